This is an optimization exercise on Yosys and OpenROAD, whose aim is a short achievable clock period and few clock cycles, not a production implementation.
Function was checked by simulation only, so behaviour that the tests miss may differ from the original.
Runs are listed by start time; runs that overlapped did not see each other's results, and the first one shown may already differ from the original design.
Not every run is shown, and edits may drop behaviour that the tests do not exercise.
No activity file was given, so power comes from the tool's default toggle rates.

`flow/design.v`:
```
`timescale 1ns / 1ps
module immgen(
  input [2:0] imm_sel,
  input [31:7] inst,
  output [31:0] imm
);
assign imm = (imm_sel == 3'b000) ? {{21{inst[31]}}, inst[30:20]} :  
             (imm_sel == 3'b001) ? {{21{inst[31]}}, inst[30:25], inst[11:7]} :  
             (imm_sel == 3'b010) ? {{20{inst[31]}}, inst[7], inst[30:25],inst[11:8], 1'b0}  :  
             (imm_sel == 3'b011) ? {inst[31], inst[30:12], 12'b0} :  
             {{12{inst[31]}}, inst[19:12], inst[20], inst[30:21], 1'b0};  
endmodule
`timescale 1ns / 1ps
module regfile(
    input [4:0] a_rs1,
	output [31:0] rs1,
	input [4:0] a_rs2,
	output [31:0] rs2,
	input [4:0] a_rd,
	input [31:0] rd,
	input we, 
	input clk 
);
reg [31:0] regfile [31:0];  
assign rs1 = a_rs1!=0 ? regfile[a_rs1] : 0;
assign rs2 = a_rs2!=0 ? regfile[a_rs2] : 0;
always @(posedge clk) begin
	if (we)
		regfile[a_rd] <= rd;
end
endmodule
`timescale 1ns / 1ps
module branchcomp (
    input [31:0] a, 
    input [31:0] b,
    input br_un,
    output br_eq,
	output br_lt
);
wire [31:0] b_n;
wire [31:0] addout;
wire cout;
assign br_eq = a == b;
assign b_n = ~b;
assign addout = a + b_n + 1;
assign br_lt = (a[31] == b[31]) ? addout[31] :
                (br_un) ? b[31] : 
                a[31];
endmodule
`timescale 1ns / 1ps
module alu (
    input [31:0] a, b,
    input [3:0] aluop,
    output [31:0] result
);    
    wire [31:0] logicout;  
    wire [31:0] addout;  
    wire [31:0] arithout;  
    wire [31:0] n_b;  
    wire [31:0] sel_b;  
    wire [31:0] sltu_slt;  
    wire [31:0] sll;  
    wire [32:0] shift_right;  
    wire cout;  
assign shift_right = $signed({(aluop[3]) ? a[31] : 1'b0, a[31:0]}) >>> b[4:0];
assign logicout = (aluop[1:0] == 2'b00) ? a ^ b :
                  (aluop[1:0] == 2'b10) ? a | b :
                  (aluop[1:0] == 2'b11) ? a & b :
                  shift_right[31:0];
assign n_b = ~b;
assign sel_b = (aluop[3] | aluop[1]) ? n_b : b;
assign addout = a + sel_b + {31'b0, (aluop[3] | aluop[1])};
assign sltu_slt = (a[31] == b[31]) ? {31'b0, addout[31]} :
                  (aluop[0]) ? {31'b0, b[31]} : 
                  {31'b0, a[31]};
assign sll = a << b[4:0];
assign arithout = (aluop[1:0] == 2'b00) ? addout :
                  (aluop[1:0] == 2'b01) ? sll :
                  sltu_slt;
assign result = (aluop[2]) ? logicout : arithout;
endmodule
`timescale 1ns / 1ps
module loadstoreunit(
    input [2:0] funct3,
    input [31:0] data_w, addr, data_rdata,
    input mem_rw,
    output [31:0] data_r, data_addr, data_wdata,
    output [3:0] data_we
);
localparam [1:0] LB_LBU = 2'b00;
localparam [1:0] LH_LHU = 2'b01;
localparam [1:0] LW = 2'b10;
localparam [1:0] SB = 2'b00;
localparam [1:0] SH = 2'b01;
localparam [1:0] SW = 2'b10;
localparam [1:0] BYTE_0 = 2'b00;
localparam [1:0] BYTE_1 = 2'b01;
localparam [1:0] BYTE_2 = 2'b10;
localparam [1:0] BYTE_3 = 2'b11;
wire [7:0] lb_sel;
wire [31:0] lb_s_u; 
wire [15:0] lh_sel;
wire [31:0] lh_s_u;
wire [3:0] we_sb_sel, we_sh_sel, we_sel;
assign data_addr = {addr[31:2], 2'b0};
assign lb_sel = (addr[1:0] == BYTE_0) ? data_rdata[7:0] :
                (addr[1:0] == BYTE_1) ? data_rdata[15:8] :
                (addr[1:0] == BYTE_2) ? data_rdata[23:16] :
                data_rdata[31:24];  
assign lb_s_u = funct3[2] ? {24'b0, lb_sel} : {{24{lb_sel[7]}}, lb_sel};
assign lh_sel = addr[1] ? data_rdata[31:16] : data_rdata[15:0];
assign lh_s_u = funct3[2] ? {16'b0, lh_sel} : {{16{lh_sel[15]}}, lh_sel};
assign data_r = (funct3[1:0] == LB_LBU) ? lb_s_u :
             (funct3[1:0] == LH_LHU) ? lh_s_u :
             data_rdata;  
assign data_wdata = (funct3[1:0] == SB) ? {4{data_w[7:0]}} :
                    (funct3[1:0] == SH) ? {2{data_w[15:0]}} :
                    data_w;  
assign we_sb_sel = (addr[1:0] == BYTE_0) ? 4'b0001 :
                   (addr[1:0] == BYTE_1) ? 4'b0010 :
                   (addr[1:0] == BYTE_2) ? 4'b0100 :
                   4'b1000;  
assign we_sh_sel = addr[1] ? 4'b1100 : 4'b0011;
assign we_sel = (funct3[1:0] == SB) ? we_sb_sel :
                (funct3[1:0] == SH) ? we_sh_sel :
                4'b1111;  
assign data_we = mem_rw ? we_sel : 4'b0000;
endmodule
`timescale 1ns / 1ps
module controlunit(
	input [4:0] opcode,
	input [2:0] funct3,
	input funct7,
	input br_eq,
	input br_lt,
	output pc_sel,
	output [2:0] imm_sel,
	output reg_wen,
	output br_un,
	output [1:0] a_sel,
	output b_sel,
	output [3:0] alu_sel,
	output mem_rw,
	output [1:0] wb_sel,
	output trap
);
localparam [4:0] LOAD = 5'b00000;
localparam [4:0] OP_IMM = 5'b00100;
localparam [4:0] AUIPC = 5'b00101;
localparam [4:0] STORE = 5'b01000;
localparam [4:0] OP = 5'b01100;
localparam [4:0] LUI = 5'b01101;
localparam [4:0] BRANCH = 5'b11000;
localparam [4:0] JALR = 5'b11001;
localparam [4:0] JAL = 5'b11011;
localparam [4:0] SYSTEM = 5'b11100;
localparam [2:0] BEQ = 3'b000;
localparam [2:0] BNE = 3'b001;
localparam [2:0] BLT = 3'b100;
localparam [2:0] BGE = 3'b101;
localparam [2:0] BLTU = 3'b110;
localparam [2:0] BGEU = 3'b111;
localparam [2:0] SRAI_SRLI = 3'b101;
wire branch_taken;
wire alu4_imm;  
assign pc_sel = ((opcode == JALR) | (opcode == JAL) | branch_taken);
assign branch_taken = ((opcode == BRANCH) & (funct3 == BEQ) & br_eq) |
					  ((opcode == BRANCH) & (funct3 == BNE) & ~br_eq) | 
					  ((opcode == BRANCH) & (funct3 == BLT) & br_lt) |
					  ((opcode == BRANCH) & (funct3 == BLTU) & br_lt) |
					  ((opcode == BRANCH) & (funct3 == BGE) & ~br_lt) |
					  ((opcode == BRANCH) & (funct3 == BGEU) & ~br_lt);
assign imm_sel = (opcode == STORE) ? 3'b001 :  
				 (opcode == BRANCH) ? 3'b010 :  
				 ((opcode == AUIPC) | (opcode == LUI)) ? 3'b011 :  
				 (opcode == JAL) ? 3'b101 :  
				 3'b000;  
assign reg_wen = ~((opcode == STORE) | (opcode == BRANCH));
assign br_un = (opcode == BRANCH) & funct3[1];
assign a_sel = (opcode == LUI) ? 2'b10 :
			   (opcode == AUIPC) | (opcode == BRANCH) | (opcode == JAL) ? 2'b01 :
			   2'b00;
assign b_sel = (opcode == OP);
assign alu4_imm = (funct3[2:0] == SRAI_SRLI) ? funct7 : 1'b0;
assign alu_sel = (opcode == OP) ? {funct7, funct3[2:0]} : 
				 (opcode == OP_IMM) ? {alu4_imm, funct3[2:0]} : 
				 4'b0000;  
assign mem_rw = (opcode == STORE);
assign wb_sel = (opcode == LOAD) ? 2'b00 :  
				((opcode == JALR) | (opcode == JAL)) ? 2'b10 : 
				2'b01;  
assign trap = (opcode == SYSTEM);  
endmodule
`timescale 1ns / 1ps
module rv32i(
   input clk,
	input reset,
   input  [31:0] inst_rdata,
   output [31:0] inst_addr,
   input [31:0] data_rdata,
   output [31:0] data_addr,
   output [31:0] data_wdata,
   output [3:0] data_we,
   output trap
);
wire [31:0] inst;  
reg [31:0] pc;  
wire [31:0] pc_next;  
wire [31:0] pc_plus_4;  
wire [31:0] wb;
wire [31:0] rs1;
wire [31:0] rs2;
wire [4:0] a_rs1;
wire [31:0] imm; 
wire [31:0] a;  
wire [31:0] b;  
wire [31:0] alu;  
wire [31:0] mem;  
wire pc_sel;  
wire [2:0] imm_sel;
wire reg_wen;
wire br_un;
wire br_eq;
wire br_lt;
wire [1:0] a_sel;  
wire b_sel;  
wire [3:0] alu_sel;
wire mem_rw;
wire [1:0] wb_sel;  
always @ (posedge clk) begin
	if (reset) pc <= 32'b0;  
	else pc <= pc_next;  
end
assign pc_plus_4 = pc + 4; 
assign pc_next = pc_sel ? alu : pc_plus_4;
assign inst = inst_rdata;
assign inst_addr = pc;
immgen i_imm (
   .imm_sel(imm_sel),
   .inst(inst[31:7]),
   .imm(imm));
regfile i_regf (
   .a_rs1(inst[19:15]),
   .a_rs2(inst[24:20]),
   .a_rd(inst[11:7]),
   .rs1(rs1),
   .rs2(rs2),
   .rd(wb),
   .we(reg_wen),
   .clk(clk));
branchcomp i_branchcomp(
   .a(rs1),
   .b(rs2),
   .br_un(br_un),
   .br_eq(br_eq),
   .br_lt(br_lt));
assign a = (a_sel == 2'b00) ? rs1 : 
           (a_sel == 2'b01) ? pc :
           32'b0;
assign b = b_sel ? rs2 : imm;
alu i_alu (
   .a(a),
   .b(b),
   .result(alu),
   .aluop(alu_sel));	
loadstoreunit i_lsu(
   .funct3(inst[14:12]),
   .data_r(mem),
   .addr(alu),
   .mem_rw(mem_rw),
   .data_w(rs2),
   .data_rdata(data_rdata),
   .data_addr(data_addr),
   .data_we(data_we),
   .data_wdata(data_wdata));
assign wb = (wb_sel == 2'b00) ? mem :
            (wb_sel == 2'b01) ? alu :
            pc_plus_4;
controlunit i_cont (
   .opcode(inst[6:2]),
	.funct3(inst[14:12]),
	.funct7(inst[30]),
	.br_eq(br_eq),
	.br_lt(br_lt),
	.pc_sel(pc_sel),
	.imm_sel(imm_sel),
	.reg_wen(reg_wen),
	.br_un(br_un),
	.a_sel(a_sel),
	.b_sel(b_sel),
	.alu_sel(alu_sel),
	.mem_rw(mem_rw),
	.wb_sel(wb_sel),
   .trap(trap));
endmodule
```
`flow/run.sh`:
```
#!/bin/bash
# synth_recipe.tcl (not shown) runs the flow's synth.tcl, then flattens the netlist and writes it again
# the make line also repeats each setting of config.mk as NAME=value (left out here)
make -C /OpenROAD-flow-scripts/flow DESIGN_CONFIG=/design/flow/config.mk WORK_HOME=/design/flow/orfs CLKGATE_MAP_FILE= SYNTH_SCRIPT=/design/flow/synth_recipe.tcl finish
```
`flow/config.mk`:
```
export PLATFORM = sky130hd
export DESIGN_NAME = rv32i
export DESIGN_NICKNAME = rv32i
export VERILOG_FILES = /design/flow/design.v
export SDC_FILE = /design/flow/constraint.sdc
export NUM_CORES = 4
export LEC_CHECK = 0
export CAP_MARGIN = 20
export CORE_MARGIN = 2
export CORE_UTILIZATION = 40
export SETUP_SLACK_MARGIN = 0.3
export SLEW_MARGIN = 20
```
`flow/constraint.sdc`:
```
create_clock -name core_clock -period 11.0 [get_ports {clk}]
set_input_delay 2.2000 -clock core_clock [delete_from_list [all_inputs] [get_ports {clk}]]
set_output_delay 2.2000 -clock core_clock [all_outputs]
set_load 0.01 [all_outputs]
```
==> metrics.md, run 1 <==
| Metric | Value |
|---|---|
| Status | complete, no violations |
| Core area | 152,000 um^2 |
| Commonest cells post-synth | edfxtp_1 (1,024), mux2i_1 (495), mux4_2 (371), nor2_1 (233), nand2_1 (222) |
| Tcrit/Tclk final | 96.0% |
| Actual slew at the worst max-slew pin | 1.12 ns |
| Max_slew headroom | 25.0% |
| Power Density | 173 nW/um^2 |
| Hold_sp | pc[1] |
| RSZ-0062 raised after global routing | true |
| Yosys reg bits | 1,056 |
| Reg2Reg Depth | 25 |
| Post-synth top area share | 50.1% |
| Initial core utilization | 40.3% |
| Max-Cap Viols | 0 |
| CP startpoint kind | input pin |
| Reg power frac | 41.9% |
| Number of global-route vias before repair | 45,200 |
| Synth warnings | 2 |
| Synth Flop Type | edfxtp_1 |
| # setup viols final | 0 |
| Post-DP HPWL | 173,000 um |
| Fmax | 0.0947 GHz |
| Power, Total | 12.3 mW |
| Final #Nets | 5,020 |
| Area growth, synth to finish | 15.3% |
| CP required | 8.80 ns |
| Die width | 396 um |
| Share of cells above drive strength 1 | 23.5% |
| Synth Area per Inst | 13.6 um^2 |
| Largest net degree at the start of global routing | 76 |
| Min Hold Slack | 0.732 ns |
| I/O pin cnt | 167 |
| Full die area | 157,000 um^2 |
| Clk pwr share | 29.4% |
| Min cycle time layout | 10.56 ns |
| CTS max path bufs | 3 |
| Global-route wire length before repair | 353,000 um |
| Largest area contributor in the netlist | edfxtp_1 |
| Crit path arrival time | 8.36 ns |
| Post-synthesis cell type count | 112 |
| Switching fraction of total power | 32.8% |
| Placer congestion estimate | 1.09 |
| Root Driver | clkbuf_16 |
| Worst R2R End | i_regf.regfile[19][21] |
| Max-slew violation total from the final report | 0 |
| FFs w/ async S/R, synth | 0% |
| CP Class | input pin to output port |
| Gr usage total | 32.0% |
| Port Buf Inserts | 162 |
| P_int | 8.25 mW |
| Clk sinks | 1,056 |
| Final setup TNS | 0 ns |
| Combinational power share | 28.7% |
| Worst Skew | 0.0425 ns |
| Count leader, synth | edfxtp_1 |
| Final global-route overflow total | 0 |
| Hold Path End | pc[1] |
| Number of synthesized flops with an enable pin | 1,024 |
| Hold depth | 2 |
| Max IR drop VDD | 0.134 mV |
| Antenna violations before repair | 14 |
| CTS HTree Levels | 3 |
| Synth area leaders | edfxtp_1 (50%), mux4_2 (14%), mux2i_1 (8.1%) |
| Clock Latency Late Sink | 0.76 ns |
| CP Capture Type | output port |
| Multi-input logic area | 28,000 um^2 |
| Vias per cell | 6.72 |
| Layout fillers | 13,500 |
| R2r setup slk | 4.10 ns |
| Post-Syn Instances | 4,502 |
| CTS tree | yes |
| DRT Pass-1 Iters | 8 |
| P_sw | 4.03 mW |
| Seq/Total Area, Yosys | 51.2% |
| Die H | 396 um |
| TritonCTS Buffers | 107 |
| Worst Path Max Fanout | 75 |
| Final WL | 256,000 um |
| Via count | 46,700 |
| Final hold viol count | 0 |
| Cell Area, Synth | 61,300 um^2 |
| Clock transition at path regs | 0.09 ns |
| HP Class | register to register |
| Static leakage | 24.9 nW |
| Placement Rows | 143 |
| Routed length per instance | 36.9 um |
| Worst r2r src | i_regf.regfile[27][7] |
| DR iter-0 viols | 6,777 |
| Post-DRT Antenna Nets | 0 |
| Post-route DRC | 0 |
| Fin util | 46.5% |
| Storage cell area | 31,400 um^2 |
## placed cells by master (no fill, tap or decap), types with 92 or more instances in the layout
cell,synthesis,final
a21oi_1,184,182
a22oi_1,176,176
buf_4,27,385
clkbuf_16,0,108
clkdlybuf4s50_1,0,150
edfxtp_1,1024,1024
ha_1,128,128
inv_1,92,92
mux2i_1,495,495
mux4_2,371,371
nand2_1,222,219
nand3_1,99,99
nor2_1,233,200
o21ai_0,148,144
## state kept, by name (all words and copies together), names as in the netlist
register        count
i_regf.regfile   1024
pc                 32
## power by group through the flow
| stage | combinational, mW | clock [mW] | sequential, mW |
|---|---|---|---|
| after floorplan | 1.78 | 0 | 5.21 |
| after global placement | 3.36 | 0 | 5.22 |
| after detailed placement | 3.39 | 0 | 5.22 |
| after CTS | 3.41 | 3.65 | 5.14 |
| after global routing | 3.65 | 3.79 | 5.15 |
| final | 3.52 | 3.61 | 5.14 |
## layout make-up
cell class                      count  share of cell area, %
Antenna cell                        7                 0.0248
Multi-Input combinational cell   2975                   39.6
Sequential cell                  1056                   44.4
Clock inverter                     75                  0.932
Clock buffer                      122                   3.89
Timing Repair Buffer              567                   7.00
Tap cell                         2030                   3.59
Inverter                          118                  0.630
## critical path, stage by stage
cell             delay (ns)
buf_8                  0.28
buf_12                 0.40
mux4_2                 0.34
mux4_2                 0.24
nand2_1                0.05
a21oi_1                0.88
o221ai_1               0.22
buf_4                  0.23
xnor2_1                0.13
ha_1                   0.37
a21o_1                 0.21
a21o_1                 0.23
a221oi_1               0.31
or2_2                  0.19
nand3_1                0.34
a21oi_2                0.34
xnor2_1                0.20
a32oi_1                0.08
a21oi_1                0.26
clkdlybuf4s50_1        0.67
## cells by family (layout without fill, tap and decap cells)
logic type | count (synthesis) | after routing | synth area share, %
AOI/OAI and AO/OA | 1036 | 1036 | 11.9
xor gates and xnor gates | 87 | 87 | 1.25
adders and majority gates | 129 | 129 | 2.64
buffers and inverters | 472 | 882 | 3.96
DFF | 1056 | 1056 | 51.2
muxes | 934 | 934 | 23.0
other | 1 | 9 | 0.00611
and+or+nand+nor | 787 | 787 | 6.11
## per-layer routing
| metal | up-vias | global-route usage (%) | wire length [um] |
|---|---|---|---|
| li1 | 18800 | - | - |
| met1 | 23900 | 41.4 | 94900 |
| met2 | 3208 | 48.8 | 114000 |
| met3 | 778 | 7.42 | 28700 |
| met4 | 4 | 20.0 | 18500 |
| met5 | - | 0 | 25 |
## worst max path at each step
stage	to	slack (ns)	startpoint	depth (start not counted)
after floorplan	data_we[0]	0.96	inst_rdata[20]	28
after global placement	data_addr[26]	0.30	inst_rdata[19]	25
after detailed placement	data_addr[26]	0.36	inst_rdata[19]	24
after CTS	data_addr[28]	0.35	inst_rdata[19]	27
after global routing	data_addr[28]	0.27	inst_rdata[20]	27
final	data_addr[27]	0.44	inst_rdata[21]	20
## per-stage QoR
stage               std cells  area, um^2  setup WS (ns)
global route             6944       70700          0.274
finish                   6950       70800          0.439
global placement         6743       67200          0.304
floorplan                4503       61400          0.963
detailed placement       6744       67200          0.362
CTS                      6941       70600          0.347
## what timing repair did
item | CTS | global route
setup buffers | 0 | 2
gates resized for setup | 0 | 20
hold buffers | 0 | 0
setup endpoints to repair | 0 | 18
Testbench counts, summed over its fixed seeds: cycles 126,595.
==> run 2, diff against run 1 <==
==> flow/design.v (replaced) <==
`timescale 1ns / 1ps
module immgen(
  input i_type, s_type, b_type, u_type, j_type,
  input [31:7] inst,
  output [31:0] imm
);
assign imm = ({32{i_type}} & {{21{inst[31]}}, inst[30:20]}) |
             ({32{s_type}} & {{21{inst[31]}}, inst[30:25], inst[11:7]}) |
             ({32{b_type}} & {{20{inst[31]}}, inst[7], inst[30:25], inst[11:8], 1'b0}) |
             ({32{u_type}} & {inst[31:12], 12'b0}) |
             ({32{j_type}} & {{12{inst[31]}}, inst[19:12], inst[20], inst[30:21], 1'b0});
endmodule
`timescale 1ns / 1ps
module regfile(
    input [4:0] a_rs1,
	output [31:0] rs1,
	input [4:0] a_rs2,
	output [31:0] rs2,
	input [4:0] a_rd,
	input [31:0] rd,
	input we,
	input clk
);
reg [31:0] regfile [31:0];
assign rs1 = a_rs1!=0 ? regfile[a_rs1] : 0;
assign rs2 = a_rs2!=0 ? regfile[a_rs2] : 0;
always @(posedge clk) begin
	if (we)
		regfile[a_rd] <= rd;
end
endmodule
`timescale 1ns / 1ps
module branchcomp (
    input [31:0] a,
    input [31:0] b,
    input br_un,
    output br_eq,
	output br_lt
);
wire [32:0] as = {~br_un & a[31], a};
wire [32:0] bs = {~br_un & b[31], b};
assign br_eq = a == b;
assign br_lt = $signed(as) < $signed(bs);
endmodule
`timescale 1ns / 1ps
module alu (
    input [31:0] a, b,
    input sub,           
    input arith,         
    input sel_add, sel_sll, sel_sr, sel_slt, sel_xor, sel_or, sel_and,
    input lt,            
    output [31:0] sum,
    output [31:0] result
);
wire [31:0] bb = sub ? ~b : b;
assign sum = a + bb + {31'b0, sub};
wire [31:0] sll = a << b[4:0];
wire [32:0] sr = $signed({arith & a[31], a}) >>> b[4:0];
assign result = ({32{sel_add}} & sum) |
                ({32{sel_sll}} & sll) |
                ({32{sel_sr}}  & sr[31:0]) |
                ({32{sel_slt}} & {31'b0, lt}) |
                ({32{sel_xor}} & (a ^ b)) |
                ({32{sel_or}}  & (a | b)) |
                ({32{sel_and}} & (a & b));
endmodule
`timescale 1ns / 1ps
module loadstoreunit(
    input [2:0] st_funct3,
    input [1:0] st_addr,
    input [31:0] st_data,
    input st_en,
    output [31:0] st_wdata,
    output [3:0] st_we,
    input [2:0] ld_funct3,
    input [1:0] ld_addr,
    input [31:0] data_rdata,
    output [31:0] ld_data
);
assign st_wdata = (st_funct3[1:0] == 2'b00) ? {4{st_data[7:0]}} :
                  (st_funct3[1:0] == 2'b01) ? {2{st_data[15:0]}} :
                  st_data;
wire [3:0] we_b = 4'b0001 << st_addr;
wire [3:0] we_h = st_addr[1] ? 4'b1100 : 4'b0011;
assign st_we = ~st_en ? 4'b0000 :
               (st_funct3[1:0] == 2'b00) ? we_b :
               (st_funct3[1:0] == 2'b01) ? we_h :
               4'b1111;
wire [7:0] lb = (ld_addr == 2'd0) ? data_rdata[7:0] :
                (ld_addr == 2'd1) ? data_rdata[15:8] :
                (ld_addr == 2'd2) ? data_rdata[23:16] :
                data_rdata[31:24];
wire [15:0] lh = ld_addr[1] ? data_rdata[31:16] : data_rdata[15:0];
assign ld_data = (ld_funct3[1:0] == 2'b00) ? {{24{~ld_funct3[2] & lb[7]}}, lb} :
                 (ld_funct3[1:0] == 2'b01) ? {{16{~ld_funct3[2] & lh[15]}}, lh} :
                 data_rdata;
endmodule
`timescale 1ns / 1ps
module controlunit(
	input [4:0] opcode,
	input [2:0] funct3,
	input funct7,
	input [4:0] rd,
	output is_load, is_store, is_branch, is_jal, is_jalr, is_sys,
	output uses_rs1, uses_rs2,
	output wen,
	output i_type, s_type, b_type, u_type, j_type,
	output a_pc, a_zero, b_imm,
	output sub, arith, cmp_un,
	output sel_add, sel_sll, sel_sr, sel_slt, sel_xor, sel_or, sel_and, sel_link
);
localparam [4:0] LOAD = 5'b00000;
localparam [4:0] OP_IMM = 5'b00100;
localparam [4:0] AUIPC = 5'b00101;
localparam [4:0] STORE = 5'b01000;
localparam [4:0] OP = 5'b01100;
localparam [4:0] LUI = 5'b01101;
localparam [4:0] BRANCH = 5'b11000;
localparam [4:0] JALR = 5'b11001;
localparam [4:0] JAL = 5'b11011;
localparam [4:0] SYSTEM = 5'b11100;
wire op     = opcode == OP;
wire op_imm = opcode == OP_IMM;
wire lui    = opcode == LUI;
wire auipc  = opcode == AUIPC;
wire alu_op = op | op_imm;
assign is_load   = opcode == LOAD;
assign is_store  = opcode == STORE;
assign is_branch = opcode == BRANCH;
assign is_jal    = opcode == JAL;
assign is_jalr   = opcode == JALR;
assign is_sys    = opcode == SYSTEM;
assign uses_rs1 = alu_op | is_load | is_store | is_branch | is_jalr;
assign uses_rs2 = op | is_store | is_branch;
assign wen = (alu_op | lui | auipc | is_load | is_jal | is_jalr) & (rd != 5'd0);
assign i_type = op_imm | is_load | is_jalr;
assign s_type = is_store;
assign b_type = is_branch;
assign u_type = lui | auipc;
assign j_type = is_jal;
assign a_pc   = auipc;
assign a_zero = lui;
assign b_imm  = ~(op | is_branch);
assign sub    = op & funct7 & (funct3 == 3'b000);
assign arith  = funct7;
assign cmp_un = is_branch ? funct3[1] : funct3[0];
assign sel_add  = (alu_op & (funct3 == 3'b000)) | is_load | is_store | lui | auipc;
assign sel_sll  = alu_op & (funct3 == 3'b001);
assign sel_slt  = alu_op & (funct3[2:1] == 2'b01);
assign sel_xor  = alu_op & (funct3 == 3'b100);
assign sel_sr   = alu_op & (funct3 == 3'b101);
assign sel_or   = alu_op & (funct3 == 3'b110);
assign sel_and  = alu_op & (funct3 == 3'b111);
assign sel_link = is_jal | is_jalr;
endmodule
`timescale 1ns / 1ps
module rv32i(
   input clk,
	input reset,
   input  [31:0] inst_rdata,
   output [31:0] inst_addr,
   input [31:0] data_rdata,
   output [31:0] data_addr,
   output [31:0] data_wdata,
   output [3:0] data_we,
   output trap
);
reg [31:0] pc_f;
reg [15:0] btb_v;
reg [25:0] btb_tag [0:15];
reg [29:0] btb_tgt [0:15];
reg valid_d;
reg [31:0] ir_d;
reg [31:0] pc_d;
reg pred_d;
reg [31:0] opa_e, opb_e, sd_e;
reg fa_m_e, fa_w_e, fb_m_e, fb_w_e, fs_m_e, fs_w_e;
reg [4:0] rd_e;
reg wen_e, is_load_e, is_store_e, is_branch_e, is_jal_e, is_jalr_e;
reg pred_e, pred_btb_e;
reg [2:0] funct3_e;
reg sub_e, arith_e, cmp_un_e;
reg sel_add_e, sel_sll_e, sel_sr_e, sel_slt_e, sel_xor_e, sel_or_e, sel_and_e, sel_link_e;
reg [31:0] pc_e, link_e, alt_e, target_e;
reg trap_e;
reg wen_m, is_load_m;
reg [4:0] rd_m;
reg [31:0] result_m;
reg [2:0] funct3_m;
reg [1:0] addr_lo_m;
reg [29:0] daddr_m;
reg [3:0] dwe_m;
reg [31:0] dwdata_m;
reg wen_w;
reg [4:0] rd_w;
reg [31:0] value_w;
assign inst_addr = pc_f;
wire [3:0] f_idx = pc_f[5:2];
wire btb_hit = btb_v[f_idx] & (btb_tag[f_idx] == pc_f[31:6]);
wire [31:0] btb_target = {btb_tgt[f_idx], 2'b00};
wire [4:0] rs1_d = ir_d[19:15];
wire [4:0] rs2_d = ir_d[24:20];
wire [4:0] rd_d  = ir_d[11:7];
wire [2:0] funct3_d = ir_d[14:12];
wire is_load_d, is_store_d, is_branch_d, is_jal_d, is_jalr_d, is_sys_d;
wire uses_rs1_d, uses_rs2_d, wen_d;
wire i_type_d, s_type_d, b_type_d, u_type_d, j_type_d;
wire a_pc_d, a_zero_d, b_imm_d;
wire sub_d, arith_d, cmp_un_d;
wire sel_add_d, sel_sll_d, sel_sr_d, sel_slt_d, sel_xor_d, sel_or_d, sel_and_d, sel_link_d;
controlunit i_cont (
	.opcode(ir_d[6:2]), .funct3(funct3_d), .funct7(ir_d[30]), .rd(rd_d),
	.is_load(is_load_d), .is_store(is_store_d), .is_branch(is_branch_d),
	.is_jal(is_jal_d), .is_jalr(is_jalr_d), .is_sys(is_sys_d),
	.uses_rs1(uses_rs1_d), .uses_rs2(uses_rs2_d), .wen(wen_d),
	.i_type(i_type_d), .s_type(s_type_d), .b_type(b_type_d), .u_type(u_type_d), .j_type(j_type_d),
	.a_pc(a_pc_d), .a_zero(a_zero_d), .b_imm(b_imm_d),
	.sub(sub_d), .arith(arith_d), .cmp_un(cmp_un_d),
	.sel_add(sel_add_d), .sel_sll(sel_sll_d), .sel_sr(sel_sr_d), .sel_slt(sel_slt_d),
	.sel_xor(sel_xor_d), .sel_or(sel_or_d), .sel_and(sel_and_d), .sel_link(sel_link_d));
wire [31:0] imm_d;
immgen i_imm (
   .i_type(i_type_d), .s_type(s_type_d), .b_type(b_type_d), .u_type(u_type_d), .j_type(j_type_d),
   .inst(ir_d[31:7]),
   .imm(imm_d));
wire [31:0] target_d = pc_d + imm_d;
wire [31:0] link_d = pc_d + 32'd4;
wire [31:0] rf1, rf2;
regfile i_regf (
   .a_rs1(rs1_d), .a_rs2(rs2_d),
   .rs1(rf1), .rs2(rf2),
   .a_rd(rd_w), .rd(value_w), .we(wen_w),
   .clk(clk));
wire m_hit1 = wen_m & ~is_load_m & (rd_m == rs1_d);
wire m_hit2 = wen_m & ~is_load_m & (rd_m == rs2_d);
wire w_hit1 = wen_w & (rd_w == rs1_d);
wire w_hit2 = wen_w & (rd_w == rs2_d);
wire [31:0] rs1_val = m_hit1 ? result_m : w_hit1 ? value_w : rf1;
wire [31:0] rs2_val = m_hit2 ? result_m : w_hit2 ? value_w : rf2;
wire e_dep1 = wen_e & (rd_e == rs1_d);
wire e_dep2 = wen_e & (rd_e == rs2_d);
wire ml_dep1 = wen_m & is_load_m & (rd_m == rs1_d);
wire ml_dep2 = wen_m & is_load_m & (rd_m == rs2_d);
wire stall = valid_d & is_load_e & ((uses_rs1_d & e_dep1) | (uses_rs2_d & e_dep2));
wire redirect_d = valid_d & ~pred_d & ~stall & (is_jal_d | (is_branch_d & ir_d[31]));
wire pred_taken_d = pred_d | redirect_d;
wire [31:0] a_e = fa_m_e ? result_m : fa_w_e ? value_w : opa_e;
wire [31:0] b_e = fb_m_e ? result_m : fb_w_e ? value_w : opb_e;
wire [31:0] s_e = fs_m_e ? result_m : fs_w_e ? value_w : sd_e;
wire br_eq, br_lt;
branchcomp i_branchcomp (
   .a(a_e), .b(b_e), .br_un(cmp_un_e),
   .br_eq(br_eq), .br_lt(br_lt));
wire [31:0] sum_e, alu_e;
alu i_alu (
   .a(a_e), .b(b_e), .sub(sub_e), .arith(arith_e),
   .sel_add(sel_add_e), .sel_sll(sel_sll_e), .sel_sr(sel_sr_e), .sel_slt(sel_slt_e),
   .sel_xor(sel_xor_e), .sel_or(sel_or_e), .sel_and(sel_and_e),
   .lt(br_lt),
   .sum(sum_e), .result(alu_e));
wire [31:0] result_e = alu_e | ({32{sel_link_e}} & link_e);
wire cond_e = funct3_e[2] ? (br_lt ^ funct3_e[0]) : (br_eq ^ funct3_e[0]);
wire taken_e = is_jal_e | (is_branch_e & cond_e);
wire mispredict = (is_branch_e & (cond_e ^ pred_e)) | is_jalr_e;
wire [31:0] mp_pc = is_jalr_e ? {sum_e[31:1], 1'b0} : alt_e;
wire [31:0] st_wdata;
wire [3:0] st_we;
wire [31:0] ld_data;
loadstoreunit i_lsu (
   .st_funct3(funct3_e), .st_addr(sum_e[1:0]), .st_data(s_e), .st_en(is_store_e),
   .st_wdata(st_wdata), .st_we(st_we),
   .ld_funct3(funct3_m), .ld_addr(addr_lo_m), .data_rdata(data_rdata),
   .ld_data(ld_data));
assign data_addr = {daddr_m, 2'b00};
assign data_we = dwe_m;
assign data_wdata = dwdata_m;
assign trap = trap_e;
wire go_d = valid_d & ~stall & ~mispredict;
wire [3:0] e_idx = pc_e[5:2];
always @(posedge clk) begin
	if (reset) pc_f <= 32'b0;
	else if (mispredict) pc_f <= mp_pc;
	else if (stall) pc_f <= pc_f;
	else if (redirect_d) pc_f <= target_d;
	else if (btb_hit) pc_f <= btb_target;
	else pc_f <= pc_f + 32'd4;
	if (reset) btb_v <= 16'b0;
	else if ((is_branch_e | is_jal_e) & taken_e) btb_v[e_idx] <= 1'b1;
	else if (is_branch_e & ~cond_e & pred_btb_e) btb_v[e_idx] <= 1'b0;
	if ((is_branch_e | is_jal_e) & taken_e) begin
		btb_tag[e_idx] <= pc_e[31:6];
		btb_tgt[e_idx] <= target_e[31:2];
	end
	if (reset | mispredict) valid_d <= 1'b0;
	else if (~stall) valid_d <= ~redirect_d;
	if (~stall) begin
		ir_d <= inst_rdata;
		pc_d <= pc_f;
		pred_d <= btb_hit;
	end
	if (reset | ~go_d) begin
		wen_e <= 1'b0;
		is_load_e <= 1'b0;
		is_store_e <= 1'b0;
		is_branch_e <= 1'b0;
		is_jal_e <= 1'b0;
		is_jalr_e <= 1'b0;
		trap_e <= 1'b0;
	end else begin
		wen_e <= wen_d;
		is_load_e <= is_load_d;
		is_store_e <= is_store_d;
		is_branch_e <= is_branch_d;
		is_jal_e <= is_jal_d;
		is_jalr_e <= is_jalr_d;
		trap_e <= is_sys_d;
	end
	if (~stall) begin
		opa_e <= a_zero_d ? 32'b0 : a_pc_d ? pc_d : rs1_val;
		opb_e <= b_imm_d ? imm_d : rs2_val;
		sd_e <= rs2_val;
		fa_m_e <= uses_rs1_d & e_dep1;
		fa_w_e <= uses_rs1_d & ~e_dep1 & ml_dep1;
		fb_m_e <= ~b_imm_d & e_dep2;
		fb_w_e <= ~b_imm_d & ~e_dep2 & ml_dep2;
		fs_m_e <= e_dep2;
		fs_w_e <= ~e_dep2 & ml_dep2;
		rd_e <= rd_d;
		pred_e <= pred_taken_d;
		pred_btb_e <= pred_d;
		funct3_e <= funct3_d;
		sub_e <= sub_d;
		arith_e <= arith_d;
		cmp_un_e <= cmp_un_d;
		sel_add_e <= sel_add_d;
		sel_sll_e <= sel_sll_d;
		sel_sr_e <= sel_sr_d;
		sel_slt_e <= sel_slt_d;
		sel_xor_e <= sel_xor_d;
		sel_or_e <= sel_or_d;
		sel_and_e <= sel_and_d;
		sel_link_e <= sel_link_d;
		pc_e <= pc_d;
		link_e <= link_d;
		alt_e <= pred_taken_d ? link_d : target_d;
		target_e <= target_d;
	end
	if (reset) begin
		wen_m <= 1'b0;
		is_load_m <= 1'b0;
		dwe_m <= 4'b0;
	end else begin
		wen_m <= wen_e;
		is_load_m <= is_load_e;
		dwe_m <= st_we;
	end
	rd_m <= rd_e;
	result_m <= result_e;
	funct3_m <= funct3_e;
	addr_lo_m <= sum_e[1:0];
	daddr_m <= sum_e[31:2];
	dwdata_m <= st_wdata;
	if (reset) wen_w <= 1'b0;
	else wen_w <= wen_m;
	rd_w <= rd_m;
	value_w <= is_load_m ? ld_data : result_m;
end
endmodule
==> metrics.md, run 2 <==
| Metric | Value |
|---|---|
| Area growth, synth to finish | 13.3% |
| Global-route wire length before repair | 528,000 um (+50%) |
| Actual slew at the worst max-slew pin | 1.19 ns (+0.0667 ns) |
| Critical path's most frequent cell | buf_4 |
| DRT Pass-1 Iters | 6 (-2) |
| Reg2Reg Depth | 17 (-32%) |
| Largest family of logic cells by synthesized area | multiplexers |
| Post-DRT Antenna Nets | 0 (unchanged) |
| Seq/Total Area, Yosys | 62.5% (+11 points) |
| Crit path arrival time | 7.84 ns (-0.52 ns) |
| Placed Area | 121,000 um^2 (+80%) |
| FFs w/ async S/R, synth | 0% (unchanged) |
| Vias per cell | 6.24 (-7.3%) |
| Hold depth | 0 (-2) |
| R2r setup slk | 3.63 ns (-0.47 ns) |
| WP buf/inv | 3 (-1) |
| PostCTS Resize Cnt | 0 (unchanged) |
| Synth Flop Type | edfxtp_1 |
| Clk sinks | 2,448 (+130%) |
| Antenna violations before repair | 30 (+16) |
| Clock transition at path regs | 0.06 ns (-0.03 ns) |
| Commonest cells post-synth | edfxtp_1 (2,230), mux4_2 (892), nor2_1 (517), nand2_1 (362), a21oi_1 (343) |
| Max_slew headroom | 20.0% (-5.0 points) |
| Die H | 538 um (+36%) |
| Root Driver | clkbuf_16 |
| Most common cell after layout, fill and taps aside | edfxtp_1 |
| HP Class | register to register |
| CP required | 11.46 ns (+2.66 ns) |
| Cell Area, Synth | 114,000 um^2 (+86%) |
| Final WL | 377,000 um (+47%) |
| Worst r2r src | fb_w_e |
| Post-DP HPWL | 236,000 um (+37%) |
| Post-route DRC | 0 (unchanged) |
| Full die area | 290,000 um^2 (+85%) |
| Hold_sp | rd_m[3] |
| CTS max path bufs | 4 (+1) |
| Critical Path Start | fb_w_e |
| Largest registers | i_regf.regfile (1024), btb_tgt (480), btb_tag (416) |
| Max-Cap Viols | 0 (unchanged) |
| CP startpoint kind | register |
| Largest reg by FF count | i_regf.regfile |
| Max-slew violation total from the final report | 0 (unchanged) |
| Number of global-route vias before repair | 68,800 (+52%) |
| Worst Path Max Fanout | 49 (-35%) |
| Hold-fix buffers, CTS | 0 (unchanged) |
| # setup viols final | 0 (unchanged) |
| Initial core utilization | 40.1% (-0.21 points) |
| Largest net degree at the start of global routing | 147 (+93%) |
| Post-Synth Adder-Cell Area | 1.84% (-0.80 points) |
| Final global-route overflow total | 0 (unchanged) |
| Final hold viol count | 0 (unchanged) |
| Crit-path slowest cell | buf_4 |
| Placed Cells | 10,700 (+59%) |
| Worst Skew | 0.0675 ns (+0.0250 ns) |
| Port Buf Inserts | 162 (unchanged) |
| Synth Area per Inst | 16.2 um^2 (+19%) |
| Min cycle time layout | 7.37 ns (-3.19 ns) |
| Final cell count without fillers | 11,200 (+62%) |
| Synth area leaders | edfxtp_1 (59%), mux4_2 (18%), dfxtp_1 (3.8%) |
| Static leakage | 43.9 nW (+76%) |
| Placement Rows | 196 (+37%) |
| DR iter-0 viols | 9,445 (+39%) |
| Number of synthesized flops with an enable pin | 2,230 (+120%) |
| Post-synthesis cell type count | 82 (-27%) |
| Gr usage total | 25.5% (-6.5 points) |
| Fmax | 0.136 GHz (+43%) |
| Mux cell area share after synthesis | 20.9% (-2.0 points) |
| CP Class | register to register |
| Final setup TNS | 0 ns (unchanged) |
| Place WS | 3.91 ns (+3.55 ns) |
| Synth warnings | 2 (unchanged) |
| Crit-path cells | buf_4, mux2i_1, o21a_2, buf_4, ha_1, nor4_1, nand4_1, nor3_1, a211oi_1, o211ai_1, mux2i_1, or2_2, a21o_1, nor2b_1, nor2b_1, and2_4, buf_4 |
| CTS tree | yes |
| Critical path's largest stage delay | 0.69 ns (-0.19 ns) |
| Max IR drop VDD | 0.134 mV (-0.16%) |
| CTS HTree Levels | 5 (+2) |
| Count leader, synth | edfxtp_1 |
| CP delay by family, top | simple AND/OR/NAND/NOR gates |
| Post-Synth Simple-Gate Area | 5.15% (-0.96 points) |
| Yosys reg bits | 2,448 (+130%) |
| Post-Syn Instances | 7,067 (+57%) |
| Status | complete, no violations |
| Min Hold Slack | 0.395 ns (-0.337 ns) |
| Synth Area in XOR/XNOR | 1.66% (+0.40 points) |
| Largest area contributor in the netlist | edfxtp_1 |
| TritonCTS Buffers | 267 (+150%) |
| CP Capture Type | register |
| Clock Latency Late Sink | 0.90 ns (+0.14 ns) |
| Tcrit/Tclk final | 67.0% (-29 points) |
| Final #Nets | 7,487 (+49%) |
| Placer congestion estimate | 0.976 (-10%) |
| Worst R2R End | btb_tgt[1][24] |
| Share of cells above drive strength 1 | 22.7% (-0.82 points) |
| RSZ-0062 raised after global routing | false |
| Compound-Gate Fraction of Synth Area | 5.84% (-6.1 points) |
| Worst Slack Setup Final | 3.63 ns (+3.19 ns) |
| Max FFs per register | 1,024 (unchanged) |
| I/O pin cnt | 167 (unchanged) |
| Via count | 70,000 (+50%) |
| Post-synth top area share | 58.7% (+8.5 points) |
| Die width | 538 um (+36%) |
| Power Density | 169 nW/um^2 (-2.5%) |
| Core area | 284,000 um^2 (+87%) |
| Hold Path End | rd_w[3] |
| Setup Buffers After CTS | 0 (unchanged) |
| Most frequent cells in the layout | edfxtp_1 (2,230), mux4_2 (892), nor2_1 (480) |
| Routed length per instance | 33.5 um (-9.0%) |
| Post-route cell area | 129,000 um^2 (+83%) |
run 2: cell type report:
class                      count  area (um^2)
fill                       24600       155000
sequential                  2448        71400
multi-input combinational   4003        40900
clock buffer                 331         7080
tap                         3762         4710
timing repair buffer         399         3540
clock inverter               143         1230
inverter                     135          508
antenna                       10         25.0
run 2: logic make-up (layout without fill, tap and decap cells):
| kind of cell | count (synthesis) | in the layout |
|---|---|---|
| fa+ha+maj | 167 | 167 |
| simple gates | 1297 | 1297 |
| compound gates | 1062 | 1062 |
| xor+xnor | 216 | 216 |
| buf+inv | 617 | 1008 |
| mux | 1259 | 1259 |
| other cells | 1 | 12 |
| flops | 2448 | 2448 |
run 2: power by group:
group          switching [mW]  internal (mW)  total (mW)
Sequential              0.249           10.4        10.6
Combinational            1.56          0.984        2.55
Clock                    3.78           4.92        8.69
Total                    5.59           16.3        21.9
run 2: how the worst max path moves through the flow:
| stage | to | slack, ns | cells past startpoint |
|---|---|---|---|
| 6_report | btb_tgt[1][24] | 3.63 | 17 |
| 5_1_grt | btb_tgt[1][24] | 3.32 | 17 |
| 4_1_cts | btb_tgt[3][24] | 3.86 | 17 |
| 3_5_place_dp | btb_tgt[3][18] | 3.91 | 17 |
| 3_3_place_gp | btb_tgt[3][24] | 3.80 | 16 |
| 2_1_floorplan | alt_e[0] | 0.75 | 9 |
run 2: layer usage:
metal  vias to the layer above  track usage, %  share of wire, %
li1                      28700               -                 -
met1                     36800            35.1                40
met2                      3795            40.1                46
met3                       699            4.76               9.6
met4                         6            10.2               4.5
met5                         -               0            0.0096
run 2: stage by stage:
stage	util (%)	power, mW
after floorplan	-	12.2
after CTS	45.4	22.0
after global placement	42.5	13.3
final	45.5	21.9
after detailed placement	42.5	13.3
after global routing	45.5	22.5
Testbench counts for the RTL of run 2, summed over its fixed seeds: cycles 140,210.
==> run 3, diff against run 2 <==
--- a/flow/design.v
+++ b/flow/design.v
@@ -168,5 +168,9 @@
 reg [31:0] pc_f;
-reg [15:0] btb_v;
-reg [25:0] btb_tag [0:15];
-reg [29:0] btb_tgt [0:15];
+reg [7:0] btb_v;
+reg [26:0] btb_tag [0:7];
+reg [29:0] btb_tgt [0:7];
+reg upd_set, upd_clr;
+reg [2:0] upd_idx;
+reg [26:0] upd_tag;
+reg [29:0] upd_tgt;
 reg valid_d;
@@ -185,2 +189,3 @@
 reg trap_e;
+reg kill_e;
 reg wen_m, is_load_m;
@@ -197,5 +202,11 @@
 assign inst_addr = pc_f;
-wire [3:0] f_idx = pc_f[5:2];
-wire btb_hit = btb_v[f_idx] & (btb_tag[f_idx] == pc_f[31:6]);
+wire [2:0] f_idx = pc_f[4:2];
+wire btb_hit = btb_v[f_idx] & (btb_tag[f_idx] == pc_f[31:5]);
 wire [31:0] btb_target = {btb_tgt[f_idx], 2'b00};
+wire wen_x = wen_e & ~kill_e;
+wire is_load_x = is_load_e & ~kill_e;
+wire is_store_x = is_store_e & ~kill_e;
+wire is_branch_x = is_branch_e & ~kill_e;
+wire is_jal_x = is_jal_e & ~kill_e;
+wire is_jalr_x = is_jalr_e & ~kill_e;
 wire [4:0] rs1_d = ir_d[19:15];
@@ -239,7 +250,7 @@
 wire [31:0] rs2_val = m_hit2 ? result_m : w_hit2 ? value_w : rf2;
-wire e_dep1 = wen_e & (rd_e == rs1_d);
-wire e_dep2 = wen_e & (rd_e == rs2_d);
+wire e_dep1 = wen_x & (rd_e == rs1_d);
+wire e_dep2 = wen_x & (rd_e == rs2_d);
 wire ml_dep1 = wen_m & is_load_m & (rd_m == rs1_d);
 wire ml_dep2 = wen_m & is_load_m & (rd_m == rs2_d);
-wire stall = valid_d & is_load_e & ((uses_rs1_d & e_dep1) | (uses_rs2_d & e_dep2));
+wire stall = valid_d & is_load_x & ((uses_rs1_d & e_dep1) | (uses_rs2_d & e_dep2));
 wire redirect_d = valid_d & ~pred_d & ~stall & (is_jal_d | (is_branch_d & ir_d[31]));
@@ -262,4 +273,4 @@
 wire cond_e = funct3_e[2] ? (br_lt ^ funct3_e[0]) : (br_eq ^ funct3_e[0]);
-wire taken_e = is_jal_e | (is_branch_e & cond_e);
-wire mispredict = (is_branch_e & (cond_e ^ pred_e)) | is_jalr_e;
+wire taken_e = is_jal_x | (is_branch_x & cond_e);
+wire mispredict = (is_branch_x & (cond_e ^ pred_e)) | is_jalr_x;
 wire [31:0] mp_pc = is_jalr_e ? {sum_e[31:1], 1'b0} : alt_e;
@@ -269,3 +280,3 @@
 loadstoreunit i_lsu (
-   .st_funct3(funct3_e), .st_addr(sum_e[1:0]), .st_data(s_e), .st_en(is_store_e),
+   .st_funct3(funct3_e), .st_addr(sum_e[1:0]), .st_data(s_e), .st_en(is_store_x),
    .st_wdata(st_wdata), .st_we(st_we),
@@ -277,4 +288,3 @@
 assign trap = trap_e;
-wire go_d = valid_d & ~stall & ~mispredict;
-wire [3:0] e_idx = pc_e[5:2];
+wire go_d = valid_d & ~stall;
 always @(posedge clk) begin
@@ -286,8 +296,18 @@
 	else pc_f <= pc_f + 32'd4;
-	if (reset) btb_v <= 16'b0;
-	else if ((is_branch_e | is_jal_e) & taken_e) btb_v[e_idx] <= 1'b1;
-	else if (is_branch_e & ~cond_e & pred_btb_e) btb_v[e_idx] <= 1'b0;
-	if ((is_branch_e | is_jal_e) & taken_e) begin
-		btb_tag[e_idx] <= pc_e[31:6];
-		btb_tgt[e_idx] <= target_e[31:2];
+	if (reset) begin
+		upd_set <= 1'b0;
+		upd_clr <= 1'b0;
+	end else begin
+		upd_set <= taken_e;
+		upd_clr <= is_branch_x & ~cond_e & pred_btb_e;
+	end
+	upd_idx <= pc_e[4:2];
+	upd_tag <= pc_e[31:5];
+	upd_tgt <= target_e[31:2];
+	if (reset) btb_v <= 8'b0;
+	else if (upd_set) btb_v[upd_idx] <= 1'b1;
+	else if (upd_clr) btb_v[upd_idx] <= 1'b0;
+	if (upd_set) begin
+		btb_tag[upd_idx] <= upd_tag;
+		btb_tgt[upd_idx] <= upd_tgt;
 	end
@@ -308,3 +328,5 @@
 		trap_e <= 1'b0;
+		kill_e <= 1'b0;
 	end else begin
+		kill_e <= mispredict;
 		wen_e <= wen_d;
@@ -315,5 +337,5 @@
 		is_jalr_e <= is_jalr_d;
-		trap_e <= is_sys_d;
+		trap_e <= is_sys_d & ~mispredict;
 	end
-	if (~stall) begin
+	begin
 		opa_e <= a_zero_d ? 32'b0 : a_pc_d ? pc_d : rs1_val;
@@ -352,4 +374,4 @@
 	end else begin
-		wen_m <= wen_e;
-		is_load_m <= is_load_e;
+		wen_m <= wen_x;
+		is_load_m <= is_load_x;
 		dwe_m <= st_we;
==> flow/flow/run.sh (new file) <==
#!/bin/bash
set -euo pipefail
MARGIN=7.6

# 1. standard synthesis, unchanged
bash standard.sh synth > synth.log 2>&1

# 2. floorplan to final layout, with the setup-repair margin
sed "s|\"\${@:-finish}\"|SETUP_SLACK_MARGIN=$MARGIN \"\${@:-finish}\"|" standard.sh > standard_margin.sh
grep -q "SETUP_SLACK_MARGIN=$MARGIN" standard_margin.sh
bash standard_margin.sh finish > layout.log 2>&1
test -f out/final.def
==> flow/standard.sh (new file) <==
#!/bin/bash
# synth_recipe.tcl (not shown) runs the flow's synth.tcl, then flattens the netlist and writes it again
# the make line also repeats each setting of config.mk as NAME=value (left out here)
make -C /OpenROAD-flow-scripts/flow DESIGN_CONFIG=/design/flow/config.mk WORK_HOME=/design/flow/orfs CLKGATE_MAP_FILE= SYNTH_SCRIPT=/design/flow/synth_recipe.tcl "${@:-finish}"
removed: flow/run.sh
==> metrics.md, run 3 <==
| Metric | Value |
|---|---|
| CP required | 11.72 ns (+0.26 ns) |
| HP Class | register to register |
| Full die area | 244,000 um^2 (-16%) |
| Clock Latency Late Sink | 0.92 ns (+0.02 ns) |
| Root Driver | clkbuf_16 |
| Largest reg by FF count | i_regf.regfile |
| Hold_sp | pc_e[10] |
| Synth area leaders | edfxtp_1 (48%), mux4_2 (18%), dfxtp_1 (11%) |
| CTS HTree Levels | 4 (-1) |
| Most frequent cells in the layout | edfxtp_1 (1,543), mux4_2 (754), dfxtp_1 (390) |
| CP Capture Type | register |
| Count leader, synth | edfxtp_1 |
| CP Class | register to register |
| Fmax | 0.246 GHz (+81%) |
| Die H | 494 um (-8.2%) |
| Worst Slack Setup Final | 6.94 ns (+3.31 ns) |
| Clock transition at path regs | 0.06 ns (about the same) |
| Worst Path Max Fanout | 6 (-88%) |
| DR iter-0 viols | 8,067 (-15%) |
| Largest net degree at the start of global routing | 66 (-55%) |
| Yosys reg bits | 2,062 (-16%) |
| Antenna violations before repair | 37 (+23%) |
| Most common cell after layout, fill and taps aside | edfxtp_1 |
| Max-Cap Viols | 0 (unchanged) |
| Global-route wire length before repair | 488,000 um (-7.7%) |
| Final WL | 356,000 um (-5.4%) |
| Post-Syn Instances | 6,301 (-11%) |
| Synth warnings | 2 (unchanged) |
| CTS tree | yes |
| Static leakage | 41.5 nW (-5.5%) |
| Synth Flop Type | edfxtp_1 |
| Vias per cell | 6.27 (+0.58%) |
| Routed length per instance | 34.9 um (+4.1%) |
| Die width | 494 um (-8.2%) |
| Number of global-route vias before repair | 62,500 (-9.2%) |
| Synth Area per Inst | 15.2 um^2 (-5.7%) |
| RSZ-0062 raised after global routing | true |
| Final #Nets | 7,085 (-5.4%) |
| Crit path arrival time | 4.78 ns (-3.06 ns) |
| Min cycle time layout | 4.06 ns (-3.31 ns) |
| Place WS | 5.43 ns (+1.51 ns) |
| Tcrit/Tclk final | 36.9% (-30 points) |
| TritonCTS Buffers | 212 (-21%) |
| Final cell count without fillers | 10,200 (-9.0%) |
| CTS max path bufs | 3 (-1) |
| Clk sinks | 2,062 (-16%) |
| Initial core utilization | 40.3% (+0.16 points) |
| Post-route DRC | 0 (unchanged) |
| DRT Pass-1 Iters | 8 (+2) |
| Max FFs per register | 1,024 (unchanged) |
| CP startpoint kind | register |
| Actual slew at the worst max-slew pin | 1.20 ns (+0.0135 ns) |
| Post-synth top area share | 48.3% (-10 points) |
| Final global-route overflow total | 0 (unchanged) |
| Max-slew violation total from the final report | 0 (unchanged) |
| Min Hold Slack | 0.234 ns (-0.161 ns) |
| Final hold viol count | 0 (unchanged) |
| I/O pin cnt | 167 (unchanged) |
| Placement Rows | 179 (-8.7%) |
| Placed Cells | 9,367 (-13%) |
| Power Density | 164 nW/um^2 (-3.1%) |
| Number of synthesized flops with an enable pin | 1,543 (-31%) |
| Cell Area, Synth | 96,000 um^2 (-16%) |
| Largest area contributor in the netlist | edfxtp_1 |
| Placer congestion estimate | 0.964 (-1.2%) |
| # setup viols final | 0 (unchanged) |
| FFs w/ async S/R, synth | 0% (unchanged) |
| Worst r2r src | fb_w_e |
| Post-DRT Antenna Nets | 0 (unchanged) |
| Gr usage total | 28.4% (+2.9 points) |
| Share of cells above drive strength 1 | 37.0% (+14 points) |
| Final setup TNS | 0 ns (unchanged) |
| Port Buf Inserts | 162 (unchanged) |
| Worst Skew | 0.104 ns (+0.0370 ns) |
| Area growth, synth to finish | 23.8% |
| Core area | 238,000 um^2 (-16%) |
| Max IR drop VDD | 0.137 mV (+2.3%) |
| Largest registers | i_regf.regfile (1024), btb_tgt (240), btb_tag (216) |
| Seq/Total Area, Yosys | 59.1% (-3.4 points) |
| Via count | 64,100 (-8.5%) |
| Status | complete, no violations |
| Commonest cells post-synth | edfxtp_1 (1,543), mux4_2 (754), dfxtp_1 (519), nor2_1 (440), mux2i_1 (378) |
| Post-DP HPWL | 216,000 um (-8.6%) |
| Post-synthesis cell type count | 92 (+12%) |
| Critical Path Start | fb_w_e |
| Max_slew headroom | 19.4% (-0.60 points) |
[run 3: cell families after synthesis]
kind of cell             count (synthesis)  share of synthesized area, %
multiplexers                          1220                          22.7
AO/OA/AOI/OAI                          949                          6.43
AND/OR/NAND/NOR                       1160                          5.58
flip-flops                            2062                          59.1
adder cells (fa/ha/maj)                166                          2.18
buffers and inverters                  550                          2.30
XOR/XNOR                               193                          1.76
other                                    1                       0.00391
[run 3: per-stage QoR]
stage	total power [mW]	instance area, um^2	utilization [%]
2_1_floorplan	10.4	97000	-
3_3_place_gp	11.4	102000	42.9
3_5_place_dp	11.4	102000	42.9
4_1_cts	19.3	116000	48.8
5_1_grt	20.0	119000	49.9
6_report	19.5	119000	49.9
[run 3: cell type report]
type / count / area (um^2)
antenna: 11 / 27.5
clock buffer: 259 / 5630
clock inverter: 140 / 1710
fill: 19900 / 119000
inverter: 120 / 498
multi-input combinational: 3694 / 41500
sequential: 2062 / 57000
tap: 3167 / 3960
timing repair buffer: 763 / 8510
[run 3: final timing paths]
| check | end | slack, ns | depth (start not counted) |
|---|---|---|---|
| hold / removal | upd_tag[5] | 0.23 | 0 |
| setup reg to reg | result_m[30] | 6.94 | 16 |
| setup / recovery | result_m[30] | 6.94 | 16 |
| hold reg to reg | upd_tag[5] | 0.23 | 0 |
[run 3: layer usage]
metal	global-route usage, %	part of all wire (%)
met1	37.9	38
met4	14.4	6.1
met2	44.3	46
met3	5.42	9.4
met5	0	0.0095
[run 3: where the power goes]
| group | switching (mW) | total [mW] | internal (mW) |
|---|---|---|---|
| clock | 3.23 | 7.51 | 4.27 |
| sequential | 0.262 | 8.87 | 8.61 |
| combinational | 1.78 | 3.11 | 1.33 |
[run 3: what timing repair did]
item                                     CTS  global route
pin swaps                                141           158
endpoints found under the setup margin   388           281
hold buffers                               0             0
endpoints found under the hold margin      0             0
gates resized for setup                 1261           269
gates cloned                              29            17
buffers inserted                         290           103
[run 3: critical path, stage by stage (launching register included)]
cell	delay (ns)
dfxtp_4	0.40
buf_12	0.17
mux2_4	0.33
mux2i_4	0.19
buf_12	0.13
o21ai_4	0.05
fa_2	0.41
a211oi_2	0.24
o211ai_1	0.13
buf_4	0.17
nand3_4	0.07
o21ai_4	0.11
a311oi_4	0.41
a211oi_4	0.14
or2_1	0.28
a211o_1	0.34
a221o_1	0.33
Testbench counts for the RTL of run 3, summed over its fixed seeds: cycles 140,756.
==> run 4, diff against run 3 <==
--- a/flow/design.v
+++ b/flow/design.v
@@ -179,3 +179,9 @@
 reg pred_d;
-reg [31:0] opa_e, opb_e, sd_e;
+reg is_load_d, is_store_d, is_branch_d, is_jal_d, is_jalr_d, is_sys_d;
+reg uses_rs1_d, uses_rs2_d, wen_d;
+reg a_pc_d, a_zero_d, b_imm_d;
+reg sub_d, arith_d, cmp_un_d;
+reg sel_add_d, sel_sll_d, sel_sr_d, sel_slt_d, sel_xor_d, sel_or_d, sel_and_d, sel_link_d;
+reg [31:0] imm_d;
+reg [31:0] opa_e, opb_e, sd_e, imm_e;
 reg fa_m_e, fa_w_e, fb_m_e, fb_w_e, fs_m_e, fs_w_e;
@@ -189,2 +195,3 @@
 reg trap_e;
+reg br_inv_e;
 reg kill_e;
@@ -205,2 +212,23 @@
 wire [31:0] btb_target = {btb_tgt[f_idx], 2'b00};
+wire is_load_f, is_store_f, is_branch_f, is_jal_f, is_jalr_f, is_sys_f;
+wire uses_rs1_f, uses_rs2_f, wen_f;
+wire i_type_f, s_type_f, b_type_f, u_type_f, j_type_f;
+wire a_pc_f, a_zero_f, b_imm_f;
+wire sub_f, arith_f, cmp_un_f;
+wire sel_add_f, sel_sll_f, sel_sr_f, sel_slt_f, sel_xor_f, sel_or_f, sel_and_f, sel_link_f;
+controlunit i_cont (
+	.opcode(inst_rdata[6:2]), .funct3(inst_rdata[14:12]), .funct7(inst_rdata[30]), .rd(inst_rdata[11:7]),
+	.is_load(is_load_f), .is_store(is_store_f), .is_branch(is_branch_f),
+	.is_jal(is_jal_f), .is_jalr(is_jalr_f), .is_sys(is_sys_f),
+	.uses_rs1(uses_rs1_f), .uses_rs2(uses_rs2_f), .wen(wen_f),
+	.i_type(i_type_f), .s_type(s_type_f), .b_type(b_type_f), .u_type(u_type_f), .j_type(j_type_f),
+	.a_pc(a_pc_f), .a_zero(a_zero_f), .b_imm(b_imm_f),
+	.sub(sub_f), .arith(arith_f), .cmp_un(cmp_un_f),
+	.sel_add(sel_add_f), .sel_sll(sel_sll_f), .sel_sr(sel_sr_f), .sel_slt(sel_slt_f),
+	.sel_xor(sel_xor_f), .sel_or(sel_or_f), .sel_and(sel_and_f), .sel_link(sel_link_f));
+wire [31:0] imm_f;
+immgen i_imm (
+   .i_type(i_type_f), .s_type(s_type_f), .b_type(b_type_f), .u_type(u_type_f), .j_type(j_type_f),
+   .inst(inst_rdata[31:7]),
+   .imm(imm_f));
 wire wen_x = wen_e & ~kill_e;
@@ -215,23 +243,2 @@
 wire [2:0] funct3_d = ir_d[14:12];
-wire is_load_d, is_store_d, is_branch_d, is_jal_d, is_jalr_d, is_sys_d;
-wire uses_rs1_d, uses_rs2_d, wen_d;
-wire i_type_d, s_type_d, b_type_d, u_type_d, j_type_d;
-wire a_pc_d, a_zero_d, b_imm_d;
-wire sub_d, arith_d, cmp_un_d;
-wire sel_add_d, sel_sll_d, sel_sr_d, sel_slt_d, sel_xor_d, sel_or_d, sel_and_d, sel_link_d;
-controlunit i_cont (
-	.opcode(ir_d[6:2]), .funct3(funct3_d), .funct7(ir_d[30]), .rd(rd_d),
-	.is_load(is_load_d), .is_store(is_store_d), .is_branch(is_branch_d),
-	.is_jal(is_jal_d), .is_jalr(is_jalr_d), .is_sys(is_sys_d),
-	.uses_rs1(uses_rs1_d), .uses_rs2(uses_rs2_d), .wen(wen_d),
-	.i_type(i_type_d), .s_type(s_type_d), .b_type(b_type_d), .u_type(u_type_d), .j_type(j_type_d),
-	.a_pc(a_pc_d), .a_zero(a_zero_d), .b_imm(b_imm_d),
-	.sub(sub_d), .arith(arith_d), .cmp_un(cmp_un_d),
-	.sel_add(sel_add_d), .sel_sll(sel_sll_d), .sel_sr(sel_sr_d), .sel_slt(sel_slt_d),
-	.sel_xor(sel_xor_d), .sel_or(sel_or_d), .sel_and(sel_and_d), .sel_link(sel_link_d));
-wire [31:0] imm_d;
-immgen i_imm (
-   .i_type(i_type_d), .s_type(s_type_d), .b_type(b_type_d), .u_type(u_type_d), .j_type(j_type_d),
-   .inst(ir_d[31:7]),
-   .imm(imm_d));
 wire [31:0] target_d = pc_d + imm_d;
@@ -271,7 +278,9 @@
    .sum(sum_e), .result(alu_e));
+wire [31:0] addr_e = a_e + imm_e;
 wire [31:0] result_e = alu_e | ({32{sel_link_e}} & link_e);
-wire cond_e = funct3_e[2] ? (br_lt ^ funct3_e[0]) : (br_eq ^ funct3_e[0]);
+wire cmp_e = funct3_e[2] ? br_lt : br_eq;
+wire cond_e = cmp_e ^ funct3_e[0];
 wire taken_e = is_jal_x | (is_branch_x & cond_e);
-wire mispredict = (is_branch_x & (cond_e ^ pred_e)) | is_jalr_x;
-wire [31:0] mp_pc = is_jalr_e ? {sum_e[31:1], 1'b0} : alt_e;
+wire mispredict = (is_branch_x & (cmp_e ^ br_inv_e)) | is_jalr_x;
+wire [31:0] mp_pc = is_jalr_e ? {addr_e[31:1], 1'b0} : alt_e;
 wire [31:0] st_wdata;
@@ -280,3 +289,3 @@
 loadstoreunit i_lsu (
-   .st_funct3(funct3_e), .st_addr(sum_e[1:0]), .st_data(s_e), .st_en(is_store_x),
+   .st_funct3(funct3_e), .st_addr(addr_e[1:0]), .st_data(s_e), .st_en(is_store_x),
    .st_wdata(st_wdata), .st_we(st_we),
@@ -319,2 +328,26 @@
 		pred_d <= btb_hit;
+		is_load_d <= is_load_f;
+		is_store_d <= is_store_f;
+		is_branch_d <= is_branch_f;
+		is_jal_d <= is_jal_f;
+		is_jalr_d <= is_jalr_f;
+		is_sys_d <= is_sys_f;
+		uses_rs1_d <= uses_rs1_f;
+		uses_rs2_d <= uses_rs2_f;
+		wen_d <= wen_f;
+		a_pc_d <= a_pc_f;
+		a_zero_d <= a_zero_f;
+		b_imm_d <= b_imm_f;
+		sub_d <= sub_f;
+		arith_d <= arith_f;
+		cmp_un_d <= cmp_un_f;
+		sel_add_d <= sel_add_f;
+		sel_sll_d <= sel_sll_f;
+		sel_sr_d <= sel_sr_f;
+		sel_slt_d <= sel_slt_f;
+		sel_xor_d <= sel_xor_f;
+		sel_or_d <= sel_or_f;
+		sel_and_d <= sel_and_f;
+		sel_link_d <= sel_link_f;
+		imm_d <= imm_f;
 	end
@@ -343,2 +376,3 @@
 		sd_e <= rs2_val;
+		imm_e <= imm_d;
 		fa_m_e <= uses_rs1_d & e_dep1;
@@ -351,2 +385,3 @@
 		pred_e <= pred_taken_d;
+		br_inv_e <= funct3_d[0] ^ pred_taken_d;
 		pred_btb_e <= pred_d;
@@ -381,4 +416,4 @@
 	funct3_m <= funct3_e;
-	addr_lo_m <= sum_e[1:0];
-	daddr_m <= sum_e[31:2];
+	addr_lo_m <= addr_e[1:0];
+	daddr_m <= addr_e[31:2];
 	dwdata_m <= st_wdata;
--- a/flow/config.mk
+++ b/flow/config.mk
@@ -9,4 +9,4 @@
 export CORE_MARGIN = 2
-export CORE_UTILIZATION = 40
-export SETUP_SLACK_MARGIN = 0.3
+export CORE_UTILIZATION = 55
+export PLACE_DENSITY = 0.68
 export SLEW_MARGIN = 20
==> metrics.md, run 4 <==
| Metric | Value |
|---|---|
| Status | complete, no violations |
| Count leader, synth | edfxtp_1 |
| Largest net degree at the start of global routing | 85 (+29%) |
| Crit path arrival time | 5.24 ns (+0.46 ns) |
| Worst Path Max Fanout | 5 (-1) |
| CTS tree | yes |
| I/O pin cnt | 167 (unchanged) |
| Crit-path slowest cell | nor4bb_1 |
| Most frequent cells in the layout | edfxtp_1 (1,587), mux4_2 (743), dfxtp_1 (450) |
| Post-DP HPWL | 209,000 um (-3.2%) |
| Clock Latency Late Sink | 0.91 ns (about the same) |
| Root Driver | clkbuf_16 |
| Routed length per instance | 35.7 um (+2.3%) |
| Final hold viol count | 0 (unchanged) |
| Cell Area, Synth | 99,900 um^2 (+4.1%) |
| Number of global-route vias before repair | 64,400 (+3.0%) |
| Most common cell after layout, fill and taps aside | edfxtp_1 |
| Static leakage | 42.3 nW (+1.9%) |
| DR iter-0 viols | 9,229 (+14%) |
| Post-Syn Instances | 6,679 (+6.0%) |
| Yosys reg bits | 2,138 (+3.7%) |
| Initial core utilization | 55.3% (+15 points) |
| Critical path's most frequent cell | buf_4 |
| Max-slew violation total from the final report | 0 (unchanged) |
| Port Buf Inserts | 162 (unchanged) |
| Post-synthesis cell type count | 94 (+2.2%) |
| Antenna violations before repair | 42 (+14%) |
| Post-route DRC | 0 (unchanged) |
| Full die area | 185,000 um^2 (-24%) |
| Post-DRT Antenna Nets | 0 (unchanged) |
| Synth Flop Type | edfxtp_1 |
| Die H | 430 um (-13%) |
| Final #Nets | 7,359 (+3.9%) |
| Synth warnings | 2 (unchanged) |
| CP Class | register to register |
| CP required | 11.72 ns (about the same) |
| DRT Pass-1 Iters | 6 (-2) |
| HP Class | register to register |
| Final global-route overflow total | 0 (unchanged) |
| Post-synth top area share | 47.7% (-0.58 points) |
| Placer congestion estimate | 1.03 (+7.2%) |
| Fin util | 65.7% (+16 points) |
| Max_slew headroom | 14.6% (-4.8 points) |
| CTS max path bufs | 3 (unchanged) |
| R2r setup slk | 6.48 ns (-0.46 ns) |
| Hold_sp | pc_e[15] |
| Share of cells above drive strength 1 | 31.4% (-5.6 points) |
| Hold Path End | upd_tag[10] |
| Seq/Total Area, Yosys | 58.7% (-0.36 points) |
| Synth Area per Inst | 15.0 um^2 (-1.8%) |
| Final setup TNS | 0 ns (unchanged) |
| Reg2Reg Depth | 14 (-2) |
| Clk sinks | 2,138 (+3.7%) |
| Worst Skew | 0.0550 ns (-0.0495 ns) |
| Max-Cap Viols | 0 (unchanged) |
| Tcrit/Tclk final | 41.1% (+4.2 points) |
| Worst R2R End | upd_clr |
| Placement Rows | 156 (-13%) |
| Number of synthesized flops with an enable pin | 1,587 (+2.9%) |
| Core area | 181,000 um^2 (-24%) |
| Actual slew at the worst max-slew pin | 1.27 ns (+0.0671 ns) |
| Die width | 430 um (-13%) |
| Crit. path cell count | 14 (-2) |
| Hold depth | 0 (unchanged) |
| Largest reg by FF count | i_regf.regfile |
| Hold-fix buffers, CTS | 0 (unchanged) |
| TritonCTS Buffers | 214 (+0.94%) |
| Area growth, synth to finish | 18.7% |
| CP startpoint kind | register |
| CP delay by family, top | simple AND/OR/NAND/NOR gates |
| # setup viols final | 0 (unchanged) |
| Max FFs per register | 1,024 (unchanged) |
| Synth area leaders | edfxtp_1 (48%), mux4_2 (17%), dfxtp_1 (11%) |
| Largest registers | i_regf.regfile (1024), btb_tgt (240), btb_tag (216) |
| WP buf/inv | 3 (unchanged) |
| Gr usage total | 36.8% (+8.4 points) |
| Clock transition at path regs | 0.06 ns (about the same) |
| RSZ-0062 raised after global routing | true |
| Commonest cells post-synth | edfxtp_1 (1,587), mux4_2 (743), dfxtp_1 (551), nor2_1 (484), mux2i_1 (406) |
| CP Capture Type | register |
| Min cycle time layout | 4.52 ns (+0.461 ns) |
| CTS HTree Levels | 4 (unchanged) |
| Crit-path cells | buf_12, buf_4, mux2i_1, nor2_1, a21oi_2, ha_1, or4_4, nor4b_4, o311ai_2, buf_4, a41o_1, a21oi_1, xnor2_1, nor4bb_1 |
| Fmax | 0.221 GHz (-10%) |
| Critical path's largest stage delay | 0.79 ns (+0.38 ns) |
| Worst r2r src | fb_w_e |
| Vias per cell | 6.89 (+9.9%) |
| Via count | 66,700 (+4.1%) |
| FFs w/ async S/R, synth | 0% (unchanged) |
| Global-route wire length before repair | 479,000 um (-1.8%) |
| Max IR drop VDD | 0.178 mV (+30%) |
| Largest area contributor in the netlist | edfxtp_1 |
| Final WL | 345,000 um (-3.1%) |
| Power Density | 166 nW/um^2 (+1.2%) |
## run 4: cell count changes in the layout (fill, tap and decap cells not counted), moves of 48 or more
cell and delta:
nand2_1 +78, buf_4 -74, buf_6 -69, ha_1 +66, a21oi_1 +62, dfxtp_1 +60
nor2_1 +57, mux2i_1 +48
## run 4: metrics by stage
| step | setup slack, ns | power (mW) | cells | hold slack (ns) | instance area, um^2 |
|---|---|---|---|---|---|
| after floorplan | 6.95 | 10.8 | 6680 | 0.310 | 101000 |
| after global placement | 5.11 | 11.8 | 8932 | 0.310 | 105000 |
| after detailed placement | 5.07 | 11.8 | 8932 | 0.312 | 105000 |
| after CTS | 6.62 | 19.5 | 9547 | 0.326 | 116000 |
| after global routing | 6.42 | 20.2 | 9653 | 0.329 | 119000 |
| final | 6.48 | 19.7 | 9681 | 0.322 | 119000 |
## run 4: timing repair
item	in CTS	in global routing
gates cloned	29	9
gates resized for setup	956	240
buffers inserted	183	95
pin swaps	92	108
endpoints found under the setup margin	366	283
## run 4: worst max-delay path by stage
stage,startpoint,to,slack (ns)
2_1_floorplan,fb_w_e,pc_f[10],6.95
3_3_place_gp,fb_w_e,pc_f[14],5.11
3_5_place_dp,fb_w_e,pc_f[11],5.07
4_1_cts,fb_w_e,pc_f[7],6.62
5_1_grt,fb_w_e,pc_f[3],6.42
6_report,fb_w_e,upd_clr,6.48
## run 4: layout make-up
cell class	instances	area, um^2
fill	12400	61900
sequential	2138	59000
multi-input combinational	3980	41900
timing repair buffer	631	6900
clock buffer	284	5980
tap	2370	2970
clock inverter	119	1340
inverter	130	512
antenna	29	72.6
## run 4: power breakdown
part           switching [mW]  internal, mW
logic                    1.72          1.21
clock network            3.20          4.38
registers               0.260          8.91
total                    5.18          14.5
## run 4: per-layer routing
metal  vias up  share of wire [%]  track usage, %
met5         -              0.051               0
met4        26                7.9            24.4
met3      1109                 11            9.06
met2      4604                 45            55.4
met1     33700                 35            47.7
li1      27200                  -               -
## run 4: worst reg2reg max path: cells and delay by family, from the launching register on
family,cells,cell delay (ns)
compound gates,4,1.09
buf+inv,3,0.46
fa+ha+maj,1,0.33
mux,1,0.21
xor+xnor,1,0.14
flops,1,0.37
simple gates,4,1.75
## run 4: kinds of logic after synthesis
family	synth area share, %
other cells	0.00375
fa+ha+maj	2.50
mux	22.1
buf+inv	2.23
compound gates	6.66
simple gates	5.83
xor+xnor	1.91
flops	58.7
Testbench counts for the RTL of run 4, summed over its fixed seeds: cycles 140,756.
==> run 5, diff against run 4 <==
--- a/flow/design.v
+++ b/flow/design.v
@@ -169,3 +169,3 @@
 reg [7:0] btb_v;
-reg [26:0] btb_tag [0:7];
+reg [29:0] btb_tag [0:7];
 reg [29:0] btb_tgt [0:7];
@@ -173,3 +173,3 @@
 reg [2:0] upd_idx;
-reg [26:0] upd_tag;
+reg [29:0] upd_tag;
 reg [29:0] upd_tgt;
@@ -186,3 +186,2 @@
 reg [31:0] opa_e, opb_e, sd_e, imm_e;
-reg fa_m_e, fa_w_e, fb_m_e, fb_w_e, fs_m_e, fs_w_e;
 reg [4:0] rd_e;
@@ -199,3 +198,3 @@
 reg [4:0] rd_m;
-reg [31:0] result_m;
+reg [31:0] result_mb;   
 reg [2:0] funct3_m;
@@ -207,7 +206,16 @@
 reg [4:0] rd_w;
-reg [31:0] value_w;
+reg [31:0] value_w;     
 assign inst_addr = pc_f;
-wire [2:0] f_idx = pc_f[4:2];
-wire btb_hit = btb_v[f_idx] & (btb_tag[f_idx] == pc_f[31:5]);
-wire [31:0] btb_target = {btb_tgt[f_idx], 2'b00};
+wire [7:0] btb_hits;
+wire [29:0] btb_sel [0:8];
+assign btb_sel[0] = 30'b0;
+genvar bi;
+generate
+	for (bi = 0; bi < 8; bi = bi + 1) begin : btb_cmp
+		assign btb_hits[bi] = btb_v[bi] & (btb_tag[bi] == pc_f[31:2]);
+		assign btb_sel[bi+1] = btb_sel[bi] | ({30{btb_hits[bi]}} & btb_tgt[bi]);
+	end
+endgenerate
+wire btb_hit = |btb_hits;
+wire [31:0] btb_target = {btb_sel[8], 2'b00};
 wire is_load_f, is_store_f, is_branch_f, is_jal_f, is_jalr_f, is_sys_f;
@@ -251,12 +259,11 @@
    .clk(clk));
-wire m_hit1 = wen_m & ~is_load_m & (rd_m == rs1_d);
-wire m_hit2 = wen_m & ~is_load_m & (rd_m == rs2_d);
+wire m_hit1 = wen_m & (rd_m == rs1_d);
+wire m_hit2 = wen_m & (rd_m == rs2_d);
 wire w_hit1 = wen_w & (rd_w == rs1_d);
 wire w_hit2 = wen_w & (rd_w == rs2_d);
-wire [31:0] rs1_val = m_hit1 ? result_m : w_hit1 ? value_w : rf1;
-wire [31:0] rs2_val = m_hit2 ? result_m : w_hit2 ? value_w : rf2;
+wire [31:0] m_val = is_load_m ? ld_data : result_mb;
+wire [31:0] rs1_val = m_hit1 ? m_val : w_hit1 ? value_w : rf1;
+wire [31:0] rs2_val = m_hit2 ? m_val : w_hit2 ? value_w : rf2;
 wire e_dep1 = wen_x & (rd_e == rs1_d);
 wire e_dep2 = wen_x & (rd_e == rs2_d);
-wire ml_dep1 = wen_m & is_load_m & (rd_m == rs1_d);
-wire ml_dep2 = wen_m & is_load_m & (rd_m == rs2_d);
 wire stall = valid_d & is_load_x & ((uses_rs1_d & e_dep1) | (uses_rs2_d & e_dep2));
@@ -264,5 +271,5 @@
 wire pred_taken_d = pred_d | redirect_d;
-wire [31:0] a_e = fa_m_e ? result_m : fa_w_e ? value_w : opa_e;
-wire [31:0] b_e = fb_m_e ? result_m : fb_w_e ? value_w : opb_e;
-wire [31:0] s_e = fs_m_e ? result_m : fs_w_e ? value_w : sd_e;
+wire [31:0] a_e = opa_e;
+wire [31:0] b_e = opb_e;
+wire [31:0] s_e = sd_e;
 wire br_eq, br_lt;
@@ -313,3 +320,3 @@
 	upd_idx <= pc_e[4:2];
-	upd_tag <= pc_e[31:5];
+	upd_tag <= pc_e[31:2];
 	upd_tgt <= target_e[31:2];
@@ -373,12 +380,6 @@
 	begin
-		opa_e <= a_zero_d ? 32'b0 : a_pc_d ? pc_d : rs1_val;
-		opb_e <= b_imm_d ? imm_d : rs2_val;
-		sd_e <= rs2_val;
+		opa_e <= (uses_rs1_d & e_dep1) ? result_e : a_zero_d ? 32'b0 : a_pc_d ? pc_d : rs1_val;
+		opb_e <= (~b_imm_d & e_dep2) ? result_e : b_imm_d ? imm_d : rs2_val;
+		sd_e <= e_dep2 ? result_e : rs2_val;
 		imm_e <= imm_d;
-		fa_m_e <= uses_rs1_d & e_dep1;
-		fa_w_e <= uses_rs1_d & ~e_dep1 & ml_dep1;
-		fb_m_e <= ~b_imm_d & e_dep2;
-		fb_w_e <= ~b_imm_d & ~e_dep2 & ml_dep2;
-		fs_m_e <= e_dep2;
-		fs_w_e <= ~e_dep2 & ml_dep2;
 		rd_e <= rd_d;
@@ -414,3 +415,3 @@
 	rd_m <= rd_e;
-	result_m <= result_e;
+	if (wen_x) result_mb <= result_e;
 	funct3_m <= funct3_e;
@@ -422,3 +423,3 @@
 	rd_w <= rd_m;
-	value_w <= is_load_m ? ld_data : result_m;
+	if (wen_m) value_w <= is_load_m ? ld_data : result_mb;
 end
==> metrics.md, run 5 <==
| Metric | Value |
|---|---|
| Placed Area | 105,000 um^2 (+0.43%) |
| CP startpoint kind | register |
| Most common cell after layout, fill and taps aside | edfxtp_1 |
| Placer congestion estimate | 1.00 (-3.0%) |
| Fin util | 67.3% (+1.6 points) |
| Hold Path End | upd_tgt[10] |
| Synth warnings | 2 (unchanged) |
| Reg2Reg Depth | 13 (-1) |
| HP Class | register to register |
| CTS tree | yes |
| Worst Path Max Fanout | 4 (-1) |
| Post-synthesis cell type count | 102 (+8.5%) |
| Min cycle time layout | 3.87 ns (-0.655 ns) |
| R2r setup slk | 7.13 ns (+0.66 ns) |
| Number of global-route vias before repair | 65,000 (+1.0%) |
| RSZ-0062 raised after global routing | true |
| Crit path arrival time | 4.62 ns (-0.62 ns) |
| Seq/Total Area, Yosys | 59.6% (+0.84 points) |
| Commonest cells post-synth | edfxtp_1 (1,675), mux4_2 (712), dfxtp_1 (478), nor2_1 (367), xnor2_1 (318) |
| Compound-Gate Fraction of Synth Area | 7.12% (+0.46 points) |
| Max FFs per register | 1,024 (unchanged) |
| Die width | 431 um (+0.29%) |
| Tcrit/Tclk final | 35.2% (-6.0 points) |
| Post-DRT Antenna Nets | 0 (unchanged) |
| Post-route DRC | 0 (unchanged) |
| DR iter-0 viols | 10,700 (+16%) |
| Most frequent cells in the layout | edfxtp_1 (1,675), mux4_2 (712), buf_4 (393) |
| Final #Nets | 7,437 (+1.1%) |
| Largest net degree at the start of global routing | 85 (unchanged) |
| Fmax | 0.258 GHz (+17%) |
| Root Driver | clkbuf_16 |
| Power, Total | 19.2 mW (-2.4%) |
| Synth Area in XOR/XNOR | 3.77% (+1.9 points) |
| Final WL | 360,000 um (+4.2%) |
| CTS HTree Levels | 4 (unchanged) |
| Met1 usage in global routing | 49.4% (+1.7 points) |
| Most Crowded Layer GR | met2 |
| CTS max path bufs | 3 (unchanged) |
| M2 GR Usage | 57.5% (+2.1 points) |
| Placement Rows | 156 (unchanged) |
| Count leader, synth | edfxtp_1 |
| Largest reg by FF count | i_regf.regfile |
| Routed length per instance | 36.9 um (+3.4%) |
| Post-synth top area share | 50.0% (+2.4 points) |
| Via count | 68,800 (+3.1%) |
| Gr usage total | 37.9% (+1.2 points) |
| Number of synthesized flops with an enable pin | 1,675 (+5.5%) |
| Clock Latency Late Sink | 0.88 ns (-0.03 ns) |
| Post-DP HPWL | 213,000 um (+2.0%) |
| Place WS | 5.68 ns (+0.602 ns) |
| Max-Cap Viols | 0 (unchanged) |
| Post-route cell area | 122,000 um^2 (+2.7%) |
| Worst Skew | 0.0665 ns (+0.0116 ns) |
| Synth Flop Type | edfxtp_1 |
| Largest family of logic cells by synthesized area | multiplexers |
| Final hold viol count | 0 (unchanged) |
| Status | complete, no violations |
| CP Capture Type | register |
| Die H | 431 um (+0.29%) |
| Min Hold Slack | 0.321 ns (-0.00146 ns) |
| Final setup TNS | 0 ns (unchanged) |
| CP Class | register to register |
| Actual slew at the worst max-slew pin | 1.27 ns (-0.0000604 ns) |
| # setup viols final | 0 (unchanged) |
| Clk sinks | 2,153 (+0.70%) |
| I/O pin cnt | 167 (unchanged) |
| Max-slew violation total from the final report | 0 (unchanged) |
| Clock transition at path regs | 0.07 ns (about the same) |
| Max IR drop VDD | 0.151 mV (-15%) |
| DRT Pass-1 Iters | 8 (+2) |
| Worst Slack Setup Final | 7.13 ns (+0.655 ns) |
| Max_slew headroom | 15.2% (+0.61 points) |
| Post-Synth Simple-Gate Area | 6.15% (+0.32 points) |
| Initial core utilization | 55.5% (+0.14 points) |
| Final global-route overflow total | 0 (unchanged) |
| Synth area leaders | edfxtp_1 (50%), mux4_2 (16%), dfxtp_1 (9.5%) |
| Post-Synth Adder-Cell Area | 2.56% (+0.060 points) |
| Full die area | 186,000 um^2 (+0.57%) |
| Hold_sp | target_e[12] |
| Yosys reg bits | 2,153 (+0.70%) |
| Post-Syn Instances | 6,579 (-1.5%) |
| Final cell count without fillers | 9,751 (+0.72%) |
| FFs w/ async S/R, synth | 0% (unchanged) |
| Static leakage | 42.7 nW (+0.95%) |
| Vias per cell | 7.05 (+2.4%) |
| Hold depth | 0 (unchanged) |
| Share of cells above drive strength 1 | 34.4% (+3.0 points) |
| Antenna violations before repair | 42 (unchanged) |
| Power Density | 158 nW/um^2 (-5.0%) |
| Synth Area per Inst | 15.3 um^2 (+2.1%) |
| Worst R2R End | pc_f[26] |
| Hold-fix buffers, CTS | 0 (unchanged) |
| Cell Area, Synth | 101,000 um^2 (+0.58%) |
| Global-route wire length before repair | 494,000 um (+3.3%) |
| Worst r2r src | opb_e[30] |
| CP required | 11.75 ns (+0.03 ns) |
| Largest registers | i_regf.regfile (1024), btb_tag (240), btb_tgt (240) |
| Mux cell area share after synthesis | 18.1% (-4.0 points) |
| Port Buf Inserts | 162 (unchanged) |
| TritonCTS Buffers | 209 (-2.3%) |
| Core area | 181,000 um^2 (+0.32%) |
| Largest area contributor in the netlist | edfxtp_1 |
| Placed Cells | 8,884 (-0.54%) |
| Area growth, synth to finish | 21.3% |
| GR Util met3 | 9.30% (+0.25 points) |
| Layout fillers | 12,200 (-1.3%) |
==> run 5: cell count changes after synthesis, sizes merged, moves of 87 or more <==
cell and change:
a21oi -123, clkbuf -87, edfxtp +88, mux2i -298, nand4 +108, nor2 -117
xnor2 +171
==> run 5: worst max-delay path, cell delays in order, from the launching register on <==
cell and delay (ns):
dfxtp_2 0.42, inv_1 0.09, ha_1 0.35, nor4_4 0.30
and2_4 0.20, and3_4 0.21, o311ai_2 0.10, buf_4 0.18
a31oi_4 0.30, mux2_4 0.36, a211o_4 0.36, buf_12 0.17
or4b_4 0.55, o2111a_1 0.16
==> run 5: worst max path at each step <==
stage	from	end
2_1_floorplan	data_rdata[31]	opb_e[20]
3_3_place_gp	opb_e[2]	pc_f[26]
3_5_place_dp	opb_e[2]	pc_f[26]
4_1_cts	pc_f[24]	inst_addr[24]
5_1_grt	opa_e[31]	pc_f[26]
6_report	opb_e[30]	pc_f[26]
==> run 5: logic make-up after synthesis <==
kind of cell	Yosys count
simple gates	1238
xor+xnor	430
buf+inv	598
compound gates	1037
fa+ha+maj	204
other cells	1
mux	918
flops	2153
==> run 5: report_power, final <==
part           leakage, nW  internal, mW  switching, mW
combinational         19.8          1.10           1.44
sequential            19.4          8.88          0.224
clock                 3.54          4.29           3.27
total                 42.7          14.3           4.93
==> run 5: cell type report <==
cell class | instances | area [um^2] | share of cell area [%]
repair inverters | 3 | 22.5 | 0.0185
well taps | 2370 | 2970 | 2.43
clock inverters | 127 | 1560 | 1.28
diodes | 28 | 70.1 | 0.0575
flip-flops and latches | 2153 | 60200 | 49.4
inverters | 179 | 734 | 0.603
multi-input cells | 3830 | 41600 | 34.2
repair buffers | 791 | 9030 | 7.41
clock buffers | 270 | 5700 | 4.67
==> run 5: layer usage <==
| layer | vias up | part of all wire (%) |
|---|---|---|
| met5 | - | 0.029 |
| met4 | 16 | 7.8 |
| met3 | 1239 | 13 |
| met2 | 5251 | 45 |
| met1 | 34900 | 34 |
| li1 | 27400 | - |
==> run 5: what timing repair did <==
item | in CTS | in global routing
endpoints found under the hold margin | 0 | 0
pin swaps | 144 | 149
setup buffers | 267 | 110
cloned | 34 | 13
resized for setup | 1232 | 357
setup endpoints to repair | 433 | 345
Testbench counts for the RTL of run 5, summed over its fixed seeds: cycles 140,756.
==> run 6, diff against run 5 <==
--- a/flow/design.v
+++ b/flow/design.v
@@ -76,2 +76,4 @@
     input [1:0] ld_addr,
+    output [11:0] ld_sel_next,
+    input [11:0] ld_sel,
     input [31:0] data_rdata,
@@ -88,10 +90,27 @@
                4'b1111;
-wire [7:0] lb = (ld_addr == 2'd0) ? data_rdata[7:0] :
-                (ld_addr == 2'd1) ? data_rdata[15:8] :
-                (ld_addr == 2'd2) ? data_rdata[23:16] :
-                data_rdata[31:24];
-wire [15:0] lh = ld_addr[1] ? data_rdata[31:16] : data_rdata[15:0];
-assign ld_data = (ld_funct3[1:0] == 2'b00) ? {{24{~ld_funct3[2] & lb[7]}}, lb} :
-                 (ld_funct3[1:0] == 2'b01) ? {{16{~ld_funct3[2] & lh[15]}}, lh} :
-                 data_rdata;
+wire ld_b = ld_funct3[1:0] == 2'b00;
+wire ld_h = ld_funct3[1:0] == 2'b01;
+wire ld_w = ~ld_b & ~ld_h;
+wire ld_s = ~ld_funct3[2];
+wire [3:0] lane_b = 4'b0001 << ld_addr;
+wire [3:0] lane_h = ld_addr[1] ? 4'b0100 : 4'b0001;
+wire [3:0] b0_n = ld_b ? lane_b : ld_h ? lane_h : 4'b0001;
+wire [1:0] b1_n = ld_w ? 2'b01 : ld_h ? (ld_addr[1] ? 2'b10 : 2'b01) : 2'b00;
+wire [3:0] e_n = ~ld_s ? 4'b0000 : ld_b ? lane_b : ld_h ? (ld_addr[1] ? 4'b1000 : 4'b0010) : 4'b0000;
+assign ld_sel_next = {ld_b, ld_w, e_n, b1_n, b0_n};
+wire [3:0] b0 = ld_sel[3:0];
+wire [1:0] b1 = ld_sel[5:4];
+wire [3:0] e  = ld_sel[9:6];
+wire sel_w = ld_sel[10];
+wire sel_b = ld_sel[11];
+wire [7:0] lane0 = data_rdata[7:0];
+wire [7:0] lane1 = data_rdata[15:8];
+wire [7:0] lane2 = data_rdata[23:16];
+wire [7:0] lane3 = data_rdata[31:24];
+wire ext = (e[0] & lane0[7]) | (e[1] & lane1[7]) | (e[2] & lane2[7]) | (e[3] & lane3[7]);
+wire [7:0] byte0 = ({8{b0[0]}} & lane0) | ({8{b0[1]}} & lane1) | ({8{b0[2]}} & lane2) | ({8{b0[3]}} & lane3);
+wire [7:0] byte1 = ({8{b1[0]}} & lane1) | ({8{b1[1]}} & lane3) | {8{ext & sel_b}};
+wire [7:0] byte2 = ({8{sel_w}} & lane2) | {8{ext}};
+wire [7:0] byte3 = ({8{sel_w}} & lane3) | {8{ext}};
+assign ld_data = {byte3, byte2, byte1, byte0};
 endmodule
@@ -168,2 +187,3 @@
 reg [31:0] pc_f;
+reg [29:0] pc_btb;   
 reg [7:0] btb_v;
@@ -171,3 +191,3 @@
 reg [29:0] btb_tgt [0:7];
-reg upd_set, upd_clr;
+reg upd_br, upd_jal, upd_eq, upd_lt, upd_f2, upd_f0, upd_pbtb;
 reg [2:0] upd_idx;
@@ -187,3 +207,3 @@
 reg [4:0] rd_e;
-reg wen_e, is_load_e, is_store_e, is_branch_e, is_jal_e, is_jalr_e;
+reg wen_e, is_load_e, is_store_e, is_branch_e, is_jal_e, is_jalr_e, auipc_e, fused_e;
 reg pred_e, pred_btb_e;
@@ -199,4 +219,3 @@
 reg [31:0] result_mb;   
-reg [2:0] funct3_m;
-reg [1:0] addr_lo_m;
+reg [11:0] ld_sel_m;
 reg [29:0] daddr_m;
@@ -214,3 +233,3 @@
 	for (bi = 0; bi < 8; bi = bi + 1) begin : btb_cmp
-		assign btb_hits[bi] = btb_v[bi] & (btb_tag[bi] == pc_f[31:2]);
+		assign btb_hits[bi] = btb_v[bi] & (btb_tag[bi] == pc_btb);
 		assign btb_sel[bi+1] = btb_sel[bi] | ({30{btb_hits[bi]}} & btb_tgt[bi]);
@@ -269,3 +288,5 @@
 wire stall = valid_d & is_load_x & ((uses_rs1_d & e_dep1) | (uses_rs2_d & e_dep2));
-wire redirect_d = valid_d & ~pred_d & ~stall & (is_jal_d | (is_branch_d & ir_d[31]));
+wire fuse_d = is_jalr_d & auipc_e & ~kill_e & e_dep1;
+wire [31:0] target_jr = target_e + imm_d;
+wire redirect_d = valid_d & ~pred_d & ~stall & (is_jal_d | (is_branch_d & ir_d[31]) | fuse_d);
 wire pred_taken_d = pred_d | redirect_d;
@@ -290,3 +311,3 @@
 wire taken_e = is_jal_x | (is_branch_x & cond_e);
-wire mispredict = (is_branch_x & (cmp_e ^ br_inv_e)) | is_jalr_x;
+wire mispredict = (is_branch_x & (cmp_e ^ br_inv_e)) | (is_jalr_x & ~fused_e);
 wire [31:0] mp_pc = is_jalr_e ? {addr_e[31:1], 1'b0} : alt_e;
@@ -295,2 +316,3 @@
 wire [31:0] ld_data;
+wire [11:0] ld_sel_e;
 loadstoreunit i_lsu (
@@ -298,3 +320,4 @@
    .st_wdata(st_wdata), .st_we(st_we),
-   .ld_funct3(funct3_m), .ld_addr(addr_lo_m), .data_rdata(data_rdata),
+   .ld_funct3(funct3_e), .ld_addr(addr_e[1:0]), .ld_sel_next(ld_sel_e),
+   .ld_sel(ld_sel_m), .data_rdata(data_rdata),
    .ld_data(ld_data));
@@ -305,16 +328,26 @@
 wire go_d = valid_d & ~stall;
+wire upd_cond = (upd_f2 ? upd_lt : upd_eq) ^ upd_f0;
+wire upd_set = upd_jal | (upd_br & upd_cond);
+wire upd_clr = upd_br & ~upd_cond & upd_pbtb;
+wire [31:0] pc_next = mispredict ? mp_pc :
+                      stall ? pc_f :
+                      redirect_d ? (fuse_d ? {target_jr[31:1], 1'b0} : target_d) :
+                      btb_hit ? btb_target :
+                      pc_f + 32'd4;
 always @(posedge clk) begin
 	if (reset) pc_f <= 32'b0;
-	else if (mispredict) pc_f <= mp_pc;
-	else if (stall) pc_f <= pc_f;
-	else if (redirect_d) pc_f <= target_d;
-	else if (btb_hit) pc_f <= btb_target;
-	else pc_f <= pc_f + 32'd4;
+	else pc_f <= pc_next;
+	pc_btb <= pc_next[31:2];
 	if (reset) begin
-		upd_set <= 1'b0;
-		upd_clr <= 1'b0;
+		upd_br <= 1'b0;
+		upd_jal <= 1'b0;
 	end else begin
-		upd_set <= taken_e;
-		upd_clr <= is_branch_x & ~cond_e & pred_btb_e;
+		upd_br <= is_branch_x;
+		upd_jal <= is_jal_x;
 	end
+	upd_eq <= br_eq;
+	upd_lt <= br_lt;
+	upd_f2 <= funct3_e[2];
+	upd_f0 <= funct3_e[0];
+	upd_pbtb <= pred_btb_e;
 	upd_idx <= pc_e[4:2];
@@ -367,2 +400,4 @@
 		is_jalr_e <= 1'b0;
+		auipc_e <= 1'b0;
+		fused_e <= 1'b0;
 		trap_e <= 1'b0;
@@ -377,2 +412,4 @@
 		is_jalr_e <= is_jalr_d;
+		auipc_e <= a_pc_d;
+		fused_e <= fuse_d;
 		trap_e <= is_sys_d & ~mispredict;
@@ -416,4 +453,3 @@
 	if (wen_x) result_mb <= result_e;
-	funct3_m <= funct3_e;
-	addr_lo_m <= addr_e[1:0];
+	ld_sel_m <= ld_sel_e;
 	daddr_m <= addr_e[31:2];
--- a/flow/config.mk
+++ b/flow/config.mk
@@ -9,4 +9,4 @@
 export CORE_MARGIN = 2
-export CORE_UTILIZATION = 55
-export PLACE_DENSITY = 0.68
+export CORE_UTILIZATION = 40
+export SETUP_SLACK_MARGIN = 0.3
 export SLEW_MARGIN = 20
==> metrics.md, run 6 <==
| Metric | Value |
|---|---|
| Synth Flop Type | edfxtp_1 |
| Clk sinks | 2,199 (+2.1%) |
| Switching fraction of total power | 26.4% (+0.75 points) |
| Via count | 72,200 (+5.0%) |
| Antenna violations before repair | 56 (+33%) |
| Critical path's most frequent cell | buf_4 |
| Synth Area per Inst | 14.7 um^2 (-3.7%) |
| Largest net degree at the start of global routing | 76 (-11%) |
| Die width | 512 um (+19%) |
| Number of synthesized flops with an enable pin | 1,675 (unchanged) |
| Actual slew at the worst max-slew pin | 1.27 ns (+0.000238 ns) |
| Full die area | 263,000 um^2 (+41%) |
| Placed Cells | 10,300 (+16%) |
| Initial core utilization | 40.2% (-15 points) |
| Min cycle time layout | 3.71 ns (-0.164 ns) |
| R2r setup slk | 7.29 ns (+0.16 ns) |
| RSZ-0062 raised after global routing | true |
| Post-Syn Instances | 7,030 (+6.9%) |
| Clock Latency Late Sink | 0.94 ns (+0.06 ns) |
| Fmax | 0.270 GHz (+4.4%) |
| Post-synthesis cell type count | 95 (-6.9%) |
| Most frequent cells in the layout | edfxtp_1 (1,675), mux4_2 (704), buf_4 (402) |
| CP required | 11.76 ns (about the same) |
| Crit-path cells | buf_12, buf_4, xor2_4, ha_4, a21oi_4, a21oi_2, o2111ai_4, a21oi_4, o41a_1, buf_4, buf_6, a21boi_2, o211ai_1, buf_4, o21a_1, mux2_4 |
| Max FFs per register | 1,024 (unchanged) |
| Cell Area, Synth | 103,000 um^2 (+2.9%) |
| Count leader, synth | edfxtp_1 |
| I/O pin cnt | 167 (unchanged) |
| Port Buf Inserts | 162 (unchanged) |
| Post-route DRC | 0 (unchanged) |
| Clk pwr share | 40.0% (+0.7 points) |
| Number of global-route vias before repair | 68,700 (+5.6%) |
| Max-slew violation total from the final report | 0 (unchanged) |
| Commonest cells post-synth | edfxtp_1 (1,675), mux4_2 (704), dfxtp_1 (524), nor2_1 (424), a21oi_1 (351) |
| Crit-path slowest cell | o41a_1 |
| Post-synth top area share | 48.6% (-1.4 points) |
| Worst Path Max Fanout | 7 (+3) |
| Critical path's largest stage delay | 0.47 ns (-0.08 ns) |
| Synth area leaders | edfxtp_1 (49%), mux4_2 (15%), dfxtp_1 (10%) |
| Share of cells above drive strength 1 | 34.3% (-0.13 points) |
| Largest reg by FF count | i_regf.regfile |
| Max IR drop VDD | 0.177 mV (+18%) |
| Status | complete, no violations |
| Seq/Total Area, Yosys | 58.8% (-0.77 points) |
| CP startpoint kind | register |
| Crit path arrival time | 4.46 ns (-0.16 ns) |
| Post-DRT Antenna Nets | 0 (unchanged) |
| CP Class | register to register |
| Die H | 512 um (+19%) |
| Largest area contributor in the netlist | edfxtp_1 |
| P_sw | 5.36 mW (+8.6%) |
| Gr usage total | 29.9% (-8.0 points) |
| # setup viols final | 0 (unchanged) |
| Max_slew headroom | 14.9% (-0.30 points) |
| Final cell count without fillers | 11,300 (+15%) |
| CTS max path bufs | 3 (unchanged) |
| Final WL | 405,000 um (+13%) |
| CTS tree | yes |
| Combinational power share | 13.9% (+0.7 points) |
| Min Hold Slack | 0.288 ns (-0.0329 ns) |
| Synth warnings | 2 (unchanged) |
| Core area | 257,000 um^2 (+42%) |
| Power Density | 158 nW/um^2 (+0.52%) |
| Placement Rows | 186 (+19%) |
| TritonCTS Buffers | 227 (+8.6%) |
| Worst Skew | 0.0848 ns (+0.0183 ns) |
| Vias per cell | 6.42 (-9.0%) |
| Final setup TNS | 0 ns (unchanged) |
| CTS HTree Levels | 4 (unchanged) |
| Hold-fix buffers, CTS | 0 (unchanged) |
| Tcrit/Tclk final | 33.7% (-1.5 points) |
| Final global-route overflow total | 0 (unchanged) |
| CP Capture Type | register |
| Yosys reg bits | 2,199 (+2.1%) |
| Largest registers | i_regf.regfile (1024), btb_tag (240), btb_tgt (240) |
| Final #Nets | 7,913 (+6.4%) |
| Clock transition at path regs | 0.07 ns (about the same) |
| Place WS | 5.67 ns (-0.00896 ns) |
| Root Driver | clkbuf_16 |
| Max-Cap Viols | 0 (unchanged) |
| Final hold viol count | 0 (unchanged) |
| Area growth, synth to finish | 23.7% |
| DRT Pass-1 Iters | 6 (-2) |
| DR iter-0 viols | 10,400 (-3.4%) |
| FFs w/ async S/R, synth | 0% (unchanged) |
| Worst Slack Setup Final | 7.29 ns (+0.164 ns) |
| Routed length per instance | 36.0 um (-2.5%) |
| Placer congestion estimate | 1.03 (+2.9%) |
| Most common cell after layout, fill and taps aside | edfxtp_1 |
| Post-DP HPWL | 251,000 um (+18%) |
| P_int | 14.9 mW (+4.5%) |
| HP Class | register to register |
| Static leakage | 44.7 nW (+4.7%) |
| Reg power frac | 46.2% (-1.2 points) |
| Global-route wire length before repair | 550,000 um (+11%) |
-- run 6: cell types whose count changed in the layout (fill, tap and decap cells not counted), moves of 41 or more --
cell | previous run | this run
nand2_1 | 279 | 322
dfxtp_4 | 51 | 95
a222oi_1 | 1 | 59
nor2_1 | 295 | 372
a21oi_1 | 161 | 275
mux2_2 | 57 | 98
-- run 6: power groups by stage --
stage	registers, mW	logic, mW	clock network [mW]
6_report	9.36	2.81	8.11
5_1_grt	9.36	2.90	8.47
4_1_cts	9.35	2.56	8.16
3_5_place_dp	9.59	2.12	0
3_3_place_gp	9.59	2.12	0
2_1_floorplan	9.37	1.34	0
-- run 6: worst paths after layout --
check,from,to,cells past startpoint
setup / recovery,sub_e,opb_e[24],16
hold / removal,pc_e[7],upd_tag[5],0
setup reg to reg,sub_e,opb_e[24],16
hold reg to reg,pc_e[7],upd_tag[5],0
-- run 6: logic make-up after synthesis --
family | synth area share, %
flops | 58.8
simple gates | 6.58
compound gates | 8.01
mux | 17.6
buf+inv | 2.42
xor+xnor | 3.78
fa+ha+maj | 2.87
other cells | 0.00363
-- run 6: critical path, delay by kind of cell (launching register included) --
kind	cells	cell delay (ns)
AOI/OAI and AO/OA	8	1.70
xor gates and xnor gates	1	0.21
adders and majority gates	1	0.24
buffers and inverters	5	0.78
DFF	1	0.38
muxes	1	0.27
-- run 6: what timing repair did --
| action | CTS | global route |
|---|---|---|
| buffers inserted | 251 | 153 |
| cloned | 51 | 12 |
| endpoints found under the setup margin | 527 | 710 |
| resized for setup | 1306 | 366 |
| pin swaps | 106 | 115 |
| hold endpoints to repair | 0 | 0 |
-- run 6: area by class of cell --
cell class | instances | area, um^2
antenna | 50 | 125
clock buffer | 297 | 6240
clock inverter | 136 | 1650
fill | 21500 | 129000
inverter | 166 | 661
multi-input combinational | 4230 | 44700
sequential | 2199 | 61200
tap | 3384 | 4230
timing repair buffer | 787 | 9120
timing repair inverter | 1 | 11.3
-- run 6: per-layer routing --
layer,up-vias,global-route usage (%),part of all wire [%]
li1,29200,-,-
met1,37300,40.7,38
met2,4769,44.8,44
met3,945,6.01,11
met4,8,16.9,6.9
met5,-,0,0.052
-- run 6: stage by stage --
| step | total power, mW | instance area [um^2] | utilization (%) |
|---|---|---|---|
| after floorplan | 10.7 | 104000 | - |
| after global placement | 11.7 | 109000 | 42.5 |
| after detailed placement | 11.7 | 109000 | 42.5 |
| after CTS | 20.1 | 124000 | 48.3 |
| after global routing | 20.7 | 128000 | 49.8 |
| final | 20.3 | 128000 | 49.8 |
Testbench counts for the RTL of run 6, summed over its fixed seeds: cycles 139,412.
==> run 7, diff against run 6 <==
--- a/flow/design.v
+++ b/flow/design.v
@@ -54,7 +54,9 @@
 );
-wire [31:0] bb = sub ? ~b : b;
-assign sum = a + bb + {31'b0, sub};
+wire [31:0] sum_a = a + b;
+wire [31:0] sum_s = a - b;
+assign sum = sub ? sum_s : sum_a;
 wire [31:0] sll = a << b[4:0];
 wire [32:0] sr = $signed({arith & a[31], a}) >>> b[4:0];
-assign result = ({32{sel_add}} & sum) |
+assign result = ({32{sel_add & ~sub}} & sum_a) |
+                ({32{sub}} & sum_s) |
                 ({32{sel_sll}} & sll) |
==> metrics.md, run 7 <==
| Metric | Value |
|---|---|
| Min Hold Slack | 0.285 ns (-0.00315 ns) |
| TritonCTS Buffers | 223 (-1.8%) |
| # setup viols final | 0 (unchanged) |
| DRT Pass-1 Iters | 7 (+1) |
| Core area | 257,000 um^2 (about the same) |
| Max IR drop VDD | 0.168 mV (-5.1%) |
| Commonest cells post-synth | edfxtp_1 (1,675), mux4_2 (699), dfxtp_1 (524), nor2_1 (414), nand2_1 (368) |
| Root Driver | clkbuf_16 |
| Critical path's most frequent cell | buf_12 |
| Post-DRT Antenna Nets | 0 (unchanged) |
| Number of synthesized flops with an enable pin | 1,675 (unchanged) |
| Yosys reg bits | 2,199 (unchanged) |
| Full die area | 262,000 um^2 (-0.15%) |
| CTS tree | yes |
| RSZ-0062 raised after global routing | true |
| Reg2Reg Depth | 15 (-1) |
| Status | complete, no violations |
| Die width | 512 um (about the same) |
| FFs w/ async S/R, synth | 0% (unchanged) |
| Count leader, synth | edfxtp_1 |
| Number of global-route vias before repair | 68,200 (-0.63%) |
| Cell Area, Synth | 103,000 um^2 (-0.15%) |
| Final global-route overflow total | 0 (unchanged) |
| Worst R2R End | pc_btb[28] |
| Power, Total | 20.2 mW (about the same) |
| Synth warnings | 2 (unchanged) |
| Worst Slack Setup Final | 7.13 ns (-0.169 ns) |
| Met1 wire length | 142,000 um (-8.6%) |
| Combinational power share | 15.1% (+1.2 points) |
| Largest net degree at the start of global routing | 79 (+3.9%) |
| R2r setup slk | 7.13 ns (-0.17 ns) |
| Post-synth top area share | 48.7% (+0.073 points) |
| Most common cell after layout, fill and taps aside | edfxtp_1 |
| Fmax | 0.258 GHz (-4.4%) |
| Port Buf Inserts | 162 (unchanged) |
| Largest area contributor in the netlist | edfxtp_1 |
| CP Class | register to register |
| Switching fraction of total power | 26.7% (+0.30 points) |
| Placer congestion estimate | 0.955 (-7.4%) |
| Crit path arrival time | 4.60 ns (+0.14 ns) |
| Hold depth | 0 (unchanged) |
| CP startpoint kind | register |
| Antenna violations before repair | 45 (-20%) |
| Final setup TNS | 0 ns (unchanged) |
| Clock transition at path regs | 0.07 ns (about the same) |
| Final cell count without fillers | 11,200 (-0.089%) |
| Worst Skew | 0.106 ns (+0.0215 ns) |
| Layout fillers | 21,500 (-0.17%) |
| Hold_sp | pc_e[13] |
| Max_slew headroom | 18.6% (+3.7 points) |
| Crit-path cells | buf_12, inv_2, ha_4, nor3_4, nand4_1, nor3_4, buf_12, xor2_2, a32oi_2, o32a_4, buf_12, nand2_8, a2111o_1, a21oi_2, a211oi_1 |
| P_int | 14.8 mW (-0.50%) |
| Post-Syn Instances | 7,077 (+0.67%) |
| I/O pin cnt | 167 (unchanged) |
| Multi-input logic area | 44,200 um^2 (-1.1%) |
| Share of cells above drive strength 1 | 33.6% (-0.70 points) |
| Metal2 WL | 183,000 um (+2.9%) |
| Highest routed layer | met5 |
| Storage cell area | 61,200 um^2 (about the same) |
| Largest reg by FF count | i_regf.regfile |
| Power Density | 160 nW/um^2 (+0.97%) |
| Post-synthesis cell type count | 97 (+2.1%) |
| Hold Path End | upd_tag[11] |
| Global-route wire length before repair | 536,000 um (-2.6%) |
| CP Capture Type | register |
| Worst r2r src | opb_e[4] |
| Final WL | 391,000 um (-3.4%) |
| Static leakage | 43.6 nW (-2.4%) |
| Clock Latency Late Sink | 0.95 ns (about the same) |
| Clk pwr share | 38.7% (-1.3 points) |
| CP required | 11.73 ns (-0.03 ns) |
| HP Class | register to register |
| Placement Rows | 186 (unchanged) |
| Max-Cap Viols | 0 (unchanged) |
| Clk sinks | 2,199 (unchanged) |
| Actual slew at the worst max-slew pin | 1.22 ns (-0.0506 ns) |
| Tcrit/Tclk final | 35.2% (+1.5 points) |
| Post-route DRC | 0 (unchanged) |
| Final hold viol count | 0 (unchanged) |
| Synth Flop Type | edfxtp_1 |
| Place WS | 5.20 ns (-0.464 ns) |
| Gr usage total | 28.9% (-1.0 points) |
| CTS HTree Levels | 4 (unchanged) |
| Most frequent cells in the layout | edfxtp_1 (1,675), mux4_2 (699), dfxtp_1 (372), buf_4 (372), nor2_1 (363) |
| DR iter-0 viols | 10,300 (-1.0%) |
| Routed length per instance | 34.8 um (-3.3%) |
| Largest registers | i_regf.regfile (1024), btb_tag (240), btb_tgt (240) |
| Post-DP HPWL | 243,000 um (-3.2%) |
| Placed Cells | 10,300 (+0.46%) |
| Reg power frac | 46.2% (about the same) |
| Min cycle time layout | 3.87 ns (+0.169 ns) |
| Via count | 71,600 (-0.83%) |
| Met3 WL post-DR | 40,300 um (-8.3%) |
| Synth Area per Inst | 14.6 um^2 (-0.81%) |
| Final #Nets | 7,903 (-0.13%) |
| Max FFs per register | 1,024 (unchanged) |
| CTS max path bufs | 3 (unchanged) |
| Max-slew violation total from the final report | 0 (unchanged) |
| Initial core utilization | 40.2% (about the same) |
| Area growth, synth to finish | 22.6% |
| Seq/Total Area, Yosys | 58.9% (+0.088 points) |
| Crit-path slowest cell | dfxtp_4 |
| Critical path's largest stage delay | 0.42 ns (-0.05 ns) |
| P_sw | 5.41 mW (+1.0%) |
| Synth area leaders | edfxtp_1 (49%), mux4_2 (15%), dfxtp_1 (10%) |
| Worst Path Max Fanout | 12 (+5) |
| Die H | 512 um (about the same) |
| Vias per cell | 6.37 (-0.74%) |
-- run 7: cell types whose count changed after synthesis, sizes merged, moves of 13 or more --
cell / change
a221o: -13
a21oi: -24
nor3: +35
o21ai: +54
nand2b: +17
nand2: +30
or2: +13
xor2: +22
a221oi: +35
ha: -37
a211oi: -31
xnor2: -48
nand4: -57
and2: +19
-- run 7: worst max-delay path, delay by kind of cell (launching register included) --
| family | cells | cell delay (ns) |
|---|---|---|
| xor gates and xnor gates | 1 | 0.08 |
| adders and majority gates | 1 | 0.29 |
| and+or+nand+nor | 4 | 1.20 |
| AOI/OAI and AO/OA | 5 | 1.18 |
| DFF | 1 | 0.42 |
| buffers and inverters | 4 | 0.56 |
-- run 7: power groups by stage --
stage	combinational [mW]	clock [mW]	sequential (mW)
after floorplan	1.44	0	9.38
after global placement	2.24	0	9.57
after detailed placement	2.24	0	9.57
after CTS	2.68	7.91	9.35
after global routing	3.18	8.24	9.36
final	3.06	7.83	9.36
-- run 7: cell families after synthesis --
kind of cell,count (synthesis),share of synthesized area [%]
flops,2199,58.9
compound gates,1277,8.35
simple gates,1444,6.78
xor+xnor,420,3.56
mux,917,17.5
other cells,1,0.00363
fa+ha+maj,199,2.45
buf+inv,620,2.47
-- run 7: how the worst max path moves through the flow --
stage / start / slack (ns) / depth (start not counted) / to
after floorplan: upd_f2 / 6.77 / 6 / btb_tag[3][0]
after global placement: opb_e[3] / 5.33 / 12 / pc_f[14]
after detailed placement: opb_e[3] / 5.20 / 12 / pc_f[14]
after CTS: opa_e[26] / 7.20 / 14 / pc_f[27]
after global routing: opb_e[31] / 7.15 / 14 / pc_f[27]
final: opb_e[4] / 7.13 / 15 / pc_btb[28]
-- run 7: layout make-up --
type | count | share of cell area (%)
antenna | 19 | 0.0376
tap | 3384 | 3.34
timing repair inverter | 3 | 0.0208
clock inverter | 127 | 1.22
timing repair buffer | 768 | 6.78
sequential | 2199 | 48.3
clock buffer | 297 | 4.83
multi-input combinational | 4275 | 34.9
inverter | 168 | 0.544
-- run 7: metal layers --
layer / GRT usage (%) / up-vias
li1: - / 29200
met1: 36.5 / 36800
met2: 45.9 / 4568
met3: 6.66 / 994
met4: 16.0 / 8
met5: 0 / -
-- run 7: through the flow --
stage,area [um^2],utilization [%]
2_1_floorplan,104000,-
3_3_place_gp,109000,42.5
3_5_place_dp,109000,42.5
4_1_cts,123000,47.8
5_1_grt,127000,49.3
6_report,127000,49.3
-- run 7: repair_timing --
item                                     CTS  global route
gates cloned                              48            14
resized for setup                       1227           438
endpoints found under the hold margin      0             0
hold buffers                               0             0
buffers inserted                         220           165
endpoints found under the setup margin   566           447
pin swaps                                 80           131
Testbench counts for the RTL of run 7, summed over its fixed seeds: cycles 139,412.
==> run 8, diff against run 7 <==
--- a/flow/design.v
+++ b/flow/design.v
@@ -54,9 +54,7 @@
 );
-wire [31:0] sum_a = a + b;
-wire [31:0] sum_s = a - b;
-assign sum = sub ? sum_s : sum_a;
+wire [31:0] bb = sub ? ~b : b;
+assign sum = a + bb + {31'b0, sub};
 wire [31:0] sll = a << b[4:0];
 wire [32:0] sr = $signed({arith & a[31], a}) >>> b[4:0];
-assign result = ({32{sel_add & ~sub}} & sum_a) |
-                ({32{sub}} & sum_s) |
+assign result = ({32{sel_add}} & sum) |
                 ({32{sel_sll}} & sll) |
@@ -124,3 +122,3 @@
 	input [4:0] rd,
-	output is_load, is_store, is_branch, is_jal, is_jalr, is_sys,
+	output is_load, is_store, is_branch, is_jal, is_jalr, is_sys, is_addi,
 	output uses_rs1, uses_rs2,
@@ -153,2 +151,3 @@
 assign is_sys    = opcode == SYSTEM;
+assign is_addi   = op_imm & (funct3 == 3'b000);
 assign uses_rs1 = alu_op | is_load | is_store | is_branch | is_jalr;
@@ -201,3 +200,3 @@
 reg pred_d;
-reg is_load_d, is_store_d, is_branch_d, is_jal_d, is_jalr_d, is_sys_d;
+reg is_load_d, is_store_d, is_branch_d, is_jal_d, is_jalr_d, is_sys_d, is_addi_d;
 reg uses_rs1_d, uses_rs2_d, wen_d;
@@ -207,5 +206,6 @@
 reg [31:0] imm_d;
+reg bz_rs1_d, bz_rs2_d;   
 reg [31:0] opa_e, opb_e, sd_e, imm_e;
 reg [4:0] rd_e;
-reg wen_e, is_load_e, is_store_e, is_branch_e, is_jal_e, is_jalr_e, auipc_e, fused_e;
+reg wen_e, is_load_e, is_store_e, is_branch_e, is_jal_e, is_jalr_e, auipc_e, fused_e, addi_e;
 reg pred_e, pred_btb_e;
@@ -241,3 +241,3 @@
 wire [31:0] btb_target = {btb_sel[8], 2'b00};
-wire is_load_f, is_store_f, is_branch_f, is_jal_f, is_jalr_f, is_sys_f;
+wire is_load_f, is_store_f, is_branch_f, is_jal_f, is_jalr_f, is_sys_f, is_addi_f;
 wire uses_rs1_f, uses_rs2_f, wen_f;
@@ -250,3 +250,3 @@
 	.is_load(is_load_f), .is_store(is_store_f), .is_branch(is_branch_f),
-	.is_jal(is_jal_f), .is_jalr(is_jalr_f), .is_sys(is_sys_f),
+	.is_jal(is_jal_f), .is_jalr(is_jalr_f), .is_sys(is_sys_f), .is_addi(is_addi_f),
 	.uses_rs1(uses_rs1_f), .uses_rs2(uses_rs2_f), .wen(wen_f),
@@ -292,4 +292,10 @@
 wire [31:0] target_jr = target_e + imm_d;
-wire redirect_d = valid_d & ~pred_d & ~stall & (is_jal_d | (is_branch_d & ir_d[31]) | fuse_d);
-wire pred_taken_d = pred_d | redirect_d;
+wire bz_d = addi_e & ((bz_rs1_d & e_dep1) | (bz_rs2_d & e_dep2));
+wire addi_zero_e = (opa_e ^ opb_e) == {opa_e[30:0] | opb_e[30:0], 1'b0};
+wire bz_taken_d = addi_zero_e ^ funct3_d[0];
+wire static_taken_d = bz_d ? bz_taken_d : (is_jal_d | (is_branch_d & ir_d[31]));
+wire redirect_tk_d = ~pred_d & static_taken_d;
+wire redirect_nt_d = pred_d & bz_d & ~bz_taken_d;
+wire redirect_d = valid_d & ~stall & (redirect_tk_d | redirect_nt_d | (~pred_d & fuse_d));
+wire pred_taken_d = bz_d ? bz_taken_d : (pred_d | redirect_d);
 wire [31:0] a_e = opa_e;
@@ -335,3 +341,3 @@
                       stall ? pc_f :
-                      redirect_d ? (fuse_d ? {target_jr[31:1], 1'b0} : target_d) :
+                      redirect_d ? (fuse_d ? {target_jr[31:1], 1'b0} : redirect_nt_d ? link_d : target_d) :
                       btb_hit ? btb_target :
@@ -375,2 +381,3 @@
 		is_jalr_d <= is_jalr_f;
+		is_addi_d <= is_addi_f;
 		is_sys_d <= is_sys_f;
@@ -394,2 +401,4 @@
 		imm_d <= imm_f;
+		bz_rs1_d <= is_branch_f & (inst_rdata[14:13] == 2'b00) & (inst_rdata[24:20] == 5'd0);
+		bz_rs2_d <= is_branch_f & (inst_rdata[14:13] == 2'b00) & (inst_rdata[19:15] == 5'd0) & (inst_rdata[24:20] != 5'd0);
 	end
@@ -404,2 +413,3 @@
 		fused_e <= 1'b0;
+		addi_e <= 1'b0;
 		trap_e <= 1'b0;
@@ -416,2 +426,3 @@
 		fused_e <= fuse_d;
+		addi_e <= is_addi_d;
 		trap_e <= is_sys_d & ~mispredict;
==> metrics.md, run 8 <==
| Metric | Value |
|---|---|
| Post-route cell area | 128,000 um^2 (+1.2%) |
| Largest net degree at the start of global routing | 65 (-18%) |
| Final setup TNS | 0 ns (unchanged) |
| Compound-Gate Fraction of Synth Area | 8.14% (-0.20 points) |
| Max FFs per register | 1,024 (unchanged) |
| Max IR drop VDD | 0.146 mV (-14%) |
| Post-route DRC | 0 (unchanged) |
| Core area | 260,000 um^2 (+1.4%) |
| Placed Area | 111,000 um^2 (+1.9%) |
| Post-Synth Adder-Cell Area | 2.83% (+0.39 points) |
| Max-Cap Viols | 0 (unchanged) |
| Max_slew headroom | 25.4% (+6.8 points) |
| Synth Area in XOR/XNOR | 3.93% (+0.36 points) |
| Most common cell after layout, fill and taps aside | edfxtp_1 |
| Global-route wire length before repair | 552,000 um (+2.9%) |
| Synth area leaders | edfxtp_1 (48%), mux4_2 (15%), dfxtp_1 (10%) |
| Fmax | 0.256 GHz (-0.81%) |
| Port Buf Inserts | 162 (unchanged) |
| Full die area | 266,000 um^2 (+1.5%) |
| CTS tree | yes |
| CTS HTree Levels | 4 (unchanged) |
| Post-Synth Simple-Gate Area | 6.96% (+0.19 points) |
| Largest family of logic cells by synthesized area | multiplexers |
| Clock transition at path regs | 0.06 ns (about the same) |
| FFs w/ async S/R, synth | 0% (unchanged) |
| Seq/Total Area, Yosys | 58.1% (-0.77 points) |
| Critical path's largest stage delay | 0.59 ns (+0.17 ns) |
| Static leakage | 44.6 nW (+2.2%) |
| Power, Total | 20.1 mW (-0.61%) |
| Routed length per instance | 35.3 um (+1.4%) |
| Storage cell area | 61,300 um^2 (+0.20%) |
| Crit-path slowest cell | or4b_4 |
| HP Class | register to register |
| Count leader, synth | edfxtp_1 |
| Worst Skew | 0.119 ns (+0.0129 ns) |
| CP Capture Type | register |
| Post-Syn Instances | 7,181 (+1.5%) |
| Clk sinks | 2,203 (+0.18%) |
| Crit-path cells | inv_4, ha_4, or4_4, or4b_4, or2_1, o22a_4, a21oi_4, mux2i_4, buf_12, buf_12, buf_6, a22o_1, o32a_1, and2_1 |
| Actual slew at the worst max-slew pin | 1.12 ns (-0.102 ns) |
| Largest registers | i_regf.regfile (1024), btb_tag (240), btb_tgt (240) |
| TritonCTS Buffers | 233 (+4.5%) |
| Worst Slack Setup Final | 7.09 ns (-0.0316 ns) |
| Fin util | 49.2% (-0.067 points) |
| Power Density | 157 nW/um^2 (-1.8%) |
| Die width | 516 um (+0.75%) |
| Critical path's most frequent cell | buf_12 |
| Multi-input logic area | 45,300 um^2 (+2.6%) |
| Synth Area per Inst | 14.6 um^2 (about the same) |
| Number of synthesized flops with an enable pin | 1,678 (+0.18%) |
| Placer congestion estimate | 0.981 (+2.7%) |
| Post-synth top area share | 48.1% (-0.64 points) |
| I/O pin cnt | 167 (unchanged) |
| CP required | 11.81 ns (+0.08 ns) |
| Worst Path Max Fanout | 7 (-5) |
| Placement Rows | 187 (+0.54%) |
| Area growth, synth to finish | 22.3% |
| Largest reg by FF count | i_regf.regfile |
| Status | complete, no violations |
| Post-DRT Antenna Nets | 0 (unchanged) |
| Root Driver | clkbuf_16 |
| Tcrit/Tclk final | 35.5% (+0.29 points) |
| Vias per cell | 6.37 (-0.11%) |
| Place WS | 5.65 ns (+0.451 ns) |
| Most frequent cells in the layout | edfxtp_1 (1,678), mux4_2 (703), dfxtp_1 (368) |
| Die H | 516 um (+0.75%) |
| Min cycle time layout | 3.91 ns (+0.0316 ns) |
| Antenna violations before repair | 49 (+8.9%) |
| DRT Pass-1 Iters | 8 (+1) |
| CTS max path bufs | 4 (+1) |
| Layout fillers | 22,000 (+2.5%) |
| Synth warnings | 2 (unchanged) |
| RSZ-0062 raised after global routing | true |
| # setup viols final | 0 (unchanged) |
| CP Class | register to register |
| Mux cell area share after synthesis | 17.6% (+0.062 points) |
| Post-DP HPWL | 254,000 um (+4.2%) |
| Number of global-route vias before repair | 69,800 (+2.3%) |
| Crit path arrival time | 4.71 ns (+0.11 ns) |
| Final #Nets | 8,030 (+1.6%) |
| Synth Flop Type | edfxtp_1 |
| Cell Area, Synth | 105,000 um^2 (+1.5%) |
| Post-synthesis cell type count | 102 (+5.2%) |
| Yosys reg bits | 2,203 (+0.18%) |
| Share of cells above drive strength 1 | 32.6% (-1.0 points) |
| CP startpoint kind | register |
| Largest area contributor in the netlist | edfxtp_1 |
| Initial core utilization | 40.3% (+0.063 points) |
| Final hold viol count | 0 (unchanged) |
| Final global-route overflow total | 0 (unchanged) |
| Max-slew violation total from the final report | 0 (unchanged) |
| Gr usage total | 29.5% (+0.63 points) |
| DR iter-0 viols | 9,672 (-5.9%) |
| Commonest cells post-synth | edfxtp_1 (1,678), mux4_2 (703), dfxtp_1 (525), nor2_1 (362), xnor2_1 (352) |
| Final WL | 404,000 um (+3.2%) |
| Via count | 72,800 (+1.7%) |
| Clock Latency Late Sink | 0.89 ns (-0.06 ns) |
## run 8: cell count changes in the layout (fill, tap and decap cells not counted), sizes merged, moves of 16 or more
cell	change
mux2	+18
nor3	-21
a21oi	-48
nand2	-27
xor2	-20
nand4	+69
nand3	+25
nor2b	-23
nor2	-53
o21ai	-49
and3	+16
xnor2	+70
ha	+37
a221o	+20
## run 8: per-layer routing
layer / global-route usage [%] / up-vias / part of all wire [%]
met1: 38.1 / 37600 / 37
met5: 0 / - / 0.0067
met4: 14.8 / 4 / 5.8
met3: 6.48 / 942 / 10
met2: 47.0 / 4520 / 47
li1: - / 29700 / -
## run 8: power breakdown
part / internal [mW] / switching [mW]
clock network: 4.57 / 3.38
logic: 1.22 / 1.61
registers: 9.08 / 0.271
total: 14.9 / 5.26
## run 8: worst max-delay path, delay by kind of cell (launching register included)
kind                       cells  cell delay (ns)
AOI/OAI and AO/OA              4             0.88
DFF                            1             0.39
adders and majority gates      1             0.23
and+or+nand+nor                4             1.51
buffers and inverters          4             0.50
muxes                          1             0.29
## run 8: layout make-up
cell class / count / share of cell area (%)
Clock inverter: 121 / 0.887
Multi-Input combinational cell: 4343 / 35.4
Inverter: 185 / 0.580
Clock buffer: 309 / 5.08
Sequential cell: 2203 / 47.8
Timing Repair Buffer: 763 / 6.78
Tap cell: 3496 / 3.41
Antenna cell: 20 / 0.0391
## run 8: logic make-up after synthesis
kind of cell             Yosys count
AND/OR/NAND/NOR                 1460
AO/OA/AOI/OAI                   1225
other                              1
flip-flops                      2203
adder cells (fa/ha/maj)          235
multiplexers                     942
XOR/XNOR                         470
buffers and inverters            645
## run 8: final timing paths
check | slack (ns) | endpoint | cells past startpoint | from
worst min-delay path | 0.30 | upd_tag[18] | 0 | pc_e[20]
worst max-delay path | 7.09 | pc_f[20] | 14 | opb_e[20]
worst max register to register | 7.09 | pc_f[20] | 14 | opb_e[20]
worst min register to register | 0.30 | upd_tag[18] | 0 | pc_e[20]
## run 8: metrics by stage
stage | hold slack [ns] | instances
3_3_place_gp | 0.313 | 10600
6_report | 0.297 | 11400
3_5_place_dp | 0.312 | 10600
4_1_cts | 0.301 | 11300
2_1_floorplan | 0.310 | 7182
5_1_grt | 0.304 | 11400
## run 8: timing repair
| item | CTS | global route |
|---|---|---|
| hold buffers | 0 | 0 |
| endpoints found under the setup margin | 706 | 384 |
| resized for setup | 1130 | 403 |
| pin swaps | 89 | 104 |
| cloned | 40 | 13 |
| buffers inserted | 237 | 113 |
Testbench counts for the RTL of run 8, summed over its fixed seeds: cycles 137,561.
==> run 9, diff against run 8 <==
--- a/flow/config.mk
+++ b/flow/config.mk
@@ -10,3 +10,3 @@
 export CORE_UTILIZATION = 40
-export SETUP_SLACK_MARGIN = 0.3
 export SLEW_MARGIN = 20
+export TNS_END_PERCENT = 5
==> metrics.md, run 9 <==
| Metric | Value |
|---|---|
| Status | complete, no violations |
| Share of cells above drive strength 1 | 27.1% (-5.4 points) |
| Core area | 260,000 um^2 (unchanged) |
| Crit-path cells | inv_4, ha_4, or4_4, or4b_4, or2_0, o22a_2, a21oi_4, mux2_4, nor2_8, buf_12, and3_1 |
| Post-synthesis cell type count | 102 (unchanged) |
| Min cycle time layout | 3.87 ns (-0.0328 ns) |
| Commonest cells post-synth | edfxtp_1 (1,678), mux4_2 (703), dfxtp_1 (525), nor2_1 (362), xnor2_1 (352) |
| HP Class | register to register |
| Most common cell after layout, fill and taps aside | edfxtp_1 |
| Post-Syn Instances | 7,181 (unchanged) |
| Clock transition at path regs | 0.07 ns (about the same) |
| Number of synthesized flops with an enable pin | 1,678 (unchanged) |
| CP required | 11.77 ns (-0.04 ns) |
| Placement Rows | 187 (unchanged) |
| Critical path's largest stage delay | 0.54 ns (-0.05 ns) |
| Full die area | 266,000 um^2 (unchanged) |
| CTS HTree Levels | 4 (unchanged) |
| Post-Synth Simple-Gate Area | 6.96% (unchanged) |
| Actual slew at the worst max-slew pin | 1.08 ns (-0.0399 ns) |
| Final global-route overflow total | 0 (unchanged) |
| Largest area contributor in the netlist | edfxtp_1 |
| Worst Path Max Fanout | 8 (+1) |
| CP Capture Type | register |
| Global-route wire length before repair | 536,000 um (-2.8%) |
| Post-DP HPWL | 251,000 um (-1.1%) |
| Min Hold Slack | 0.244 ns (-0.0534 ns) |
| Final #Nets | 7,846 (-2.3%) |
| Synth Area per Inst | 14.6 um^2 (unchanged) |
| Area growth, synth to finish | 18.5% |
| Post-route DRC | 0 (unchanged) |
| Clock Latency Late Sink | 0.93 ns (+0.04 ns) |
| Max_slew headroom | 28.1% (+2.7 points) |
| Vias per cell | 6.37 (+0.14%) |
| Yosys reg bits | 2,203 (unchanged) |
| CP delay by family, top | simple AND/OR/NAND/NOR gates |
| FFs w/ async S/R, synth | 0% (unchanged) |
| Initial core utilization | 40.3% (unchanged) |
| Final hold viol count | 0 (unchanged) |
| Most frequent cells in the layout | edfxtp_1 (1,678), mux4_2 (703), dfxtp_1 (402) |
| Post-Synth Adder-Cell Area | 2.83% (unchanged) |
| Cell Area, Synth | 105,000 um^2 (unchanged) |
| TritonCTS Buffers | 228 (-2.1%) |
| Largest net degree at the start of global routing | 67 (+3.1%) |
| Static leakage | 43.1 nW (-3.3%) |
| Power Density | 161 nW/um^2 (+2.7%) |
| Largest registers | i_regf.regfile (1024), btb_tag (240), btb_tgt (240) |
| Mux cell area share after synthesis | 17.6% (unchanged) |
| Die H | 516 um (unchanged) |
| Max-Cap Viols | 0 (unchanged) |
| Routed length per instance | 35.0 um (-0.78%) |
| WP buf/inv | 2 (-2) |
| Max-slew violation total from the final report | 0 (unchanged) |
| Largest reg by FF count | i_regf.regfile |
| Largest family of logic cells by synthesized area | multiplexers |
| DR iter-0 viols | 10,500 (+8.1%) |
| Final WL | 395,000 um (-2.3%) |
| Worst Skew | 0.103 ns (-0.0160 ns) |
| Post-DRT Antenna Nets | 0 (unchanged) |
| Root Driver | clkbuf_16 |
| Compound-Gate Fraction of Synth Area | 8.14% (unchanged) |
| Synth warnings | 2 (unchanged) |
| Die width | 516 um (unchanged) |
| CP Class | register to register |
| DRT Pass-1 Iters | 9 (+1) |
| Count leader, synth | edfxtp_1 |
| Clk sinks | 2,203 (unchanged) |
| Antenna violations before repair | 58 (+18%) |
| Max IR drop VDD | 0.180 mV (+23%) |
| # setup viols final | 0 (unchanged) |
| CTS tree | yes |
| CTS max path bufs | 3 (-1) |
| Final setup TNS | 0 ns (unchanged) |
| Gr usage total | 28.7% (-0.82 points) |
| Via count | 71,800 (-1.4%) |
| Synth Flop Type | edfxtp_1 |
| Seq/Total Area, Yosys | 58.1% (unchanged) |
| Fmax | 0.258 GHz (+0.85%) |
| Synth area leaders | edfxtp_1 (48%), mux4_2 (15%), dfxtp_1 (10%) |
| Number of global-route vias before repair | 68,400 (-1.9%) |
| Tcrit/Tclk final | 35.2% (-0.30 points) |
| I/O pin cnt | 167 (unchanged) |
| Synth Area in XOR/XNOR | 3.93% (unchanged) |
| CP startpoint kind | register |
| Crit-path slowest cell | or4b_4 |
| Port Buf Inserts | 162 (unchanged) |
| Max FFs per register | 1,024 (unchanged) |
| Post-synth top area share | 48.1% (unchanged) |
| Crit path arrival time | 4.65 ns (-0.06 ns) |
| RSZ-0062 raised after global routing | true |
| Placer congestion estimate | 0.977 (-0.40%) |
[run 9: cell types whose count changed in the layout (fill, tap and decap cells not counted), moves of 20 or more]
cell,change
buf_6,-135
dlygate4sd2_1,+75
buf_4,-70
mux2_2,+36
mux2_4,-36
dfxtp_1,+34
o21ai_0,+30
a21oi_1,+29
buf_16,-28
buf_2,-28
nor3_1,+23
a221oi_1,+20
dfxtp_2,-20
[run 9: per-stage QoR]
step / setup WS, ns / instance area [um^2] / instances / total power, mW / utilization, %
after CTS: 7.07 / 122000 / 11100 / 19.9 / 46.9
after global placement: 5.09 / 111000 / 10600 / 11.7 / 42.6
after floorplan: 6.76 / 105000 / 7182 / 10.8 / -
after global routing: 7.14 / 124000 / 11300 / 20.5 / 47.7
final: 7.13 / 124000 / 11300 / 20.0 / 47.7
after detailed placement: 5.07 / 111000 / 10600 / 11.8 / 42.6
[run 9: worst reg2reg max path, delay by kind of cell, from the launching register on]
family | cells | cell delay, ns
AND/OR/NAND/NOR | 5 | 1.90
AO/OA/AOI/OAI | 2 | 0.52
buffers and inverters | 2 | 0.24
flip-flops | 1 | 0.40
multiplexers | 1 | 0.44
adder cells (fa/ha/maj) | 1 | 0.23
[run 9: cells by family (layout without fill, tap and decap cells)]
| logic type | count (synthesis) | in the layout |
|---|---|---|
| muxes | 942 | 942 |
| buffers and inverters | 645 | 1209 |
| DFF | 2203 | 2203 |
| adders and majority gates | 235 | 235 |
| xor gates and xnor gates | 470 | 470 |
| AOI/OAI and AO/OA | 1225 | 1225 |
| other | 1 | 23 |
| and+or+nand+nor | 1460 | 1464 |
[run 9: path summary, 6_finish.rpt]
kind | start | cells after the start | slack, ns | endpoint
max | opb_e[19] | 11 | 7.13 | trap_e
min | pc_e[12] | 0 | 0.24 | upd_tag[10]
max reg2reg | opb_e[19] | 11 | 7.13 | trap_e
min reg2reg | pc_e[12] | 0 | 0.24 | upd_tag[10]
[run 9: final cells by class]
| type | instances | area [um^2] |
|---|---|---|
| Clock buffer | 291 | 6290 |
| Tap cell | 3496 | 4370 |
| Fill cell | 22300 | 136000 |
| Timing Repair Buffer | 588 | 6330 |
| Antenna cell | 21 | 52.6 |
| Sequential cell | 2203 | 61200 |
| Inverter | 185 | 742 |
| Multi-Input combinational cell | 4338 | 43500 |
| Timing Repair inverter | 1 | 11.3 |
| Clock inverter | 144 | 1700 |
[run 9: layer usage]
layer / global-route usage, % / vias to the layer above / wire length (um)
li1: - / 29300 / -
met1: 37.7 / 36900 / 149000
met2: 44.4 / 4618 / 180000
met3: 7.22 / 947 / 44300
met4: 13.9 / 10 / 22300
met5: 0 / - / 71
[run 9: timing repair]
item,CTS,global route
buffers inserted,106,87
pin swaps,49,66
endpoints found under the setup margin,862,771
hold buffers,0,0
gates resized for setup,548,239
gates cloned,16,11
[run 9: power breakdown]
group | total [mW] | leakage, nW | switching [mW] | internal, mW
Clock | 8.14 | 3.87 | 3.51 | 4.63
Combinational | 2.56 | 19.4 | 1.49 | 1.06
Sequential | 9.35 | 19.8 | 0.275 | 9.07
==> run 10, diff against run 9 <==
--- a/flow/design.v
+++ b/flow/design.v
@@ -54,7 +54,9 @@
 );
-wire [31:0] bb = sub ? ~b : b;
-assign sum = a + bb + {31'b0, sub};
+wire [31:0] sum_a = a + b;
+wire [31:0] sum_s = a - b;
+assign sum = sub ? sum_s : sum_a;
 wire [31:0] sll = a << b[4:0];
 wire [32:0] sr = $signed({arith & a[31], a}) >>> b[4:0];
-assign result = ({32{sel_add}} & sum) |
+assign result = ({32{sel_add & ~sub}} & sum_a) |
+                ({32{sub}} & sum_s) |
                 ({32{sel_sll}} & sll) |
@@ -216,2 +218,3 @@
 reg trap_e;
+reg trap_m;   
 reg br_inv_e;
@@ -334,3 +337,3 @@
 assign data_wdata = dwdata_m;
-assign trap = trap_e;
+assign trap = trap_m;
 wire go_d = valid_d & ~stall;
@@ -427,3 +430,3 @@
 		addi_e <= is_addi_d;
-		trap_e <= is_sys_d & ~mispredict;
+		trap_e <= is_sys_d;
 	end
@@ -455,2 +458,4 @@
 	end
+	if (reset) trap_m <= 1'b0;
+	else trap_m <= trap_e & ~kill_e;
 	if (reset) begin
@@ -465,3 +470,3 @@
 	rd_m <= rd_e;
-	if (wen_x) result_mb <= result_e;
+	result_mb <= result_e;
 	ld_sel_m <= ld_sel_e;
@@ -472,3 +477,3 @@
 	rd_w <= rd_m;
-	if (wen_m) value_w <= is_load_m ? ld_data : result_mb;
+	value_w <= is_load_m ? ld_data : result_mb;
 end
==> metrics.md, run 10 <==
| Metric | Value |
|---|---|
| Status | complete, no violations |
| Final setup TNS | 0 ns (unchanged) |
| Area growth, synth to finish | 21.3% |
| Clock transition at path regs | 0.06 ns (about the same) |
| Synth Flop Type | edfxtp_1 |
| CP required | 11.78 ns (about the same) |
| Post-Synth Adder-Cell Area | 2.44% (-0.39 points) |
| Clk sinks | 2,204 (+0.045%) |
| Final WL | 394,000 um (-0.17%) |
| Clock Latency Late Sink | 0.94 ns (about the same) |
| Largest reg by FF count | i_regf.regfile |
| Max-slew violation total from the final report | 0 (unchanged) |
| Share of cells above drive strength 1 | 30.9% (+3.8 points) |
| Commonest cells post-synth | edfxtp_1 (1,614), mux4_2 (712), dfxtp_1 (590), nor2_1 (393), nand2_1 (349) |
| Post-synthesis cell type count | 105 (+2.9%) |
| Power Density | 167 nW/um^2 (+3.2%) |
| CTS tree | yes |
| Actual slew at the worst max-slew pin | 1.14 ns (+0.0572 ns) |
| Seq/Total Area, Yosys | 58.2% (+0.098 points) |
| Crit path arrival time | 4.65 ns (about the same) |
| Final #Nets | 7,895 (+0.62%) |
| RSZ-0062 raised after global routing | true |
| Die H | 513 um (-0.59%) |
| Hold-fix buffers, CTS | 0 (unchanged) |
| Placement Rows | 186 (-0.53%) |
| Reg2Reg Depth | 13 (+2) |
| Global-route wire length before repair | 537,000 um (+0.14%) |
| Post-Synth Simple-Gate Area | 6.46% (-0.50 points) |
| Core area | 257,000 um^2 (-1.2%) |
| Largest area contributor in the netlist | edfxtp_1 |
| Most common cell after layout, fill and taps aside | edfxtp_1 |
| Fmax | 0.259 GHz (+0.15%) |
| Post-Syn Instances | 7,118 (-0.88%) |
| TritonCTS Buffers | 228 (unchanged) |
| Largest family of logic cells by synthesized area | multiplexers |
| Compound-Gate Fraction of Synth Area | 8.58% (+0.44 points) |
| Synth area leaders | edfxtp_1 (47%), mux4_2 (15%), dfxtp_1 (11%) |
| Min cycle time layout | 3.87 ns (-0.00599 ns) |
| Post-DP HPWL | 251,000 um (+0.14%) |
| CTS max path bufs | 3 (unchanged) |
| Routed length per instance | 35.1 um (about the same) |
| # setup viols final | 0 (unchanged) |
| Number of global-route vias before repair | 68,200 (-0.41%) |
| Placed Area | 109,000 um^2 (-1.4%) |
| Max IR drop VDD | 0.176 mV (-1.9%) |
| Static leakage | 43.9 nW (+1.8%) |
| DRT Pass-1 Iters | 7 (-2) |
| Placed Cells | 10,400 (-1.9%) |
| Post-DRT Antenna Nets | 0 (unchanged) |
| Yosys reg bits | 2,204 (+0.045%) |
| DR iter-0 viols | 10,200 (-2.4%) |
| Synth Area in XOR/XNOR | 3.74% (-0.19 points) |
| CP Class | register to register |
| Port Buf Inserts | 162 (unchanged) |
| Final global-route overflow total | 0 (unchanged) |
| Largest net degree at the start of global routing | 89 (+33%) |
| Initial core utilization | 40.3% (about the same) |
| Max-Cap Viols | 0 (unchanged) |
| Full die area | 263,000 um^2 (-1.2%) |
| Number of synthesized flops with an enable pin | 1,614 (-3.8%) |
| Power, Total | 20.9 mW (+4.4%) |
| CP Capture Type | register |
| Post-synth top area share | 46.8% (-1.3 points) |
| Max_slew headroom | 23.8% (-4.3 points) |
| FFs w/ async S/R, synth | 0% (unchanged) |
| Count leader, synth | edfxtp_1 |
| Gr usage total | 28.8% (+0.076 points) |
| Cell Area, Synth | 104,000 um^2 (-1.2%) |
| Final cell count without fillers | 11,200 (-0.22%) |
| Vias per cell | 6.42 (+0.74%) |
| I/O pin cnt | 167 (unchanged) |
| Antenna violations before repair | 57 (-1.7%) |
| Die width | 513 um (-0.59%) |
| Worst Skew | 0.109 ns (+0.00564 ns) |
| Worst Path Max Fanout | 4 (-4) |
| Root Driver | clkbuf_16 |
| CP startpoint kind | register |
| Synth Area per Inst | 14.5 um^2 (-0.31%) |
| Largest registers | i_regf.regfile (1024), btb_tag (240), btb_tgt (240) |
| Tcrit/Tclk final | 35.2% (-0.054 points) |
| Via count | 72,200 (+0.52%) |
| Fin util | 48.9% (+1.1 points) |
| Synth warnings | 2 (unchanged) |
| Placer congestion estimate | 1.03 (+5.2%) |
| Most frequent cells in the layout | edfxtp_1 (1,614), mux4_2 (712), dfxtp_1 (459) |
| Post-route cell area | 126,000 um^2 (+1.2%) |
| CTS HTree Levels | 4 (unchanged) |
| Max FFs per register | 1,024 (unchanged) |
| HP Class | register to register |
| Hold depth | 0 (unchanged) |
| Final hold viol count | 0 (unchanged) |
| Layout fillers | 21,600 (-3.1%) |
| Post-route DRC | 0 (unchanged) |
| Mux cell area share after synthesis | 18.1% (+0.55 points) |
run 10: cell types whose count changed after synthesis, sizes merged, moves of 23 or more:
cell | previous run | this run
a211oi | 42 | 97
a21oi | 279 | 318
a221oi | 84 | 41
buf | 153 | 176
dfxtp | 525 | 590
edfxtp | 1678 | 1614
ha | 231 | 194
mux2i | 97 | 137
nand2b | 49 | 25
nand4 | 144 | 101
nor2 | 363 | 394
o21ai | 200 | 225
xnor2 | 352 | 309
run 10: path summary, 6_finish.rpt:
check | start | endpoint | slack (ns)
worst max-delay path | opb_e[1] | pc_f[5] | 7.13
worst max register to register | opb_e[1] | pc_f[5] | 7.13
worst min register to register | pc_e[25] | upd_tag[23] | 0.24
worst min-delay path | pc_e[25] | upd_tag[23] | 0.24
run 10: area by class of cell:
class | instances | area [um^2] | share of cell area, %
sequential | 2204 | 60600 | 48.3
inverter | 169 | 693 | 0.552
clock buffer | 304 | 6540 | 5.21
antenna | 25 | 62.6 | 0.0498
tap | 3384 | 4230 | 3.37
multi-input combinational | 4284 | 43900 | 34.9
clock inverter | 129 | 1600 | 1.27
timing repair buffer | 743 | 7990 | 6.36
run 10: through the flow:
step	hold slack [ns]	worst slack, ns
6_report	0.238	7.13
5_1_grt	0.248	7.16
4_1_cts	0.236	7.25
3_5_place_dp	0.312	4.79
3_3_place_gp	0.311	4.80
2_1_floorplan	0.310	6.77
run 10: kinds of logic after synthesis:
logic type	after synthesis
compound gates	1290
xor+xnor	442
fa+ha+maj	199
buf+inv	638
flops	2204
mux	970
other cells	1
simple gates	1374
run 10: power breakdown:
group	switching (mW)	leakage [nW]	internal, mW
registers	0.411	20.0	9.25
clock network	3.51	3.96	4.73
logic	1.75	19.9	1.27
total	5.67	43.9	15.2
run 10: critical path, stage by stage (launching register included):
cell	delay, ns
dfxtp_4	0.39
clkinvlp_4	0.16
ha_4	0.31
nor2_2	0.05
o311a_4	0.36
o31a_1	0.34
o21ai_4	0.28
nor3_4	0.11
or4b_4	0.52
a311o_2	0.52
buf_4	0.19
a221oi_4	0.26
o22ai_1	0.14
and2_1	0.17
run 10: routing by layer:
metal / vias to the layer above / global-route usage (%) / share of wire [%]
li1: 29300 / - / -
met1: 37100 / 38.6 / 38
met2: 4724 / 44.6 / 45
met3: 1036 / 5.73 / 11
met4: 18 / 14.5 / 6.3
met5: - / 0 / 0.029
run 10: timing repair:
action / CTS / global route
pin swaps: 68 / 95
buffers inserted: 180 / 179
gates cloned: 29 / 25
gates resized for setup: 816 / 322
setup endpoints to repair: 748 / 860
Testbench counts for the RTL of run 10, summed over its fixed seeds: cycles 137,625.
==> run 11, diff against run 10 <==
==> flow/design.v: back to that of run 6 <==
==> metrics.md, run 11 <==
| Metric | Value |
|---|---|
| Actual slew at the worst max-slew pin | 1.12 ns (-0.0204 ns) |
| Synth warnings | 2 (unchanged) |
| Most frequent cells in the layout | edfxtp_1 (1,675), mux4_2 (704), dfxtp_1 (420) |
| DRT Pass-1 Iters | 9 (+2) |
| Power, Total | 19.9 mW (-4.7%) |
| Final WL | 388,000 um (-1.5%) |
| Final #Nets | 7,704 (-2.4%) |
| Port Buf Inserts | 162 (unchanged) |
| Placement Rows | 186 (unchanged) |
| Worst Slack Setup Final | 7.05 ns (-0.0858 ns) |
| Placed Cells | 10,300 (-0.59%) |
| CTS HTree Levels | 4 (unchanged) |
| Largest reg by FF count | i_regf.regfile |
| Largest area contributor in the netlist | edfxtp_1 |
| Critical path's largest stage delay | 0.75 ns (+0.23 ns) |
| Max-Cap Viols | 0 (unchanged) |
| HP Class | register to register |
| Final cell count without fillers | 11,000 (-2.1%) |
| Fin util | 47.8% (-1.1 points) |
| CP startpoint kind | register |
| Synth Flop Type | edfxtp_1 |
| Routed length per instance | 35.3 um (+0.64%) |
| Area growth, synth to finish | 18.7% |
| Synth Area per Inst | 14.7 um^2 (+1.1%) |
| CP Capture Type | register |
| Gr usage total | 28.7% (-0.11 points) |
| Worst Skew | 0.135 ns (+0.0262 ns) |
| Via count | 70,000 (-3.0%) |
| FFs w/ async S/R, synth | 0% (unchanged) |
| Max FFs per register | 1,024 (unchanged) |
| Global-route wire length before repair | 530,000 um (-1.2%) |
| Min Hold Slack | 0.272 ns (+0.0338 ns) |
| Final hold viol count | 0 (unchanged) |
| Largest net degree at the start of global routing | 82 (-7.9%) |
| Most Crowded Layer GR | met2 |
| Largest family of logic cells by synthesized area | multiplexers |
| Post-Synth Adder-Cell Area | 2.87% (+0.43 points) |
| Number of global-route vias before repair | 67,400 (-1.1%) |
| Max IR drop VDD | 0.187 mV (+6.4%) |
| Post-Synth Simple-Gate Area | 6.58% (+0.11 points) |
| Met1 usage in global routing | 39.3% (+0.75 points) |
| CTS tree | yes |
| Largest registers | i_regf.regfile (1024), btb_tag (240), btb_tgt (240) |
| Compound-Gate Fraction of Synth Area | 8.01% (-0.58 points) |
| Commonest cells post-synth | edfxtp_1 (1,675), mux4_2 (704), dfxtp_1 (524), nor2_1 (424), a21oi_1 (351) |
| Full die area | 263,000 um^2 (-0.16%) |
| CTS max path bufs | 3 (unchanged) |
| Post-route DRC | 0 (unchanged) |
| Final setup TNS | 0 ns (unchanged) |
| Clock Latency Late Sink | 0.95 ns (about the same) |
| I/O pin cnt | 167 (unchanged) |
| Place WS | 5.72 ns (+0.934 ns) |
| Crit path arrival time | 4.70 ns (+0.05 ns) |
| Die H | 512 um (about the same) |
| Synth area leaders | edfxtp_1 (49%), mux4_2 (15%), dfxtp_1 (10%) |
| Root Driver | clkbuf_16 |
| Number of synthesized flops with an enable pin | 1,675 (+3.8%) |
| Post-Syn Instances | 7,030 (-1.2%) |
| DR iter-0 viols | 10,500 (+2.4%) |
| CP Class | register to register |
| Synth Area in XOR/XNOR | 3.78% (+0.040 points) |
| Vias per cell | 6.36 (-0.88%) |
| Power Density | 162 nW/um^2 (-2.5%) |
| CP required | 11.74 ns (-0.04 ns) |
| GR Util met3 | 5.83% (+0.10 points) |
| Final global-route overflow total | 0 (unchanged) |
| Max_slew headroom | 25.2% (+1.4 points) |
| Most common cell after layout, fill and taps aside | edfxtp_1 |
| Fmax | 0.253 GHz (-2.2%) |
| Core area | 257,000 um^2 (about the same) |
| TritonCTS Buffers | 225 (-1.3%) |
| Worst Path Max Fanout | 32 (+28) |
| Post-synthesis cell type count | 95 (-9.5%) |
| Placer congestion estimate | 0.992 (-3.5%) |
| RSZ-0062 raised after global routing | true |
| Clk sinks | 2,199 (-0.23%) |
| Initial core utilization | 40.2% (about the same) |
| Min cycle time layout | 3.95 ns (+0.0858 ns) |
| Max-slew violation total from the final report | 0 (unchanged) |
| Count leader, synth | edfxtp_1 |
| Antenna violations before repair | 25 (-56%) |
| Share of cells above drive strength 1 | 27.4% (-3.5 points) |
| Cell Area, Synth | 103,000 um^2 (-0.16%) |
| Layout fillers | 22,000 (+1.8%) |
| # setup viols final | 0 (unchanged) |
| Crit-path slowest cell | buf_4 |
| Status | complete, no violations |
| Hold-fix buffers, CTS | 0 (unchanged) |
| Post-DP HPWL | 244,000 um (-2.8%) |
| Post-route cell area | 123,000 um^2 (-2.3%) |
| Placed Area | 109,000 um^2 (-0.10%) |
| Yosys reg bits | 2,199 (-0.23%) |
| Mux cell area share after synthesis | 17.6% (-0.57 points) |
| Seq/Total Area, Yosys | 58.8% (+0.59 points) |
| Tcrit/Tclk final | 35.9% (+0.78 points) |
| M2 GR Usage | 43.4% (-1.2 points) |
| Crit-path cells | buf_4, buf_4, mux4_2, mux2i_2, nor2_1, a21oi_1, a211oi_1, a21oi_1, o22ai_1 |
| Post-synth top area share | 48.6% (+1.8 points) |
| Clock transition at path regs | 0.07 ns (about the same) |
| Post-DRT Antenna Nets | 0 (unchanged) |
| Die width | 512 um (about the same) |
| Static leakage | 42.6 nW (-3.0%) |
[run 11: cell types whose count changed in the layout (fill, tap and decap cells not counted), sizes merged, moves of 19 or more]
cell           previous run  this run
mux2i                   137        95
a21oi                   318       351
o21ai                   225       196
buf                     565       416
dlygate4sd2              35        62
clkbuf                  327       308
ha                      194       231
a211oi                   97        68
nand4                   101       132
nor2                    395       425
edfxtp                 1614      1675
dfxtp                   590       524
clkdlybuf4s15            43        17
xnor2                   309       330
[run 11: area by class of cell]
| cell class | count | area (um^2) | area share, % |
|---|---|---|---|
| tap | 3384 | 4230 | 3.45 |
| multi-input combinational | 4227 | 42600 | 34.7 |
| inverter | 166 | 644 | 0.525 |
| sequential | 2199 | 61100 | 49.8 |
| antenna | 16 | 40.0 | 0.0326 |
| clock buffer | 296 | 6150 | 5.01 |
| clock inverter | 131 | 1630 | 1.33 |
| timing repair buffer | 584 | 6400 | 5.22 |
[run 11: path summary, 6_finish.rpt]
kind                            startpoint         to  slack [ns]  depth (start not counted)
worst max register to register    register   opa_e[4]        7.05                          9
worst min-delay path             sel_slt_d  sel_slt_e        0.27                          0
worst max-delay path              register   opa_e[4]        7.05                          9
worst min register to register   sel_slt_d  sel_slt_e        0.27                          0
[run 11: report_power, final]
group / switching, mW / internal, mW
registers: 0.285 / 9.05
logic: 1.55 / 1.08
clock network: 3.45 / 4.52
[run 11: kinds of logic after synthesis]
| logic type | Yosys count |
|---|---|
| AO/OA/AOI/OAI | 1224 |
| XOR/XNOR | 446 |
| adder cells (fa/ha/maj) | 235 |
| buffers and inverters | 607 |
| flip-flops | 2199 |
| multiplexers | 918 |
| other | 1 |
| AND/OR/NAND/NOR | 1400 |
[run 11: critical path, delay by kind of cell, from the launching register on]
family                 cells  cell delay [ns]
AO/OA/AOI/OAI              4             0.85
buffers and inverters      2             1.34
flip-flops                 1             0.53
multiplexers               2             0.95
AND/OR/NAND/NOR            1             0.11
[run 11: metal layers]
layer	part of all wire, %	up-vias
li1	-	28600
met3	10	798
met1	39	36200
met4	5.8	6
met5	0.0095	-
met2	45	4359
[run 11: repair_timing]
action                     CTS  global route
cloned                      24            11
hold endpoints to repair     0             0
pin swaps                   60            37
setup endpoints to repair  756           614
gates resized for setup    763           100
setup buffers              161            34
Testbench counts for the RTL of run 11, summed over its fixed seeds: cycles 139,412.
==> run 12, diff against run 11 <==
--- a/flow/design.v
+++ b/flow/design.v
@@ -54,7 +54,9 @@
 );
-wire [31:0] bb = sub ? ~b : b;
-assign sum = a + bb + {31'b0, sub};
+wire [31:0] sum_a = a + b;
+wire [31:0] sum_s = a - b;
+assign sum = sub ? sum_s : sum_a;
 wire [31:0] sll = a << b[4:0];
 wire [32:0] sr = $signed({arith & a[31], a}) >>> b[4:0];
-assign result = ({32{sel_add}} & sum) |
+assign result = ({32{sel_add & ~sub}} & sum_a) |
+                ({32{sub}} & sum_s) |
                 ({32{sel_sll}} & sll) |
@@ -122,3 +124,3 @@
 	input [4:0] rd,
-	output is_load, is_store, is_branch, is_jal, is_jalr, is_sys,
+	output is_load, is_store, is_branch, is_jal, is_jalr, is_sys, is_addi,
 	output uses_rs1, uses_rs2,
@@ -151,2 +153,3 @@
 assign is_sys    = opcode == SYSTEM;
+assign is_addi   = op_imm & (funct3 == 3'b000);
 assign uses_rs1 = alu_op | is_load | is_store | is_branch | is_jalr;
@@ -189,3 +192,4 @@
 reg [7:0] btb_v;
-reg [29:0] btb_tag [0:7];
+localparam TAGW = 10;   
+reg [TAGW-1:0] btb_tag [0:7];
 reg [29:0] btb_tgt [0:7];
@@ -193,3 +197,3 @@
 reg [2:0] upd_idx;
-reg [29:0] upd_tag;
+reg [TAGW-1:0] upd_tag;
 reg [29:0] upd_tgt;
@@ -199,3 +203,3 @@
 reg pred_d;
-reg is_load_d, is_store_d, is_branch_d, is_jal_d, is_jalr_d, is_sys_d;
+reg is_load_d, is_store_d, is_branch_d, is_jal_d, is_jalr_d, is_sys_d, is_addi_d;
 reg uses_rs1_d, uses_rs2_d, wen_d;
@@ -205,5 +209,6 @@
 reg [31:0] imm_d;
+reg bz_rs1_d, bz_rs2_d;   
 reg [31:0] opa_e, opb_e, sd_e, imm_e;
 reg [4:0] rd_e;
-reg wen_e, is_load_e, is_store_e, is_branch_e, is_jal_e, is_jalr_e, auipc_e, fused_e;
+reg wen_e, is_load_e, is_store_e, is_branch_e, is_jal_e, is_jalr_e, auipc_e, fused_e, addi_e;
 reg pred_e, pred_btb_e;
@@ -214,2 +219,3 @@
 reg trap_e;
+reg trap_m;   
 reg br_inv_e;
@@ -233,3 +239,3 @@
 	for (bi = 0; bi < 8; bi = bi + 1) begin : btb_cmp
-		assign btb_hits[bi] = btb_v[bi] & (btb_tag[bi] == pc_btb);
+		assign btb_hits[bi] = btb_v[bi] & (btb_tag[bi] == pc_btb[TAGW-1:0]);
 		assign btb_sel[bi+1] = btb_sel[bi] | ({30{btb_hits[bi]}} & btb_tgt[bi]);
@@ -239,3 +245,3 @@
 wire [31:0] btb_target = {btb_sel[8], 2'b00};
-wire is_load_f, is_store_f, is_branch_f, is_jal_f, is_jalr_f, is_sys_f;
+wire is_load_f, is_store_f, is_branch_f, is_jal_f, is_jalr_f, is_sys_f, is_addi_f;
 wire uses_rs1_f, uses_rs2_f, wen_f;
@@ -248,3 +254,3 @@
 	.is_load(is_load_f), .is_store(is_store_f), .is_branch(is_branch_f),
-	.is_jal(is_jal_f), .is_jalr(is_jalr_f), .is_sys(is_sys_f),
+	.is_jal(is_jal_f), .is_jalr(is_jalr_f), .is_sys(is_sys_f), .is_addi(is_addi_f),
 	.uses_rs1(uses_rs1_f), .uses_rs2(uses_rs2_f), .wen(wen_f),
@@ -290,4 +296,10 @@
 wire [31:0] target_jr = target_e + imm_d;
-wire redirect_d = valid_d & ~pred_d & ~stall & (is_jal_d | (is_branch_d & ir_d[31]) | fuse_d);
-wire pred_taken_d = pred_d | redirect_d;
+wire bz_d = addi_e & ((bz_rs1_d & e_dep1) | (bz_rs2_d & e_dep2));
+wire addi_zero_e = (opa_e ^ opb_e) == {opa_e[30:0] | opb_e[30:0], 1'b0};
+wire bz_taken_d = addi_zero_e ^ funct3_d[0];
+wire static_taken_d = bz_d ? bz_taken_d : (is_jal_d | (is_branch_d & ir_d[31]));
+wire redirect_tk_d = ~pred_d & static_taken_d;
+wire redirect_nt_d = pred_d & ((bz_d & ~bz_taken_d) | ~(is_branch_d | is_jal_d));
+wire redirect_d = valid_d & ~stall & (redirect_tk_d | redirect_nt_d | (~pred_d & fuse_d));
+wire pred_taken_d = bz_d ? bz_taken_d : (pred_d | redirect_d);
 wire [31:0] a_e = opa_e;
@@ -311,4 +323,5 @@
 wire taken_e = is_jal_x | (is_branch_x & cond_e);
-wire mispredict = (is_branch_x & (cmp_e ^ br_inv_e)) | (is_jalr_x & ~fused_e);
-wire [31:0] mp_pc = is_jalr_e ? {addr_e[31:1], 1'b0} : alt_e;
+wire tgt_bad_e = (is_branch_x | is_jal_x) & pred_btb_e & pred_e & (pc_d[31:2] != target_e[31:2]);
+wire mispredict = (is_branch_x & (cmp_e ^ br_inv_e)) | (is_jalr_x & ~fused_e) | tgt_bad_e;
+wire [31:0] mp_pc = tgt_bad_e ? pc_e : is_jalr_e ? {addr_e[31:1], 1'b0} : alt_e;
 wire [31:0] st_wdata;
@@ -326,3 +339,3 @@
 assign data_wdata = dwdata_m;
-assign trap = trap_e;
+assign trap = trap_m;
 wire go_d = valid_d & ~stall;
@@ -333,3 +346,3 @@
                       stall ? pc_f :
-                      redirect_d ? (fuse_d ? {target_jr[31:1], 1'b0} : target_d) :
+                      redirect_d ? (fuse_d ? {target_jr[31:1], 1'b0} : redirect_nt_d ? link_d : target_d) :
                       btb_hit ? btb_target :
@@ -353,3 +366,3 @@
 	upd_idx <= pc_e[4:2];
-	upd_tag <= pc_e[31:2];
+	upd_tag <= pc_e[TAGW+1:2];
 	upd_tgt <= target_e[31:2];
@@ -373,2 +386,3 @@
 		is_jalr_d <= is_jalr_f;
+		is_addi_d <= is_addi_f;
 		is_sys_d <= is_sys_f;
@@ -392,2 +406,4 @@
 		imm_d <= imm_f;
+		bz_rs1_d <= is_branch_f & (inst_rdata[14:13] == 2'b00) & (inst_rdata[24:20] == 5'd0);
+		bz_rs2_d <= is_branch_f & (inst_rdata[14:13] == 2'b00) & (inst_rdata[19:15] == 5'd0) & (inst_rdata[24:20] != 5'd0);
 	end
@@ -402,2 +418,3 @@
 		fused_e <= 1'b0;
+		addi_e <= 1'b0;
 		trap_e <= 1'b0;
@@ -414,3 +431,4 @@
 		fused_e <= fuse_d;
-		trap_e <= is_sys_d & ~mispredict;
+		addi_e <= is_addi_d;
+		trap_e <= is_sys_d;
 	end
@@ -442,2 +460,4 @@
 	end
+	if (reset) trap_m <= 1'b0;
+	else trap_m <= trap_e & ~kill_e;
 	if (reset) begin
@@ -452,3 +472,3 @@
 	rd_m <= rd_e;
-	if (wen_x) result_mb <= result_e;
+	result_mb <= result_e;
 	ld_sel_m <= ld_sel_e;
@@ -459,3 +479,3 @@
 	rd_w <= rd_m;
-	if (wen_m) value_w <= is_load_m ? ld_data : result_mb;
+	value_w <= is_load_m ? ld_data : result_mb;
 end
==> flow/flow/run.sh (replaced) <==
#!/bin/bash
# Own layout flow: the standard layout, with the standard synthesis run
# unchanged, and the later steps run with
#  - port buffers of a plain buffer cell (buf_8) instead of the one
#    buffer_ports picks by itself (a clkdlybuf4s50 delay cell).
set -euo pipefail
MARGIN=7.6
PORTBUF=sky130_fd_sc_hd__buf_8

# 1. standard synthesis, unchanged
bash standard.sh synth > synth.log 2>&1

# 2. floorplan to final layout
sed "s|\"\${@:-finish}\"|SETUP_SLACK_MARGIN=$MARGIN BUFFER_PORTS_ARGS=\"-buffer_cell $PORTBUF\" \"\${@:-finish}\"|" standard.sh > standard_margin.sh
grep -q "SETUP_SLACK_MARGIN=$MARGIN BUFFER_PORTS_ARGS=" standard_margin.sh
bash standard_margin.sh finish > layout.log 2>&1
test -f out/final.def
--- a/flow/config.mk
+++ b/flow/config.mk
@@ -10,3 +10,3 @@
 export CORE_UTILIZATION = 40
+export SETUP_SLACK_MARGIN = 0.3
 export SLEW_MARGIN = 20
-export TNS_END_PERCENT = 5
==> metrics.md, run 12 <==
| Metric | Value |
|---|---|
| Worst Path Max Fanout | 5 (-84%) |
| CTS HTree Levels | 4 (unchanged) |
| Synth Flop Type | edfxtp_1 |
| Max IR drop VDD | 0.149 mV (-20%) |
| Placer congestion estimate | 1.01 (+1.5%) |
| Post-synthesis cell type count | 93 (-2.1%) |
| P_int | 14.2 mW (-2.9%) |
| Worst Skew | 0.0876 ns (-0.0475 ns) |
| Clk sinks | 2,005 (-8.8%) |
| Placed Area | 103,000 um^2 (-5.5%) |
| CTS tree | yes |
| M2 GR Usage | 46.8% (+3.5 points) |
| Post-route DRC | 0 (unchanged) |
| Antenna violations before repair | 24 (-4.0%) |
| P_sw | 5.50 mW (+4.0%) |
| Crit-path cells | clkinvlp_4, buf_12, ha_4, buf_4, buf_12, buf_4, or4_4, a21boi_4, o22ai_4, o311ai_4, o31a_1, buf_4, a21oi_2, a222oi_1, a31oi_2, o21a_1, mux2_2 |
| Largest registers | i_regf.regfile (1024), btb_tgt (240), btb_tag (80) |
| Actual slew at the worst max-slew pin | 1.22 ns (+0.101 ns) |
| Commonest cells post-synth | edfxtp_1 (1,454), mux4_2 (692), dfxtp_1 (551), nor2_1 (445), nand2_1 (385) |
| Final global-route overflow total | 0 (unchanged) |
| Gr usage total | 30.1% (+1.4 points) |
| Number of synthesized flops with an enable pin | 1,454 (-13%) |
| CP Class | register to register |
| CTS max path bufs | 3 (unchanged) |
| Power Density | 163 nW/um^2 (+0.59%) |
| I/O pin cnt | 167 (unchanged) |
| Final WL | 376,000 um (-3.1%) |
| Min Hold Slack | 0.286 ns (+0.0144 ns) |
| Die H | 494 um (-3.5%) |
| Max FFs per register | 1,024 (unchanged) |
| Max_slew headroom | 18.9% (-6.4 points) |
| Clk pwr share | 37.2% (-2.8 points) |
| DRT Pass-1 Iters | 6 (-3) |
| Vias per cell | 6.41 (+0.77%) |
| Post-DP HPWL | 233,000 um (-4.7%) |
| Largest reg by FF count | i_regf.regfile |
| Core area | 239,000 um^2 (-7.2%) |
| FFs w/ async S/R, synth | 0% (unchanged) |
| Post-synth top area share | 45.4% (-3.2 points) |
| CP startpoint kind | register |
| Yosys reg bits | 2,005 (-8.8%) |
| Met1 usage in global routing | 38.7% (-0.67 points) |
| Multi-input logic area | 43,100 um^2 (+1.3%) |
| Number of global-route vias before repair | 67,300 (-0.15%) |
| Most Crowded Layer GR | met2 |
| Hold-fix buffers, CTS | 0 (unchanged) |
| Static leakage | 43.2 nW (+1.4%) |
| Final setup TNS | 0 ns (unchanged) |
| DR iter-0 viols | 9,184 (-12%) |
| Final #Nets | 7,755 (+0.66%) |
| CP required | 11.74 ns (about the same) |
| Clock transition at path regs | 0.07 ns (about the same) |
| Reg power frac | 45.1% (-1.7 points) |
| Storage cell area | 55,000 um^2 (-9.9%) |
| Final hold viol count | 0 (unchanged) |
| Count leader, synth | edfxtp_1 |
| Tcrit/Tclk final | 37.7% (+1.8 points) |
| Seq/Total Area, Yosys | 56.9% (-1.9 points) |
| GR Util met3 | 7.71% (+1.9 points) |
| Fmax | 0.241 GHz (-4.7%) |
| Post-route cell area | 121,000 um^2 (-1.7%) |
| Global-route wire length before repair | 521,000 um (-1.8%) |
| Full die area | 244,000 um^2 (-7.0%) |
| Cell Area, Synth | 96,100 um^2 (-7.0%) |
| CP delay by family, top | compound AO/OA/AOI/OAI gates |
| Root Driver | clkbuf_16 |
| Via count | 69,600 (-0.62%) |
| Status | complete, no violations |
| Max-slew violation total from the final report | 0 (unchanged) |
| Crit-path slowest cell | or4_4 |
| Most frequent cells in the layout | edfxtp_1 (1,454), mux4_2 (692), buf_4 (445) |
| Die width | 494 um (-3.5%) |
| Area growth, synth to finish | 25.6% |
| Max-Cap Viols | 0 (unchanged) |
| Layout fillers | 19,900 (-9.7%) |
| Final cell count without fillers | 10,900 (-1.4%) |
| RSZ-0062 raised after global routing | true |
| Port Buf Inserts | 162 (unchanged) |
| Min cycle time layout | 4.15 ns (+0.196 ns) |
| Largest area contributor in the netlist | edfxtp_1 |
| HP Class | register to register |
| WP buf/inv | 6 (+4) |
| # setup viols final | 0 (unchanged) |
| Critical path's most frequent cell | buf_4 |
| Critical path's largest stage delay | 0.50 ns (-0.25 ns) |
| Post-DRT Antenna Nets | 0 (unchanged) |
| Fin util | 50.6% (+2.8 points) |
| Most common cell after layout, fill and taps aside | edfxtp_1 |
| Routed length per instance | 34.7 um (-1.7%) |
| Synth Area per Inst | 14.0 um^2 (-4.5%) |
| Share of cells above drive strength 1 | 36.1% (+8.6 points) |
| Placed Cells | 9,901 (-4.0%) |
| Placement Rows | 179 (-3.8%) |
| Switching fraction of total power | 27.9% (+1.4 points) |
| Combinational power share | 17.7% (+4.5 points) |
| Synth area leaders | edfxtp_1 (45%), mux4_2 (16%), dfxtp_1 (11%) |
| Post-Syn Instances | 6,844 (-2.6%) |
| Clock Latency Late Sink | 0.91 ns (-0.04 ns) |
| TritonCTS Buffers | 204 (-9.3%) |
| Synth warnings | 2 (unchanged) |
| Initial core utilization | 40.3% (+0.062 points) |
| CP Capture Type | register |
| Crit path arrival time | 4.88 ns (+0.18 ns) |
| Largest net degree at the start of global routing | 85 (+3.7%) |
[run 12: cell types whose count changed in the layout (fill, tap and decap cells not counted), moves of 72 or more]
cell	previous run	this run
nand4_1	132	54
xnor2_1	313	197
buf_4	292	445
edfxtp_1	1675	1454
buf_6	27	124
dfxtp_2	35	107
buf_8	25	184
[run 12: cell type report]
cell class	count	area share (%)
clock inverter	138	1.42
antenna	15	0.0311
clock buffer	247	4.48
inverter	211	0.735
multi-input combinational	4187	35.7
timing repair buffer	878	8.71
tap	3167	3.28
sequential	2005	45.6
timing repair inverter	3	0.0218
[run 12: cells by family (layout without fill, tap and decap cells)]
kind of cell               Yosys count  after routing  share of synthesized area, %
AOI/OAI and AO/OA                 1395           1396                          9.68
xor gates and xnor gates           308            308                          2.81
adders and majority gates          199            199                          2.63
buffers and inverters              656           1477                          2.65
DFF                               2005           2005                          56.9
muxes                              935            935                          18.9
other                                1             17                       0.00390
and+or+nand+nor                   1345           1347                          6.47
[run 12: metrics by stage]
stage	total power [mW]	setup slack [ns]
2_1_floorplan	10.4	7.15
3_3_place_gp	11.6	5.83
3_5_place_dp	11.6	5.79
4_1_cts	19.5	6.95
5_1_grt	20.2	6.80
6_report	19.7	6.85
[run 12: final timing paths]
path / end / cells past startpoint / slack (ns) / startpoint
hold / removal: rd_e[1] / 0 / 0.29 / ir_d[8]
setup reg to reg: opb_e[24] / 17 / 6.85 / opb_e[3]
hold reg to reg: rd_e[1] / 0 / 0.29 / ir_d[8]
setup / recovery: opb_e[24] / 17 / 6.85 / opb_e[3]
[run 12: routing by layer]
metal | share of wire [%] | wire length, um
met2 | 46 | 172000
met3 | 11 | 41900
met5 | 0.022 | 83
met4 | 6.6 | 24700
met1 | 37 | 138000
[run 12: power groups by stage]
stage | Sequential [mW] | Clock, mW | Combinational (mW)
after global routing | 8.92 | 7.70 | 3.60
after floorplan | 8.88 | 0 | 1.52
after detailed placement | 9.08 | 0 | 2.54
after CTS | 8.88 | 7.41 | 3.17
final | 8.90 | 7.35 | 3.48
after global placement | 9.08 | 0 | 2.52
[run 12: timing repair]
item                       in CTS  in global routing
pin swaps                     155                155
resized for setup             847                313
setup endpoints to repair     490                367
setup buffers                 380                118
gates cloned                   46                  6
Testbench counts for the RTL of run 12, summed over its fixed seeds: cycles 137,625.
==> run 13, diff against run 12 <==
==> flow/design.v: back to that of run 6 <==
==> metrics.md, run 13 <==
| Metric | Value |
|---|---|
| Status | complete, no violations |
| M2 GR Usage | 44.2% (-2.6 points) |
| P_sw | 5.28 mW (-3.9%) |
| Clock transition at path regs | 0.06 ns (about the same) |
| Cell Area, Synth | 103,000 um^2 (+7.5%) |
| Number of synthesized flops with an enable pin | 1,675 (+15%) |
| Synth warnings | 2 (unchanged) |
| P_int | 14.8 mW (+4.3%) |
| Tcrit/Tclk final | 33.7% (-4.0 points) |
| Routed length per instance | 35.9 um (+3.6%) |
| Global-route wire length before repair | 544,000 um (+4.4%) |
| Worst Skew | 0.112 ns (+0.0241 ns) |
| Via count | 72,100 (+3.5%) |
| Seq/Total Area, Yosys | 58.8% (+1.9 points) |
| Clock Latency Late Sink | 0.92 ns (about the same) |
| Final #Nets | 7,844 (+1.1%) |
| Full die area | 263,000 um^2 (+7.5%) |
| Critical Path Start | sub_e |
| Antenna violations before repair | 31 (+29%) |
| Largest registers | i_regf.regfile (1024), btb_tag (240), btb_tgt (240) |
| Commonest cells post-synth | edfxtp_1 (1,675), mux4_2 (704), dfxtp_1 (524), nor2_1 (424), a21oi_1 (351) |
| Placement Rows | 186 (+3.9%) |
| Area growth, synth to finish | 22.7% |
| Power Density | 159 nW/um^2 (-2.9%) |
| Most frequent cells in the layout | edfxtp_1 (1,675), mux4_2 (704), nor2_1 (377) |
| Worst r2r src | sub_e |
| Final global-route overflow total | 0 (unchanged) |
| GR Util met3 | 5.85% (-1.9 points) |
| RSZ-0062 raised after global routing | true |
| Reg2Reg Depth | 17 (unchanged) |
| CTS max path bufs | 3 (unchanged) |
| Max-slew violation total from the final report | 0 (unchanged) |
| Count leader, synth | edfxtp_1 |
| Largest reg by FF count | i_regf.regfile |
| R2r setup slk | 7.29 ns (+0.44 ns) |
| Synth area leaders | edfxtp_1 (49%), mux4_2 (15%), dfxtp_1 (10%) |
| Yosys reg bits | 2,199 (+9.7%) |
| DR iter-0 viols | 11,000 (+19%) |
| Max-Cap Viols | 0 (unchanged) |
| Synth Flop Type | edfxtp_1 |
| Fmax | 0.269 GHz (+12%) |
| Final hold viol count | 0 (unchanged) |
| Worst R2R End | opb_e[24] |
| Placed Cells | 10,300 (+3.8%) |
| Most common cell after layout, fill and taps aside | edfxtp_1 |
| Gr usage total | 29.5% (-0.60 points) |
| TritonCTS Buffers | 225 (+10%) |
| Min cycle time layout | 3.71 ns (-0.436 ns) |
| CTS HTree Levels | 4 (unchanged) |
| Number of global-route vias before repair | 68,000 (+1.0%) |
| Post-synthesis cell type count | 95 (+2.2%) |
| Root Driver | clkbuf_16 |
| Largest area contributor in the netlist | edfxtp_1 |
| Vias per cell | 6.46 (+0.70%) |
| Post-DRT Antenna Nets | 0 (unchanged) |
| Placer congestion estimate | 0.988 (-1.8%) |
| Initial core utilization | 40.2% (-0.062 points) |
| I/O pin cnt | 167 (unchanged) |
| Crit path to | opb_e[24] |
| Post-route cell area | 127,000 um^2 (+5.1%) |
| Combinational power share | 14.0% (-3.7 points) |
| Final cell count without fillers | 11,200 (+2.8%) |
| Post-synth top area share | 48.6% (+3.2 points) |
| Share of cells above drive strength 1 | 33.5% (-2.6 points) |
| Met1 usage in global routing | 40.4% (+1.8 points) |
| Largest net degree at the start of global routing | 68 (-20%) |
| Worst Path Max Fanout | 7 (+2) |
| Final setup TNS | 0 ns (unchanged) |
| Max FFs per register | 1,024 (unchanged) |
| Fin util | 49.4% (-1.2 points) |
| Crit path arrival time | 4.47 ns (-0.41 ns) |
| Final WL | 401,000 um (+6.5%) |
| Actual slew at the worst max-slew pin | 1.27 ns (+0.0566 ns) |
| CP Class | register to register |
| Reg power frac | 46.5% (+1.4 points) |
| Post-route DRC | 0 (unchanged) |
| HP Class | register to register |
| Most Crowded Layer GR | met2 |
| CP Capture Type | register |
| Post-Syn Instances | 7,030 (+2.7%) |
| Placed Area | 110,000 um^2 (+6.6%) |
| Clk pwr share | 39.5% (+2.3 points) |
| Die width | 512 um (+3.7%) |
| CP required | 11.76 ns (+0.02 ns) |
| Port Buf Inserts | 162 (unchanged) |
| # setup viols final | 0 (unchanged) |
| DRT Pass-1 Iters | 8 (+2) |
| Clk sinks | 2,199 (+9.7%) |
| Max_slew headroom | 14.8% (-4.1 points) |
| FFs w/ async S/R, synth | 0% (unchanged) |
| CP startpoint kind | register |
| Core area | 257,000 um^2 (+7.7%) |
| Static leakage | 44.2 nW (+2.5%) |
| Switching fraction of total power | 26.3% (-1.6 points) |
| Synth Area per Inst | 14.7 um^2 (+4.7%) |
| Max IR drop VDD | 0.161 mV (+8.1%) |
| Die H | 512 um (+3.7%) |
| Power, Total | 20.1 mW (+2.0%) |
| Post-DP HPWL | 249,000 um (+7.1%) |
| CTS tree | yes |
## run 13: cell types whose count changed in the layout (fill, tap and decap cells not counted), sizes merged, moves of 57 or more
cell    delta
buf      -182
edfxtp   +221
o21ai     -65
xnor2    +111
clkbuf    +63
nand4     +78
a222oi    +57
## run 13: stage by stage
stage / hold WS [ns] / setup WS (ns)
after global placement: 0.312 / 5.54
after global routing: 0.312 / 7.21
after detailed placement: 0.312 / 5.44
after floorplan: 0.310 / 6.76
after CTS: 0.308 / 7.29
final: 0.310 / 7.29
## run 13: what timing repair did
action | CTS | global route
setup endpoints to repair | 492 | 586
gates resized for setup | 729 | 272
pin swaps | 98 | 90
setup buffers | 248 | 96
hold buffers | 0 | 0
gates cloned | 47 | 20
## run 13: critical path: stages (launching register included)
cell and delay (ns):
dfxtp_4 0.41, buf_12 0.19, xor2_2 0.15, inv_1 0.07, fa_2 0.34, nand3b_1 0.23
a21oi_2 0.28, o2111ai_4 0.18, a21oi_4 0.26, buf_6 0.15, buf_6 0.09, o41a_1 0.26
a21boi_2 0.10, nand4_1 0.10, o211ai_1 0.10, buf_4 0.19, o21a_1 0.19, mux2_4 0.28
## run 13: per-layer routing
layer / vias up / part of all wire [%]
met1: 37300 / 38
met2: 4879 / 44
met3: 869 / 11
met4: 8 / 6.6
met5: - / 0.013
li1: 29000 / -
## run 13: cell type report
class                           instances  area [um^2]
Antenna cell                           34         85.1
Clock buffer                          300         6260
Clock inverter                        122         1490
Fill cell                           21600       130000
Inverter                              166          662
Multi-Input combinational cell       4233        43600
Sequential cell                      2199        61300
Tap cell                             3384         4230
Timing Repair Buffer                  717         9270
Timing Repair inverter                  1         8.76
## run 13: worst min path at each step
| stage | start | cells past startpoint | slack, ns | end |
|---|---|---|---|---|
| 2_1_floorplan | pred_btb_e | 0 | 0.31 | upd_pbtb |
| 3_3_place_gp | pc_e[9] | 0 | 0.31 | upd_tag[7] |
| 3_5_place_dp | pc_e[20] | 0 | 0.31 | upd_tag[18] |
| 4_1_cts | pc_e[5] | 0 | 0.31 | upd_tag[3] |
| 5_1_grt | pc_e[5] | 0 | 0.31 | upd_tag[3] |
| 6_report | pc_e[5] | 0 | 0.31 | upd_tag[3] |
## run 13: power groups by stage
stage / Combinational (mW) / Sequential (mW) / Clock, mW
5_1_grt: 2.90 / 9.37 / 8.34
3_5_place_dp: 2.17 / 9.60 / 0
3_3_place_gp: 2.17 / 9.59 / 0
6_report: 2.81 / 9.37 / 7.95
2_1_floorplan: 1.34 / 9.37 / 0
4_1_cts: 2.59 / 9.36 / 8.03
## run 13: cell families (layout without fill, tap and decap cells)
| logic type | count (synthesis) | count (layout) | synth area share, % |
|---|---|---|---|
| AOI/OAI and AO/OA | 1224 | 1226 | 8.01 |
| xor gates and xnor gates | 446 | 446 | 3.78 |
| adders and majority gates | 235 | 235 | 2.87 |
| buffers and inverters | 607 | 1306 | 2.42 |
| DFF | 2199 | 2199 | 58.8 |
| muxes | 918 | 918 | 17.6 |
| other | 1 | 36 | 0.00363 |
| and+or+nand+nor | 1400 | 1406 | 6.58 |
Testbench counts for the RTL of run 13, summed over its fixed seeds: cycles 139,412.
==> run 14, diff against run 13 <==
--- a/flow/design.v
+++ b/flow/design.v
@@ -54,7 +54,9 @@
 );
-wire [31:0] bb = sub ? ~b : b;
-assign sum = a + bb + {31'b0, sub};
+wire [31:0] sum_a = a + b;
+wire [31:0] sum_s = a - b;
+assign sum = sub ? sum_s : sum_a;
 wire [31:0] sll = a << b[4:0];
 wire [32:0] sr = $signed({arith & a[31], a}) >>> b[4:0];
-assign result = ({32{sel_add}} & sum) |
+assign result = ({32{sel_add & ~sub}} & sum_a) |
+                ({32{sub}} & sum_s) |
                 ({32{sel_sll}} & sll) |
@@ -189,3 +191,4 @@
 reg [7:0] btb_v;
-reg [29:0] btb_tag [0:7];
+localparam TAGW = 10;   
+reg [TAGW-1:0] btb_tag [0:7];
 reg [29:0] btb_tgt [0:7];
@@ -193,3 +196,3 @@
 reg [2:0] upd_idx;
-reg [29:0] upd_tag;
+reg [TAGW-1:0] upd_tag;
 reg [29:0] upd_tgt;
@@ -214,2 +217,3 @@
 reg trap_e;
+reg trap_m;   
 reg br_inv_e;
@@ -223,4 +227,6 @@
 reg [31:0] dwdata_m;
-reg wen_w;
-reg [4:0] rd_w;
+reg wen_w, wen_w2, wen_w3;
+reg [4:0] rd_w, rd_w2, rd_w3;
+reg [31:0] value_w2, value_w3;   
+reg [31:0] rf1_d, rf2_d;          
 reg [31:0] value_w;     
@@ -233,3 +239,3 @@
 	for (bi = 0; bi < 8; bi = bi + 1) begin : btb_cmp
-		assign btb_hits[bi] = btb_v[bi] & (btb_tag[bi] == pc_btb);
+		assign btb_hits[bi] = btb_v[bi] & (btb_tag[bi] == pc_btb[TAGW-1:0]);
 		assign btb_sel[bi+1] = btb_sel[bi] | ({30{btb_hits[bi]}} & btb_tgt[bi]);
@@ -274,3 +280,3 @@
 regfile i_regf (
-   .a_rs1(rs1_d), .a_rs2(rs2_d),
+   .a_rs1(inst_rdata[19:15]), .a_rs2(inst_rdata[24:20]),
    .rs1(rf1), .rs2(rf2),
@@ -282,5 +288,9 @@
 wire w_hit2 = wen_w & (rd_w == rs2_d);
+wire w2_hit1 = wen_w2 & (rd_w2 == rs1_d);
+wire w2_hit2 = wen_w2 & (rd_w2 == rs2_d);
+wire w3_hit1 = wen_w3 & (rd_w3 == rs1_d);
+wire w3_hit2 = wen_w3 & (rd_w3 == rs2_d);
 wire [31:0] m_val = is_load_m ? ld_data : result_mb;
-wire [31:0] rs1_val = m_hit1 ? m_val : w_hit1 ? value_w : rf1;
-wire [31:0] rs2_val = m_hit2 ? m_val : w_hit2 ? value_w : rf2;
+wire [31:0] rs1_val = m_hit1 ? m_val : w_hit1 ? value_w : w2_hit1 ? value_w2 : w3_hit1 ? value_w3 : rf1_d;
+wire [31:0] rs2_val = m_hit2 ? m_val : w_hit2 ? value_w : w2_hit2 ? value_w2 : w3_hit2 ? value_w3 : rf2_d;
 wire e_dep1 = wen_x & (rd_e == rs1_d);
@@ -290,3 +300,6 @@
 wire [31:0] target_jr = target_e + imm_d;
-wire redirect_d = valid_d & ~pred_d & ~stall & (is_jal_d | (is_branch_d & ir_d[31]) | fuse_d);
+wire static_taken_d = is_jal_d | (is_branch_d & ir_d[31]);
+wire redirect_tk_d = ~pred_d & static_taken_d;
+wire redirect_nt_d = pred_d & ~(is_branch_d | is_jal_d);
+wire redirect_d = valid_d & ~stall & (redirect_tk_d | redirect_nt_d | (~pred_d & fuse_d));
 wire pred_taken_d = pred_d | redirect_d;
@@ -311,4 +324,5 @@
 wire taken_e = is_jal_x | (is_branch_x & cond_e);
-wire mispredict = (is_branch_x & (cmp_e ^ br_inv_e)) | (is_jalr_x & ~fused_e);
-wire [31:0] mp_pc = is_jalr_e ? {addr_e[31:1], 1'b0} : alt_e;
+wire tgt_bad_e = (is_branch_x | is_jal_x) & pred_btb_e & pred_e & (pc_d[31:2] != target_e[31:2]);
+wire mispredict = (is_branch_x & (cmp_e ^ br_inv_e)) | (is_jalr_x & ~fused_e) | tgt_bad_e;
+wire [31:0] mp_pc = tgt_bad_e ? pc_e : is_jalr_e ? {addr_e[31:1], 1'b0} : alt_e;
 wire [31:0] st_wdata;
@@ -326,3 +340,3 @@
 assign data_wdata = dwdata_m;
-assign trap = trap_e;
+assign trap = trap_m;
 wire go_d = valid_d & ~stall;
@@ -333,3 +347,3 @@
                       stall ? pc_f :
-                      redirect_d ? (fuse_d ? {target_jr[31:1], 1'b0} : target_d) :
+                      redirect_d ? (fuse_d ? {target_jr[31:1], 1'b0} : redirect_nt_d ? link_d : target_d) :
                       btb_hit ? btb_target :
@@ -353,3 +367,3 @@
 	upd_idx <= pc_e[4:2];
-	upd_tag <= pc_e[31:2];
+	upd_tag <= pc_e[TAGW+1:2];
 	upd_tgt <= target_e[31:2];
@@ -392,2 +406,4 @@
 		imm_d <= imm_f;
+		rf1_d <= rf1;
+		rf2_d <= rf2;
 	end
@@ -414,3 +430,3 @@
 		fused_e <= fuse_d;
-		trap_e <= is_sys_d & ~mispredict;
+		trap_e <= is_sys_d;
 	end
@@ -442,2 +458,4 @@
 	end
+	if (reset) trap_m <= 1'b0;
+	else trap_m <= trap_e & ~kill_e;
 	if (reset) begin
@@ -452,3 +470,3 @@
 	rd_m <= rd_e;
-	if (wen_x) result_mb <= result_e;
+	result_mb <= result_e;
 	ld_sel_m <= ld_sel_e;
@@ -456,6 +474,17 @@
 	dwdata_m <= st_wdata;
-	if (reset) wen_w <= 1'b0;
-	else wen_w <= wen_m;
+	if (reset) begin
+		wen_w <= 1'b0;
+		wen_w2 <= 1'b0;
+		wen_w3 <= 1'b0;
+	end else begin
+		wen_w <= wen_m;
+		wen_w2 <= wen_w;
+		wen_w3 <= wen_w2;
+	end
+	rd_w2 <= rd_w;
+	rd_w3 <= rd_w2;
+	value_w2 <= value_w;
+	value_w3 <= value_w2;
 	rd_w <= rd_m;
-	if (wen_m) value_w <= is_load_m ? ld_data : result_mb;
+	value_w <= is_load_m ? ld_data : result_mb;
 end
==> metrics.md, run 14 <==
| Metric | Value |
|---|---|
| Commonest cells post-synth | edfxtp_1 (1,515), mux4_2 (703), dfxtp_1 (616), nor2_1 (552), nand2_1 (373) |
| Fmax | 0.271 GHz (+0.65%) |
| DR iter-0 viols | 8,931 (-19%) |
| Largest reg by FF count | i_regf.regfile |
| # setup viols final | 0 (unchanged) |
| RSZ-0062 raised after global routing | true |
| CTS tree | yes |
| Final WL | 367,000 um (-8.4%) |
| Worst Skew | 0.108 ns (-0.00329 ns) |
| CP startpoint kind | register |
| Final global-route overflow total | 0 (unchanged) |
| CTS max path bufs | 3 (unchanged) |
| HP Class | register to register |
| I/O pin cnt | 167 (unchanged) |
| DRT Pass-1 Iters | 6 (-2) |
| Max FFs per register | 1,024 (unchanged) |
| P_int | 14.8 mW (-0.58%) |
| Max_slew headroom | 32.6% (+18 points) |
| Reg power frac | 46.2% (-0.3 points) |
| Cell Area, Synth | 101,000 um^2 (-2.7%) |
| Max IR drop VDD | 0.175 mV (+8.7%) |
| Clock Latency Late Sink | 0.92 ns (about the same) |
| Clock transition at path regs | 0.07 ns (about the same) |
| Number of global-route vias before repair | 67,900 (-0.23%) |
| Post-route DRC | 0 (unchanged) |
| Clk pwr share | 38.5% (-1.0 points) |
| Seq/Total Area, Yosys | 57.5% (-1.3 points) |
| Max-slew violation total from the final report | 0 (unchanged) |
| Vias per cell | 6.24 (-3.5%) |
| CP Capture Type | register |
| Antenna violations before repair | 15 (-52%) |
| Worst Path Max Fanout | 4 (-3) |
| Post-synthesis cell type count | 99 (+4.2%) |
| Actual slew at the worst max-slew pin | 1.00 ns (-0.270 ns) |
| Min cycle time layout | 3.69 ns (-0.0239 ns) |
| Largest registers | i_regf.regfile (1024), btb_tgt (240), btb_tag (80) |
| Synth warnings | 2 (unchanged) |
| Initial core utilization | 40.1% (-0.11 points) |
| Root Driver | clkbuf_16 |
| Crit path arrival time | 4.46 ns (about the same) |
| Power, Total | 20.2 mW (+0.34%) |
| Largest area contributor in the netlist | edfxtp_1 |
| Die width | 506 um (-1.3%) |
| Tcrit/Tclk final | 33.5% (-0.22 points) |
| Storage cell area | 58,100 um^2 (-5.1%) |
| Switching fraction of total power | 26.9% (+0.68 points) |
| P_sw | 5.44 mW (+2.9%) |
| Multi-input logic area | 43,000 um^2 (-1.3%) |
| M2 GR Usage | 44.7% (+0.48 points) |
| Die H | 506 um (-1.3%) |
| Number of synthesized flops with an enable pin | 1,515 (-9.6%) |
| Via count | 69,600 (-3.4%) |
| Power Density | 165 nW/um^2 (+3.9%) |
| Synth Flop Type | edfxtp_1 |
| Final hold viol count | 0 (unchanged) |
| Gr usage total | 27.8% (-1.7 points) |
| Post-Syn Instances | 7,149 (+1.7%) |
| Final setup TNS | 0 ns (unchanged) |
| Full die area | 256,000 um^2 (-2.7%) |
| Max-Cap Viols | 0 (unchanged) |
| Synth Area per Inst | 14.1 um^2 (-4.3%) |
| Post-DP HPWL | 222,000 um (-11%) |
| TritonCTS Buffers | 221 (-1.8%) |
| Clk sinks | 2,131 (-3.1%) |
| Post-route cell area | 123,000 um^2 (-3.4%) |
| Most frequent cells in the layout | edfxtp_1 (1,515), mux4_2 (703), nor2_1 (498) |
| Routed length per instance | 32.9 um (-8.4%) |
| Layout fillers | 21,300 (-1.5%) |
| Port Buf Inserts | 162 (unchanged) |
| Min Hold Slack | 0.335 ns (+0.0251 ns) |
| Combinational power share | 15.3% (+1.3 points) |
| Post-synth top area share | 45.2% (-3.4 points) |
| Synth area leaders | edfxtp_1 (45%), mux4_2 (16%), dfxtp_1 (12%) |
| Core area | 251,000 um^2 (-2.4%) |
| CP required | 11.78 ns (+0.02 ns) |
| Status | complete, no violations |
| GR Util met3 | 5.30% (-0.55 points) |
| Most common cell after layout, fill and taps aside | edfxtp_1 |
| R2r setup slk | 7.31 ns (+0.02 ns) |
| Static leakage | 43.4 nW (-1.8%) |
| Count leader, synth | edfxtp_1 |
| CP Class | register to register |
| Placer congestion estimate | 0.973 (-1.5%) |
| Global-route wire length before repair | 511,000 um (-6.1%) |
| Final #Nets | 7,868 (+0.31%) |
| Largest net degree at the start of global routing | 78 (+15%) |
| Post-DRT Antenna Nets | 0 (unchanged) |
| Placement Rows | 184 (-1.1%) |
| Share of cells above drive strength 1 | 30.9% (-2.7 points) |
| Yosys reg bits | 2,131 (-3.1%) |
| Most Crowded Layer GR | met2 |
| Met1 usage in global routing | 36.4% (-4.1 points) |
| Placed Area | 107,000 um^2 (-2.4%) |
| CTS HTree Levels | 4 (unchanged) |
| FFs w/ async S/R, synth | 0% (unchanged) |
| Area growth, synth to finish | 21.8% |
run 14: cell families (layout without fill, tap and decap cells):
| group | after synthesis | count (layout) | share of synthesized area, % |
|---|---|---|---|
| adders and majority gates | 199 | 199 | 2.51 |
| AOI/OAI and AO/OA | 1416 | 1416 | 9.46 |
| buffers and inverters | 651 | 1297 | 2.51 |
| other | 1 | 14 | 0.00373 |
| and+or+nand+nor | 1438 | 1439 | 6.55 |
| DFF | 2131 | 2131 | 57.5 |
| muxes | 989 | 989 | 18.7 |
| xor gates and xnor gates | 324 | 324 | 2.82 |
run 14: metal layers:
layer  vias to the layer above  part of all wire [%]
met3                       864                   9.0
met1                     35800                    38
met5                         -                 0.016
met2                      3772                    47
met4                         8                   5.6
li1                      29100                     -
run 14: worst max-delay path: stages, from the launching register on:
cell and delay (ns):
dfxtp_4 0.41, clkinvlp_4 0.13, buf_12 0.15, ha_4 0.15, or2_1 0.22, o211ai_1 0.17
buf_4 0.17, a2111oi_4 0.07, buf_4 0.18, buf_4 0.13, buf_6 0.11, a211oi_4 0.27
a31oi_4 0.20, a32o_2 0.30, mux2i_1 0.20, nand3_2 0.19, a21o_4 0.28, mux2_4 0.25
run 14: final timing paths:
check | start | end | cells past startpoint
setup reg to reg | opb_e[1] | opb_e[27] | 17
hold reg to reg | sd_e[2] | dwdata_m[2] | 0
hold / removal | sd_e[2] | dwdata_m[2] | 0
setup / recovery | opb_e[1] | opb_e[27] | 17
run 14: area by class of cell:
class | instances | share of cell area (%)
clock inverter | 119 | 1.25
timing repair buffer | 708 | 7.17
tap | 3348 | 3.42
clock buffer | 298 | 4.95
inverter | 167 | 0.589
sequential | 2131 | 47.4
antenna | 12 | 0.0245
multi-input combinational | 4369 | 35.1
timing repair inverter | 5 | 0.0480
run 14: through the flow:
stage               utilization (%)  setup WS [ns]  std cells
detailed placement             42.8           4.94      10300
global placement               42.8           4.95      10300
global route                   48.9           7.27      11100
CTS                            47.9           7.29      11000
floorplan                         -           6.95       7150
finish                         48.9           7.31      11200
run 14: what timing repair did:
action,in CTS,in global routing
setup endpoints to repair,623,361
hold buffers,0,0
gates cloned,43,21
buffers inserted,232,91
resized for setup,569,207
pin swaps,106,75
run 14: power by group through the flow:
stage | logic, mW | registers, mW | clock network (mW)
after global routing | 3.21 | 9.36 | 8.19
after global placement | 2.44 | 9.51 | 0
after CTS | 2.86 | 9.32 | 7.87
after floorplan | 1.56 | 9.31 | 0
after detailed placement | 2.44 | 9.52 | 0
final | 3.09 | 9.33 | 7.77
Testbench counts for the RTL of run 14, summed over its fixed seeds: cycles 139,476.
==> run 15, diff against run 14 <==
--- a/flow/config.mk
+++ b/flow/config.mk
@@ -9,4 +9,3 @@
 export CORE_MARGIN = 2
-export CORE_UTILIZATION = 40
-export SETUP_SLACK_MARGIN = 0.3
+export CORE_UTILIZATION = 50
 export SLEW_MARGIN = 20
==> metrics.md, run 15 <==
| Metric | Value |
|---|---|
| Status | complete, no violations |
| CP Class | register to register |
| Initial core utilization | 50.3% (+10 points) |
| Yosys reg bits | 2,131 (unchanged) |
| Core area | 200,000 um^2 (-20%) |
| Final setup TNS | 0 ns (unchanged) |
| Place WS | 4.93 ns (-0.0127 ns) |
| Final WL | 378,000 um (+2.9%) |
| Critical path's largest stage delay | 0.54 ns (+0.13 ns) |
| Share of cells above drive strength 1 | 31.7% (+0.82 points) |
| Post-synthesis cell type count | 99 (unchanged) |
| TritonCTS Buffers | 218 (-1.4%) |
| DRT Pass-1 Iters | 8 (+2) |
| Post-Syn Instances | 7,149 (unchanged) |
| Largest net degree at the start of global routing | 71 (-9.0%) |
| Post-Synth Simple-Gate Area | 6.55% (unchanged) |
| Synth area leaders | edfxtp_1 (45%), mux4_2 (16%), dfxtp_1 (12%) |
| Clock Latency Late Sink | 0.90 ns (-0.02 ns) |
| Max FFs per register | 1,024 (unchanged) |
| RSZ-0062 raised after global routing | true |
| Static leakage | 43.7 nW (+0.52%) |
| Worst Slack Setup Final | 7.21 ns (-0.104 ns) |
| Most frequent cells in the layout | edfxtp_1 (1,515), mux4_2 (703), nor2_1 (501) |
| Fmax | 0.264 GHz (-2.8%) |
| Final global-route overflow total | 0 (unchanged) |
| Hold-fix buffers, CTS | 0 (unchanged) |
| Number of synthesized flops with an enable pin | 1,515 (unchanged) |
| Die H | 453 um (-10%) |
| Hold depth | 0 (unchanged) |
| DR iter-0 viols | 9,152 (+2.5%) |
| Largest area contributor in the netlist | edfxtp_1 |
| Min cycle time layout | 3.79 ns (+0.104 ns) |
| Routed length per instance | 36.0 um (+9.5%) |
| Vias per cell | 6.72 (+7.7%) |
| Number of global-route vias before repair | 68,500 (+0.93%) |
| FFs w/ async S/R, synth | 0% (unchanged) |
| Largest family of logic cells by synthesized area | multiplexers |
| I/O pin cnt | 167 (unchanged) |
| Area growth, synth to finish | 21.7% (about the same) |
| Final #Nets | 7,888 (+0.25%) |
| Max_slew headroom | 22.1% (-10 points) |
| Via count | 70,500 (+1.3%) |
| Antenna violations before repair | 24 (+9) |
| Port Buf Inserts | 162 (unchanged) |
| Placed Cells | 9,654 (-6.6%) |
| Max-slew violation total from the final report | 0 (unchanged) |
| Gr usage total | 36.1% (+8.3 points) |
| Max-Cap Viols | 0 (unchanged) |
| Power, Total | 20.4 mW (+1.0%) |
| CTS HTree Levels | 4 (unchanged) |
| Crit path arrival time | 4.61 ns (+0.15 ns) |
| Placer congestion estimate | 0.998 (+2.6%) |
| Largest registers | i_regf.regfile (1024), btb_tgt (240), btb_tag (80) |
| Post-route DRC | 0 (unchanged) |
| CP required | 11.82 ns (+0.04 ns) |
| Compound-Gate Fraction of Synth Area | 9.46% (unchanged) |
| CP Capture Type | register |
| Actual slew at the worst max-slew pin | 1.16 ns (+0.156 ns) |
| Die width | 453 um (-10%) |
| Post-synth top area share | 45.2% (unchanged) |
| HP Class | register to register |
| Crit-path slowest cell | dfxtp_2 |
| Cell Area, Synth | 101,000 um^2 (unchanged) |
| Largest reg by FF count | i_regf.regfile |
| Count leader, synth | edfxtp_1 |
| Post-DP HPWL | 229,000 um (+2.9%) |
| Final hold viol count | 0 (unchanged) |
| Worst Path Max Fanout | 13 (+9) |
| CTS max path bufs | 3 (unchanged) |
| Reg2Reg Depth | 15 (-2) |
| Seq/Total Area, Yosys | 57.5% (unchanged) |
| Synth Area per Inst | 14.1 um^2 (unchanged) |
| Tcrit/Tclk final | 34.5% (+0.95 points) |
| # setup viols final | 0 (unchanged) |
| Post-Synth Adder-Cell Area | 2.51% (unchanged) |
| Placement Rows | 164 (-11%) |
| CP startpoint kind | register |
| Critical path's most frequent cell | buf_12 |
| Synth Area in XOR/XNOR | 2.82% (unchanged) |
| Synth warnings | 2 (unchanged) |
| Worst Skew | 0.0774 ns (-0.0310 ns) |
| Power Density | 167 nW/um^2 (+1.1%) |
| CTS tree | yes |
| Clk sinks | 2,131 (unchanged) |
| Max IR drop VDD | 0.171 mV (-2.6%) |
| Fin util | 61.3% (+12 points) |
| Commonest cells post-synth | edfxtp_1 (1,515), mux4_2 (703), dfxtp_1 (616), nor2_1 (552), nand2_1 (373) |
| Most common cell after layout, fill and taps aside | edfxtp_1 |
| Mux cell area share after synthesis | 18.7% (unchanged) |
| Root Driver | clkbuf_16 |
| Global-route wire length before repair | 521,000 um (+2.0%) |
| Layout fillers | 15,200 (-29%) |
| Post-DRT Antenna Nets | 0 (unchanged) |
| Synth Flop Type | edfxtp_1 |
| Final cell count without fillers | 10,500 (-6.0%) |
| Clock transition at path regs | 0.06 ns (about the same) |
| Full die area | 205,000 um^2 (-20%) |
| Crit-path cells | inv_1, ha_4, inv_2, a21oi_2, o31ai_4, a31oi_1, o21ai_1, o31a_1, buf_12, mux2_4, nor3_4, buf_6, buf_12, mux2i_4, nor2b_4 |
==> run 15: per-stage QoR <==
step	hold WS (ns)	cell area, um^2
after CTS	0.329	121000
final	0.328	122000
after global routing	0.332	122000
after floorplan	0.323	102000
after detailed placement	0.327	107000
after global placement	0.323	107000
==> run 15: cell families after synthesis <==
kind of cell,count (synthesis)
AOI/OAI and AO/OA,1416
xor gates and xnor gates,324
adders and majority gates,199
buffers and inverters,651
DFF,2131
muxes,989
other,1
and+or+nand+nor,1438
==> run 15: final timing paths <==
check,start,end,slack [ns]
max,opa_e[22],pc_f[7],7.21
min,ir_d[9],rd_e[2],0.33
max reg2reg,opa_e[22],pc_f[7],7.21
min reg2reg,ir_d[9],rd_e[2],0.33
==> run 15: timing repair <==
item / in CTS / in global routing
gates resized for setup: 716 / 144
setup endpoints to repair: 596 / 355
buffers inserted: 262 / 72
gates cloned: 44 / 26
pin swaps: 113 / 69
==> run 15: where the power goes <==
group | internal [mW] | total [mW] | switching (mW) | leakage [nW]
registers | 8.94 | 9.35 | 0.403 | 19.5
clock network | 4.56 | 7.89 | 3.33 | 3.72
logic | 1.40 | 3.16 | 1.76 | 20.5
total | 14.9 | 20.4 | 5.50 | 43.7
==> run 15: final cells by class <==
cell class / count / area (um^2) / share of cell area [%]
Antenna cell: 17 / 42.5 / 0.0347
Clock buffer: 281 / 5910 / 4.83
Clock inverter: 132 / 1780 / 1.46
Inverter: 167 / 704 / 0.575
Multi-Input combinational cell: 4369 / 43400 / 35.4
Sequential cell: 2131 / 58200 / 47.5
Tap cell: 2656 / 3320 / 2.71
Timing Repair Buffer: 732 / 9070 / 7.41
Timing Repair inverter: 4 / 35.0 / 0.0286
==> run 15: worst max-delay path, delay by kind of cell, from the launching register on <==
| family | cells | cell delay (ns) |
|---|---|---|
| muxes | 2 | 0.60 |
| buffers and inverters | 5 | 0.74 |
| DFF | 1 | 0.54 |
| adders and majority gates | 1 | 0.42 |
| AOI/OAI and AO/OA | 5 | 1.10 |
| and+or+nand+nor | 2 | 0.33 |
==> run 15: per-layer routing <==
layer / share of wire [%] / GRT usage (%) / vias to the layer above / routed length [um]
met5: 0.022 / 0 / - / 83
met4: 6.8 / 20.9 / 14 / 25600
met3: 9.3 / 7.20 / 1017 / 35200
met2: 47 / 57.3 / 4146 / 178000
met1: 37 / 46.3 / 36200 / 139000
li1: - / - / 29100 / -
==> run 16, diff against run 15 <==
--- a/flow/flow/run.sh
+++ b/flow/flow/run.sh
@@ -6,3 +6,3 @@
 set -euo pipefail
-MARGIN=7.6
+MARGIN=8.0
 PORTBUF=sky130_fd_sc_hd__buf_8
--- a/flow/config.mk
+++ b/flow/config.mk
@@ -9,3 +9,4 @@
 export CORE_MARGIN = 2
-export CORE_UTILIZATION = 50
+export CORE_UTILIZATION = 40
+export SETUP_SLACK_MARGIN = 0.3
 export SLEW_MARGIN = 20
==> metrics.md, run 16 <==
| Metric | Value |
|---|---|
| Combinational power share | 16.3% (+0.8 points) |
| Antenna violations before repair | 27 (+13%) |
| Final setup TNS | 0 ns (unchanged) |
| Die H | 506 um (+12%) |
| Synth Area per Inst | 14.1 um^2 (unchanged) |
| Die width | 506 um (+12%) |
| HP Class | register to register |
| CP Capture Type | register |
| Most common cell after layout, fill and taps aside | edfxtp_1 |
| Min cycle time layout | 4.02 ns (+0.227 ns) |
| Post-Synth Simple-Gate Area | 6.55% (unchanged) |
| Tcrit/Tclk final | 36.5% (+2.1 points) |
| Largest area contributor in the netlist | edfxtp_1 |
| Static leakage | 45.1 nW (+3.3%) |
| Most frequent cells in the layout | edfxtp_1 (1,515), mux4_2 (703), nor2_1 (487) |
| CTS max path bufs | 3 (unchanged) |
| Largest net degree at the start of global routing | 65 (-8.5%) |
| P_int | 14.8 mW (-0.72%) |
| Routed length per instance | 33.7 um (-6.4%) |
| Final WL | 381,000 um (+0.82%) |
| Root Driver | clkbuf_16 |
| P_sw | 5.50 mW (about the same) |
| TritonCTS Buffers | 214 (-1.8%) |
| Placer congestion estimate | 0.978 (-2.0%) |
| DRT Pass-1 Iters | 9 (+1) |
| Post-DP HPWL | 220,000 um (-4.0%) |
| I/O pin cnt | 167 (unchanged) |
| Post-route DRC | 0 (unchanged) |
| Max IR drop VDD | 0.168 mV (-1.7%) |
| Worst Skew | 0.102 ns (+0.0243 ns) |
| Post-Synth Adder-Cell Area | 2.51% (unchanged) |
| Cell Area, Synth | 101,000 um^2 (unchanged) |
| Post-DRT Antenna Nets | 0 (unchanged) |
| RSZ-0062 raised after global routing | true |
| Critical path's largest stage delay | 0.56 ns (+0.02 ns) |
| Status | complete, no violations |
| Final hold viol count | 0 (unchanged) |
| Worst Path Max Fanout | 16 (+3) |
| Gr usage total | 28.7% (-7.4 points) |
| Crit path arrival time | 4.78 ns (+0.17 ns) |
| Largest family of logic cells by synthesized area | multiplexers |
| Clk sinks | 2,131 (unchanged) |
| DR iter-0 viols | 9,649 (+5.4%) |
| Global-route wire length before repair | 523,000 um (+0.49%) |
| Synth warnings | 2 (unchanged) |
| CP required | 11.76 ns (-0.06 ns) |
| Clock Latency Late Sink | 0.90 ns (about the same) |
| Clk pwr share | 37.5% (-1.2 points) |
| Yosys reg bits | 2,131 (unchanged) |
| Mux cell area share after synthesis | 18.7% (unchanged) |
| Core area | 251,000 um^2 (+25%) |
| # setup viols final | 0 (unchanged) |
| Share of cells above drive strength 1 | 34.6% (+3.0 points) |
| Max FFs per register | 1,024 (unchanged) |
| CTS HTree Levels | 4 (unchanged) |
| Full die area | 256,000 um^2 (+25%) |
| Max_slew headroom | 21.2% (-0.91 points) |
| Reg power frac | 46.1% (+0.3 points) |
| Max-slew violation total from the final report | 0 (unchanged) |
| Via count | 71,900 (+2.1%) |
| Seq/Total Area, Yosys | 57.5% (unchanged) |
| CTS tree | yes |
| Post-synthesis cell type count | 99 (unchanged) |
| Port Buf Inserts | 162 (unchanged) |
| Crit-path slowest cell | dfxtp_1 |
| Layout fillers | 20,800 (+37%) |
| Synth area leaders | edfxtp_1 (45%), mux4_2 (16%), dfxtp_1 (12%) |
| Number of synthesized flops with an enable pin | 1,515 (unchanged) |
| FFs w/ async S/R, synth | 0% (unchanged) |
| CP Class | register to register |
| Post-synth top area share | 45.2% (unchanged) |
| Placed Area | 108,000 um^2 (+0.84%) |
| Actual slew at the worst max-slew pin | 1.18 ns (+0.0194 ns) |
| Post-Syn Instances | 7,149 (unchanged) |
| CP startpoint kind | register |
| Largest registers | i_regf.regfile (1024), btb_tgt (240), btb_tag (80) |
| Hold-fix buffers, CTS | 0 (unchanged) |
| Clock transition at path regs | 0.07 ns (about the same) |
| Switching fraction of total power | 27.1% (+0.14 points) |
| Final global-route overflow total | 0 (unchanged) |
| Max-Cap Viols | 0 (unchanged) |
| Synth Area in XOR/XNOR | 2.82% (unchanged) |
| Area growth, synth to finish | 26.2% |
| Largest reg by FF count | i_regf.regfile |
| Vias per cell | 6.36 (-5.3%) |
| Count leader, synth | edfxtp_1 |
| Final #Nets | 8,022 (+1.7%) |
| Post-route cell area | 127,000 um^2 (+3.7%) |
| Synth Flop Type | edfxtp_1 |
| Number of global-route vias before repair | 69,000 (+0.79%) |
| Initial core utilization | 40.1% (-10 points) |
| Placement Rows | 184 (+12%) |
| Compound-Gate Fraction of Synth Area | 9.46% (unchanged) |
| Power Density | 160 nW/um^2 (-4.1%) |
| Commonest cells post-synth | edfxtp_1 (1,515), mux4_2 (703), dfxtp_1 (616), nor2_1 (552), nand2_1 (373) |
| Crit-path cells | inv_1, ha_4, inv_1, a21oi_1, o31ai_2, a31oi_1, o21ai_2, o31a_1, buf_12, buf_6, mux2i_4, nand2_4, buf_12, clkbuf_16, nor3_1, a2111oi_0 |
| Fmax | 0.249 GHz (-5.7%) |
[run 16: repair_timing]
action / CTS / global route
setup endpoints to repair: 927 / 493
gates resized for setup: 881 / 286
setup buffers: 311 / 134
gates cloned: 106 / 23
pin swaps: 124 / 127
[run 16: area by class of cell]
| type | instances | area, um^2 | share of cell area [%] |
|---|---|---|---|
| timing repair buffer | 871 | 12300 | 9.66 |
| timing repair inverter | 3 | 33.8 | 0.0266 |
| clock inverter | 131 | 1660 | 1.31 |
| sequential | 2131 | 58200 | 45.8 |
| clock buffer | 269 | 5670 | 4.47 |
| inverter | 167 | 717 | 0.565 |
| multi-input combinational | 4369 | 44200 | 34.8 |
| antenna | 9 | 22.5 | 0.0177 |
| tap | 3348 | 4190 | 3.30 |
[run 16: through the flow]
step | total power, mW | worst slack [ns] | utilization, % | hold WS (ns) | instances
floorplan | 10.9 | 6.96 | - | 0.323 | 7150
global placement | 11.9 | 4.97 | 42.9 | 0.326 | 10300
detailed placement | 12.0 | 4.98 | 42.9 | 0.329 | 10300
CTS | 20.1 | 7.05 | 49.5 | 0.298 | 11100
global route | 20.8 | 6.94 | 50.6 | 0.321 | 11300
finish | 20.3 | 6.98 | 50.6 | 0.315 | 11300
[run 16: path summary, 6_finish.rpt]
check | end | cells past startpoint | slack [ns] | from
worst max-delay path | pc_f[17] | 16 | 6.98 | opb_e[24]
worst min-delay path | value_w3[28] | 0 | 0.31 | value_w2[28]
worst max register to register | pc_f[17] | 16 | 6.98 | opb_e[24]
worst min register to register | value_w3[28] | 0 | 0.31 | value_w2[28]
[run 16: cells by family (layout without fill, tap and decap cells)]
group / Yosys count / after routing
AOI/OAI and AO/OA: 1416 / 1416
xor gates and xnor gates: 324 / 324
adders and majority gates: 199 / 199
buffers and inverters: 651 / 1441
DFF: 2131 / 2131
muxes: 989 / 989
other: 1 / 11
and+or+nand+nor: 1438 / 1439
[run 16: per-layer routing]
| layer | track usage [%] | wire [um] | vias up |
|---|---|---|---|
| li1 | - | - | 29400 |
| met1 | 37.4 | 141000 | 36800 |
| met2 | 45.5 | 177000 | 4599 |
| met3 | 6.38 | 40900 | 1030 |
| met4 | 13.6 | 22200 | 6 |
| met5 | 0 | 42 | - |
[run 16: power groups by stage]
stage	logic (mW)	registers, mW	clock network (mW)
floorplan	1.58	9.31	0
global placement	2.43	9.51	0
detailed placement	2.44	9.53	0
CTS	3.02	9.36	7.68
global route	3.43	9.38	8.00
finish	3.31	9.36	7.61
[run 16: critical path: cells and delay by family, from the launching register on]
| family | cells | cell delay, ns |
|---|---|---|
| compound gates | 6 | 1.61 |
| buf+inv | 6 | 0.86 |
| flops | 1 | 0.56 |
| fa+ha+maj | 1 | 0.43 |
| simple gates | 2 | 0.23 |
| mux | 1 | 0.19 |
==> run 17, diff against run 16 <==
--- a/flow/flow/run.sh
+++ b/flow/flow/run.sh
@@ -6,3 +6,3 @@
 set -euo pipefail
-MARGIN=8.0
+MARGIN=7.6
 PORTBUF=sky130_fd_sc_hd__buf_8
--- a/flow/config.mk
+++ b/flow/config.mk
@@ -9,4 +9,3 @@
 export CORE_MARGIN = 2
-export CORE_UTILIZATION = 40
-export SETUP_SLACK_MARGIN = 0.3
+export CORE_UTILIZATION = 35
 export SLEW_MARGIN = 20
==> metrics.md, run 17 <==
| Metric | Value |
|---|---|
| Status | complete, no violations |
| Final #Nets | 7,873 (-1.9%) |
| Core area | 285,000 um^2 (+14%) |
| Clock Latency Late Sink | 0.93 ns (+0.03 ns) |
| Placed Cells | 10,700 (+4.1%) |
| Largest reg by FF count | i_regf.regfile |
| Commonest cells post-synth | edfxtp_1 (1,515), mux4_2 (703), dfxtp_1 (616), nor2_1 (552), nand2_1 (373) |
| Via count | 70,800 (-1.6%) |
| Worst Path Max Fanout | 4 (-12) |
| CP required | 11.69 ns (-0.07 ns) |
| CTS max path bufs | 4 (+1) |
| Post-synth top area share | 45.2% (unchanged) |
| CP Capture Type | register |
| Actual slew at the worst max-slew pin | 1.06 ns (-0.119 ns) |
| Place WS | 5.44 ns (+0.462 ns) |
| Post-route cell area | 124,000 um^2 (-2.4%) |
| Synth warnings | 2 (unchanged) |
| Root Driver | clkbuf_16 |
| # setup viols final | 0 (unchanged) |
| Final cell count without fillers | 11,600 (+2.4%) |
| Fin util | 43.4% (-7.2 points) |
| Die H | 540 um (+6.8%) |
| Number of global-route vias before repair | 68,200 (-1.1%) |
| Initial core utilization | 35.2% (-4.9 points) |
| Final hold viol count | 0 (unchanged) |
| Full die area | 292,000 um^2 (+14%) |
| CTS HTree Levels | 4 (unchanged) |
| Max IR drop VDD | 0.148 mV (-12%) |
| HP Class | register to register |
| Placed Area | 108,000 um^2 (+0.24%) |
| Post-Syn Instances | 7,149 (unchanged) |
| Cell Area, Synth | 101,000 um^2 (unchanged) |
| Seq/Total Area, Yosys | 57.5% (unchanged) |
| Worst Slack Setup Final | 7.23 ns (+0.248 ns) |
| Post-DRT Antenna Nets | 0 (unchanged) |
| Crit-path cells | buf_6, ha_4, fa_2, o21bai_4, a221oi_4, nor4_4, buf_4, o311ai_4, a32oi_4, a21o_1, mux2_4, a21oi_2, buf_6, o21ai_4, mux2_4 |
| Final WL | 379,000 um (-0.45%) |
| Critical path's largest stage delay | 0.42 ns (-0.14 ns) |
| Placement Rows | 196 (+6.5%) |
| Max FFs per register | 1,024 (unchanged) |
| Power Density | 164 nW/um^2 (+2.7%) |
| Fmax | 0.265 GHz (+6.6%) |
| Number of synthesized flops with an enable pin | 1,515 (unchanged) |
| Placer congestion estimate | 0.977 (-0.14%) |
| Post-route DRC | 0 (unchanged) |
| Synth Area per Inst | 14.1 um^2 (unchanged) |
| Largest area contributor in the netlist | edfxtp_1 |
| Largest registers | i_regf.regfile (1024), btb_tgt (240), btb_tag (80) |
| Worst Skew | 0.116 ns (+0.0140 ns) |
| Final global-route overflow total | 0 (unchanged) |
| Power, Total | 20.3 mW (+0.21%) |
| Min cycle time layout | 3.77 ns (-0.248 ns) |
| Port Buf Inserts | 162 (unchanged) |
| Post-synthesis cell type count | 99 (unchanged) |
| DR iter-0 viols | 9,317 (-3.4%) |
| Post-DP HPWL | 229,000 um (+4.3%) |
| Static leakage | 43.6 nW (-3.3%) |
| Area growth, synth to finish | 23.1% |
| Final setup TNS | 0 ns (unchanged) |
| Crit-path slowest cell | dfxtp_4 |
| CTS tree | yes |
| Vias per cell | 6.11 (-3.9%) |
| Max-Cap Viols | 0 (unchanged) |
| Largest net degree at the start of global routing | 67 (+3.1%) |
| CP startpoint kind | register |
| Hold-fix buffers, CTS | 0 (unchanged) |
| CP Class | register to register |
| Global-route wire length before repair | 521,000 um (-0.36%) |
| Clock transition at path regs | 0.06 ns (about the same) |
| Tcrit/Tclk final | 34.3% (-2.3 points) |
| Clk sinks | 2,131 (unchanged) |
| Antenna violations before repair | 33 (+22%) |
| Max_slew headroom | 28.8% (+7.6 points) |
| Most frequent cells in the layout | edfxtp_1 (1,515), mux4_2 (703), nor2_1 (494) |
| Die width | 540 um (+6.8%) |
| Max-slew violation total from the final report | 0 (unchanged) |
| Layout fillers | 25,500 (+23%) |
| Min Hold Slack | 0.330 ns (+0.0154 ns) |
| Most common cell after layout, fill and taps aside | edfxtp_1 |
| Share of cells above drive strength 1 | 31.9% (-2.8 points) |
| Routed length per instance | 32.8 um (-2.8%) |
| TritonCTS Buffers | 222 (+3.7%) |
| Count leader, synth | edfxtp_1 |
| I/O pin cnt | 167 (unchanged) |
| FFs w/ async S/R, synth | 0% (unchanged) |
| DRT Pass-1 Iters | 6 (-3) |
| Gr usage total | 24.9% (-3.8 points) |
| Synth Flop Type | edfxtp_1 |
| Yosys reg bits | 2,131 (unchanged) |
| Crit path arrival time | 4.46 ns (-0.32 ns) |
| RSZ-0062 raised after global routing | true |
| Synth area leaders | edfxtp_1 (45%), mux4_2 (16%), dfxtp_1 (12%) |
-- run 17: cell counts after synthesis --
No cell type changed its count.
-- run 17: metal layers --
layer	GRT usage [%]	up-vias	part of all wire [%]
met4	12.3	8	5.6
met2	39.4	4227	46
met1	32.9	36500	38
met3	4.58	923	9.8
met5	0	-	0.043
li1	-	29100	-
-- run 17: final cells by class --
cell class | count | area, um^2 | share of cell area (%)
repair buffers | 712 | 9200 | 7.43
clock inverters | 112 | 1300 | 1.05
multi-input cells | 4369 | 43500 | 35.1
inverters | 167 | 728 | 0.588
diodes | 22 | 55.1 | 0.0444
clock buffers | 294 | 6140 | 4.96
flip-flops and latches | 2131 | 58200 | 47.0
well taps | 3762 | 4710 | 3.80
repair inverters | 5 | 58.8 | 0.0475
-- run 17: power by group --
group	switching [mW]	total (mW)	internal, mW	leakage [nW]
Sequential	0.401	9.34	8.94	19.5
Clock	3.27	7.79	4.53	3.61
Combinational	1.78	3.19	1.41	20.5
Total	5.45	20.3	14.9	43.6
-- run 17: critical path, delay by kind of cell, from the launching register on --
family | cells | cell delay [ns]
AND/OR/NAND/NOR | 1 | 0.05
AO/OA/AOI/OAI | 7 | 1.60
buffers and inverters | 3 | 0.47
adder cells (fa/ha/maj) | 2 | 0.39
multiplexers | 2 | 0.65
flip-flops | 1 | 0.42
-- run 17: path summary, 6_finish.rpt --
path,from,end,slack (ns),depth (start not counted)
max,opb_e[0],opb_e[30],7.23,15
min,pc_e[6],upd_tag[4],0.33,0
max reg2reg,opb_e[0],opb_e[30],7.23,15
min reg2reg,pc_e[6],upd_tag[4],0.33,0
-- run 17: cell families after synthesis --
logic type               count (synthesis)  synth area share, %
multiplexers                           989                 18.7
AO/OA/AOI/OAI                         1416                 9.46
adder cells (fa/ha/maj)                199                 2.51
flip-flops                            2131                 57.5
AND/OR/NAND/NOR                       1438                 6.55
XOR/XNOR                               324                 2.82
buffers and inverters                  651                 2.51
other                                    1              0.00373
-- run 17: what timing repair did --
item / CTS / global route
cloned: 57 / 19
gates resized for setup: 696 / 227
pin swaps: 77 / 88
setup buffers: 231 / 104
setup endpoints to repair: 500 / 336
==> run 18, diff against run 17 <==
--- a/flow/flow/run.sh
+++ b/flow/flow/run.sh
@@ -6,3 +6,3 @@
 set -euo pipefail
-MARGIN=7.6
+MARGIN=7.3
 PORTBUF=sky130_fd_sc_hd__buf_8
--- a/flow/config.mk
+++ b/flow/config.mk
@@ -9,3 +9,4 @@
 export CORE_MARGIN = 2
-export CORE_UTILIZATION = 35
+export CORE_UTILIZATION = 40
+export SETUP_SLACK_MARGIN = 0.3
 export SLEW_MARGIN = 20
==> metrics.md, run 18 <==
| Metric | Value |
|---|---|
| Final cell count without fillers | 11,000 (-5.4%) |
| Full die area | 256,000 um^2 (-12%) |
| CP startpoint kind | register |
| Max FFs per register | 1,024 (unchanged) |
| Gr usage total | 26.9% (+1.9 points) |
| Tcrit/Tclk final | 34.6% (+0.27 points) |
| Commonest cells post-synth | edfxtp_1 (1,515), mux4_2 (703), dfxtp_1 (616), nor2_1 (552), nand2_1 (373) |
| Placement Rows | 184 (-6.1%) |
| Max-Cap Viols | 0 (unchanged) |
| Core area | 251,000 um^2 (-12%) |
| CTS HTree Levels | 4 (unchanged) |
| Final hold viol count | 0 (unchanged) |
| # setup viols final | 0 (unchanged) |
| Critical path's most frequent cell | buf_4 |
| Reg2Reg Depth | 15 (unchanged) |
| Count leader, synth | edfxtp_1 |
| Worst Path Max Fanout | 4 (unchanged) |
| Clock transition at path regs | 0.06 ns (about the same) |
| Power Density | 167 nW/um^2 (+1.7%) |
| Largest area contributor in the netlist | edfxtp_1 |
| RSZ-0062 raised after global routing | true |
| Clk sinks | 2,131 (unchanged) |
| Die width | 506 um (-6.4%) |
| Post-synth top area share | 45.2% (unchanged) |
| Final global-route overflow total | 0 (unchanged) |
| Antenna violations before repair | 13 (-61%) |
| Final #Nets | 7,672 (-2.6%) |
| Max-slew violation total from the final report | 0 (unchanged) |
| Synth Area per Inst | 14.1 um^2 (unchanged) |
| Port Buf Inserts | 162 (unchanged) |
| Most common cell after layout, fill and taps aside | edfxtp_1 |
| Crit-path slowest cell | a2111o_1 |
| FFs w/ async S/R, synth | 0% (unchanged) |
| Synth warnings | 2 (unchanged) |
| Crit-path cells | clkinvlp_4, buf_12, buf_4, fa_2, nor2b_4, o31a_1, a2111o_1, a311o_1, a21oi_4, o31ai_2, a221o_1, a221oi_2, buf_4, o21ai_4, mux2_4 |
| Yosys reg bits | 2,131 (unchanged) |
| Routed length per instance | 32.2 um (-1.8%) |
| Placed Cells | 10,300 (-3.8%) |
| Post-route DRC | 0 (unchanged) |
| Post-DRT Antenna Nets | 0 (unchanged) |
| Seq/Total Area, Yosys | 57.5% (unchanged) |
| Max IR drop VDD | 0.145 mV (-1.9%) |
| Post-Syn Instances | 7,149 (unchanged) |
| CP Capture Type | register |
| Root Driver | clkbuf_16 |
| Most frequent cells in the layout | edfxtp_1 (1,515), mux4_2 (703), dfxtp_1 (512) |
| Post-synthesis cell type count | 99 (unchanged) |
| Crit path arrival time | 4.57 ns (+0.11 ns) |
| Clock Latency Late Sink | 0.92 ns (about the same) |
| CP Class | register to register |
| I/O pin cnt | 167 (unchanged) |
| Largest reg by FF count | i_regf.regfile |
| Max_slew headroom | 24.4% (-4.4 points) |
| Worst Skew | 0.101 ns (-0.0144 ns) |
| Largest net degree at the start of global routing | 79 (+18%) |
| DRT Pass-1 Iters | 6 (unchanged) |
| Static leakage | 41.8 nW (-4.2%) |
| Vias per cell | 6.21 (+1.5%) |
| Largest registers | i_regf.regfile (1024), btb_tgt (240), btb_tag (80) |
| DR iter-0 viols | 7,982 (-14%) |
| HP Class | register to register |
| Die H | 506 um (-6.4%) |
| Number of global-route vias before repair | 66,300 (-2.8%) |
| Share of cells above drive strength 1 | 27.3% (-4.6 points) |
| Critical path's largest stage delay | 0.46 ns (+0.04 ns) |
| Via count | 68,000 (-3.9%) |
| Placer congestion estimate | 0.978 (+0.14%) |
| Actual slew at the worst max-slew pin | 1.13 ns (+0.0654 ns) |
| Global-route wire length before repair | 495,000 um (-5.1%) |
| CTS tree | yes |
| Area growth, synth to finish | 18.2% |
| Final setup TNS | 0 ns (unchanged) |
| Hold depth | 0 (unchanged) |
| Synth area leaders | edfxtp_1 (45%), mux4_2 (16%), dfxtp_1 (12%) |
| Synth Flop Type | edfxtp_1 |
| Min cycle time layout | 3.80 ns (+0.0299 ns) |
| Status | complete, no violations |
| Final WL | 353,000 um (-7.1%) |
| Number of synthesized flops with an enable pin | 1,515 (unchanged) |
| CTS max path bufs | 3 (-1) |
| Post-DP HPWL | 223,000 um (-2.8%) |
| Initial core utilization | 40.1% (+4.9 points) |
| Fmax | 0.263 GHz (-0.79%) |
| CP required | 11.77 ns (+0.08 ns) |
| TritonCTS Buffers | 219 (-1.4%) |
| Cell Area, Synth | 101,000 um^2 (unchanged) |
-- run 18: changes by cell type in the layout (fill, tap and decap cells not counted), moves of 17 or more --
cell and delta:
buf_4 -76, dfxtp_1 +67, dfxtp_2 -55, buf_6 -42, buf_16 -37, o21ai_0 +22, a21oi_1 +21, clkbuf_16 -20
buf_12 -19, mux2i_1 +18, diode_2 -17
-- run 18: logic make-up (layout without fill, tap and decap cells) --
| family | after synthesis | count (layout) | synth area share (%) |
|---|---|---|---|
| buf+inv | 651 | 1099 | 2.51 |
| xor+xnor | 324 | 324 | 2.82 |
| mux | 989 | 989 | 18.7 |
| flops | 2131 | 2131 | 57.5 |
| simple gates | 1438 | 1438 | 6.55 |
| compound gates | 1416 | 1416 | 9.46 |
| fa+ha+maj | 199 | 199 | 2.51 |
| other cells | 1 | 7 | 0.00373 |
-- run 18: area by class of cell --
cell class	instances	area (um^2)
fillers	21500	132000
flip-flops and latches	2131	58100
multi-input cells	4368	42300
repair buffers	518	6130
clock buffers	283	5910
well taps	3348	4190
clock inverters	129	1550
inverters	167	686
repair inverters	2	17.5
diodes	5	12.5
-- run 18: path summary, 6_finish.rpt --
kind | slack, ns | from | end
max reg2reg | 7.20 | opb_e[1] | opb_e[28]
min | 0.34 | ir_d[14] | funct3_e[2]
min reg2reg | 0.34 | ir_d[14] | funct3_e[2]
max | 7.20 | opb_e[1] | opb_e[28]
-- run 18: routing by layer --
| layer | track usage (%) | wire length, um | vias up | part of all wire [%] |
|---|---|---|---|---|
| met4 | 12.1 | 18300 | 0 | 5.2 |
| li1 | - | - | 28700 | - |
| met5 | 0 | 0 | - | 0 |
| met2 | 43.6 | 168000 | 3550 | 48 |
| met3 | 4.24 | 29700 | 747 | 8.4 |
| met1 | 35.6 | 137000 | 35000 | 39 |
-- run 18: through the flow --
step	setup WS [ns]	hold WS, ns	cell area (um^2)	power (mW)	utilization, %
final	7.20	0.341	119000	19.8	47.4
after global routing	7.14	0.347	119000	20.4	47.4
after CTS	7.16	0.343	117000	19.8	46.8
after detailed placement	5.33	0.327	107000	11.9	42.7
after global placement	5.28	0.325	107000	11.9	42.7
after floorplan	6.95	0.323	102000	10.9	-
-- run 18: worst max-delay path, delay by kind of cell (launching register included) --
| family | cells | cell delay [ns] |
|---|---|---|
| compound gates | 8 | 2.15 |
| fa+ha+maj | 1 | 0.23 |
| buf+inv | 4 | 0.59 |
| mux | 1 | 0.27 |
| flops | 1 | 0.38 |
| simple gates | 1 | 0.05 |
-- run 18: power by group --
part / total (mW) / switching, mW / internal (mW) / leakage [nW]
clock: 7.66 / 3.32 / 4.34 / 3.60
sequential: 9.34 / 0.405 / 8.93 / 19.5
combinational: 2.84 / 1.61 / 1.23 / 18.7
total: 19.8 / 5.34 / 14.5 / 41.8
-- run 18: timing repair --
action                     in CTS  in global routing
cloned                         19                  7
setup buffers                 104                 80
setup endpoints to repair     396                106
hold buffers                    0                  0
gates resized for setup       368                190
pin swaps                      47                 67

-- afterwards: timing with drivers on the ports --
The flow's constraints put no driver on any port. The routed layouts listed below were extracted and timed again, unchanged, in two steps. Step 1 sets driving cells, clkbuf_16 on the clock port and buf_2 on the other inputs (assumed; they add their load-dependent delay and slew). Step 2 times the ports against the registers' clock, not the clock port: input delays grow and output delays shrink by t, the midpoint of the rising clock arrivals with the driver on. Three values: no drivers, after step 1, after step 2; two values: the first two.
| run | shift t [ns] | setup slack, ns | worst setup path at the end | latest minus earliest clock arrival (ns) | worst data-port slew with drivers (ns) |
|---|---|---|---|---|---|
| run 1 | 0.815 | 0.439 / 0.389 / 0.389 | input to output | 0.043 / 0.043 | 0.15 |
| run 2 | 0.953 | 3.626 / 3.626 / 3.626 | register to register | 0.070 / 0.070 | 0.22 |
| run 3 | 0.960 | 6.936 / 6.936 / 6.662 | input to register | 0.104 / 0.105 | 0.16 |
| run 4 | 0.979 | 6.475 / 6.475 / 6.449 | input to register | 0.060 / 0.060 | 0.16 |
| run 5 | 0.932 | 7.130 / 7.130 / 6.451 | input to register | 0.070 / 0.070 | 0.16 |
| run 6 | 0.988 | 7.295 / 7.242 / 6.530 | input to register | 0.098 / 0.097 | 0.27 |
| run 7 | 0.964 | 7.126 / 7.126 / 6.537 | input to register | 0.152 / 0.152 | 0.26 |
| run 8 | 0.956 | 7.095 / 7.095 / 6.383 | input to register | 0.151 / 0.151 | 0.23 |
| run 9 | 0.971 | 7.127 / 7.113 / 6.195 | input to register | 0.119 / 0.120 | 0.25 |
| run 10 | 0.993 | 7.133 / 7.133 / 6.274 | input to register | 0.129 / 0.128 | 0.24 |
| run 11 | 0.971 | 7.048 / 7.048 / 6.324 | input to register | 0.154 / 0.155 | 0.05 |
| run 12 | 0.948 | 6.852 / 6.852 / 6.498 | input to register | 0.103 / 0.104 | 0.25 |
| run 13 | 0.962 | 7.288 / 7.267 / 6.587 | input to register | 0.129 / 0.130 | 0.31 |
| run 14 | 0.958 | 7.312 / 7.244 / 6.418 | input to register | 0.114 / 0.114 | 0.33 |
| run 15 | 0.961 | 7.207 / 7.207 / 6.382 | input to register | 0.085 / 0.084 | 0.41 |
| run 16 | 0.954 | 6.980 / 6.980 / 6.051 | input to register | 0.109 / 0.109 | 0.70 |
| run 17 | 0.962 | 7.228 / 7.167 / 6.205 | input to register | 0.116 / 0.116 | 0.62 |
| run 18 | 0.967 | 7.198 / 7.198 / 6.236 | input to register | 0.119 / 0.119 | 0.33 |
After both steps every run listed still meets setup and hold. For run 17, which loses most, drivers alone change the setup slack by -0.061 ns; drivers and shift together by -1.023 ns.
